Background: an optimization exercise with open tools, aiming at small area. Do not read the settings as production practice.
Where RTL was checked, it was by simulation tests only, not by an equivalence proof against the original.
The runs stand in the order in which they began. Some may have run side by side, so a run need not build on the results above it, and the first need not be the original design.
The series may have gaps, and a smaller design here may also do less where the tests do not look.
The RTL of run 10 was laid out without a check of its function.
In runs 7 to 16 the design's own scripts or RTL, not TritonCTS, make the clock network.
The clock port is modelled as an ideal driver, which makes a skipped or thinned clock tree look cheaper than it is; a real chip needs a root buffer or a tree.

**design/flow/config.mk**
```make
export PLATFORM = sky130hd
export DESIGN_NAME = vending_machine
export DESIGN_NICKNAME = vending_machine
export VERILOG_FILES = /design/flow/design.v
export SDC_FILE = /design/flow/constraint.sdc
export NUM_CORES = 4
export LEC_CHECK = 0
export CAP_MARGIN = 20
export CORE_MARGIN = 2
export CORE_UTILIZATION = 40
export SLEW_MARGIN = 20
```
**design/flow/constraint.sdc**
```tcl
create_clock -name core_clock -period 10.0 [get_ports {CLK}]
set_input_delay 2.0000 -clock core_clock [delete_from_list [all_inputs] [get_ports {CLK}]]
set_output_delay 2.0000 -clock core_clock [all_outputs]
set_load 0.01 [all_outputs]
```
**design/flow/design.v**
```verilog
`timescale 1ns / 1ps
module vending_machine(
    input CLK,
    input RESET,
    input RELOAD,
    input CARD_IN,
    input [3:0] ITEM_CODE,
    input KEY_PRESS,
    input VALID_TRAN,
    input DOOR_OPEN,
    output reg VEND,
    output reg INVALID_SEL,
    output reg [2:0] COST,
    output reg FAILED_TRAN
    );
	 parameter IDLE = 4'b0000;
	 parameter RELOADING = 4'b0001;
	 parameter AWAIT_DIGIT = 4'b0010;
	 parameter CHECK_CODE = 4'b0100;
	 parameter INVALID_INPUT = 4'b0101;
	 parameter AWAIT_VALIDATION = 4'b0110;
	 parameter TRANSACTION_FAILED = 4'b0111;
	 parameter VEND_STATE = 4'b1000;
	 parameter OPEN_DOOR = 4'b1001;
	 parameter RST = 4'b1010;
	 parameter WAIT = 4'b1011;
	 parameter CHECK_VALID = 4'b1100;
	 parameter WAIT_TRAN = 4'b1101;
	 parameter WAIT_VEND = 4'b1110;
	 reg [3:0] current_state;
	 reg [3:0] next_state;
	 reg [3:0] selections [20:0];
	 reg [2:0] timeoutCounter;
	 reg clk_start;
	 reg awaitingTimeout;
	 reg [3:0] digit1;
	 reg [3:0] digit2;
	 reg awaitingDigit2;
	 reg [3:0] digit1_next;
	 reg [3:0] digit2_next;
	 reg awaitingDigit2_next;
	 reg VEND_q;
	 reg INVALID_SEL_q;
	 reg [2:0] COST_q;
	 reg FAILED_TRAN_q;
	 always@(posedge CLK)
	 begin
		if(RESET)
			current_state <= RST;
		else
			current_state <= next_state;
	 end
	 always@(posedge CLK)
	 begin
		if(RESET)
		begin
			digit1 <= 0;
			digit2 <= 0;
			awaitingDigit2 <= 0;
		end
		else
		begin
			digit1 <= digit1_next;
			digit2 <= digit2_next;
			awaitingDigit2 <= awaitingDigit2_next;
		end
	 end
	 always@(posedge CLK)
	 begin
		if(RESET)
		begin
			VEND_q <= 0;
			INVALID_SEL_q <= 0;
			COST_q <= 0;
			FAILED_TRAN_q <= 0;
		end
		else
		begin
			VEND_q <= VEND;
			INVALID_SEL_q <= INVALID_SEL;
			COST_q <= COST;
			FAILED_TRAN_q <= FAILED_TRAN;
		end
	 end
	 always@(posedge CLK)
	 begin
		if(RESET)
			clk_start <= 0;
		else if((current_state == AWAIT_DIGIT || current_state == AWAIT_VALIDATION || current_state == VEND_STATE) 
			&& clk_start == 0)	
			clk_start <= 1;
		else
			clk_start <= 0;
	 end
	 always @ (posedge CLK)
    begin
		if (RESET)
			timeoutCounter <= 3'b000;
		else if (clk_start)
			timeoutCounter <= 3'b000;
		else if(awaitingTimeout)
			timeoutCounter <= timeoutCounter + 1;
	 end
	 integer i;
	 always @ (posedge CLK)
	 begin
		if (current_state == RST)
		begin
			for (i = 0; i < 20; i = i + 1) begin
				selections[i] <= 0;
			end
		end
		else if (current_state == RELOADING)
		begin
			for (i = 0; i < 20; i = i + 1) begin
				selections[i] <= 10;
			end
		end
		else if(current_state == VEND_STATE)
		begin
			selections[digit1*10 + digit2] <= selections[digit1*10 + digit2] - 1;
		end
	 end
	 always @ (*) begin
		digit1_next = digit1;
		digit2_next = digit2;
		awaitingDigit2_next = awaitingDigit2;
		case(current_state)
			RST:
			begin
				next_state = IDLE;
				awaitingTimeout = 0;
			end
			IDLE:
				begin
					awaitingDigit2_next = 0;
					awaitingTimeout = 0;
					if(RELOAD)
						next_state = RELOADING;
					else if(CARD_IN)
						next_state = AWAIT_DIGIT;
					else
						next_state = IDLE;
				end
			RELOADING:
				begin
					awaitingTimeout = 0;
					next_state = IDLE;
				end
			AWAIT_DIGIT:
				begin
					if(KEY_PRESS && ~awaitingDigit2)
					begin
						digit1_next = ITEM_CODE;
						awaitingDigit2_next = 1;
						awaitingTimeout = 1;
						next_state = AWAIT_DIGIT;
					end
					else if(KEY_PRESS && awaitingDigit2)
					begin 
						digit2_next = ITEM_CODE;
						next_state = CHECK_VALID;
						awaitingTimeout = 0;
					end
					else
					begin
						next_state = WAIT;
						awaitingTimeout = 1;
					end
				end
			WAIT:
				begin 
					if(timeoutCounter == 2)
					begin
						next_state = INVALID_INPUT;
						awaitingTimeout = 0;
					end
					else if(KEY_PRESS && awaitingDigit2)
					begin
						digit2_next = ITEM_CODE;
						next_state = CHECK_VALID;
						awaitingTimeout = 0;
					end
					else if(KEY_PRESS && ~awaitingDigit2)
					begin
						digit1_next = ITEM_CODE;
						digit2_next = 0;
						next_state = AWAIT_DIGIT;
						awaitingDigit2_next = 1;
						awaitingTimeout = 0;
					end
					else
					begin
						next_state = WAIT;
						awaitingTimeout = 1;
					end
				end
			CHECK_VALID:
				begin
					awaitingTimeout = 0;
					if((digit1 == 1 || digit1 == 0) && (digit2 >= 0) && (digit2 <= 9))
					begin
						if (selections[digit1*10 + digit2] > 0)
							next_state = AWAIT_VALIDATION;
						else
							next_state = INVALID_INPUT;
					end
					else
						next_state = INVALID_INPUT;
				end
			INVALID_INPUT:
			begin
				next_state = IDLE;
				awaitingTimeout = 0;
			end
			AWAIT_VALIDATION:
				begin
					if(VALID_TRAN)
					begin
						next_state = VEND_STATE;
						awaitingTimeout = 0;
					end
					else
					begin
						next_state = WAIT_TRAN;
						awaitingTimeout = 1;
					end
				end
			WAIT_TRAN:
				begin
					if(timeoutCounter == 2)
					begin
						next_state = TRANSACTION_FAILED;
						awaitingTimeout = 0;
					end
					else if(VALID_TRAN)
					begin
						next_state = VEND_STATE;
						awaitingTimeout = 0;
					end
					else
					begin
						next_state = WAIT_TRAN;
						awaitingTimeout = 1;
					end
				end
			TRANSACTION_FAILED:
			begin
				next_state = IDLE;
				awaitingTimeout = 0;
			end
			VEND_STATE:
				begin
					if(DOOR_OPEN)
					begin
						next_state = OPEN_DOOR;
						awaitingTimeout = 0;
					end
					else
					begin
						next_state = WAIT_VEND;
						awaitingTimeout = 1; 
					end
				end
			WAIT_VEND:
				begin
					if(timeoutCounter == 2)
					begin
						next_state = IDLE;
						awaitingTimeout = 0;
					end
					else if(DOOR_OPEN)
					begin
						next_state = OPEN_DOOR;
						awaitingTimeout = 0;
					end
					else
					begin
						next_state = WAIT_VEND;
						awaitingTimeout = 1;
					end
				end
			OPEN_DOOR:
				begin
					awaitingTimeout = 0;
					if(~DOOR_OPEN)
						next_state = IDLE;
					else
						next_state = OPEN_DOOR;
				end
			default: 
			begin
				next_state = IDLE;
				awaitingTimeout = 0;
			end
		endcase	
	end
	always @(*) begin
		VEND = VEND_q;
		INVALID_SEL = INVALID_SEL_q;
		COST = COST_q;
		FAILED_TRAN = FAILED_TRAN_q;
		case(current_state)
			IDLE,
			AWAIT_DIGIT,
			CHECK_CODE,
			WAIT,
			CHECK_VALID,
			RST,
			RELOADING:
				begin
					VEND = 0;
					INVALID_SEL = 0;
					COST = 3'b000;
					FAILED_TRAN = 0;
				end
			INVALID_INPUT:
				begin
					VEND = 0;
					INVALID_SEL = 1;
					COST = 3'b000;
					FAILED_TRAN = 0;
				end
			AWAIT_VALIDATION:
				begin
					if((digit1 == 0) && (digit2 >= 0) && (digit2 <= 3))
						COST = 1;
					else if((digit1 == 0) && (digit2 >= 4) && (digit2 <= 7))
						COST = 2;
					else if(((digit1 == 0) && (digit2 >= 8) && (digit2 <= 9))
								|| ((digit1 == 1) && (digit2 >= 0) && (digit2 <= 1)))
						COST = 3;
					else if((digit1 == 1) && (digit2 >= 2) && (digit2 <= 5))
						COST = 4;
					else if((digit1 == 1) && (digit2 >= 6) && (digit2 <= 7))
						COST = 5;
					else if((digit1 == 1) && (digit2 >= 8) && (digit2 <= 9))
						COST = 6;
				end
			TRANSACTION_FAILED:
				FAILED_TRAN = 1;
			VEND_STATE:
				begin
					VEND = 1;
				end
		endcase
	end  
endmodule
```
**design/flow/run.sh**
```bash
#!/bin/bash
# synth_recipe.tcl (not shown) runs the flow's synth.tcl, then flattens the netlist and writes it again
# the make line also repeats each setting of config.mk as NAME=value (left out here)
make -C /OpenROAD-flow-scripts/flow DESIGN_CONFIG=/design/flow/config.mk WORK_HOME=/design/flow/orfs CLKGATE_MAP_FILE= SYNTH_SCRIPT=/design/flow/synth_recipe.tcl finish
```
==> summary.md, run 1 <==
| Metric | Value |
|---|---|
| Max Buffers Root-to-Sink | 2 |
| Fmax | 196.6 MHz |
| Vias | 4809 |
| Crit path required time | 10120 ps |
| Crit path cell chain | ha_2 -> buf_4 -> mux4_2 -> nand2_1 -> mux2i_1 -> or4_4 -> inv_2 -> ha_1 -> xor2_1 -> buf_4 -> inv_1 |
| DR WL met2 | 8.133 mm |
| Clk_skew | 8.011 ps |
| Detailed Route WL | 16.53 mm |
| Layout Cells excl Fill | 850 |
| Slew Viols, Final | 0 |
| Total GRT Usage | 17.98% |
| Setup bufs post-CTS | 0 |
| Critical-path top delay cell | xor2_1 |
| Final Hold Violating Endpoints | 0 |
| Unrepaired setup endpoints after global routing | false |
| Main synth FF type | edfxtp_1 |
| CP max stage delay | 820 ps |
| Post-synthesis sequential area ratio | 59.26% |
| Final Critical Period | 5086 ps |
| Max Cap Violations | 0 |
| First-pass GRT wire length | 26.84 mm |
| Commonest cells after routing, fill and taps aside | edfxtp_1 (128), nor2_1 (84), nand2_1 (65) |
| Yosys reg bits | 151 |
| Area after DPL | 7570 sq um |
| Final Wtd Congestion | 0.8598 |
| Clock Sinks | 151 |
| Antenna diodes | 0 |
| Initial cell density of the core | 40.57% |
| 1st-pass router iterations | 5 |
| NumNets Final | 627 |
| Post-cts repair resize count | 0 |
| Async set-reset flop share out of synthesis | 0% |
| CP most frequent cell | buf_4 |
| Final core utilization | 45.32% |
| Kind of critical path | flip-flop to flip-flop |
| DRC Markers | 0 |
| Syn_nets | 626 |
| Initial antenna violation count | 0 |
| Max-slew headroom | 31.12% |
| Met3 Routed Length | 758 um |
| Worst R2R Setup Slack | 4910 ps |
| Area Overhead vs Synth | 11.70% |
| CTS Root Cell | clkbuf_16 |
| EDFF count, synth | 128 |
| Total CTS buffers | 17 |
| Die Ht | 138.8 um |
| Clock latency on the worst-skew pair | 430 ps |
| PortBufs | 16 |
| Mapped cell area | 7263 sq um |
| Die Wd | 138.8 um |
| Wire length on met1 | 7.315 mm |
| Critical path's top delay family | buffers and inverters |
| Core ar. | 17900 sq um |
| Hpwl dp | 11.15 mm |
| Highest routed layer | met4 |
| Clock H-tree levels | 4 |
| Crit path max fanout | 27 |
| Post-route ant nets | 0 |
| CP bufs+invs | 4 |
| Netlist cell types | 55 |
| Ys Warns | 1 |
| Worst Hold Class | flip-flop to flip-flop |
| FP Rows | 49 |
| Vias in the first global route | 4871 |
| Initial DRC Count | 416 |
| Post-DR wirelength/cell | 19.44 um |
| Crit path DAT | 5210 ps |
| Layout cells sized above 1 | 11.27% |
| FILL cells | 1643 |
| TritonCTS clock tree | done |
| Die ar. | 19250 sq um |
| Largest net degree at the start of global routing | 37 |
| Outcome | no timing/DRC/antenna violations |
| Tcrit/Tclk final | 50.86% |
| TNS Setup | 0 ps |
| Worst Tran Pin Value | 1030 ps |
| Setup Viol. Count Final | 0 |
| Fin area | 8113 sq um |
| I/O pin count | 17 |
| Dpl cells | 818 |
| Commonest non-fill, non-tap cell in the layout | edfxtp_1 |
| Grt total ovfl | 0 |
| Setup crit end kind | flip-flop |
| Cts hold-fix bufs | 0 |
| Via density | 5.658 |
| Worst-path clk slew | 60 ps |
| Mapped Avg Cell Area | 11.97 sq um |
| Worst setup SP type | flip-flop |
| Synth Instances | 607 |
logic make-up after synthesis:
| logic type | count (synthesis) | synth area share (%) |
|---|---|---|
| AO/OA/AOI/OAI | 117 | 9.458 |
| XOR/XNOR | 10 | 1.671 |
| adder cells (fa/ha/maj) | 8 | 1.481 |
| buffers and inverters | 48 | 3.118 |
| flip-flops | 151 | 59.26 |
| multiplexers | 55 | 11.54 |
| AND/OR/NAND/NOR | 218 | 13.47 |
cells in the mapped netlist (all sizes together), types with 9 or more instances:
| cell | n | area [sq um] |
|---|---|---|
| nor2b | 13 | 81.33 |
| a21oi | 26 | 130.1 |
| nor3 | 10 | 50.05 |
| buf | 12 | 91.33 |
| nand3 | 19 | 100.1 |
| mux2i | 33 | 342.8 |
| inv | 9 | 33.79 |
| nand2 | 66 | 247.7 |
| dfxtp | 23 | 460.4 |
| nor2 | 84 | 315.3 |
| edfxtp | 128 | 3844 |
| o21ai | 56 | 280.3 |
| clkbuf | 27 | 101.4 |
| mux4 | 22 | 495.5 |
area by class of cell:
cell class	instances	area (sq um)	area share [%]
clock inverters	14	111.4	1.373
flip-flops and latches	151	4305	53.07
multi-input cells	408	2749	33.88
well taps	229	286.5	3.532
inverters	9	33.78	0.4164
clock buffers	18	429.2	5.290
repair buffers	21	197.7	2.437
registers in the layout, summed over array words and instances, names as in the netlist:
signal and count:
timeoutCounter 3, FAILED_TRAN_q 1, awaitingDigit2 1, current_state 4, digit2 4, VEND_q 1
digit1 4, COST_q 3, INVALID_SEL_q 1, clk_start 1, selections 128
stage by stage:
stage	hold slack [ps]	setup WS [ps]
floorplan	446.5	6416
global placement	473.8	5129
detailed placement	498.7	4965
CTS	505.5	4933
global route	532.5	4663
finish	499.2	4914
worst reg2reg max path: stages, from the launching register on:
cell     delay, ps
dfxtp_1        380
ha_2           790
buf_4          510
mux4_2         380
nand2_1         80
mux2i_1         70
or4_4          710
inv_2          250
ha_1           240
xor2_1         820
buf_4          360
inv_1          210
layer usage:
| layer | vias up | track usage, % |
|---|---|---|
| met5 | - | 0 |
| met4 | 0 | 6.858 |
| met3 | 28 | 3.867 |
| met2 | 131 | 29.23 |
| met1 | 2400 | 23.86 |
| li1 | 2250 | - |
final timing paths:
path                                         end  depth (start not counted)              startpoint
setup / recovery     selections[28][2]$_DFFE_PP_                         11  digit1[0]$_SDFFE_PP0P_
hold / removal    timeoutCounter[2]$_SDFFE_PP0P_                          1    clk_start$_SDFF_PP0_
setup reg to reg     selections[28][2]$_DFFE_PP_                         11  digit1[0]$_SDFFE_PP0P_
hold reg to reg   timeoutCounter[2]$_SDFFE_PP0P_                          1    clk_start$_SDFF_PP0_
Power of run 1 is not shown: the default activity estimate is doubtful for this run.
==> run 2, diff against run 1 <==
==> design/flow/design.v (replaced) <==
`timescale 1ns / 1ps
module vending_machine(
    input CLK,
    input RESET,
    input RELOAD,
    input CARD_IN,
    input [3:0] ITEM_CODE,
    input KEY_PRESS,
    input VALID_TRAN,
    input DOOR_OPEN,
    output VEND,
    output INVALID_SEL,
    output [2:0] COST,
    output FAILED_TRAN
    );
	localparam RST = 4'd0, IDLE = 4'd1, RELOADING = 4'd2, AD0 = 4'd3, AD1 = 4'd4,
	           WT0 = 4'd5, WT1 = 4'd6, CV = 4'd7, INV = 4'd8, AV = 4'd9, WTR = 4'd10,
	           TF = 4'd11, VS = 4'd12, WV = 4'd13, OD = 4'd14;
	reg [3:0] S, NS;
	reg tstart;
	reg [1:0] tc;
	reg cnt;
	reg h;
	reg [3:0] dd;
	reg ld1, ld2;
	reg [6:0] pr [0:9];
	wire valid = ~(dd[3] & (dd[2] | dd[1]));
	reg [9:0] sel;
	reg [6:0] cur;
	integer j;
	always @(*) begin
		cur = 7'd0;
		for (j = 0; j < 10; j = j + 1) begin
			sel[j] = (dd == j);
			cur = cur | (pr[j] & {7{sel[j]}});
		end
	end
	wire nz = h ? (cur >= 7'd11) : (cur % 7'd11 != 7'd0);
	wire t2 = (tc == 2'd2);
	always @(*) begin
		NS = S; cnt = 1'b0; ld1 = 1'b0; ld2 = 1'b0;
		case (S)
			RST: NS = IDLE;
			IDLE: NS = RELOAD ? RELOADING : CARD_IN ? AD0 : IDLE;
			RELOADING: NS = IDLE;
			AD0: begin
				cnt = 1'b1;
				if (KEY_PRESS) begin ld1 = 1'b1; NS = AD1; end
				else NS = WT0;
			end
			AD1: begin
				if (KEY_PRESS) begin ld2 = 1'b1; NS = CV; end
				else begin NS = WT1; cnt = 1'b1; end
			end
			WT0: begin
				if (t2) NS = INV;
				else if (KEY_PRESS) begin ld1 = 1'b1; NS = AD1; end
				else cnt = 1'b1;
			end
			WT1: begin
				if (t2) NS = INV;
				else if (KEY_PRESS) begin ld2 = 1'b1; NS = CV; end
				else cnt = 1'b1;
			end
			CV: NS = (valid && nz) ? AV : INV;
			INV: NS = IDLE;
			AV: begin
				if (VALID_TRAN) NS = VS;
				else begin NS = WTR; cnt = 1'b1; end
			end
			WTR: begin
				if (t2) NS = TF;
				else if (VALID_TRAN) NS = VS;
				else cnt = 1'b1;
			end
			TF: NS = IDLE;
			VS: begin
				if (DOOR_OPEN) NS = OD;
				else begin NS = WV; cnt = 1'b1; end
			end
			WV: begin
				if (t2) NS = IDLE;
				else if (DOOR_OPEN) NS = OD;
				else cnt = 1'b1;
			end
			OD: NS = DOOR_OPEN ? OD : IDLE;
			default: NS = IDLE;
		endcase
	end
	always @(posedge CLK) begin
		if (RESET) begin
			S <= RST; tstart <= 1'b0; tc <= 2'd0;
		end else begin
			S <= NS;
			tstart <= (S == AD0 || S == AD1 || S == AV || S == VS) && !tstart;
			if (tstart) tc <= 2'd0;
			else if (cnt) tc <= tc + 2'd1;
		end
	end
	always @(posedge CLK) begin
		if (ld1) begin
			h <= ITEM_CODE[0];
			dd <= {4{|ITEM_CODE[3:1]}};
		end else if (ld2)
			dd <= dd | ITEM_CODE;
	end
	wire st_rst = (S == RST), st_rel = (S == RELOADING), st_vs = (S == VS);
	wire [6:0] bus = st_rst ? 7'd0 : st_rel ? 7'd120 : cur - (h ? 7'd11 : 7'd1);
	integer i;
	always @(posedge CLK) begin
		for (i = 0; i < 10; i = i + 1)
			if (st_rst || st_rel || (st_vs && sel[i])) pr[i] <= bus;
	end
	wire active = (S == AV) || (S == WTR) || (S == TF) || (S == VS) || (S == WV) || (S == OD);
	assign VEND = (S == VS) || (S == WV) || (S == OD);
	assign INVALID_SEL = (S == INV);
	assign FAILED_TRAN = (S == TF);
	reg [2:0] cls;
	always @(*) begin
		case ({h, dd})
			5'h00, 5'h01, 5'h02, 5'h03: cls = 3'd1;
			5'h04, 5'h05, 5'h06, 5'h07: cls = 3'd2;
			5'h08, 5'h09, 5'h10, 5'h11: cls = 3'd3;
			5'h12, 5'h13, 5'h14, 5'h15: cls = 3'd4;
			5'h16, 5'h17: cls = 3'd5;
			default: cls = 3'd6;
		endcase
	end
	assign COST = active ? cls : 3'd0;
endmodule
==> design/flow/flow/run.sh (new file) <==
#!/bin/bash
# Layout flow: the standard ORFS flow, except that the combinational logic
# is mapped with an area-oriented ABC script (flow/area.abc, loaded by
# flow/synth.tcl, which is synth_recipe.tcl with that one change), adders are
# left to ABC, ports are buffered with buf_1 and the clock tree uses small
# buffers. Each tool's output goes to the ORFS logs under orfs/logs and to
# make.log in this folder.
set -euo pipefail
W=$(pwd)
CTS_BUFS="sky130_fd_sc_hd__clkbuf_8"
export MY_ABC_SCRIPT=$W/flow/area.abc
ARGS=(
  -C "$FLOW_HOME"
  DESIGN_CONFIG="$FLOW_CONFIG"
  WORK_HOME="$W/orfs"
  CLKGATE_MAP_FILE=
  ADDER_MAP_FILE=
  SYNTH_SCRIPT="$W/flow/synth.tcl"
  CAP_MARGIN=20 SLEW_MARGIN=20 CORE_MARGIN=2
  CORE_UTILIZATION="${U:-45}"
  BUFFER_PORTS_ARGS="-buffer_cell sky130_fd_sc_hd__buf_1"
  GPL_TIMING_DRIVEN=0
  CTS_ARGS="-sink_clustering_enable -repair_clock_nets -dont_use_dummy_load -buf_list $CTS_BUFS"
)
make "${ARGS[@]}" finish > "$W/make.log" 2>&1
R=$W/orfs/results/$FLOW_PLATFORM/vending_machine/base
: # left out here: write the final layout as DEF
==> design/flow/flow/area.abc (new file) <==
strash
&get -n
&deepsyn -T 30
&put
dch
map -a
topo
==> design/flow/flow/synth.tcl (new file) <==
proc synth {args} { yosys synth -nofsm -noshare {*}$args }
proc abc {args} {
  set i [lsearch -exact $args -script]
  if { $i >= 0 && [info exists ::env(MY_ABC_SCRIPT)] } {
    set args [lreplace $args [expr {$i + 1}] [expr {$i + 1}] $::env(MY_ABC_SCRIPT)]
  }
  yosys abc {*}$args
}
source $::env(SCRIPTS_DIR)/synth.tcl
# left out here: clear keep_hierarchy, flatten, clean up, hide names made inside functions, write 1_2_yosys.v
==> design/flow/standard.sh (new file) <==
#!/bin/bash
# synth_recipe.tcl (not shown) runs the flow's synth.tcl, then flattens the netlist and writes it again
# the make line also repeats each setting of config.mk as NAME=value (left out here)
make -C /OpenROAD-flow-scripts/flow DESIGN_CONFIG=/design/flow/config.mk WORK_HOME=/design/flow/orfs CLKGATE_MAP_FILE= SYNTH_SCRIPT=/design/flow/synth_recipe.tcl "${@:-finish}"
removed: design/flow/run.sh
==> summary.md, run 2 <==
| Metric | Value |
|---|---|
| Post-DR wirelength/cell | 18.69 um (-3.9%) |
| Syn_nets | 333 (-47%) |
| Max reg flops | 70 (-45%) |
| Critical-path top delay cell | a21oi_1 |
| Outcome | no timing/DRC/antenna violations |
| Crit path DAT | 4920 ps (-290 ps) |
| Hold Path Cell Cnt | 2 (+1) |
| Launch point of the worst path | dd[0]$_DFFE_PP_ |
| Crit path max fanout | 10 (-63%) |
| Initial DRC Count | 218 (-48%) |
| Worst Tran Pin Value | 1037 ps (+7.796 ps) |
| Worst Hold Class | flip-flop to flip-flop |
| Worst-path clk slew | 70 ps (about the same) |
| Main synth FF type | edfxtp_1 |
| Register name with the most flops | pr |
| Area of the multi-input gates | 1056 sq um (-62%) |
| CP max stage delay | 740 ps (-80 ps) |
| Unrepaired setup endpoints after global routing | false |
| TritonCTS clock tree | done |
| Max-slew headroom | 30.10% (-1.0 points) |
| FP Rows | 32 (-35%) |
| NumNets Final | 360 (-43%) |
| Post-synth top area cell | edfxtp_1 |
| Crit path cell chain | clkinv_1 -> nand3_1 -> clkinv_1 -> a22o_2 -> nor3_1 -> clkinv_1 -> nand2_1 -> o21ai_0 -> or2_2 -> maj3_1 -> nor2_1 -> clkinv_1 -> nor2_1 -> clkinv_1 -> a21oi_1 |
| Vias in the first global route | 2435 (-50%) |
| Most frequent cell after synthesis | edfxtp_1 |
| Worst setup SP type | flip-flop |
| Register area | 2392 sq um (-44%) |
| Yosys reg bits | 82 (-46%) |
| Total GRT Usage | 21.17% (+3.2 points) |
| Final Critical Period | 4922 ps (-163.8 ps) |
| Die ar. | 8676 sq um (-55%) |
| Mapped cell area | 3576 sq um (-51%) |
| Grt total ovfl | 0 (unchanged) |
| Commonest non-fill, non-tap cell in the layout | edfxtp_1 |
| FILL cells | 699 (-57%) |
| PortBufs | 16 (unchanged) |
| Initial cell density of the core | 46.28% (+5.7 points) |
| Kind of critical path | flip-flop to flip-flop |
| Synth top area share | 62.98% (+10 points) |
| 1st-pass router iterations | 5 (unchanged) |
| Die Wd | 93.15 um (-33%) |
| Slew Viols, Final | 0 (unchanged) |
| Reg2Reg Depth | 15 (+4) |
| Via density | 5.704 (+0.82%) |
| Worst R2R Setup Slack | 5080 ps (+160 ps) |
| Netlist cell types | 27 (-51%) |
| Mapped Avg Cell Area | 11.11 sq um (-7.2%) |
| Die Ht | 93.15 um (-33%) |
| First-pass GRT wire length | 13.37 mm (-50%) |
| Largest net degree at the start of global routing | 16 (-57%) |
| Layout cells sized above 1 | 6.052% (-5.2 points) |
| Initial antenna violation count | 0 (unchanged) |
| Vias | 2561 (-47%) |
| Setup Viol. Count Final | 0 (unchanged) |
| Largest regs | pr (70), S (4), dd (4) |
| Fmax | 203.2 MHz (+3.3%) |
| Cts hold-fix bufs | 0 (unchanged) |
| Post-route ant nets | 0 (unchanged) |
| Total CTS buffers | 9 (-8) |
| Commonest cells after routing, fill and taps aside | edfxtp_1 (75), nor2_1 (52), clkinv_1 (42) |
| Tcrit/Tclk final | 49.22% (-1.6 points) |
| Synth Instances | 322 (-47%) |
| Async set-reset flop share out of synthesis | 0% (unchanged) |
| DRC Markers | 0 (unchanged) |
| Setup bufs post-CTS | 0 (unchanged) |
| Clock latency on the worst-skew pair | 360 ps (-70 ps) |
| Clock Sinks | 82 (-46%) |
| Reg-to-Reg Start | dd[0]$_DFFE_PP_ |
| I/O pin count | 17 (unchanged) |
| CTS Root Cell | clkbuf_8 |
| Crit path required time | 10000 ps (-120 ps) |
| Core ar. | 7727 sq um (-57%) |
| Final Hold Violating Endpoints | 0 (unchanged) |
| Hold wc startpoint | tc[1]$_SDFFE_PP0P_ |
| Antenna diodes | 0 (unchanged) |
| Detailed Route WL | 8.391 mm (-49%) |
| Area Overhead vs Synth | 9.552% |
| CP most frequent cell | clkinv_1 |
| Setup crit end kind | flip-flop |
| TNS Setup | 0 ps (unchanged) |
| Clk_skew | 31.74 ps (+23.73 ps) |
| Max Cap Violations | 0 (unchanged) |
| Final Wtd Congestion | 0.8591 (about the same) |
| Post-synth top cells | edfxtp_1 (75), nor2_1 (52), clkinv_1 (42) |
| Ys Warns | 2 (+1) |
| Max Buffers Root-to-Sink | 2 (unchanged) |
| Post-cts repair resize count | 0 (unchanged) |
| CP Capture Point | pr[6][5]$_DFFE_PP_ |
| EDFF count, synth | 75 (-41%) |
| Hpwl dp | 6.005 mm (-46%) |
| Clock H-tree levels | 3 (-1) |
| Post-synthesis sequential area ratio | 66.90% (+7.6 points) |
| FF-to-FF End | pr[6][5]$_DFFE_PP_ |
| Area contributors post-synth | edfxtp_1 (63%), nor2_1 (5.5%), clkinv_1 (4.4%) |
[run 2: cell count changes after synthesis, sizes merged, moves of 29 or more]
| cell | delta |
|---|---|
| edfxtp | -53 |
| clkinv | +42 |
| o21ai | -41 |
| mux2i | -33 |
| nor2 | -32 |
| nand2 | -29 |
[run 2: layout make-up]
| type | count | share of cell area [%] |
|---|---|---|
| well taps | 102 | 3.258 |
| clock buffers | 9 | 3.162 |
| flip-flops and latches | 82 | 61.07 |
| inverters | 42 | 4.024 |
| repair buffers | 16 | 1.533 |
| multi-input cells | 198 | 26.96 |
[run 2: cells by family (layout without fill, tap and decap cells)]
kind of cell	count (synthesis)	count (layout)	synth area share, %
AOI/OAI and AO/OA	73	73	13.47
xor gates and xnor gates	2	2	0.4899
adders and majority gates	1	1	0.2799
buffers and inverters	42	67	4.409
DFF	82	82	66.90
and+or+nand+nor	122	122	14.45
[run 2: worst max-delay path: cells and delay by family (launching register included)]
family / cells / cell delay, ps
and+or+nand+nor: 6 / 1470
buffers and inverters: 5 / 1010
AOI/OAI and AO/OA: 3 / 1130
adders and majority gates: 1 / 350
DFF: 1 / 590
[run 2: worst min path at each step]
stage	slack, ps	end
2_1_floorplan	470	tc[1]$_SDFFE_PP0P_
3_3_place_gp	480	tc[1]$_SDFFE_PP0P_
3_5_place_dp	500	tc[1]$_SDFFE_PP0P_
4_1_cts	510	tc[1]$_SDFFE_PP0P_
5_1_grt	530	tc[1]$_SDFFE_PP0P_
6_report	500	tc[1]$_SDFFE_PP0P_
[run 2: per-stage QoR]
| stage | util [%] | hold slack [ps] | setup slack, ps | instances | instance area [sq um] |
|---|---|---|---|---|---|
| after floorplan | - | 472.3 | 6497 | 322 | 3576 |
| after global placement | 48.70 | 482.1 | 5198 | 440 | 3764 |
| after detailed placement | 48.96 | 495.0 | 5017 | 440 | 3784 |
| after CTS | 50.57 | 505.1 | 4992 | 449 | 3908 |
| after global routing | 50.70 | 534.2 | 4502 | 449 | 3918 |
| final | 50.70 | 502.2 | 5078 | 449 | 3918 |
[run 2: metal layers]
layer	vias to the layer above	GRT usage, %	part of all wire, %	routed length, um
li1	1228	-	-	-
met1	1228	31.84	47	3946
met2	91	31.28	45	3753
met3	14	3.546	6.5	543
met4	0	7.353	1.8	147
met5	-	0	0	0
Power of run 2 is not shown: the default activity estimate is doubtful for this run.
==> run 3, diff against run 2 <==
--- a/design/flow/flow/run.sh
+++ b/design/flow/flow/run.sh
@@ -20,7 +20,7 @@
   CORE_UTILIZATION="${U:-45}"
   BUFFER_PORTS_ARGS="-buffer_cell sky130_fd_sc_hd__buf_1"
   GPL_TIMING_DRIVEN=0
-  CTS_ARGS="-sink_clustering_enable -repair_clock_nets -dont_use_dummy_load -buf_list $CTS_BUFS"
+  CTS_ARGS="-sink_clustering_enable -repair_clock_nets -dont_use_dummy_load -buf_list $CTS_BUFS -sink_clustering_size 25 -sink_clustering_max_diameter 200"
 )
 make "${ARGS[@]}" finish > "$W/make.log" 2>&1
 R=$W/orfs/results/$FLOW_PLATFORM/vending_machine/base
==> summary.md, run 3 <==
| Metric | Value |
|---|---|
| Setup Viol. Count Final | 0 (unchanged) |
| Die Wd | 93.15 um (unchanged) |
| Post-cts repair resize count | 0 (unchanged) |
| Final Critical Period | 4922 ps (unchanged) |
| Syn_nets | 333 (unchanged) |
| Via density | 5.704 (unchanged) |
| Mapped Avg Cell Area | 11.11 sq um (unchanged) |
| Worst Hold Class | flip-flop to flip-flop |
| Worst-path clk slew | 70 ps (about the same) |
| Clk_skew | 31.74 ps (unchanged) |
| Outcome | no timing/DRC/antenna violations |
| Kind of critical path | flip-flop to flip-flop |
| Clock H-tree levels | 3 (unchanged) |
| EDFF count, synth | 75 (unchanged) |
| Layout cells sized above 1 | 6.052% (unchanged) |
| TNS Setup | 0 ps (unchanged) |
| Post-DR wirelength/cell | 18.69 um (unchanged) |
| Register name with the most flops | pr |
| Async set-reset flop share out of synthesis | 0% (unchanged) |
| Most frequent cell after synthesis | edfxtp_1 |
| Cts hold-fix bufs | 0 (unchanged) |
| Post-synthesis sequential area ratio | 66.90% (unchanged) |
| Total CTS buffers | 9 (unchanged) |
| Max reg flops | 70 (unchanged) |
| NumNets Final | 360 (unchanged) |
| FP Rows | 32 (unchanged) |
| Final Wtd Congestion | 0.8591 (unchanged) |
| Crit path DAT | 4920 ps (about the same) |
| Commonest cells after routing, fill and taps aside | edfxtp_1 (75), nor2_1 (52), clkinv_1 (42) |
| TritonCTS clock tree | done |
| Unrepaired setup endpoints after global routing | false |
| Commonest non-fill, non-tap cell in the layout | edfxtp_1 |
| Die Ht | 93.15 um (unchanged) |
| PortBufs | 16 (unchanged) |
| FILL cells | 699 (unchanged) |
| DRC Markers | 0 (unchanged) |
| Initial DRC Count | 218 (unchanged) |
| Vias | 2561 (unchanged) |
| First-pass GRT wire length | 13.37 mm (unchanged) |
| I/O pin count | 17 (unchanged) |
| Crit path max fanout | 10 (unchanged) |
| 1st-pass router iterations | 5 (unchanged) |
| Max-slew headroom | 30.10% (unchanged) |
| Clock Sinks | 82 (unchanged) |
| Synth Instances | 322 (unchanged) |
| Tcrit/Tclk final | 49.22% (unchanged) |
| Die ar. | 8676 sq um (unchanged) |
| Max Cap Violations | 0 (unchanged) |
| Final Hold Violating Endpoints | 0 (unchanged) |
| Slew Viols, Final | 0 (unchanged) |
| Total GRT Usage | 21.17% (unchanged) |
| Detailed Route WL | 8.391 mm (unchanged) |
| Area contributors post-synth | edfxtp_1 (63%), nor2_1 (5.5%), clkinv_1 (4.4%) |
| Fmax | 203.2 MHz (unchanged) |
| Hpwl dp | 6.005 mm (unchanged) |
| Yosys reg bits | 82 (unchanged) |
| Worst Tran Pin Value | 1037 ps (unchanged) |
| Clock latency on the worst-skew pair | 360 ps (about the same) |
| Area Overhead vs Synth | 9.552% (unchanged) |
| Netlist cell types | 27 (unchanged) |
| Setup bufs post-CTS | 0 (unchanged) |
| Post-route ant nets | 0 (unchanged) |
| Crit path required time | 10000 ps (about the same) |
| Largest regs | pr (70), S (4), dd (4) |
| Main synth FF type | edfxtp_1 |
| Antenna diodes | 0 (unchanged) |
| Largest net degree at the start of global routing | 16 (unchanged) |
| Grt total ovfl | 0 (unchanged) |
| Setup crit end kind | flip-flop |
| Initial cell density of the core | 46.28% (unchanged) |
| Core ar. | 7727 sq um (unchanged) |
| Mapped cell area | 3576 sq um (unchanged) |
| CTS Root Cell | clkbuf_8 |
| Vias in the first global route | 2435 (unchanged) |
| Worst setup SP type | flip-flop |
| Post-synth top cells | edfxtp_1 (75), nor2_1 (52), clkinv_1 (42) |
| Max Buffers Root-to-Sink | 2 (unchanged) |
| Ys Warns | 2 (unchanged) |
| Synth top area share | 62.98% (unchanged) |
| Initial antenna violation count | 0 (unchanged) |
| Post-synth top area cell | edfxtp_1 |
## run 3: cell counts in the layout (fill, tap and decap cells not counted)
Identical to the previous run, type by type.
## run 3: metrics by stage
step / hold slack, ps / area [sq um] / instances / setup WS, ps / util (%)
floorplan: 472.3 / 3576 / 322 / 6497 / -
global placement: 482.1 / 3764 / 440 / 5198 / 48.70
detailed placement: 495.0 / 3784 / 440 / 5017 / 48.96
CTS: 505.1 / 3908 / 449 / 4992 / 50.57
global route: 534.2 / 3918 / 449 / 4502 / 50.70
finish: 502.2 / 3918 / 449 / 5078 / 50.70
## run 3: worst paths after layout
kind                                         start                 end  slack [ps]  cells after the start
worst max-delay path               dd[0]$_DFFE_PP_  pr[6][5]$_DFFE_PP_        5080                     15
worst max register to register     dd[0]$_DFFE_PP_  pr[6][5]$_DFFE_PP_        5080                     15
worst min-delay path            tc[1]$_SDFFE_PP0P_  tc[1]$_SDFFE_PP0P_         500                      2
worst min register to register  tc[1]$_SDFFE_PP0P_  tc[1]$_SDFFE_PP0P_         500                      2
## run 3: worst max-delay path: stages, from the launching register on
cell and delay (ps):
edfxtp_1 590, clkinv_1 380, nand3_1 250, clkinv_1 240, a22o_2 290, nor3_1 520
clkinv_1 180, nand2_1 110, o21ai_0 100, or2_2 350, maj3_1 350, nor2_1 100
clkinv_1 110, nor2_1 140, clkinv_1 100, a21oi_1 740
## run 3: cell type report
type / instances / area (sq um) / area share (%)
multi-input cells: 198 / 1056 / 26.96
well taps: 102 / 127.6 / 3.258
repair buffers: 16 / 60.06 / 1.533
clock buffers: 9 / 123.9 / 3.162
inverters: 42 / 157.7 / 4.024
flip-flops and latches: 82 / 2392 / 61.07
## run 3: logic make-up (layout without fill, tap and decap cells)
kind of cell	count (synthesis)	after routing	synth area share, %
flip-flops	82	82	66.90
buffers and inverters	42	67	4.409
adder cells (fa/ha/maj)	1	1	0.2799
AO/OA/AOI/OAI	73	73	13.47
AND/OR/NAND/NOR	122	122	14.45
XOR/XNOR	2	2	0.4899
## run 3: per-layer routing
layer / global-route usage [%] / vias up / part of all wire (%)
met5: 0 / - / 0
met4: 7.353 / 0 / 1.8
met3: 3.546 / 14 / 6.5
met2: 31.28 / 91 / 45
met1: 31.84 / 1228 / 47
li1: - / 1228 / -
Power of run 3 is not shown: the default activity estimate is doubtful for this run.
==> run 4, diff against run 3 <==
--- a/design/flow/flow/run.sh
+++ b/design/flow/flow/run.sh
@@ -20,7 +20,7 @@
   CORE_UTILIZATION="${U:-45}"
   BUFFER_PORTS_ARGS="-buffer_cell sky130_fd_sc_hd__buf_1"
   GPL_TIMING_DRIVEN=0
-  CTS_ARGS="-sink_clustering_enable -repair_clock_nets -dont_use_dummy_load -buf_list $CTS_BUFS -sink_clustering_size 25 -sink_clustering_max_diameter 200"
+  CTS_ARGS="-sink_clustering_enable -repair_clock_nets -dont_use_dummy_load -root_buf sky130_fd_sc_hd__clkbuf_8 -buf_list sky130_fd_sc_hd__clkbuf_16 -sink_clustering_size 40 -sink_clustering_max_diameter 300"
 )
 make "${ARGS[@]}" finish > "$W/make.log" 2>&1
 R=$W/orfs/results/$FLOW_PLATFORM/vending_machine/base
==> summary.md, run 4 <==
| Metric | Value |
|---|---|
| Total GRT Usage | 21.17% (unchanged) |
| Critical-path top delay cell | a21oi_1 |
| Initial cell density of the core | 46.28% (unchanged) |
| Crit path DAT | 4920 ps (about the same) |
| Syn_nets | 333 (unchanged) |
| Register name with the most flops | pr |
| Clock latency on the worst-skew pair | 360 ps (about the same) |
| Total CTS buffers | 9 (unchanged) |
| Kind of critical path | flip-flop to flip-flop |
| FP Rows | 32 (unchanged) |
| Crit path max fanout | 10 (unchanged) |
| Ys Warns | 2 (unchanged) |
| Die Ht | 93.15 um (unchanged) |
| Final Wtd Congestion | 0.8591 (unchanged) |
| Setup bufs post-CTS | 0 (unchanged) |
| Most frequent cell after synthesis | edfxtp_1 |
| Clock Sinks | 82 (unchanged) |
| Initial DRC Count | 218 (unchanged) |
| Hpwl dp | 6.005 mm (unchanged) |
| Worst Hold Class | flip-flop to flip-flop |
| Clk_skew | 31.74 ps (unchanged) |
| TritonCTS clock tree | done |
| Max Cap Violations | 0 (unchanged) |
| Grt total ovfl | 0 (unchanged) |
| Max reg flops | 70 (unchanged) |
| Worst Tran Pin Value | 1037 ps (unchanged) |
| DRC Markers | 0 (unchanged) |
| Worst setup SP type | flip-flop |
| Area contributors post-synth | edfxtp_1 (63%), nor2_1 (5.5%), clkinv_1 (4.4%) |
| CP most frequent cell | clkinv_1 |
| CP max stage delay | 740 ps (about the same) |
| Outcome | no timing/DRC/antenna violations |
| Slew Viols, Final | 0 (unchanged) |
| Vias in the first global route | 2435 (unchanged) |
| Fmax | 203.2 MHz (unchanged) |
| Tcrit/Tclk final | 49.22% (unchanged) |
| GRT met1 Usage | 31.84% (unchanged) |
| PortBufs | 16 (unchanged) |
| EDFF count, synth | 75 (unchanged) |
| Largest regs | pr (70), S (4), dd (4) |
| Layout cells sized above 1 | 6.052% (unchanged) |
| Setup crit end kind | flip-flop |
| Post-synthesis sequential area ratio | 66.90% (unchanged) |
| Mapped cell area | 3576 sq um (unchanged) |
| Die Wd | 93.15 um (unchanged) |
| Detailed Route WL | 8.391 mm (unchanged) |
| Core ar. | 7727 sq um (unchanged) |
| Commonest cells after routing, fill and taps aside | edfxtp_1 (75), nor2_1 (52), clkinv_1 (42) |
| Via density | 5.704 (unchanged) |
| Initial antenna violation count | 0 (unchanged) |
| I/O pin count | 17 (unchanged) |
| Unrepaired setup endpoints after global routing | false |
| Largest net degree at the start of global routing | 16 (unchanged) |
| Global routing's busiest layer | met1 |
| Routing usage on met3 | 3.546% (unchanged) |
| Post-synth top cells | edfxtp_1 (75), nor2_1 (52), clkinv_1 (42) |
| Max-slew headroom | 30.10% (unchanged) |
| Final Critical Period | 4922 ps (unchanged) |
| First-pass GRT wire length | 13.37 mm (unchanged) |
| Main synth FF type | edfxtp_1 |
| Netlist cell types | 27 (unchanged) |
| Synth Instances | 322 (unchanged) |
| GR Util met2 | 31.28% (unchanged) |
| Synth top area share | 62.98% (unchanged) |
| Max Buffers Root-to-Sink | 2 (unchanged) |
| Post-DR wirelength/cell | 18.69 um (unchanged) |
| CTS Root Cell | clkbuf_8 |
| Vias | 2561 (unchanged) |
| Crit path required time | 10000 ps (about the same) |
| Mapped Avg Cell Area | 11.11 sq um (unchanged) |
| Post-cts repair resize count | 0 (unchanged) |
| Cts hold-fix bufs | 0 (unchanged) |
| Setup Viol. Count Final | 0 (unchanged) |
| Final Hold Violating Endpoints | 0 (unchanged) |
| Worst-path clk slew | 70 ps (about the same) |
| Async set-reset flop share out of synthesis | 0% (unchanged) |
| Worst R2R Setup Slack | 5080 ps (about the same) |
| Post-synth top area cell | edfxtp_1 |
| Post-route ant nets | 0 (unchanged) |
| Yosys reg bits | 82 (unchanged) |
| Area Overhead vs Synth | 9.552% (unchanged) |
| TNS Setup | 0 ps (unchanged) |
| Antenna diodes | 0 (unchanged) |
| Commonest non-fill, non-tap cell in the layout | edfxtp_1 |
| Die ar. | 8676 sq um (unchanged) |
| Clock H-tree levels | 3 (unchanged) |
| Crit path cell chain | clkinv_1 -> nand3_1 -> clkinv_1 -> a22o_2 -> nor3_1 -> clkinv_1 -> nand2_1 -> o21ai_0 -> or2_2 -> maj3_1 -> nor2_1 -> clkinv_1 -> nor2_1 -> clkinv_1 -> a21oi_1 |
| 1st-pass router iterations | 5 (unchanged) |
| NumNets Final | 360 (unchanged) |
-- run 4: cell counts after synthesis --
Identical to the previous run, type by type.
-- run 4: layout make-up --
cell class,instances,area (sq um)
Multi-Input combinational cell,198,1056
Fill cell,699,3810
Clock buffer,9,123.9
Sequential cell,82,2392
Timing Repair Buffer,16,60.06
Tap cell,102,127.6
Inverter,42,157.7
-- run 4: cells by family after synthesis --
| logic type | Yosys count | synth area share (%) |
|---|---|---|
| simple gates | 122 | 14.45 |
| flops | 82 | 66.90 |
| compound gates | 73 | 13.47 |
| buf+inv | 42 | 4.409 |
| xor+xnor | 2 | 0.4899 |
| fa+ha+maj | 1 | 0.2799 |
-- run 4: worst max-delay path: cells and delay by family (launching register included) --
| kind | cells | cell delay (ps) |
|---|---|---|
| compound gates | 3 | 1130 |
| fa+ha+maj | 1 | 350 |
| buf+inv | 5 | 1010 |
| flops | 1 | 590 |
| simple gates | 6 | 1470 |
-- run 4: path summary, 6_finish.rpt --
check | to | depth (start not counted) | startpoint
min reg2reg | tc[1]$_SDFFE_PP0P_ | 2 | tc[1]$_SDFFE_PP0P_
max | pr[6][5]$_DFFE_PP_ | 15 | dd[0]$_DFFE_PP_
max reg2reg | pr[6][5]$_DFFE_PP_ | 15 | dd[0]$_DFFE_PP_
min | tc[1]$_SDFFE_PP0P_ | 2 | tc[1]$_SDFFE_PP0P_
-- run 4: stage by stage --
stage	instances	utilization, %	area, sq um	hold WS, ps	setup WS [ps]
after floorplan	322	-	3576	472.3	6497
after global placement	440	48.70	3764	482.1	5198
after detailed placement	440	48.96	3784	495.0	5017
after CTS	449	50.57	3908	505.1	4992
after global routing	449	50.70	3918	534.2	4502
final	449	50.70	3918	502.2	5078
-- run 4: metal layers --
metal / vias to the layer above / part of all wire [%]
li1: 1228 / -
met1: 1228 / 47
met2: 91 / 45
met3: 14 / 6.5
met4: 0 / 1.8
met5: - / 0
Power of run 4 is not shown: the default activity estimate is doubtful for this run.
==> run 5, diff against run 4 <==
--- a/design/flow/flow/run.sh
+++ b/design/flow/flow/run.sh
@@ -17,10 +17,10 @@
   ADDER_MAP_FILE=
   SYNTH_SCRIPT="$W/flow/synth.tcl"
   CAP_MARGIN=20 SLEW_MARGIN=20 CORE_MARGIN=2
-  CORE_UTILIZATION="${U:-45}"
+  CORE_UTILIZATION=65 PLACE_DENSITY=0.75
   BUFFER_PORTS_ARGS="-buffer_cell sky130_fd_sc_hd__buf_1"
   GPL_TIMING_DRIVEN=0
-  CTS_ARGS="-sink_clustering_enable -repair_clock_nets -dont_use_dummy_load -root_buf sky130_fd_sc_hd__clkbuf_8 -buf_list sky130_fd_sc_hd__clkbuf_16 -sink_clustering_size 40 -sink_clustering_max_diameter 300"
+  CTS_ARGS="-sink_clustering_enable -repair_clock_nets -dont_use_dummy_load -buf_list sky130_fd_sc_hd__clkbuf_8"
 )
 make "${ARGS[@]}" finish > "$W/make.log" 2>&1
 R=$W/orfs/results/$FLOW_PLATFORM/vending_machine/base
==> summary.md, run 5 <==
| Metric | Value |
|---|---|
| Fmax | 205.3 MHz (+1.1%) |
| 1st-pass router iterations | 5 (unchanged) |
| Layout Cells excl Fill | 419 (-6.7%) |
| NumNets Final | 360 (unchanged) |
| Kind of critical path | flip-flop to flip-flop |
| Worst setup SP type | flip-flop |
| FP Rows | 27 (-16%) |
| Initial DRC Count | 248 (+14%) |
| Crit path required time | 10020 ps (+20 ps) |
| Worst-path clk slew | 60 ps (about the same) |
| Max reg flops | 70 (unchanged) |
| Slew Viols, Final | 0 (unchanged) |
| Layout cells sized above 1 | 5.764% (-0.29 points) |
| FILL cells | 400 (-43%) |
| PortBufs | 16 (unchanged) |
| Area contributors post-synth | edfxtp_1 (63%), nor2_1 (5.5%), clkinv_1 (4.4%) |
| Area after DPL | 3751 sq um (-0.86%) |
| Critical-path top delay cell | a21oi_1 |
| Initial cell density of the core | 66.16% (+20 points) |
| Post-Synth XOR/XNOR Area | 0.4899% (unchanged) |
| Vias | 2603 (+1.6%) |
| TNS Setup | 0 ps (unchanged) |
| Yosys reg bits | 82 (unchanged) |
| Clock latency on the worst-skew pair | 350 ps (about the same) |
| Post-synthesis sequential area ratio | 66.90% (unchanged) |
| Tcrit/Tclk final | 48.71% (-0.52 points) |
| Grt total ovfl | 0 (unchanged) |
| Setup Viol. Count Final | 0 (unchanged) |
| Fin area | 3875 sq um (-1.1%) |
| EDFF count, synth | 75 (unchanged) |
| Largest net degree at the start of global routing | 15 (-1) |
| Final Critical Period | 4871 ps (-51.85 ps) |
| Max Buffers Root-to-Sink | 2 (unchanged) |
| Post-synth top cells | edfxtp_1 (75), nor2_1 (52), clkinv_1 (42) |
| Post-synthesis adder-cell area fraction | 0.2799% (unchanged) |
| Synthesized-area fraction occupied by and/or/nand/nor cells | 14.45% (unchanged) |
| CP max stage delay | 640 ps (-100 ps) |
| TritonCTS clock tree | done |
| Async set-reset flop share out of synthesis | 0% (unchanged) |
| Initial antenna violation count | 0 (unchanged) |
| Post-synth top area cell | edfxtp_1 |
| Syn_nets | 333 (unchanged) |
| Crit path DAT | 4890 ps (-30 ps) |
| Area of the multi-input gates | 1051 sq um (-0.47%) |
| Ys Warns | 2 (unchanged) |
| Mapped Avg Cell Area | 11.11 sq um (unchanged) |
| Max-slew headroom | 29.29% (-0.82 points) |
| Max Cap Violations | 0 (unchanged) |
| Final Hold Violating Endpoints | 0 (unchanged) |
| Outcome | no timing/DRC/antenna violations |
| Die Ht | 78.17 um (-16%) |
| Total CTS buffers | 9 (unchanged) |
| Critical path's top delay family | simple AND/OR/NAND/NOR gates |
| First-pass GRT wire length | 12.51 mm (-6.4%) |
| Post-synthesis mux area share | 0% (unchanged) |
| CP bufs+invs | 5 (unchanged) |
| DRC Markers | 0 (unchanged) |
| Worst Tran Pin Value | 1053 ps (+15.13 ps) |
| Main synth FF type | edfxtp_1 |
| Crit path max fanout | 10 (unchanged) |
| Via density | 6.212 (+8.9%) |
| Clk_skew | 22.14 ps (-9.598 ps) |
| Synth top area share | 62.98% (unchanged) |
| Core ar. | 5405 sq um (-30%) |
| Post-DR wirelength/cell | 18.82 um (+0.70%) |
| Post-route ant nets | 0 (unchanged) |
| Antenna diodes | 0 (unchanged) |
| Detailed Route WL | 7.885 mm (-6.0%) |
| Vias in the first global route | 2504 (+2.8%) |
| Unrepaired setup endpoints after global routing | false |
| Netlist cell types | 27 (unchanged) |
| I/O pin count | 17 (unchanged) |
| Total GRT Usage | 28.32% (+7.2 points) |
| Clock Sinks | 82 (unchanged) |
| Dpl cells | 410 (-6.8%) |
| Die Wd | 78.17 um (-16%) |
| Die ar. | 6111 sq um (-30%) |
| Post-cts repair resize count | 0 (unchanged) |
| Mapped cell area | 3576 sq um (unchanged) |
| Hpwl dp | 5.613 mm (-6.5%) |
| Setup bufs post-CTS | 0 (unchanged) |
| Area Overhead vs Synth | 8.363% |
| Clock H-tree levels | 3 (unchanged) |
| CP most frequent cell | clkinv_1 |
| Largest family of logic cells by synthesized area | simple AND/OR/NAND/NOR gates |
| Setup crit end kind | flip-flop |
| CTS Root Cell | clkbuf_8 |
| Largest regs | pr (70), S (4), dd (4) |
| Commonest cells after routing, fill and taps aside | edfxtp_1 (75), nor2_1 (52), clkinv_1 (42) |
| Worst Hold Class | flip-flop to flip-flop |
| Register area | 2392 sq um (unchanged) |
| Cts hold-fix bufs | 0 (unchanged) |
| Crit path cell chain | clkinv_1 -> nand3_1 -> clkinv_1 -> a22oi_1 -> nand3_1 -> nor4_1 -> clkinv_1 -> or2_2 -> maj3_1 -> nor2_1 -> clkinv_1 -> nor2_1 -> clkinv_1 -> a21oi_1 |
| Complex-gate fraction of the synthesized area | 13.47% (unchanged) |
| Synth Instances | 322 (unchanged) |
| Register name with the most flops | pr |
| Final Wtd Congestion | 0.9046 (+5.3%) |
| Most frequent cell after synthesis | edfxtp_1 |
| Commonest non-fill, non-tap cell in the layout | edfxtp_1 |
==> run 5: cell counts after synthesis <==
No cell type changed its count.
==> run 5: layout make-up <==
class | instances | share of cell area [%]
flip-flops and latches | 82 | 61.74
multi-input cells | 198 | 27.12
inverters | 42 | 4.068
clock buffers | 9 | 3.197
well taps | 72 | 2.325
repair buffers | 16 | 1.550
==> run 5: worst register-to-register path: cells and delay by family, from the launching register on <==
family | cells | cell delay [ps]
compound gates | 2 | 890
fa+ha+maj | 1 | 360
buf+inv | 5 | 1150
flops | 1 | 560
simple gates | 6 | 1610
==> run 5: path summary, 6_finish.rpt <==
check | slack [ps] | endpoint | from | depth (start not counted)
worst max-delay path | 5130 | pr[8][5]$_DFFE_PP_ | dd[0]$_DFFE_PP_ | 14
worst min-delay path | 500 | tc[1]$_SDFFE_PP0P_ | tc[1]$_SDFFE_PP0P_ | 2
worst max register to register | 5130 | pr[8][5]$_DFFE_PP_ | dd[0]$_DFFE_PP_ | 14
worst min register to register | 500 | tc[1]$_SDFFE_PP0P_ | tc[1]$_SDFFE_PP0P_ | 2
==> run 5: per-layer routing <==
metal / vias up / wire [um] / GRT usage (%) / share of wire [%]
met5: - / 0 / 0 / 0
met4: 0 / 248 / 13.16 / 3.1
met3: 22 / 602 / 4.943 / 7.6
met2: 132 / 3651 / 43.62 / 46
met1: 1209 / 3382 / 39.95 / 43
li1: 1240 / - / - / -
==> run 5: metrics by stage <==
step	hold slack, ps	util (%)	worst slack (ps)
after floorplan	472.3	-	6497
after global placement	485.7	68.94	5210
after detailed placement	500.7	69.40	5236
after CTS	506.6	71.69	5213
after global routing	544.1	71.69	4731
final	501.2	71.69	5129
==> run 5: logic make-up after synthesis <==
| logic type | count (synthesis) |
|---|---|
| XOR/XNOR | 2 |
| adder cells (fa/ha/maj) | 1 |
| flip-flops | 82 |
| AND/OR/NAND/NOR | 122 |
| buffers and inverters | 42 |
| AO/OA/AOI/OAI | 73 |
Power of run 5 is not shown: the default activity estimate is doubtful for this run.
==> run 6, diff against run 5 <==
--- a/design/flow/flow/run.sh
+++ b/design/flow/flow/run.sh
@@ -20,7 +20,7 @@
   CORE_UTILIZATION=65 PLACE_DENSITY=0.75
   BUFFER_PORTS_ARGS="-buffer_cell sky130_fd_sc_hd__buf_1"
   GPL_TIMING_DRIVEN=0
-  CTS_ARGS="-sink_clustering_enable -repair_clock_nets -dont_use_dummy_load -buf_list sky130_fd_sc_hd__clkbuf_8"
+  CTS_ARGS="-repair_clock_nets -dont_use_dummy_load -buf_list sky130_fd_sc_hd__clkbuf_8"
 )
 make "${ARGS[@]}" finish > "$W/make.log" 2>&1
 R=$W/orfs/results/$FLOW_PLATFORM/vending_machine/base
==> summary.md, run 6 <==
| Metric | Value |
|---|---|
| Max reg flops | 70 (unchanged) |
| Slew Viols, Final | 0 (unchanged) |
| First-pass GRT wire length | 12.51 mm (unchanged) |
| Pre-CTS WS | 5236 ps (unchanged) |
| Post-synthesis sequential area ratio | 66.90% (unchanged) |
| Worst Hold Class | flip-flop to flip-flop |
| Area contributors post-synth | edfxtp_1 (63%), nor2_1 (5.5%), clkinv_1 (4.4%) |
| Worst setup SP type | flip-flop |
| Worst-path clk slew | 60 ps (about the same) |
| Post-cts repair resize count | 0 (unchanged) |
| Setup crit end kind | flip-flop |
| FP Rows | 27 (unchanged) |
| Reg-to-Reg Start | dd[0]$_DFFE_PP_ |
| Syn_nets | 333 (unchanged) |
| Worst R2R Setup Slack | 5130 ps (about the same) |
| Synth Instances | 322 (unchanged) |
| PortBufs | 16 (unchanged) |
| Ys Warns | 2 (unchanged) |
| Clock latency on the worst-skew pair | 350 ps (about the same) |
| Layout Cells excl Fill | 419 (unchanged) |
| Most frequent cell after synthesis | edfxtp_1 |
| 1st-pass router iterations | 5 (unchanged) |
| Largest net degree at the start of global routing | 15 (unchanged) |
| CP Capture Point | pr[8][5]$_DFFE_PP_ |
| Commonest cells after routing, fill and taps aside | edfxtp_1 (75), nor2_1 (52), clkinv_1 (42) |
| TritonCTS clock tree | done |
| Crit path required time | 10020 ps (about the same) |
| Final Wtd Congestion | 0.9046 (unchanged) |
| Initial cell density of the core | 66.16% (unchanged) |
| Kind of critical path | flip-flop to flip-flop |
| Core ar. | 5405 sq um (unchanged) |
| Crit path max fanout | 10 (unchanged) |
| I/O pin count | 17 (unchanged) |
| Final setup margin | 5129 ps (unchanged) |
| Max-slew headroom | 29.29% (unchanged) |
| Post-synth top area cell | edfxtp_1 |
| NumNets Final | 360 (unchanged) |
| CP most frequent cell | clkinv_1 |
| Async set-reset flop share out of synthesis | 0% (unchanged) |
| Hpwl dp | 5.613 mm (unchanged) |
| Mapped Avg Cell Area | 11.11 sq um (unchanged) |
| Register name with the most flops | pr |
| Area Overhead vs Synth | 8.363% (unchanged) |
| Crit path DAT | 4890 ps (about the same) |
| Die Wd | 78.17 um (unchanged) |
| Worst Tran Pin Value | 1053 ps (unchanged) |
| Layout cells sized above 1 | 5.764% (unchanged) |
| TNS Setup | 0 ps (unchanged) |
| Mapped cell area | 3576 sq um (unchanged) |
| Die Ht | 78.17 um (unchanged) |
| Clock H-tree levels | 3 (unchanged) |
| Commonest non-fill, non-tap cell in the layout | edfxtp_1 |
| Via density | 6.212 (unchanged) |
| CTS Root Cell | clkbuf_8 |
| Synth top area share | 62.98% (unchanged) |
| Initial DRC Count | 248 (unchanged) |
| Detailed Route WL | 7.885 mm (unchanged) |
| Total GRT Usage | 28.32% (unchanged) |
| Netlist cell types | 27 (unchanged) |
| Reg2Reg Depth | 14 (unchanged) |
| Largest regs | pr (70), S (4), dd (4) |
| Final Critical Period | 4871 ps (unchanged) |
| Total CTS buffers | 9 (unchanged) |
| Vias in the first global route | 2504 (unchanged) |
| Fmax | 205.3 MHz (unchanged) |
| CP max stage delay | 640 ps (about the same) |
| Outcome | no timing/DRC/antenna violations |
| Hold_ws | 501.2 ps (unchanged) |
| Setup bufs post-CTS | 0 (unchanged) |
| Clk_skew | 22.14 ps (unchanged) |
| Antenna diodes | 0 (unchanged) |
| Initial antenna violation count | 0 (unchanged) |
| Critical-path top delay cell | a21oi_1 |
| Die ar. | 6111 sq um (unchanged) |
| Post-synth top cells | edfxtp_1 (75), nor2_1 (52), clkinv_1 (42) |
| Dpl cells | 410 (unchanged) |
| Max Buffers Root-to-Sink | 2 (unchanged) |
| FILL cells | 400 (unchanged) |
| Max Cap Violations | 0 (unchanged) |
| Clock Sinks | 82 (unchanged) |
| Vias | 2603 (unchanged) |
| Cts hold-fix bufs | 0 (unchanged) |
| FF-to-FF End | pr[8][5]$_DFFE_PP_ |
| Tcrit/Tclk final | 48.71% (unchanged) |
| Grt total ovfl | 0 (unchanged) |
| Post-DR wirelength/cell | 18.82 um (unchanged) |
| Setup Viol. Count Final | 0 (unchanged) |
| DRC Markers | 0 (unchanged) |
| Unrepaired setup endpoints after global routing | false |
| Final Hold Violating Endpoints | 0 (unchanged) |
| Yosys reg bits | 82 (unchanged) |
| Crit path cell chain | clkinv_1 -> nand3_1 -> clkinv_1 -> a22oi_1 -> nand3_1 -> nor4_1 -> clkinv_1 -> or2_2 -> maj3_1 -> nor2_1 -> clkinv_1 -> nor2_1 -> clkinv_1 -> a21oi_1 |
| Post-route ant nets | 0 (unchanged) |
| EDFF count, synth | 75 (unchanged) |
| Launch point of the worst path | dd[0]$_DFFE_PP_ |
| Hold Path Cell Cnt | 2 (unchanged) |
| Main synth FF type | edfxtp_1 |
-- run 6: area by class of cell --
| type | count | area [sq um] | area share (%) |
|---|---|---|---|
| inverter | 42 | 157.7 | 4.068 |
| clock buffer | 9 | 123.9 | 3.197 |
| multi-input combinational | 198 | 1051 | 27.12 |
| timing repair buffer | 16 | 60.06 | 1.550 |
| sequential | 82 | 2392 | 61.74 |
| tap | 72 | 90.09 | 2.325 |
-- run 6: how the worst min path moves through the flow --
stage | start | endpoint | slack (ps)
after floorplan | tc[1]$_SDFFE_PP0P_ | tc[1]$_SDFFE_PP0P_ | 470
after global placement | tc[1]$_SDFFE_PP0P_ | tc[1]$_SDFFE_PP0P_ | 490
after detailed placement | tc[1]$_SDFFE_PP0P_ | tc[1]$_SDFFE_PP0P_ | 500
after CTS | tc[1]$_SDFFE_PP0P_ | tc[1]$_SDFFE_PP0P_ | 510
after global routing | tstart$_SDFF_PP0_ | tstart$_SDFF_PP0_ | 540
final | tc[1]$_SDFFE_PP0P_ | tc[1]$_SDFFE_PP0P_ | 500
-- run 6: routing by layer --
layer  GRT usage, %  vias to the layer above  wire [um]
met5              0                        -          0
met4          13.16                        0        248
met3          4.943                       22        602
met2          43.62                      132       3651
met1          39.95                     1209       3382
li1               -                     1240          -
-- run 6: kinds of logic after synthesis --
logic type | Yosys count | synth area share (%)
XOR/XNOR | 2 | 0.4899
buffers and inverters | 42 | 4.409
AO/OA/AOI/OAI | 73 | 13.47
adder cells (fa/ha/maj) | 1 | 0.2799
flip-flops | 82 | 66.90
AND/OR/NAND/NOR | 122 | 14.45
-- run 6: metrics by stage --
stage          util (%)  instance area (sq um)
2_1_floorplan         -                   3576
3_3_place_gp      68.94                   3726
3_5_place_dp      69.40                   3751
4_1_cts           71.69                   3875
5_1_grt           71.69                   3875
6_report          71.69                   3875
-- run 6: worst max-delay path, delay by kind of cell, from the launching register on --
family	cells	cell delay (ps)
AOI/OAI and AO/OA	2	890
adders and majority gates	1	360
DFF	1	560
buffers and inverters	5	1140
and+or+nand+nor	6	1600
Power of run 6 is not shown: the default activity estimate is doubtful for this run.
==> run 7, diff against run 6 <==
==> design/flow/flow/run.sh (replaced) <==
#!/bin/bash
# Layout flow: the standard ORFS flow, except that the combinational logic
# is mapped with an area-oriented ABC script (flow/area.abc, loaded by
# flow/synth.tcl, which is synth_recipe.tcl with that one change), adders are
# left to ABC, ports are buffered with buf_1 and the clock tree uses small
# buffers (flow/cts_hook.tcl). Each tool's output goes to the ORFS logs under orfs/logs and to
# make.log in this folder.
set -euo pipefail
W=$(pwd)
export MY_ABC_SCRIPT=$W/flow/area.abc
export CTS_NLEAF=5 CTS_LEAF_BUF=sky130_fd_sc_hd__clkbuf_8 CTS_ROOT_BUF=sky130_fd_sc_hd__clkbuf_2
ARGS=(
  -C "$FLOW_HOME"
  DESIGN_CONFIG="$FLOW_CONFIG"
  WORK_HOME="$W/orfs"
  CLKGATE_MAP_FILE=
  ADDER_MAP_FILE=
  SYNTH_SCRIPT="$W/flow/synth.tcl"
  CAP_MARGIN=20 SLEW_MARGIN=20 CORE_MARGIN=2
  CORE_UTILIZATION=65 PLACE_DENSITY=0.75
  BUFFER_PORTS_ARGS="-buffer_cell sky130_fd_sc_hd__buf_1"
  GPL_TIMING_DRIVEN=0
  PRE_CTS_TCL="$W/flow/cts_hook.tcl"
)
make "${ARGS[@]}" finish > "$W/make.log" 2>&1
R=$W/orfs/results/$FLOW_PLATFORM/vending_machine/base
: # left out here: write the final layout as DEF
==> design/flow/flow/cts_hook.tcl (new file) <==
# Clock tree (replaces TritonCTS): CTS_NLEAF leaf buffers, each driving the
# flip-flops of one cluster found by k-means on their placed positions, fed
# by one root buffer (CTS_ROOT_BUF) at their centre, which the clock port
# drives. Then the design is legalized and saved as ORFS's
# CTS step would save it, and the step ends here.
set nleaf $::env(CTS_NLEAF)
set bufname $::env(CTS_LEAF_BUF)
set db [ord::get_db]
set block [ord::get_db_block]
set master [$db findMaster $bufname]
set clkport [$block findBTerm CLK]
set clk [$clkport getNet]

set sinks {}
foreach it [$clk getITerms] {
  set bb [[$it getInst] getBBox]
  lappend sinks [list $it [expr {([$bb xMin] + [$bb xMax]) / 2.0}] [expr {([$bb yMin] + [$bb yMax]) / 2.0}]]
}
set n [llength $sinks]
puts "clock tree: $n sinks, $nleaf leaf buffers ($bufname)"

# k-means, seeded with sinks spread along the sorted x+y order
set order [lsort -real -index 0 [lmap s $sinks {list [expr {[lindex $s 1] + [lindex $s 2]}] $s}]]
set cx {}; set cy {}
for {set k 0} {$k < $nleaf} {incr k} {
  set s [lindex [lindex $order [expr {int(($k + 0.5) * $n / $nleaf)}]] 1]
  lappend cx [lindex $s 1]; lappend cy [lindex $s 2]
}
set cap [expr {int(ceil(double($n) / $nleaf))}]
for {set iter 0} {$iter < 50} {incr iter} {
  # capacity-limited assignment: nearest centre with room, sinks taken in
  # order of how much they prefer their best centre
  set prefs {}
  set idx 0
  foreach s $sinks {
    set ds {}
    for {set k 0} {$k < $nleaf} {incr k} {
      set dx [expr {[lindex $s 1] - [lindex $cx $k]}]
      set dy [expr {[lindex $s 2] - [lindex $cy $k]}]
      lappend ds [list [expr {abs($dx) + abs($dy)}] $k]
    }
    set ds [lsort -real -index 0 $ds]
    lappend prefs [list [expr {[lindex $ds 1 0] - [lindex $ds 0 0]}] $idx $ds]
    incr idx
  }
  set prefs [lsort -real -decreasing -index 0 $prefs]
  set cnt [lrepeat $nleaf 0]
  set asg [lrepeat $n 0]
  foreach p $prefs {
    foreach d [lindex $p 2] {
      set k [lindex $d 1]
      if {[lindex $cnt $k] < $cap} {
        lset cnt $k [expr {[lindex $cnt $k] + 1}]
        lset asg [lindex $p 1] $k
        break
      }
    }
  }
  set sx [lrepeat $nleaf 0.0]; set sy [lrepeat $nleaf 0.0]
  for {set i 0} {$i < $n} {incr i} {
    set k [lindex $asg $i]; set s [lindex $sinks $i]
    lset sx $k [expr {[lindex $sx $k] + [lindex $s 1]}]
    lset sy $k [expr {[lindex $sy $k] + [lindex $s 2]}]
  }
  for {set k 0} {$k < $nleaf} {incr k} {
    if {[lindex $cnt $k] > 0} {
      lset cx $k [expr {[lindex $sx $k] / [lindex $cnt $k]}]
      lset cy $k [expr {[lindex $sy $k] / [lindex $cnt $k]}]
    }
  }
}
puts "clock tree: cluster sizes $cnt"

set rootmaster [$db findMaster $::env(CTS_ROOT_BUF)]
set root [odb::dbInst_create $block $rootmaster "clkbuf_root"]
set rootnet [odb::dbNet_create $block "clknet_root"]
$rootnet setSigType CLOCK
[$root findITerm A] connect $clk
[$root findITerm X] connect $rootnet
set mx 0.0; set my 0.0
for {set k 0} {$k < $nleaf} {incr k} {
  set mx [expr {$mx + [lindex $cx $k] / $nleaf}]
  set my [expr {$my + [lindex $cy $k] / $nleaf}]
}
$root setLocation [expr {int($mx - [$rootmaster getWidth] / 2)}] [expr {int($my)}]
$root setPlacementStatus PLACED
for {set k 0} {$k < $nleaf} {incr k} {
  set inst [odb::dbInst_create $block $master "clkbuf_leaf_$k"]
  set net [odb::dbNet_create $block "clknet_leaf_$k"]
  $net setSigType CLOCK
  [$inst findITerm A] connect $rootnet
  [$inst findITerm X] connect $net
  $inst setLocation [expr {int([lindex $cx $k] - [$master getWidth] / 2)}] [expr {int([lindex $cy $k])}]
  $inst setPlacementStatus PLACED
  for {set i 0} {$i < $n} {incr i} {
    if {[lindex $asg $i] == $k} {
      set it [lindex [lindex $sinks $i] 0]
      $it disconnect
      $it connect $net
    }
  }
}
$clk setSigType CLOCK
global_connect

set_placement_padding -global \
  -left $::env(CELL_PAD_IN_SITES_DETAIL_PLACEMENT) \
  -right $::env(CELL_PAD_IN_SITES_DETAIL_PLACEMENT)
detailed_placement
check_placement -verbose

set_propagated_clock [all_clocks]
estimate_parasitics -placement
report_clock_skew
report_checks -path_delay min_max -format full_clock_expanded -group_path_count 1
orfs_write_db $::env(RESULTS_DIR)/4_1_cts.odb
orfs_write_sdc $::env(RESULTS_DIR)/4_cts.sdc
exit 0
==> summary.md, run 7 <==
| Metric | Value |
|---|---|
| Antenna diodes | 0 (unchanged) |
| Area of the multi-input gates | 1051 sq um (unchanged) |
| TNS Setup | 0 ps (unchanged) |
| Tcrit/Tclk final | 48.46% (-0.25 points) |
| Worst setup SP type | flip-flop |
| PortBufs | 16 (unchanged) |
| Reg2Reg Depth | 14 (unchanged) |
| Mapped Avg Cell Area | 11.11 sq um (unchanged) |
| FILL cells | 407 (+1.8%) |
| Layout cells sized above 1 | 4.942% (-0.82 points) |
| Crit path max fanout | 10 (unchanged) |
| Die Wd | 78.17 um (unchanged) |
| Commonest cells after routing, fill and taps aside | edfxtp_1 (75), nor2_1 (52), clkinv_1 (42) |
| Core ar. | 5405 sq um (unchanged) |
| Hold_ws | 508.2 ps (+6.968 ps) |
| Vias | 2583 (-0.77%) |
| Crit path required time | 10180 ps (+160 ps) |
| Initial DRC Count | 274 (+10%) |
| Worst Tran Pin Value | 1087 ps (+34.71 ps) |
| Vias in the first global route | 2447 (-2.3%) |
| Total GRT Usage | 26.95% (-1.4 points) |
| Ys Warns | 2 (unchanged) |
| Die Ht | 78.17 um (unchanged) |
| Async set-reset flop share out of synthesis | 0% (unchanged) |
| Register area | 2392 sq um (unchanged) |
| Worst R2R Setup Slack | 5150 ps (+20 ps) |
| Clock latency on the worst-skew pair | 490 ps (+140 ps) |
| Synth top area share | 62.98% (unchanged) |
| Post-synth top cells | edfxtp_1 (75), nor2_1 (52), clkinv_1 (42) |
| Slew Viols, Final | 0 (unchanged) |
| Area contributors post-synth | edfxtp_1 (63%), nor2_1 (5.5%), clkinv_1 (4.4%) |
| Crit path DAT | 5030 ps (+140 ps) |
| First-pass GRT wire length | 12.46 mm (-0.38%) |
| Post-synthesis sequential area ratio | 66.90% (unchanged) |
| Commonest non-fill, non-tap cell in the layout | edfxtp_1 |
| Mapped cell area | 3576 sq um (unchanged) |
| Kind of critical path | flip-flop to flip-flop |
| DRC Markers | 0 (unchanged) |
| Netlist cell types | 27 (unchanged) |
| Max-slew headroom | 26.95% (-2.3 points) |
| Via density | 6.209 (about the same) |
| Register name with the most flops | pr |
| EDFF count, synth | 75 (unchanged) |
| Initial cell density of the core | 66.16% (unchanged) |
| Setup crit end kind | flip-flop |
| Largest regs | pr (70), S (4), dd (4) |
| FF-to-FF End | pr[1][5]$_DFFE_PP_ |
| Area Overhead vs Synth | 6.963% |
| 1st-pass router iterations | 5 (unchanged) |
| Setup Viol. Count Final | 0 (unchanged) |
| Dpl cells | 410 (unchanged) |
| Initial antenna violation count | 0 (unchanged) |
| Worst Hold Class | flip-flop to flip-flop |
| Hpwl dp | 5.613 mm (unchanged) |
| Post-synth top area cell | edfxtp_1 |
| Outcome | no timing/DRC/antenna violations |
| Post-route ant nets | 0 (unchanged) |
| NumNets Final | 357 (-0.83%) |
| Final Wtd Congestion | 0.9046 (unchanged) |
| Max Cap Violations | 0 (unchanged) |
| Syn_nets | 333 (unchanged) |
| Clk_skew | 11.40 ps (-10.74 ps) |
| Max reg flops | 70 (unchanged) |
| Launch point of the worst path | dd[0]$_DFFE_PP_ |
| Final Hold Violating Endpoints | 0 (unchanged) |
| Unrepaired setup endpoints after global routing | false |
| Reg-to-Reg Start | dd[0]$_DFFE_PP_ |
| CP Capture Point | pr[1][5]$_DFFE_PP_ |
| FP Rows | 27 (unchanged) |
| Worst-path clk slew | 110 ps (+50 ps) |
| I/O pin count | 17 (unchanged) |
| Final Critical Period | 4846 ps (-24.75 ps) |
| Synth Instances | 322 (unchanged) |
| Largest net degree at the start of global routing | 18 (+3) |
| Post-DR wirelength/cell | 18.99 um (+0.89%) |
| Fmax | 206.4 MHz (+0.51%) |
| Die ar. | 6111 sq um (unchanged) |
| Layout Cells excl Fill | 416 (-0.72%) |
| Most frequent cell after synthesis | edfxtp_1 |
| Yosys reg bits | 82 (unchanged) |
| Detailed Route WL | 7.898 mm (+0.16%) |
| Grt total ovfl | 0 (unchanged) |
| Main synth FF type | edfxtp_1 |
run 7: how the worst min path moves through the flow:
stage	from	end	slack [ps]	cells after the start
2_1_floorplan	tc[1]$_SDFFE_PP0P_	tc[1]$_SDFFE_PP0P_	470	2
3_3_place_gp	tc[1]$_SDFFE_PP0P_	tc[1]$_SDFFE_PP0P_	490	2
3_5_place_dp	tc[1]$_SDFFE_PP0P_	tc[1]$_SDFFE_PP0P_	500	2
5_1_grt	tstart$_SDFF_PP0_	tstart$_SDFF_PP0_	550	2
6_report	tc[1]$_SDFFE_PP0P_	tc[1]$_SDFFE_PP0P_	510	2
run 7: logic make-up (layout without fill, tap and decap cells):
| logic type | Yosys count | after routing | share of synthesized area, % |
|---|---|---|---|
| and+or+nand+nor | 122 | 122 | 14.45 |
| DFF | 82 | 82 | 66.90 |
| AOI/OAI and AO/OA | 73 | 73 | 13.47 |
| buffers and inverters | 42 | 64 | 4.409 |
| xor gates and xnor gates | 2 | 2 | 0.4899 |
| adders and majority gates | 1 | 1 | 0.2799 |
run 7: metal layers:
metal  GRT usage [%]  wire [um]  up-vias
li1                -          -     1229
met1           39.63       3350     1211
met2           44.66       3759      131
met3           2.644        621       12
met4           5.789        166        0
met5               0          0        -
run 7: area by class of cell:
| type | count | area share [%] |
|---|---|---|
| inverter | 42 | 4.122 |
| tap | 72 | 2.355 |
| buffer | 6 | 1.930 |
| sequential | 82 | 62.54 |
| multi-input combinational | 198 | 27.48 |
| timing repair buffer | 16 | 1.570 |
run 7: critical path, stage by stage (launching register included):
cell	delay, ps
edfxtp_1	580
clkinv_1	360
nand3_1	210
clkinv_1	260
a22oi_1	250
nand3_1	120
nor4_1	600
clkinv_1	280
or2_2	390
maj3_1	360
nor2_1	110
clkinv_1	120
nor2_1	140
clkinv_1	110
a21oi_1	640
run 7: through the flow:
step	utilization, %	instance area (sq um)	worst slack (ps)
3_3_place_gp	68.94	3726	5210
2_1_floorplan	-	3576	6497
5_1_grt	70.76	3825	4724
6_report	70.76	3825	5154
3_5_place_dp	69.40	3751	5236
Power of run 7 is not shown: the default activity estimate is doubtful for this run.
==> run 8, diff against run 7 <==
--- a/design/flow/flow/run.sh
+++ b/design/flow/flow/run.sh
@@ -1,13 +1,14 @@
 #!/bin/bash
 # Layout flow: the standard ORFS flow, except that the combinational logic
-# is mapped with an area-oriented ABC script (flow/area.abc, loaded by
-# flow/synth.tcl, which is synth_recipe.tcl with that one change), adders are
+# is mapped with area-oriented ABC scripts (flow/area*.abc, run by
+# flow/synth.tcl, which keeps the smallest result and is otherwise
+# synth_recipe.tcl), adders are
 # left to ABC, ports are buffered with buf_1 and the clock tree uses small
 # buffers (flow/cts_hook.tcl). Each tool's output goes to the ORFS logs under orfs/logs and to
 # make.log in this folder.
 set -euo pipefail
 W=$(pwd)
-export MY_ABC_SCRIPT=$W/flow/area.abc
+export MY_ABC_SCRIPTS="$W/flow/area1.abc $W/flow/area2.abc $W/flow/area3.abc $W/flow/area4.abc"
 export CTS_NLEAF=5 CTS_LEAF_BUF=sky130_fd_sc_hd__clkbuf_8 CTS_ROOT_BUF=sky130_fd_sc_hd__clkbuf_2
 ARGS=(
   -C "$FLOW_HOME"
==> design/flow/flow/area1.abc (new file) <==
strash
&get -n
&deepsyn -T 60 -S 1
&dch
&nf -R 1000
&put
topo
==> design/flow/flow/area2.abc (new file) <==
strash
&get -n
&deepsyn -T 60 -S 2
&dch
&nf -R 1000
&put
topo
==> design/flow/flow/area3.abc (new file) <==
strash
&get -n
&deepsyn -T 60 -S 3
&dch
&nf -R 1000
&put
topo
==> design/flow/flow/area4.abc (new file) <==
strash
&get -n
&deepsyn -T 60 -S 4
&dch
&nf -R 1000
&put
topo
==> design/flow/flow/synth.tcl (replaced) <==
proc synth {args} { yosys synth -nofsm -noshare {*}$args }
# Map the combinational logic with each ABC script in MY_ABC_SCRIPTS and keep
# the smallest result. Everything else is synth_recipe.tcl unchanged.
proc abc {args} {
  set i [lsearch -exact $args -script]
  if { $i < 0 || ![info exists ::env(MY_ABC_SCRIPTS)] } {
    yosys abc {*}$args
    return
  }
  yosys design -save pre_abc
  set besta 1e18
  foreach scr $::env(MY_ABC_SCRIPTS) {
    yosys design -load pre_abc
    yosys abc {*}[lreplace $args [expr {$i + 1}] [expr {$i + 1}] $scr]
    set st [tee -q -s result.string stat {*}$::lib_args]
    if { ![regexp {Chip area for module[^:]*:\s*([0-9.]+)} $st -> area] } { error "no area for $scr" }
    puts "ABC script $scr: area $area"
    if { $area < $besta } {
      set besta $area
      yosys design -save best_abc
    }
  }
  puts "ABC best area $besta"
  yosys design -load best_abc
}
source $::env(SCRIPTS_DIR)/synth.tcl
# left out here: clear keep_hierarchy, flatten, clean up, hide names made inside functions, write 1_2_yosys.v
removed: design/flow/flow/area.abc
==> summary.md, run 8 <==
| Metric | Value |
|---|---|
| Post-synth top area cell | edfxtp_1 |
| Detailed Route WL | 6.876 mm (-13%) |
| Ys Warns | 2 (unchanged) |
| DR WL met2 | 3.158 mm (-16%) |
| Most frequent cell after synthesis | edfxtp_1 |
| I/O pin count | 17 (unchanged) |
| Outcome | no timing/DRC/antenna violations |
| Initial DRC Count | 236 (-14%) |
| Antenna diodes | 0 (unchanged) |
| NumNets Final | 309 (-13%) |
| Die ar. | 5942 sq um (-2.8%) |
| Final Hold Violating Endpoints | 0 (unchanged) |
| Mapped Avg Cell Area | 12.72 sq um (+15%) |
| Hold wc startpoint | tstart$_SDFF_PP0_ |
| Tcrit/Tclk final | 45.05% (-3.4 points) |
| Post-route ant nets | 0 (unchanged) |
| Critical-path top delay cell | or2_0 |
| Setup crit end kind | flip-flop |
| Fin area | 3724 sq um (-2.6%) |
| Synth Instances | 273 (-15%) |
| Pre-CTS WS | 5702 ps (+466.0 ps) |
| Core ar. | 5140 sq um (-4.9%) |
| Unrepaired setup endpoints after global routing | false |
| Wire length on met1 | 3.227 mm (-3.7%) |
| Area of the multi-input gates | 1090 sq um (+3.7%) |
| Initial antenna violation count | 0 (unchanged) |
| Largest net degree at the start of global routing | 18 (unchanged) |
| Post-DR wirelength/cell | 18.79 um (-1.0%) |
| Netlist cell types | 33 (+22%) |
| Worst-path clk slew | 100 ps (about the same) |
| Post-synthesis sequential area ratio | 68.90% (+2.0 points) |
| DRC Markers | 0 (unchanged) |
| Synth top area share | 64.86% (+1.9 points) |
| Vias in the first global route | 2214 (-9.5%) |
| Worst Tran Pin Value | 1102 ps (+14.75 ps) |
| Initial cell density of the core | 67.55% (+1.4 points) |
| Kind of critical path | flip-flop to flip-flop |
| Fmax | 222.0 MHz (+7.6%) |
| Final setup margin | 5495 ps (+340.4 ps) |
| Total GRT Usage | 23.42% (-3.5 points) |
| Area after DPL | 3640 sq um (-3.0%) |
| Via density | 6.451 (+3.9%) |
| Register name with the most flops | pr |
| Hpwl dp | 4.790 mm (-15%) |
| Async set-reset flop share out of synthesis | 0% (unchanged) |
| Setup Viol. Count Final | 0 (unchanged) |
| Final Critical Period | 4505 ps (-340.4 ps) |
| EDFF count, synth | 75 (unchanged) |
| Grt total ovfl | 0 (unchanged) |
| Register area | 2392 sq um (unchanged) |
| Slew Viols, Final | 0 (unchanged) |
| Clk_skew | 4.042 ps (-7.356 ps) |
| 1st-pass router iterations | 4 (-1) |
| FILL cells | 353 (-13%) |
| Worst setup SP type | flip-flop |
| Area Overhead vs Synth | 7.243% |
| Vias | 2361 (-8.6%) |
| Crit path max fanout | 14 (+4) |
| Commonest cells after routing, fill and taps aside | edfxtp_1 (75), nor2_1 (34), a21oi_1 (22) |
| Clock latency on the worst-skew pair | 440 ps (-50 ps) |
| CP max stage delay | 730 ps (+90 ps) |
| Worst Hold Class | flip-flop to flip-flop |
| Die Ht | 77.09 um (-1.4%) |
| Commonest non-fill, non-tap cell in the layout | edfxtp_1 |
| Post-synth top cells | edfxtp_1 (75), nor2_1 (34), a21oi_1 (22) |
| Mapped cell area | 3472 sq um (-2.9%) |
| Yosys reg bits | 82 (unchanged) |
| Max Cap Violations | 0 (unchanged) |
| Syn_nets | 284 (-15%) |
| Final Wtd Congestion | 0.8965 (-0.90%) |
| Die Wd | 77.09 um (-1.4%) |
| Launch point of the worst path | dd[3]$_DFFE_PP_ |
| TNS Setup | 0 ps (unchanged) |
| Max reg flops | 70 (unchanged) |
| Largest regs | pr (70), S (4), dd (4) |
| Layout cells sized above 1 | 4.054% (-0.89 points) |
| Crit path DAT | 4640 ps (-390 ps) |
| Max-slew headroom | 25.75% (-1.2 points) |
| FP Rows | 26 (-3.7%) |
| Reg-to-Reg Start | dd[3]$_DFFE_PP_ |
| CP bufs+invs | 0 (-5) |
| First-pass GRT wire length | 10.98 mm (-12%) |
| Highest routed layer | met4 |
| Crit path cell chain | or2_0 -> nor2_1 -> a221oi_1 -> and3_1 -> xnor2_1 -> or2_0 -> o21ai_0 -> nand2b_1 -> a21oi_1 -> and2_0 -> nand3_1 -> a21oi_1 |
| Main synth FF type | edfxtp_1 |
| PortBufs | 16 (unchanged) |
| Crit path required time | 10130 ps (-50 ps) |
| Critical path's top delay family | simple AND/OR/NAND/NOR gates |
| Met3 Routed Length | 351 um (-43%) |
| Area contributors post-synth | edfxtp_1 (65%), dfxtp_1 (4.0%), nor2_1 (3.7%) |
run 8: routing by layer:
layer  GRT usage (%)  vias up
met5               0        -
met4           5.893        0
met3           1.412       15
met2           37.54       88
met1           35.81     1132
li1                -     1126
run 8: cell families (layout without fill, tap and decap cells):
family / count (synthesis) / count (layout) / share of synthesized area (%)
buffers and inverters: 4 / 27 / 0.4323
AO/OA/AOI/OAI: 87 / 87 / 16.47
AND/OR/NAND/NOR: 96 / 96 / 13.19
XOR/XNOR: 4 / 4 / 1.009
flip-flops: 82 / 82 / 68.90
run 8: area by class of cell:
cell class                 count  area share [%]
sequential                    82           64.25
multi-input combinational    187           29.27
tap                           70           2.352
buffer                         6           1.983
timing repair buffer          17           1.747
inverter                       4          0.4032
run 8: path summary, 6_finish.rpt:
| kind | cells past startpoint | slack (ps) | end |
|---|---|---|---|
| worst max-delay path | 12 | 5490 | pr[1][6]$_DFFE_PP_ |
| worst max register to register | 12 | 5490 | pr[1][6]$_DFFE_PP_ |
| worst min-delay path | 1 | 430 | tstart$_SDFF_PP0_ |
| worst min register to register | 1 | 430 | tstart$_SDFF_PP0_ |
run 8: per-stage QoR:
| step | hold WS (ps) | utilization [%] | std cells |
|---|---|---|---|
| 5_1_grt | 448.0 | 72.44 | 366 |
| 2_1_floorplan | 398.8 | - | 273 |
| 3_5_place_dp | 419.6 | 70.81 | 360 |
| 3_3_place_gp | 414.6 | 70.42 | 359 |
| 6_report | 430.3 | 72.44 | 366 |
Power of run 8 is not shown: the default activity estimate is doubtful for this run.
==> run 9, diff against run 8 <==
--- a/design/flow/flow/run.sh
+++ b/design/flow/flow/run.sh
@@ -17,7 +17,7 @@
   CLKGATE_MAP_FILE=
   ADDER_MAP_FILE=
   SYNTH_SCRIPT="$W/flow/synth.tcl"
-  CAP_MARGIN=20 SLEW_MARGIN=20 CORE_MARGIN=2
+  CAP_MARGIN=0 SLEW_MARGIN=0 CORE_MARGIN=2
   CORE_UTILIZATION=65 PLACE_DENSITY=0.75
   BUFFER_PORTS_ARGS="-buffer_cell sky130_fd_sc_hd__buf_1"
   GPL_TIMING_DRIVEN=0
==> summary.md, run 9 <==
| Metric | Value |
|---|---|
| Outcome | no timing/DRC/antenna violations |
| Post-DR wirelength/cell | 18.52 um (-1.4%) |
| Final setup margin | 5675 ps (+179.9 ps) |
| I/O pin count | 17 (unchanged) |
| Critical-path top delay cell | or2_0 |
| Crit path max fanout | 14 (unchanged) |
| Via density | 6.522 (+1.1%) |
| Final Hold Violating Endpoints | 0 (unchanged) |
| Layout cells sized above 1 | 2.365% (-1.7 points) |
| TNS Setup | 0 ps (unchanged) |
| Setup crit end kind | flip-flop |
| Hold_ws | 434.9 ps (+4.638 ps) |
| Syn_nets | 284 (unchanged) |
| Most frequent cell after synthesis | edfxtp_1 |
| Hpwl dp | 4.765 mm (-0.51%) |
| Kind of critical path | flip-flop to flip-flop |
| Clock latency on the worst-skew pair | 450 ps (about the same) |
| Main synth FF type | edfxtp_1 |
| Pre-CTS WS | 5781 ps (+79.06 ps) |
| Complex-gate fraction of the synthesized area | 16.47% (unchanged) |
| Die Wd | 77.09 um (unchanged) |
| Fmax | 231.2 MHz (+4.2%) |
| Synth Instances | 273 (unchanged) |
| Worst-path clk slew | 100 ps (about the same) |
| Async set-reset flop share out of synthesis | 0% (unchanged) |
| Crit path cell chain | or2_0 -> nor2_1 -> a221oi_1 -> and3_1 -> xnor2_1 -> or2_0 -> o21ai_0 -> nand2b_1 -> a21oi_1 -> and2_0 -> nand3_1 -> a21oi_1 |
| Initial cell density of the core | 67.55% (unchanged) |
| Total GRT Usage | 23.47% (+0.041 points) |
| Largest net degree at the start of global routing | 18 (unchanged) |
| Register area | 2392 sq um (unchanged) |
| Yosys reg bits | 82 (unchanged) |
| Area contributors post-synth | edfxtp_1 (65%), dfxtp_1 (4.0%), nor2_1 (3.7%) |
| Vias in the first global route | 2243 (+1.3%) |
| FILL cells | 381 (+7.9%) |
| Ys Warns | 2 (unchanged) |
| Post-Synth XOR/XNOR Area | 1.009% (unchanged) |
| Post-synthesis mux area share | 0% (unchanged) |
| CP bufs+invs | 0 (unchanged) |
| Commonest non-fill, non-tap cell in the layout | edfxtp_1 |
| Mapped cell area | 3472 sq um (unchanged) |
| Die ar. | 5942 sq um (unchanged) |
| Slew Viols, Final | 0 (unchanged) |
| Initial antenna violation count | 0 (unchanged) |
| Worst Hold Class | flip-flop to flip-flop |
| Area Overhead vs Synth | 6.523% |
| Post-synth top cells | edfxtp_1 (75), nor2_1 (34), a21oi_1 (22) |
| Final Critical Period | 4325 ps (-179.9 ps) |
| Vias | 2387 (+1.1%) |
| Post-route ant nets | 0 (unchanged) |
| Post-synthesis adder-cell area fraction | 0% (unchanged) |
| Max reg flops | 70 (unchanged) |
| Crit path DAT | 4480 ps (-160 ps) |
| PortBufs | 16 (unchanged) |
| Setup Viol. Count Final | 0 (unchanged) |
| Initial DRC Count | 204 (-14%) |
| Synthesized-area fraction occupied by and/or/nand/nor cells | 13.19% (unchanged) |
| Unrepaired setup endpoints after global routing | false |
| Synth top area share | 64.86% (unchanged) |
| DRC Markers | 0 (unchanged) |
| CP max stage delay | 650 ps (-80 ps) |
| Core ar. | 5140 sq um (unchanged) |
| Final Wtd Congestion | 0.8965 (unchanged) |
| Grt total ovfl | 0 (unchanged) |
| Post-synth top area cell | edfxtp_1 |
| Mapped Avg Cell Area | 12.72 sq um (unchanged) |
| Commonest cells after routing, fill and taps aside | edfxtp_1 (75), nor2_1 (34), a21oi_1 (22) |
| Clk_skew | 7.080 ps (+3.038 ps) |
| 1st-pass router iterations | 6 (+2) |
| Post-synthesis sequential area ratio | 68.90% (unchanged) |
| Critical path's top delay family | simple AND/OR/NAND/NOR gates |
| First-pass GRT wire length | 11.12 mm (+1.3%) |
| EDFF count, synth | 75 (unchanged) |
| Tcrit/Tclk final | 43.25% (-1.8 points) |
| Max Cap Violations | 0 (unchanged) |
| Register name with the most flops | pr |
| Detailed Route WL | 6.777 mm (-1.4%) |
| Antenna diodes | 0 (unchanged) |
| Largest regs | pr (70), S (4), dd (4) |
| Die Ht | 77.09 um (unchanged) |
| Worst Tran Pin Value | 1291 ps (+188.6 ps) |
| NumNets Final | 309 (unchanged) |
| FP Rows | 26 (unchanged) |
| Netlist cell types | 33 (unchanged) |
| Max-slew headroom | 13.22% (-13 points) |
| Worst setup SP type | flip-flop |
| Largest family of logic cells by synthesized area | compound AO/OA/AOI/OAI gates |
| Area of the multi-input gates | 1065 sq um (-2.3%) |
| Crit path required time | 10150 ps (+20 ps) |
==> run 9: kinds of logic after synthesis <==
family / Yosys count
AO/OA/AOI/OAI: 87
XOR/XNOR: 4
buffers and inverters: 4
flip-flops: 82
AND/OR/NAND/NOR: 96
==> run 9: layout make-up <==
class                   count  share of cell area, %
plain buffers               6                  1.996
inverters                   4                 0.4060
multi-input cells         187                  28.79
flip-flops and latches     82                  64.68
well taps                  70                  2.368
repair buffers             17                  1.759
==> run 9: final timing paths <==
path                      from            endpoint  slack (ps)  cells past startpoint
min          tstart$_SDFF_PP0_   tstart$_SDFF_PP0_         430                      1
min reg2reg  tstart$_SDFF_PP0_   tstart$_SDFF_PP0_         430                      1
max            dd[3]$_DFFE_PP_  pr[1][6]$_DFFE_PP_        5670                     12
max reg2reg    dd[3]$_DFFE_PP_  pr[1][6]$_DFFE_PP_        5670                     12
==> run 9: routing by layer <==
metal  up-vias  GRT usage (%)  wire (um)
met3        10          1.412        357
li1       1128              -          -
met2        87          37.89       3164
met4         0          5.893        123
met1      1162          35.55       3132
met5         -              0          0
==> run 9: metrics by stage <==
stage / utilization, % / area (sq um) / std cells
6_report: 71.96 / 3699 / 366
3_3_place_gp: 70.42 / 3620 / 359
3_5_place_dp: 70.42 / 3620 / 359
2_1_floorplan: - / 3472 / 273
5_1_grt: 71.96 / 3699 / 366
Power of run 9 is not shown: the default activity estimate is doubtful for this run.
==> run 10, diff against run 9 <==
--- a/design/flow/design.v
+++ b/design/flow/design.v
@@ -13,9 +13,9 @@
     output [2:0] COST,
     output FAILED_TRAN
     );
-	localparam RST = 4'd0, IDLE = 4'd1, RELOADING = 4'd2, AD0 = 4'd3, AD1 = 4'd4,
-	           WT0 = 4'd5, WT1 = 4'd6, CV = 4'd7, INV = 4'd8, AV = 4'd9, WTR = 4'd10,
-	           TF = 4'd11, VS = 4'd12, WV = 4'd13, OD = 4'd14;
+	localparam RST = 4'd2, IDLE = 4'd5, RELOADING = 4'd1, AD0 = 4'd15, AD1 = 4'd10,
+	           WT0 = 4'd8, WT1 = 4'd9, CV = 4'd12, INV = 4'd14, AV = 4'd3, WTR = 4'd13,
+	           TF = 4'd6, VS = 4'd4, WV = 4'd11, OD = 4'd0;
 	reg [3:0] S, NS;
 	reg tstart;
 	reg [1:0] tc;
--- a/design/flow/flow/run.sh
+++ b/design/flow/flow/run.sh
@@ -17,7 +17,7 @@
   CLKGATE_MAP_FILE=
   ADDER_MAP_FILE=
   SYNTH_SCRIPT="$W/flow/synth.tcl"
-  CAP_MARGIN=0 SLEW_MARGIN=0 CORE_MARGIN=2
+  CAP_MARGIN=20 SLEW_MARGIN=20 CORE_MARGIN=2
   CORE_UTILIZATION=65 PLACE_DENSITY=0.75
   BUFFER_PORTS_ARGS="-buffer_cell sky130_fd_sc_hd__buf_1"
   GPL_TIMING_DRIVEN=0
==> summary.md, run 10 <==
| Metric | Value |
|---|---|
| Outcome | no timing/DRC/antenna violations |
| Clock latency on the worst-skew pair | 490 ps (+40 ps) |
| Worst R2R Setup Slack | 5680 ps (about the same) |
| Total GRT Usage | 27.52% (+4.1 points) |
| Critical path's top delay family | simple AND/OR/NAND/NOR gates |
| Hold EP | tc[1]$_SDFFE_PP0P_ |
| Hold wc startpoint | tstart$_SDFF_PP0_ |
| Main synth FF type | edfxtp_1 |
| Critical-path top delay cell | dfxtp_1 |
| NumNets Final | 317 (+2.6%) |
| Max reg flops | 70 (unchanged) |
| Post-DR wirelength/cell | 21.96 um (+19%) |
| Clk_skew | 10.43 ps (+3.354 ps) |
| Ys Warns | 2 (unchanged) |
| Layout Cells excl Fill | 374 (+2.2%) |
| Hpwl dp | 5.541 mm (+16%) |
| Crit path cell chain | nor2_1 -> nand2_1 -> nand2_1 -> nor4_1 -> a221oi_1 -> buf_1 |
| Grt total ovfl | 0 (unchanged) |
| Post-route ant nets | 0 (unchanged) |
| Die Wd | 77.82 um (+0.95%) |
| 1st-pass router iterations | 5 (-1) |
| Crit path required time | 8000 ps (-2150 ps) |
| Layout cells sized above 1 | 6.250% (+3.9 points) |
| Post-synthesis mux area share | 0% (unchanged) |
| Initial antenna violation count | 0 (unchanged) |
| Async set-reset flop share out of synthesis | 0% (unchanged) |
| Syn_nets | 290 (+2.1%) |
| Area Overhead vs Synth | 8.301% |
| Largest family of logic cells by synthesized area | simple AND/OR/NAND/NOR gates |
| Yosys reg bits | 82 (unchanged) |
| Die ar. | 6056 sq um (+1.9%) |
| Post-synthesis sequential area ratio | 67.54% (-1.4 points) |
| Area contributors post-synth | edfxtp_1 (64%), a222oi_1 (5.4%), dfxtp_1 (4.0%) |
| PortBufs | 16 (unchanged) |
| FP Rows | 26 (unchanged) |
| Setup crit end kind | output pin |
| Setup Viol. Count Final | 0 (unchanged) |
| Post-synth top area cell | edfxtp_1 |
| Worst Hold Class | flip-flop to flip-flop |
| Vias | 2489 (+4.3%) |
| Mapped cell area | 3542 sq um (+2.0%) |
| DRC Markers | 0 (unchanged) |
| Fin area | 3836 sq um (+3.7%) |
| Max Cap Violations | 0 (unchanged) |
| Detailed Route WL | 8.212 mm (+21%) |
| CP bufs+invs | 1 (+1) |
| Complex-gate fraction of the synthesized area | 14.62% (-1.8 points) |
| Register name with the most flops | pr |
| Worst Tran Pin Value | 922.2 ps (-368.5 ps) |
| Largest regs | pr (70), S (4), dd (4) |
| Reg2Reg Depth | 12 (unchanged) |
| Tcrit/Tclk final | 44.15% (+0.89 points) |
| Crit path max fanout | 10 (-4) |
| Mapped Avg Cell Area | 12.70 sq um (-0.18%) |
| Netlist cell types | 33 (unchanged) |
| Post-synthesis adder-cell area fraction | 0.5652% (+0.57 points) |
| Via density | 6.655 (+2.0%) |
| Vias in the first global route | 2309 (+2.9%) |
| Commonest cells after routing, fill and taps aside | edfxtp_1 (75), nor2_1 (35), nand2_1 (21) |
| Hold Path Cell Cnt | 1 (unchanged) |
| Largest net degree at the start of global routing | 18 (unchanged) |
| Die Ht | 77.82 um (+0.95%) |
| Post-Synth XOR/XNOR Area | 0.9890% (-0.020 points) |
| I/O pin count | 17 (unchanged) |
| Worst setup SP type | flip-flop |
| Core ar. | 5172 sq um (+0.63%) |
| Final Critical Period | 4415 ps (+89.40 ps) |
| FF-to-FF End | pr[2][6]$_DFFE_PP_ |
| EDFF count, synth | 75 (unchanged) |
| Area after DPL | 3762 sq um (+3.9%) |
| Fmax | 226.5 MHz (-2.0%) |
| Max-slew headroom | 38.11% (+25 points) |
| Unrepaired setup endpoints after global routing | false |
| Initial cell density of the core | 68.48% (+0.93 points) |
| Crit path DAT | 2410 ps (-2070 ps) |
| TNS Setup | 0 ps (unchanged) |
| Reg-to-Reg Start | dd[0]$_DFFE_PP_ |
| Synth top area share | 63.58% (-1.3 points) |
| Most frequent cell after synthesis | edfxtp_1 |
| Synthesized-area fraction occupied by and/or/nand/nor cells | 15.44% (+2.2 points) |
| Synth Instances | 279 (+2.2%) |
| Worst-path clk slew | 90 ps (about the same) |
| Final Hold Violating Endpoints | 0 (unchanged) |
| Commonest non-fill, non-tap cell in the layout | edfxtp_1 |
| Post-synth top cells | edfxtp_1 (75), nor2_1 (35), nand2_1 (21) |
| Dpl cells | 368 (+2.5%) |
| Final Wtd Congestion | 0.9778 (+9.1%) |
| Kind of critical path | flip-flop to output pin |
| Initial DRC Count | 360 (+76%) |
| Antenna diodes | 0 (unchanged) |
| FILL cells | 364 (-4.5%) |
| Slew Viols, Final | 0 (unchanged) |
| First-pass GRT wire length | 12.39 mm (+11%) |
| CP most frequent cell | nand2_1 |
| CP max stage delay | 530 ps (-120 ps) |
[run 10: how the worst max path moves through the flow]
stage | start | to | slack, ps | cells after the start
2_1_floorplan | S[1]$_SDFFE_PP1P_ | COST[0] | 6390 | 5
3_5_place_dp | dd[0]$_DFFE_PP_ | pr[2][6]$_DFFE_PP_ | 5800 | 12
5_1_grt | dd[0]$_DFFE_PP_ | pr[8][6]$_DFFE_PP_ | 5400 | 12
6_report | S[1]$_SDFFE_PP1P_ | COST[0] | 5590 | 6
3_3_place_gp | dd[0]$_DFFE_PP_ | pr[0][6]$_DFFE_PP_ | 5700 | 12
[run 10: worst register-to-register path: stages, from the launching register on]
cell and delay, ps:
edfxtp_1 630, clkinv_1 390, nor3_2 750, a222oi_1 190, a21boi_0 180, and3_1 250, maj3_1 390, nand2_1 160
a21oi_1 110, and2_0 200, nand2_1 130, nand2_1 60, a31oi_1 580
[run 10: kinds of logic after synthesis]
kind of cell             count (synthesis)
XOR/XNOR                                 4
adder cells (fa/ha/maj)                  2
buffers and inverters                    8
flip-flops                              82
AO/OA/AOI/OAI                           71
AND/OR/NAND/NOR                        112
[run 10: layer usage]
metal  part of all wire [%]  track usage, %  vias to the layer above
met4                    1.6           5.536                        0
met5                      0               0                        -
met3                     10           3.721                       10
li1                       -               -                     1154
met2                     48           45.69                      134
met1                     41           39.59                     1191
[run 10: layout make-up]
type / instances / area, sq um / area share (%)
Multi-Input combinational cell: 189 / 1170 / 30.50
Buffer: 6 / 73.82 / 1.924
Sequential cell: 82 / 2392 / 62.36
Timing Repair Buffer: 19 / 82.58 / 2.153
Tap cell: 70 / 87.58 / 2.283
Inverter: 8 / 30.03 / 0.7828
[run 10: through the flow]
step | util, % | setup slack, ps | hold slack (ps)
after floorplan | - | 6387 | 422.4
after global placement | 71.34 | 5695 | 447.1
after detailed placement | 72.74 | 5801 | 454.1
after global routing | 74.17 | 5400 | 504.5
final | 74.17 | 5585 | 471.2
Power of run 10 is not shown: the default activity estimate is doubtful for this run.
==> run 11, diff against run 10 <==
--- a/design/flow/design.v
+++ b/design/flow/design.v
@@ -13,9 +13,9 @@
     output [2:0] COST,
     output FAILED_TRAN
     );
-	localparam RST = 4'd2, IDLE = 4'd5, RELOADING = 4'd1, AD0 = 4'd15, AD1 = 4'd10,
-	           WT0 = 4'd8, WT1 = 4'd9, CV = 4'd12, INV = 4'd14, AV = 4'd3, WTR = 4'd13,
-	           TF = 4'd6, VS = 4'd4, WV = 4'd11, OD = 4'd0;
+	localparam RST = 4'd0, IDLE = 4'd1, RELOADING = 4'd2, AD0 = 4'd3, AD1 = 4'd4,
+	           WT0 = 4'd5, WT1 = 4'd6, CV = 4'd7, INV = 4'd8, AV = 4'd9, WTR = 4'd10,
+	           TF = 4'd11, VS = 4'd12, WV = 4'd13, OD = 4'd14;
 	reg [3:0] S, NS;
 	reg tstart;
 	reg [1:0] tc;
==> design/flow/flow/run.sh (replaced) <==
#!/bin/bash
# Layout flow: the standard ORFS flow, except that
# - the combinational logic is mapped with area-oriented ABC scripts
#   (flow/area*.abc, run by flow/synth.tcl, which keeps the smallest result
#   and is otherwise synth_recipe.tcl), and adders are left to ABC;
# - ports are buffered with buf_1 and resizing aims at the library limits;
# - the clock tree is built by flow/cts_hook.tcl: one clkbuf_2 root and five
#   clkbuf_8 leaves over k-means clusters of the flip-flops.
# Each tool's output goes to the ORFS logs under orfs/logs and to make.log
# and write_def.log in this folder.
set -euo pipefail
W=$(pwd)
export MY_ABC_SCRIPTS="$W/flow/area1.abc $W/flow/area2.abc $W/flow/area3.abc $W/flow/area4.abc"
export CTS_NLEAF=5 CTS_LEAF_BUF=sky130_fd_sc_hd__clkbuf_8 CTS_ROOT_BUF=sky130_fd_sc_hd__clkbuf_2
ARGS=(
  -C "$FLOW_HOME"
  DESIGN_CONFIG="$FLOW_CONFIG"
  WORK_HOME="$W/orfs"
  CLKGATE_MAP_FILE=
  ADDER_MAP_FILE=
  SYNTH_SCRIPT="$W/flow/synth.tcl"
  CAP_MARGIN=0 SLEW_MARGIN=0 CORE_MARGIN=2
  CORE_UTILIZATION=65 PLACE_DENSITY=0.75
  BUFFER_PORTS_ARGS="-buffer_cell sky130_fd_sc_hd__buf_1"
  GPL_TIMING_DRIVEN=0
  PRE_CTS_TCL="$W/flow/cts_hook.tcl"
)
make "${ARGS[@]}" finish > "$W/make.log" 2>&1
R=$W/orfs/results/$FLOW_PLATFORM/vending_machine/base
: # left out here: write the final layout as DEF
==> design/flow/flow/area1.abc (replaced) <==
strash
&get -n
&deepsyn -J 500 -T 240 -S 3
&dch
&nf -R 1000
&put
topo
==> design/flow/flow/area2.abc (replaced) <==
strash
&get -n
&deepsyn -J 500 -T 240 -S 6
&dch
&nf -R 1000
&put
topo
==> design/flow/flow/area3.abc (replaced) <==
strash
&get -n
&deepsyn -J 500 -T 240 -S 7
&dch
&nf -R 1000
&put
topo
==> design/flow/flow/area4.abc (replaced) <==
strash
&get -n
&deepsyn -J 500 -T 240 -S 4
&dch
&nf -R 1000
&put
topo
==> summary.md, run 11 <==
| Metric | Value |
|---|---|
| Vias | 2387 (-4.1%) |
| CP bufs+invs | 0 (-1) |
| Synth Instances | 273 (-2.2%) |
| 1st-pass router iterations | 6 (+1) |
| Critical path's top delay family | simple AND/OR/NAND/NOR gates |
| Initial antenna violation count | 0 (unchanged) |
| PortBufs | 16 (unchanged) |
| Final Critical Period | 4325 ps (-89.40 ps) |
| Post-DR wirelength/cell | 18.52 um (-16%) |
| Mapped cell area | 3472 sq um (-2.0%) |
| NumNets Final | 309 (-2.5%) |
| Async set-reset flop share out of synthesis | 0% (unchanged) |
| Clock latency on the worst-skew pair | 450 ps (-40 ps) |
| Largest regs | pr (70), S (4), dd (4) |
| Yosys reg bits | 82 (unchanged) |
| Synth top area share | 64.86% (+1.3 points) |
| Total GRT Usage | 23.47% (-4.1 points) |
| FP Rows | 26 (unchanged) |
| Unrepaired setup endpoints after global routing | false |
| Fin area | 3699 sq um (-3.6%) |
| Register area | 2392 sq um (unchanged) |
| Largest net degree at the start of global routing | 18 (unchanged) |
| Kind of critical path | flip-flop to flip-flop |
| CP max stage delay | 650 ps (+120 ps) |
| Initial DRC Count | 204 (-43%) |
| DRC Markers | 0 (unchanged) |
| Slew Viols, Final | 0 (unchanged) |
| Syn_nets | 284 (-2.1%) |
| Area of the multi-input gates | 1065 sq um (-9.0%) |
| Grt total ovfl | 0 (unchanged) |
| Final Hold Violating Endpoints | 0 (unchanged) |
| Max-slew headroom | 13.22% (-25 points) |
| Crit path max fanout | 14 (+4) |
| Hpwl dp | 4.765 mm (-14%) |
| Commonest cells after routing, fill and taps aside | edfxtp_1 (75), nor2_1 (34), a21oi_1 (22) |
| Vias in the first global route | 2243 (-2.9%) |
| TNS Setup | 0 ps (unchanged) |
| EDFF count, synth | 75 (unchanged) |
| Via density | 6.522 (-2.0%) |
| Setup crit end kind | flip-flop |
| Final setup margin | 5675 ps (+89.40 ps) |
| Die Wd | 77.09 um (-0.94%) |
| Detailed Route WL | 6.777 mm (-17%) |
| Core ar. | 5140 sq um (-0.63%) |
| Most frequent cell after synthesis | edfxtp_1 |
| Crit path required time | 10150 ps (+2150 ps) |
| Netlist cell types | 33 (unchanged) |
| Register name with the most flops | pr |
| Main synth FF type | edfxtp_1 |
| Worst Tran Pin Value | 1291 ps (+368.5 ps) |
| FILL cells | 381 (+4.7%) |
| Area Overhead vs Synth | 6.523% |
| Die ar. | 5942 sq um (-1.9%) |
| Final Wtd Congestion | 0.8965 (-8.3%) |
| Post-route ant nets | 0 (unchanged) |
| Outcome | no timing/DRC/antenna violations |
| Reg-to-Reg Start | dd[3]$_DFFE_PP_ |
| Antenna diodes | 0 (unchanged) |
| Launch point of the worst path | dd[3]$_DFFE_PP_ |
| Commonest non-fill, non-tap cell in the layout | edfxtp_1 |
| First-pass GRT wire length | 11.12 mm (-10%) |
| Area contributors post-synth | edfxtp_1 (65%), dfxtp_1 (4.0%), nor2_1 (3.7%) |
| Crit path DAT | 4480 ps (+2070 ps) |
| Fmax | 231.2 MHz (+2.1%) |
| Crit path cell chain | or2_0 -> nor2_1 -> a221oi_1 -> and3_1 -> xnor2_1 -> or2_0 -> o21ai_0 -> nand2b_1 -> a21oi_1 -> and2_0 -> nand3_1 -> a21oi_1 |
| Layout cells sized above 1 | 2.365% (-3.9 points) |
| Max Cap Violations | 0 (unchanged) |
| Tcrit/Tclk final | 43.25% (-0.89 points) |
| Hold_ws | 434.9 ps (-36.30 ps) |
| Clk_skew | 7.080 ps (-3.354 ps) |
| I/O pin count | 17 (unchanged) |
| Post-synth top area cell | edfxtp_1 |
| Worst setup SP type | flip-flop |
| Post-synthesis sequential area ratio | 68.90% (+1.4 points) |
| Setup Viol. Count Final | 0 (unchanged) |
| Area after DPL | 3620 sq um (-3.8%) |
| Pre-CTS WS | 5781 ps (-20.36 ps) |
| Hold wc startpoint | tstart$_SDFF_PP0_ |
| Worst-path clk slew | 100 ps (about the same) |
| Initial cell density of the core | 67.55% (-0.93 points) |
| Critical-path top delay cell | or2_0 |
| Ys Warns | 2 (unchanged) |
| Post-synth top cells | edfxtp_1 (75), nor2_1 (34), a21oi_1 (22) |
| Worst Hold Class | flip-flop to flip-flop |
| Die Ht | 77.09 um (-0.94%) |
| Max reg flops | 70 (unchanged) |
| Mapped Avg Cell Area | 12.72 sq um (+0.18%) |
[run 11: cells by family after synthesis]
family                 after synthesis  synth area share (%)
AND/OR/NAND/NOR                     96                 13.19
flip-flops                          82                 68.90
buffers and inverters                4                0.4323
AO/OA/AOI/OAI                       87                 16.47
XOR/XNOR                             4                 1.009
[run 11: final cells by class]
class                      count  share of cell area [%]
sequential                    82                   64.68
multi-input combinational    187                   28.79
tap                           70                   2.368
buffer                         6                   1.996
timing repair buffer          17                   1.759
inverter                       4                  0.4060
[run 11: worst reg2reg max path, stage by stage (launching register included)]
cell	delay [ps]
edfxtp_1	470
or2_0	650
nor2_1	320
a221oi_1	430
and3_1	290
xnor2_1	160
or2_0	170
o21ai_0	140
nand2b_1	210
a21oi_1	190
and2_0	240
nand3_1	130
a21oi_1	640
[run 11: per-stage QoR]
| stage | util [%] | instances |
|---|---|---|
| floorplan | - | 273 |
| global placement | 70.42 | 359 |
| detailed placement | 70.42 | 359 |
| global route | 71.96 | 366 |
| finish | 71.96 | 366 |
[run 11: final timing paths]
kind	end	slack (ps)	cells past startpoint
setup / recovery	pr[1][6]$_DFFE_PP_	5670	12
setup reg to reg	pr[1][6]$_DFFE_PP_	5670	12
hold reg to reg	tstart$_SDFF_PP0_	430	1
hold / removal	tstart$_SDFF_PP0_	430	1
[run 11: per-layer routing]
| metal | share of wire [%] | vias up | global-route usage (%) |
|---|---|---|---|
| met3 | 5.3 | 10 | 1.412 |
| met4 | 1.8 | 0 | 5.893 |
| li1 | - | 1128 | - |
| met2 | 47 | 87 | 37.89 |
| met1 | 46 | 1162 | 35.55 |
| met5 | 0 | - | 0 |
Power of run 11 is not shown: the default activity estimate is doubtful for this run.
==> run 12, diff against run 11 <==
==> design/flow/flow/area1.abc (replaced) <==
strash
&get -n
&deepsyn -J 500 -T 240 -S 3
&dch
&nf -R 1000 -C 32 -F 8 -A 4
&put
topo
==> design/flow/flow/area2.abc (replaced) <==
strash
&get -n
&deepsyn -J 500 -T 240 -S 6
&dch
&nf -R 1000 -C 32 -F 8 -A 4
&put
topo
==> design/flow/flow/area3.abc (replaced) <==
strash
&get -n
&deepsyn -J 500 -T 240 -S 4
&dch
&nf -R 1000 -C 32 -F 8 -A 4
&put
topo
==> design/flow/flow/area4.abc (replaced) <==
strash
&get -n
&deepsyn -J 500 -T 240 -S 7
&dch
&nf -R 1000 -C 32 -F 8 -A 4
&put
topo
==> summary.md, run 12 <==
| Metric | Value |
|---|---|
| Clock latency on the worst-skew pair | 460 ps (about the same) |
| Commonest cells after routing, fill and taps aside | edfxtp_1 (75), nor2_1 (26), nand2_1 (20) |
| Hold wc startpoint | tstart$_SDFF_PP0_ |
| Reg2Reg Depth | 13 (+1) |
| Crit path required time | 10160 ps (about the same) |
| Initial cell density of the core | 67.66% (+0.11 points) |
| Detailed Route WL | 7.671 mm (+13%) |
| Synth top area share | 65.17% (+0.31 points) |
| DRC Markers | 0 (unchanged) |
| Post-synth top cells | edfxtp_1 (75), nor2_1 (26), nand2_1 (20) |
| PortBufs | 16 (unchanged) |
| Die Wd | 76.92 um (-0.22%) |
| Syn_nets | 272 (-4.2%) |
| Final Hold Violating Endpoints | 0 (unchanged) |
| Worst R2R Setup Slack | 5150 ps (-520 ps) |
| Vias in the first global route | 2260 (+0.76%) |
| Vias | 2370 (-0.71%) |
| Antenna diodes | 0 (unchanged) |
| Max Cap Violations | 0 (unchanged) |
| Via density | 6.639 (+1.8%) |
| Post-route ant nets | 0 (unchanged) |
| Commonest non-fill, non-tap cell in the layout | edfxtp_1 |
| Hpwl dp | 5.201 mm (+9.1%) |
| Mapped cell area | 3456 sq um (-0.47%) |
| Outcome | no timing/DRC/antenna violations |
| Netlist cell types | 35 (+6.1%) |
| Post-synthesis mux area share | 0.2896% (+0.29 points) |
| Post-synthesis adder-cell area fraction | 0.2896% (+0.29 points) |
| Most frequent cell after synthesis | edfxtp_1 |
| Crit path cell chain | clkinv_1 -> nor3_1 -> a222oi_1 -> and4_1 -> xnor2_1 -> o22ai_1 -> or2_0 -> nand2_1 -> o21ai_0 -> or2_0 -> nor2_1 -> nor2_1 -> a21oi_1 |
| Post-synthesis sequential area ratio | 69.23% (+0.32 points) |
| Max reg flops | 70 (unchanged) |
| CP max stage delay | 1120 ps (+470 ps) |
| Layout cells sized above 1 | 4.530% (+2.2 points) |
| First-pass GRT wire length | 11.96 mm (+7.6%) |
| Async set-reset flop share out of synthesis | 0% (unchanged) |
| Post-DR wirelength/cell | 21.49 um (+16%) |
| Register area | 2392 sq um (unchanged) |
| I/O pin count | 17 (unchanged) |
| Post-Synth XOR/XNOR Area | 1.521% (+0.51 points) |
| Tcrit/Tclk final | 48.49% (+5.2 points) |
| Crit path max fanout | 10 (-4) |
| Largest family of logic cells by synthesized area | compound AO/OA/AOI/OAI gates |
| Post-synth top area cell | edfxtp_1 |
| Initial antenna violation count | 0 (unchanged) |
| Area contributors post-synth | edfxtp_1 (65%), a222oi_1 (5.5%), dfxtp_1 (4.1%) |
| CP bufs+invs | 1 (+1) |
| Synthesized-area fraction occupied by and/or/nand/nor cells | 12.56% (-0.63 points) |
| 1st-pass router iterations | 5 (-1) |
| FF-to-FF End | pr[1][5]$_DFFE_PP_ |
| TNS Setup | 0 ps (unchanged) |
| FP Rows | 26 (unchanged) |
| Worst setup SP type | flip-flop |
| Complex-gate fraction of the synthesized area | 14.81% (-1.7 points) |
| Setup Viol. Count Final | 0 (unchanged) |
| Grt total ovfl | 0 (unchanged) |
| Main synth FF type | edfxtp_1 |
| Worst Hold Class | flip-flop to flip-flop |
| Max-slew headroom | 6.413% (-6.8 points) |
| Pre-CTS WS | 5248 ps (-532.3 ps) |
| Die ar. | 5916 sq um (-0.44%) |
| Worst Tran Pin Value | 1389 ps (+98.41 ps) |
| Mapped Avg Cell Area | 13.24 sq um (+4.1%) |
| Hold Path Cell Cnt | 1 (unchanged) |
| EDFF count, synth | 75 (unchanged) |
| Critical-path top delay cell | nor3_1 |
| Initial DRC Count | 273 (+34%) |
| Final Wtd Congestion | 0.8565 (-4.5%) |
| Kind of critical path | flip-flop to flip-flop |
| Area of the multi-input gates | 1036 sq um (-2.7%) |
| Largest regs | pr (70), S (4), dd (4) |
| Yosys reg bits | 82 (unchanged) |
| Setup crit end kind | flip-flop |
| Die Ht | 76.92 um (-0.22%) |
| Core ar. | 5107 sq um (-0.63%) |
| Hold EP | tc[1]$_SDFFE_PP0P_ |
| FILL cells | 360 (-5.5%) |
| Ys Warns | 2 (unchanged) |
| Unrepaired setup endpoints after global routing | false |
| Final Critical Period | 4849 ps (+523.4 ps) |
| Critical path's top delay family | simple AND/OR/NAND/NOR gates |
| Fmax | 206.2 MHz (-11%) |
| Clk_skew | 6.630 ps (-0.4498 ps) |
| Register name with the most flops | pr |
| Synth Instances | 261 (-4.4%) |
| Largest net degree at the start of global routing | 18 (unchanged) |
| NumNets Final | 300 (-2.9%) |
| Area Overhead vs Synth | 7.784% |
| Reg-to-Reg Start | dd[0]$_DFFE_PP_ |
| Crit path DAT | 5010 ps (+530 ps) |
| Total GRT Usage | 26.25% (+2.8 points) |
| Slew Viols, Final | 0 (unchanged) |
| Worst-path clk slew | 100 ps (about the same) |
| Final setup margin | 5151 ps (-523.4 ps) |
run 12: changes by cell type in the layout (fill, tap and decap cells not counted), sizes merged, moves of 4 or more:
cell	previous run	this run
nor2b	8	1
o21ai	21	17
o22ai	8	2
a222oi	9	19
nand2b	8	1
a21oi	22	18
clkinv	4	12
o221ai	5	0
nor2	34	26
run 12: cell type report:
cell class | instances | share of cell area [%]
Buffer | 6 | 1.982
Sequential cell | 82 | 64.23
Multi-Input combinational cell | 167 | 27.81
Timing Repair Buffer | 20 | 2.419
Inverter | 12 | 1.209
Tap cell | 70 | 2.351
run 12: worst max path at each step:
| stage | depth (start not counted) | endpoint | startpoint |
|---|---|---|---|
| 2_1_floorplan | 14 | pr[0][5]$_DFFE_PP_ | dd[0]$_DFFE_PP_ |
| 3_3_place_gp | 14 | pr[4][5]$_DFFE_PP_ | dd[0]$_DFFE_PP_ |
| 3_5_place_dp | 13 | pr[0][6]$_DFFE_PP_ | dd[2]$_DFFE_PP_ |
| 5_1_grt | 13 | pr[3][6]$_DFFE_PP_ | dd[2]$_DFFE_PP_ |
| 6_report | 13 | pr[1][5]$_DFFE_PP_ | dd[0]$_DFFE_PP_ |
run 12: through the flow:
| step | instances | cell area [sq um] | hold slack, ps | util (%) |
|---|---|---|---|---|
| 2_1_floorplan | 261 | 3456 | 398.8 | - |
| 3_3_place_gp | 347 | 3603 | 411.9 | 70.55 |
| 3_5_place_dp | 351 | 3651 | 422.6 | 71.48 |
| 5_1_grt | 357 | 3725 | 450.4 | 72.93 |
| 6_report | 357 | 3725 | 430.5 | 72.93 |
run 12: cell families after synthesis:
logic type | after synthesis
muxes | 1
adders and majority gates | 1
xor gates and xnor gates | 6
and+or+nand+nor | 86
buffers and inverters | 12
AOI/OAI and AO/OA | 73
DFF | 82
run 12: routing by layer:
metal | vias up | GRT usage [%] | part of all wire, %
met1 | 1149 | 39.29 | 43
met4 | 0 | 5.455 | 1.9
met5 | - | 0 | 0
met2 | 92 | 43.33 | 48
li1 | 1112 | - | -
met3 | 17 | 1.647 | 7.1
Power of run 12 is not shown: the default activity estimate is doubtful for this run.
==> run 13, diff against run 12 <==
--- a/design/flow/flow/synth.tcl
+++ b/design/flow/flow/synth.tcl
@@ -6,6 +6,10 @@
   if { $i < 0 || ![info exists ::env(MY_ABC_SCRIPTS)] } {
     yosys abc {*}$args
     return
+  }
+  # weak x0 cells whose x1 version has the same area are left out
+  foreach c {a21boi_0 and2_0 o21ai_0 o311ai_0 or2_0} {
+    lappend args -dont_use sky130_fd_sc_hd__$c
   }
   yosys design -save pre_abc
   set besta 1e18
==> summary.md, run 13 <==
| Metric | Value |
|---|---|
| Post-synth top area cell | edfxtp_1 |
| Async set-reset flop share out of synthesis | 0% (unchanged) |
| Die Wd | 76.92 um (unchanged) |
| Crit path DAT | 5030 ps (+20 ps) |
| Via density | 6.700 (+0.93%) |
| Setup crit end kind | flip-flop |
| First-pass GRT wire length | 12.07 mm (+0.87%) |
| PortBufs | 16 (unchanged) |
| 1st-pass router iterations | 7 (+2) |
| FILL cells | 345 (-4.2%) |
| Area contributors post-synth | edfxtp_1 (65%), a222oi_1 (5.5%), dfxtp_1 (4.1%) |
| Setup Viol. Count Final | 0 (unchanged) |
| Tcrit/Tclk final | 48.64% (+0.15 points) |
| Post-synth top cells | edfxtp_1 (75), nor2_1 (26), nand2_1 (20) |
| I/O pin count | 17 (unchanged) |
| Hpwl dp | 5.151 mm (-0.97%) |
| Post-route ant nets | 0 (unchanged) |
| Clk_skew | 8.318 ps (+1.687 ps) |
| Initial DRC Count | 321 (+18%) |
| Worst-path clk slew | 100 ps (about the same) |
| Register name with the most flops | pr |
| Largest regs | pr (70), S (4), dd (4) |
| Layout cells sized above 1 | 4.530% (unchanged) |
| NumNets Final | 300 (unchanged) |
| Worst setup SP type | flip-flop |
| Die Ht | 76.92 um (unchanged) |
| EDFF count, synth | 75 (unchanged) |
| Hold wc startpoint | tstart$_SDFF_PP0_ |
| Worst R2R Setup Slack | 5140 ps (about the same) |
| Max Cap Violations | 1 (+1) |
| Hold Path Cell Cnt | 1 (unchanged) |
| Die ar. | 5916 sq um (unchanged) |
| Synth Instances | 261 (unchanged) |
| Crit path required time | 10160 ps (about the same) |
| Vias | 2392 (+0.93%) |
| Final Wtd Congestion | 0.8554 (-0.13%) |
| Final Critical Period | 4864 ps (+14.81 ps) |
| Final Hold Violating Endpoints | 0 (unchanged) |
| Synth top area share | 65.17% (unchanged) |
| SO Faults | max-capacitance violations, max-slew violations |
| FF-to-FF End | pr[6][5]$_DFFE_PP_ |
| Ys Warns | 2 (unchanged) |
| Area Overhead vs Synth | 7.712% (about the same) |
| Largest net degree at the start of global routing | 18 (unchanged) |
| Netlist cell types | 35 (unchanged) |
| Max reg flops | 70 (unchanged) |
| Commonest cells after routing, fill and taps aside | edfxtp_1 (75), nor2_1 (26), nand2_1 (20) |
| Core ar. | 5107 sq um (unchanged) |
| Main synth FF type | edfxtp_1 |
| Mapped cell area | 3456 sq um (unchanged) |
| Post-DR wirelength/cell | 21.80 um (+1.5%) |
| Antenna diodes | 0 (unchanged) |
| Fmax | 205.6 MHz (-0.30%) |
| Commonest non-fill, non-tap cell in the layout | edfxtp_1 |
| Total GRT Usage | 26.64% (+0.39 points) |
| TNS Setup | 0 ps (unchanged) |
| Worst Tran Pin Value | 1506 ps (+116.5 ps) |
| Outcome | complete, but fails checks |
| Initial antenna violation count | 0 (unchanged) |
| Kind of critical path | flip-flop to flip-flop |
| Crit path max fanout | 10 (unchanged) |
| Most frequent cell after synthesis | edfxtp_1 |
| Layout Cells excl Fill | 357 (unchanged) |
| Mapped Avg Cell Area | 13.24 sq um (unchanged) |
| Reg-to-Reg Start | dd[0]$_DFFE_PP_ |
| Unrepaired setup endpoints after global routing | false |
| Max-slew headroom | -1.145% (-7.6 points) |
| FP Rows | 26 (unchanged) |
| Detailed Route WL | 7.783 mm (+1.5%) |
| Worst Hold Class | flip-flop to flip-flop |
| Area of the multi-input gates | 1036 sq um (unchanged) |
| Reg2Reg Depth | 13 (unchanged) |
| Hold EP | tc[1]$_SDFFE_PP0P_ |
| Grt total ovfl | 0 (unchanged) |
| Dpl cells | 350 (-0.28%) |
| Register area | 2392 sq um (unchanged) |
| Vias in the first global route | 2150 (-4.9%) |
| DRC Markers | 0 (unchanged) |
| Clock latency on the worst-skew pair | 460 ps (about the same) |
| Post-synthesis sequential area ratio | 69.23% (unchanged) |
| Initial cell density of the core | 67.66% (unchanged) |
| Syn_nets | 272 (unchanged) |
| Yosys reg bits | 82 (unchanged) |
| Slew Viols, Final | 9 (+9) |
==> run 13: cell types whose count changed after synthesis <==
cell | before | now
o21ai_0 | 17 | 0
o21ai_1 | 0 | 17
and2_0 | 3 | 0
and2_1 | 0 | 3
or2_0 | 3 | 0
or2_1 | 0 | 3
==> run 13: logic make-up (layout without fill, tap and decap cells) <==
logic type      Yosys count  count (layout)  share of synthesized area (%)
buf+inv                  12              38                          1.303
mux                       1               1                         0.2897
simple gates             86              86                          12.56
fa+ha+maj                 1               1                         0.2897
xor+xnor                  6               6                          1.521
flops                    82              82                          69.23
compound gates           73              73                          14.81
==> run 13: worst max-delay path by stage <==
stage                          from                  to  cells past startpoint
finish              dd[0]$_DFFE_PP_  pr[6][5]$_DFFE_PP_                     13
global route        dd[0]$_DFFE_PP_  pr[7][5]$_DFFE_PP_                     13
detailed placement  dd[0]$_DFFE_PP_  pr[2][5]$_DFFE_PP_                     13
global placement    dd[0]$_DFFE_PP_  pr[5][5]$_DFFE_PP_                     14
floorplan           dd[0]$_DFFE_PP_  pr[0][5]$_DFFE_PP_                     14
==> run 13: area by class of cell <==
class,count,area share (%)
Tap cell,70,2.353
Multi-Input combinational cell,167,27.83
Inverter,12,1.210
Timing Repair Buffer,20,2.353
Sequential cell,82,64.27
Buffer,6,1.983
==> run 13: through the flow <==
stage / utilization, % / hold slack (ps) / cell area [sq um] / setup WS, ps
floorplan: - / 398.8 / 3456 / 6198
global placement: 70.55 / 411.9 / 3603 / 4662
detailed placement: 71.24 / 434.0 / 3638 / 5283
global route: 72.88 / 463.5 / 3722 / 4819
finish: 72.88 / 445.5 / 3722 / 5136
==> run 13: worst max-delay path, cell delays in order (launching register included) <==
cell and delay, ps:
edfxtp_1 540, clkinv_1 300, nor3_1 1240, a222oi_1 150, and4_1 380, xnor2_1 250
o22ai_1 140, or2_1 280, nand2_1 70, o21ai_1 70, or2_1 280, nor2_1 190
nor2_1 70, a21oi_1 590
==> run 13: per-layer routing <==
| layer | vias up | global-route usage (%) | share of wire (%) |
|---|---|---|---|
| met4 | 0 | 6.727 | 2.0 |
| met2 | 115 | 41.75 | 48 |
| met1 | 1156 | 41.47 | 42 |
| met3 | 15 | 1.765 | 8.6 |
| met5 | - | 0 | 0 |
| li1 | 1106 | - | - |
Power of run 13 is not shown: the default activity estimate is doubtful for this run.
==> run 14, diff against run 13 <==
--- a/design/flow/flow/run.sh
+++ b/design/flow/flow/run.sh
@@ -19,7 +19,7 @@
   CLKGATE_MAP_FILE=
   ADDER_MAP_FILE=
   SYNTH_SCRIPT="$W/flow/synth.tcl"
-  CAP_MARGIN=0 SLEW_MARGIN=0 CORE_MARGIN=2
+  CAP_MARGIN=10 SLEW_MARGIN=10 CORE_MARGIN=2
   CORE_UTILIZATION=65 PLACE_DENSITY=0.75
   BUFFER_PORTS_ARGS="-buffer_cell sky130_fd_sc_hd__buf_1"
   GPL_TIMING_DRIVEN=0
==> summary.md, run 14 <==
| Metric | Value |
|---|---|
| Via density | 6.817 (+1.7%) |
| Synth Instances | 261 (unchanged) |
| I/O pin count | 17 (unchanged) |
| Largest net degree at the start of global routing | 18 (unchanged) |
| EDFF count, synth | 75 (unchanged) |
| Mapped Avg Cell Area | 13.24 sq um (unchanged) |
| Worst-path clk slew | 100 ps (about the same) |
| First-pass GRT wire length | 11.98 mm (-0.75%) |
| Syn_nets | 272 (unchanged) |
| Core ar. | 5107 sq um (unchanged) |
| Post-synth top area cell | edfxtp_1 |
| Die ar. | 5916 sq um (unchanged) |
| Crit path DAT | 4670 ps (-360 ps) |
| Register area | 2392 sq um (unchanged) |
| Critical-path top delay cell | nor2_1 |
| Dpl cells | 349 (-0.29%) |
| Async set-reset flop share out of synthesis | 0% (unchanged) |
| Final Wtd Congestion | 0.8554 (unchanged) |
| Initial cell density of the core | 67.66% (unchanged) |
| Synth top area share | 65.17% (unchanged) |
| Post-Synth XOR/XNOR Area | 1.521% (unchanged) |
| Register name with the most flops | pr |
| CP most frequent cell | nor2_1 |
| Area contributors post-synth | edfxtp_1 (65%), a222oi_1 (5.5%), dfxtp_1 (4.1%) |
| Crit path required time | 10160 ps (about the same) |
| Ys Warns | 2 (unchanged) |
| Final Critical Period | 4506 ps (-357.3 ps) |
| Commonest non-fill, non-tap cell in the layout | edfxtp_1 |
| Max-slew headroom | 30.87% (+32 points) |
| Slew Viols, Final | 0 (-9) |
| Post-synth top cells | edfxtp_1 (75), nor2_1 (26), nand2_1 (20) |
| Crit path cell chain | clkinv_1 -> nor2_1 -> a222oi_1 -> and4_1 -> xnor2_1 -> o22ai_1 -> or2_1 -> nand2_1 -> o21ai_1 -> or2_1 -> nor2_1 -> nor2_1 -> a21oi_1 |
| Grt total ovfl | 0 (unchanged) |
| FP Rows | 26 (unchanged) |
| Worst setup SP type | flip-flop |
| CP max stage delay | 730 ps (-510 ps) |
| Clock latency on the worst-skew pair | 460 ps (about the same) |
| Crit path max fanout | 10 (unchanged) |
| Mapped cell area | 3456 sq um (unchanged) |
| Main synth FF type | edfxtp_1 |
| Clk_skew | 8.664 ps (+0.3465 ps) |
| GRT met1 Usage | 40.75% (-0.72 points) |
| Worst Hold Class | flip-flop to flip-flop |
| Total GRT Usage | 26.75% (+0.11 points) |
| Post-synthesis sequential area ratio | 69.23% (unchanged) |
| DRC Markers | 0 (unchanged) |
| PortBufs | 16 (unchanged) |
| Antenna diodes | 0 (unchanged) |
| Die Ht | 76.92 um (unchanged) |
| GR Util met2 | 42.02% (+0.26 points) |
| Setup Viol. Count Final | 0 (unchanged) |
| Die Wd | 76.92 um (unchanged) |
| FILL cells | 368 (+6.7%) |
| Final Hold Violating Endpoints | 0 (unchanged) |
| Detailed Route WL | 7.768 mm (-0.19%) |
| Post-synthesis adder-cell area fraction | 0.2896% (unchanged) |
| Layout cells sized above 1 | 5.614% (+1.1 points) |
| Initial DRC Count | 319 (-0.62%) |
| Outcome | no timing/DRC/antenna violations |
| Kind of critical path | flip-flop to flip-flop |
| Hpwl dp | 5.153 mm (about the same) |
| Fmax | 221.9 MHz (+7.9%) |
| Post-synthesis mux area share | 0.2896% (unchanged) |
| Post-route ant nets | 0 (unchanged) |
| NumNets Final | 298 (-0.67%) |
| Synthesized-area fraction occupied by and/or/nand/nor cells | 12.56% (unchanged) |
| Post-DR wirelength/cell | 21.88 um (+0.37%) |
| Largest regs | pr (70), S (4), dd (4) |
| Setup crit end kind | flip-flop |
| Largest family of logic cells by synthesized area | compound AO/OA/AOI/OAI gates |
| Netlist cell types | 35 (unchanged) |
| Vias in the first global route | 2202 (+2.4%) |
| Unrepaired setup endpoints after global routing | false |
| Vias | 2420 (+1.2%) |
| Max Cap Violations | 0 (-1) |
| Yosys reg bits | 82 (unchanged) |
| Layout Cells excl Fill | 355 (-0.56%) |
| Tcrit/Tclk final | 45.06% (-3.6 points) |
| Area Overhead vs Synth | 8.074% |
| Most frequent cell after synthesis | edfxtp_1 |
| Initial antenna violation count | 0 (unchanged) |
| Worst R2R Setup Slack | 5490 ps (+360 ps) |
| Global routing's busiest layer | met2 |
| Max reg flops | 70 (unchanged) |
| Worst Tran Pin Value | 1030 ps (-475.5 ps) |
| Area of the multi-input gates | 1061 sq um (+2.4%) |
| TNS Setup | 0 ps (unchanged) |
| Routing usage on met3 | 2.235% (+0.47 points) |
| Commonest cells after routing, fill and taps aside | edfxtp_1 (75), nor2_1 (26), nand2_1 (20) |
| Complex-gate fraction of the synthesized area | 14.81% (unchanged) |
| 1st-pass router iterations | 5 (-2) |
[run 14: cell counts after synthesis]
No cell type changed its count.
[run 14: final timing paths]
kind                                            to               from  cells after the start
worst min register to register  tc[1]$_SDFFE_PP0P_  tstart$_SDFF_PP0_                      1
worst max register to register  pr[3][5]$_DFFE_PP_    dd[0]$_DFFE_PP_                     13
worst min-delay path            tc[1]$_SDFFE_PP0P_  tstart$_SDFF_PP0_                      1
worst max-delay path            pr[3][5]$_DFFE_PP_    dd[0]$_DFFE_PP_                     13
[run 14: cell type report]
class                           count  share of cell area (%)
Sequential cell                    82                   64.05
Multi-Input combinational cell    167                   28.41
Tap cell                           70                   2.345
Timing Repair Buffer               18                   2.010
Buffer                              6                   1.977
Inverter                           12                   1.206
[run 14: cells by family (layout without fill, tap and decap cells)]
kind of cell | count (synthesis) | after routing
flip-flops | 82 | 82
multiplexers | 1 | 1
XOR/XNOR | 6 | 6
AND/OR/NAND/NOR | 86 | 86
buffers and inverters | 12 | 36
AO/OA/AOI/OAI | 73 | 73
adder cells (fa/ha/maj) | 1 | 1
[run 14: metal layers]
metal / vias to the layer above / wire length, um
li1: 1104 / -
met1: 1152 / 3191
met2: 144 / 3630
met3: 20 / 737
met4: 0 / 210
met5: - / 0
[run 14: worst max-delay path: cells and delay by family, from the launching register on]
family,cells,cell delay (ps)
compound gates,4,1040
buf+inv,1,350
simple gates,7,1970
flops,1,580
xor+xnor,1,260
[run 14: stage by stage]
| stage | instance area [sq um] | utilization (%) | setup WS, ps | hold WS (ps) |
|---|---|---|---|---|
| floorplan | 3456 | - | 6198 | 398.8 |
| global placement | 3603 | 70.55 | 4662 | 411.9 |
| detailed placement | 3651 | 71.48 | 5257 | 433.5 |
| global route | 3735 | 73.13 | 5203 | 462.6 |
| finish | 3735 | 73.13 | 5494 | 442.1 |
Power of run 14 is not shown: the default activity estimate is doubtful for this run.
==> run 15, diff against run 14 <==
--- a/design/flow/flow/run.sh
+++ b/design/flow/flow/run.sh
@@ -20,7 +20,7 @@
   ADDER_MAP_FILE=
   SYNTH_SCRIPT="$W/flow/synth.tcl"
   CAP_MARGIN=10 SLEW_MARGIN=10 CORE_MARGIN=2
-  CORE_UTILIZATION=65 PLACE_DENSITY=0.75
+  CORE_UTILIZATION=75 PLACE_DENSITY=0.85
   BUFFER_PORTS_ARGS="-buffer_cell sky130_fd_sc_hd__buf_1"
   GPL_TIMING_DRIVEN=0
   PRE_CTS_TCL="$W/flow/cts_hook.tcl"
==> summary.md, run 15 <==
| Metric | Value |
|---|---|
| Synth Instances | 261 (unchanged) |
| Reg2Reg Depth | 13 (unchanged) |
| Hold wc startpoint | tstart$_SDFF_PP0_ |
| Area Overhead vs Synth | 6.988% |
| 1st-pass router iterations | 6 (+1) |
| Async set-reset flop share out of synthesis | 0% (unchanged) |
| Reg-to-Reg Start | dd[0]$_DFFE_PP_ |
| Commonest non-fill, non-tap cell in the layout | edfxtp_1 |
| Largest net degree at the start of global routing | 18 (unchanged) |
| I/O pin count | 17 (unchanged) |
| Post-route ant nets | 0 (unchanged) |
| Hold Path Cell Cnt | 1 (unchanged) |
| Vias | 2472 (+2.1%) |
| Worst R2R Setup Slack | 5240 ps (-250 ps) |
| FP Rows | 24 (-7.7%) |
| Most frequent cell after synthesis | edfxtp_1 |
| Tcrit/Tclk final | 47.55% (+2.5 points) |
| FF-to-FF End | pr[6][6]$_DFFE_PP_ |
| Initial antenna violation count | 0 (unchanged) |
| Final Critical Period | 4755 ps (+249.1 ps) |
| Crit path max fanout | 10 (unchanged) |
| Mapped Avg Cell Area | 13.24 sq um (unchanged) |
| Die Ht | 71.88 um (-6.5%) |
| Launch point of the worst path | dd[0]$_DFFE_PP_ |
| Worst setup SP type | flip-flop |
| First-pass GRT wire length | 12.35 mm (+3.1%) |
| Worst Tran Pin Value | 1312 ps (+281.7 ps) |
| PortBufs | 16 (unchanged) |
| Max-slew headroom | 11.88% (-19 points) |
| Via density | 7.335 (+7.6%) |
| Slew Viols, Final | 0 (unchanged) |
| DRC Markers | 0 (unchanged) |
| Worst-path clk slew | 100 ps (about the same) |
| Post-synth top area cell | edfxtp_1 |
| Setup Viol. Count Final | 0 (unchanged) |
| NumNets Final | 298 (unchanged) |
| Final Hold Violating Endpoints | 0 (unchanged) |
| Netlist cell types | 35 (unchanged) |
| Antenna diodes | 0 (unchanged) |
| Initial cell density of the core | 78.82% (+11 points) |
| Clk_skew | 11.54 ps (+2.876 ps) |
| Final Wtd Congestion | 0.8938 (+4.5%) |
| Synth top area share | 65.17% (unchanged) |
| Kind of critical path | flip-flop to flip-flop |
| Setup crit end kind | flip-flop |
| Fmax | 210.3 MHz (-5.2%) |
| Area contributors post-synth | edfxtp_1 (65%), a222oi_1 (5.5%), dfxtp_1 (4.1%) |
| Clock latency on the worst-skew pair | 490 ps (+30 ps) |
| Worst Hold Class | flip-flop to flip-flop |
| Register name with the most flops | pr |
| Crit path DAT | 4950 ps (+280 ps) |
| Vias in the first global route | 2386 (+8.4%) |
| Initial DRC Count | 513 (+61%) |
| Outcome | no timing/DRC/antenna violations |
| Post-synth top cells | edfxtp_1 (75), nor2_1 (26), nand2_1 (20) |
| Ys Warns | 2 (unchanged) |
| Commonest cells after routing, fill and taps aside | edfxtp_1 (75), nor2_1 (26), nand2_1 (20) |
| EDFF count, synth | 75 (unchanged) |
| Total GRT Usage | 32.27% (+5.5 points) |
| Grt total ovfl | 0 (unchanged) |
| Die ar. | 5167 sq um (-13%) |
| Max Cap Violations | 0 (unchanged) |
| Post-synthesis sequential area ratio | 69.23% (unchanged) |
| Yosys reg bits | 82 (unchanged) |
| Layout cells sized above 1 | 4.561% (-1.1 points) |
| Core ar. | 4384 sq um (-14%) |
| Mapped cell area | 3456 sq um (unchanged) |
| Hold EP | tc[1]$_SDFFE_PP0P_ |
| Unrepaired setup endpoints after global routing | false |
| Crit path required time | 10190 ps (+30 ps) |
| Hpwl dp | 5.343 mm (+3.7%) |
| Detailed Route WL | 8.088 mm (+4.1%) |
| Main synth FF type | edfxtp_1 |
| Die Wd | 71.88 um (-6.5%) |
| Syn_nets | 272 (unchanged) |
| Largest regs | pr (70), S (4), dd (4) |
| TNS Setup | 0 ps (unchanged) |
| Max reg flops | 70 (unchanged) |
| Post-DR wirelength/cell | 24.00 um (+9.7%) |
[run 15: cell types whose count changed in the layout (fill, tap and decap cells not counted)]
cell,change
o31ai_2,-1
o31ai_1,+1
nor3_1,+2
nor3_2,-2
[run 15: how the worst max path moves through the flow]
stage                                     to  slack, ps  cells past startpoint
final                     pr[6][6]$_DFFE_PP_       5240                     13
after global routing      pr[3][5]$_DFFE_PP_       4960                     13
after detailed placement  pr[7][5]$_DFFE_PP_       5390                     13
after global placement    pr[5][5]$_DFFE_PP_       4780                     14
after floorplan           pr[0][5]$_DFFE_PP_       6200                     14
[run 15: through the flow]
step	setup WS [ps]	instance area (sq um)	util [%]	std cells	hold slack (ps)
global route	4958	3697	84.33	337	460.7
finish	5245	3697	84.33	337	441.8
floorplan	6198	3456	-	261	398.8
detailed placement	5393	3623	82.65	331	420.9
global placement	4776	3581	81.68	329	410.1
[run 15: cell families after synthesis]
kind of cell	after synthesis	share of synthesized area [%]
adders and majority gates	1	0.2897
AOI/OAI and AO/OA	73	14.81
buffers and inverters	12	1.303
muxes	1	0.2897
xor gates and xnor gates	6	1.521
and+or+nand+nor	86	12.56
DFF	82	69.23
[run 15: worst max-delay path, cell delays in order, from the launching register on]
cell and delay [ps]:
edfxtp_1 570, clkinv_1 330, nor3_1 1040, a222oi_1 160
and4_1 370, xnor2_1 240, o22ai_1 150, or2_1 290
nand2_1 70, o21ai_1 70, or2_1 270, nor2_1 180
nand2_1 110, a21oi_1 600
[run 15: final cells by class]
cell class,instances,area (sq um)
Sequential cell,82,2392
Multi-Input combinational cell,167,1046
Fill cell,224,686.9
Timing Repair Buffer,18,75.07
Buffer,6,73.82
Tap cell,52,65.06
Inverter,12,45.04
[run 15: routing by layer]
layer / routed length, um / vias up / track usage, % / share of wire, %
met4: 246 / 0 / 9.224 / 3.0
li1: - / 1101 / - / -
met5: 0 / - / 0 / 0
met1: 2860 / 1164 / 45.63 / 35
met3: 1068 / 34 / 4.923 / 13
met2: 3912 / 173 / 53.19 / 48
Power of run 15 is not shown: the default activity estimate is doubtful for this run.
==> run 16, diff against run 15 <==
==> design/flow/flow/run.sh (replaced) <==
#!/bin/bash
# Layout flow: the standard ORFS flow, except that
# - the combinational logic is mapped with area-oriented ABC scripts
#   (flow/area*.abc, run by flow/synth.tcl, which keeps the smallest result
#   and is otherwise synth_recipe.tcl), and adders are left to ABC;
# - ports are buffered with buf_1 and resizing aims at the library limits;
# - the clock tree is built by flow/cts_hook.tcl: one clkbuf_2 root and
#   clkbuf_4 leaves (seven) over k-means clusters of the flip-flops.
# Each tool's output goes to the ORFS logs under orfs/logs and to make.log
# and write_def.log in this folder.
set -euo pipefail
W=$(pwd)
export MY_ABC_SCRIPTS="$W/flow/area1.abc $W/flow/area2.abc $W/flow/area3.abc $W/flow/area4.abc"
export CTS_NLEAF=7 CTS_LEAF_BUF=sky130_fd_sc_hd__clkbuf_4 CTS_ROOT_BUF=sky130_fd_sc_hd__clkbuf_2
ARGS=(
  -C "$FLOW_HOME"
  DESIGN_CONFIG="$FLOW_CONFIG"
  WORK_HOME="$W/orfs"
  CLKGATE_MAP_FILE=
  ADDER_MAP_FILE=
  SYNTH_SCRIPT="$W/flow/synth.tcl"
  CAP_MARGIN=0 SLEW_MARGIN=0 CORE_MARGIN=2
  CORE_UTILIZATION=65 PLACE_DENSITY=0.75
  BUFFER_PORTS_ARGS="-buffer_cell sky130_fd_sc_hd__buf_1"
  GPL_TIMING_DRIVEN=0
  PRE_CTS_TCL="$W/flow/cts_hook.tcl"
)
make "${ARGS[@]}" finish > "$W/make.log" 2>&1
R=$W/orfs/results/$FLOW_PLATFORM/vending_machine/base
: # left out here: write the final layout as DEF
==> design/flow/flow/area1.abc (replaced) <==
strash
&get -n
&deepsyn -J 500 -T 240 -S 3
&dch
&nf -R 1000
&put
topo
==> design/flow/flow/area2.abc (replaced) <==
strash
&get -n
&deepsyn -J 500 -T 240 -S 6
&dch
&nf -R 1000
&put
topo
==> design/flow/flow/area3.abc (replaced) <==
strash
&get -n
&deepsyn -J 500 -T 240 -S 7
&dch
&nf -R 1000
&put
topo
==> design/flow/flow/area4.abc (replaced) <==
strash
&get -n
&deepsyn -J 500 -T 240 -S 4
&dch
&nf -R 1000
&put
topo
--- a/design/flow/flow/synth.tcl
+++ b/design/flow/flow/synth.tcl
@@ -6,10 +6,6 @@
   if { $i < 0 || ![info exists ::env(MY_ABC_SCRIPTS)] } {
     yosys abc {*}$args
     return
-  }
-  # weak x0 cells whose x1 version has the same area are left out
-  foreach c {a21boi_0 and2_0 o21ai_0 o311ai_0 or2_0} {
-    lappend args -dont_use sky130_fd_sc_hd__$c
   }
   yosys design -save pre_abc
   set besta 1e18
==> summary.md, run 16 <==
| Metric | Value |
|---|---|
| Post-DR wirelength/cell | 18.63 um (-22%) |
| Die ar. | 5942 sq um (+15%) |
| Clock latency on the worst-skew pair | 480 ps (about the same) |
| Clk_skew | 12.95 ps (+1.409 ps) |
| Initial cell density of the core | 67.55% (-11 points) |
| Largest regs | pr (70), S (4), dd (4) |
| Synth Instances | 273 (+4.6%) |
| Vias | 2394 (-3.2%) |
| Yosys reg bits | 82 (unchanged) |
| Total GRT Usage | 23.78% (-8.5 points) |
| Unrepaired setup endpoints after global routing | false |
| Max Cap Violations | 0 (unchanged) |
| Post-route ant nets | 0 (unchanged) |
| Reg-to-Reg Start | dd[3]$_DFFE_PP_ |
| Max reg flops | 70 (unchanged) |
| Synthesized-area fraction occupied by and/or/nand/nor cells | 13.19% (+0.63 points) |
| Antenna diodes | 0 (unchanged) |
| Final setup margin | 5665 ps (+420.8 ps) |
| Syn_nets | 284 (+4.4%) |
| Max-slew headroom | 13.34% (+1.5 points) |
| NumNets Final | 311 (+4.4%) |
| Pre-CTS WS | 5781 ps (+387.5 ps) |
| Area after DPL | 3620 sq um (-0.10%) |
| Netlist cell types | 33 (-5.7%) |
| Tcrit/Tclk final | 43.35% (-4.2 points) |
| Async set-reset flop share out of synthesis | 0% (unchanged) |
| Die Ht | 77.09 um (+7.2%) |
| Outcome | no timing/DRC/antenna violations |
| Complex-gate fraction of the synthesized area | 16.47% (+1.7 points) |
| Launch point of the worst path | dd[3]$_DFFE_PP_ |
| DRC Markers | 0 (unchanged) |
| Vias in the first global route | 2266 (-5.0%) |
| I/O pin count | 17 (unchanged) |
| Worst Tran Pin Value | 1289 ps (-22.92 ps) |
| Final Hold Violating Endpoints | 0 (unchanged) |
| Most frequent cell after synthesis | edfxtp_1 |
| Detailed Route WL | 6.855 mm (-15%) |
| Ys Warns | 2 (unchanged) |
| Worst Hold Class | flip-flop to flip-flop |
| Setup crit end kind | flip-flop |
| Post-synthesis sequential area ratio | 68.90% (-0.32 points) |
| FILL cells | 392 (+75%) |
| Post-synth top cells | edfxtp_1 (75), nor2_1 (34), a21oi_1 (22) |
| Commonest non-fill, non-tap cell in the layout | edfxtp_1 |
| First-pass GRT wire length | 11.22 mm (-9.2%) |
| Post-Synth XOR/XNOR Area | 1.009% (-0.51 points) |
| Hold wc startpoint | tstart$_SDFF_PP0_ |
| Largest family of logic cells by synthesized area | compound AO/OA/AOI/OAI gates |
| Crit path required time | 10170 ps (-20 ps) |
| Layout cells sized above 1 | 3.020% (-1.5 points) |
| Worst-path clk slew | 120 ps (+20 ps) |
| Final Wtd Congestion | 0.8965 (+0.30%) |
| EDFF count, synth | 75 (unchanged) |
| Crit path max fanout | 14 (+4) |
| Largest net degree at the start of global routing | 18 (unchanged) |
| Mapped cell area | 3472 sq um (+0.47%) |
| Commonest cells after routing, fill and taps aside | edfxtp_1 (75), nor2_1 (34), a21oi_1 (22) |
| Fmax | 230.7 MHz (+9.7%) |
| Setup Viol. Count Final | 0 (unchanged) |
| PortBufs | 16 (unchanged) |
| Slew Viols, Final | 0 (unchanged) |
| Post-synthesis adder-cell area fraction | 0% (-0.29 points) |
| Via density | 6.505 (-11%) |
| Hpwl dp | 4.765 mm (-11%) |
| FP Rows | 26 (+8.3%) |
| Die Wd | 77.09 um (+7.2%) |
| Main synth FF type | edfxtp_1 |
| Final Critical Period | 4335 ps (-420.8 ps) |
| Initial antenna violation count | 0 (unchanged) |
| Synth top area share | 64.86% (-0.31 points) |
| Initial DRC Count | 182 (-65%) |
| Register name with the most flops | pr |
| Post-synthesis mux area share | 0% (-0.29 points) |
| Crit path DAT | 4510 ps (-440 ps) |
| Post-synth top area cell | edfxtp_1 |
| Area Overhead vs Synth | 6.054% |
| Worst setup SP type | flip-flop |
| Kind of critical path | flip-flop to flip-flop |
| Mapped Avg Cell Area | 12.72 sq um (-3.9%) |
| Grt total ovfl | 0 (unchanged) |
| Fin area | 3682 sq um (-0.41%) |
| 1st-pass router iterations | 4 (-2) |
| Core ar. | 5140 sq um (+17%) |
| TNS Setup | 0 ps (unchanged) |
| Area contributors post-synth | edfxtp_1 (65%), dfxtp_1 (4.0%), nor2_1 (3.7%) |
[run 16: changes by cell type in the layout (fill, tap and decap cells not counted), moves of 5 or more]
cell	change
o21ai_0	+21
clkinv_1	-8
o221ai_1	+5
nor2_1	+8
o22ai_1	+6
a222oi_1	-10
o21ai_1	-17
nand2b_1	+7
clkbuf_4	+7
and2_0	+5
clkbuf_8	-5
nor2b_1	+7
[run 16: per-layer routing]
layer / wire length, um / global-route usage, %
met1: 3145 / 36.29
met2: 3201 / 37.54
met3: 364 / 1.647
met4: 144 / 6.786
met5: 0 / 0
[run 16: cell type report]
| cell class | count | area [sq um] | area share (%) |
|---|---|---|---|
| Timing Repair Buffer | 17 | 65.06 | 1.767 |
| Tap cell | 70 | 87.58 | 2.379 |
| Multi-Input combinational cell | 187 | 1065 | 28.92 |
| Sequential cell | 82 | 2392 | 64.97 |
| Buffer | 8 | 57.56 | 1.563 |
| Inverter | 4 | 15.01 | 0.4077 |
[run 16: final timing paths]
kind | to | slack, ps | depth (start not counted)
worst max-delay path | pr[3][6]$_DFFE_PP_ | 5670 | 12
worst min-delay path | tstart$_SDFF_PP0_ | 440 | 1
worst max register to register | pr[3][6]$_DFFE_PP_ | 5670 | 12
worst min register to register | tstart$_SDFF_PP0_ | 440 | 1
[run 16: through the flow]
stage | hold WS [ps] | utilization [%] | cells
after floorplan | 398.8 | - | 273
after global placement | 414.6 | 70.42 | 359
after detailed placement | 423.8 | 70.42 | 359
after global routing | 456.5 | 71.64 | 368
final | 438.3 | 71.64 | 368
[run 16: cell families after synthesis]
kind of cell	count (synthesis)
buffers and inverters	4
XOR/XNOR	4
AO/OA/AOI/OAI	87
flip-flops	82
AND/OR/NAND/NOR	96
[run 16: critical path: stages (launching register included)]
cell and delay [ps]:
edfxtp_1 480, or2_0 640, nor2_1 320, a221oi_1 420, and3_1 290, xnor2_1 160
or2_0 170, o21ai_0 140, nand2b_1 210, a21oi_1 190, and2_0 240, nand3_1 130
a21oi_1 630
Power of run 16 is not shown: the default activity estimate is doubtful for this run.

afterwards: timing with drivers on the ports:
Ports are ideal in the flow. The routed layouts listed here were re-timed in OpenROAD. Step 1, drivers: a clkbuf_16 drives CLK and a buf_2 each remaining input, both assumed. Step 2 times the ports against the registers' clock, not the clock port: input delays grow and output delays shrink by t, the midpoint of the rising clock arrivals with the driver on. a / b / c = ideal / step 1 / step 2; a / b = the first two.
run | t (ns) | setup WS [ns] | worst setup path after step 2 | clock arrival spread, ns | pins driven straight from the clock port
run 1 | 0.471 | 4.914 / 4.914 / 4.914 | register to register | 0.008 / 0.008 | 1
run 2 | 0.373 | 5.078 / 5.078 / 5.078 | register to register | 0.032 / 0.032 | 1
run 3 | 0.373 | 5.078 / 5.078 / 5.078 | register to register | 0.032 / 0.032 | 1
run 4 | 0.373 | 5.078 / 5.078 / 5.078 | register to register | 0.032 / 0.032 | 1
run 5 | 0.371 | 5.129 / 5.129 / 5.129 | register to register | 0.023 / 0.022 | 1
run 6 | 0.371 | 5.129 / 5.129 / 5.129 | register to register | 0.023 / 0.022 | 1
run 7 | 0.516 | 5.154 / 5.154 / 5.154 | register to register | 0.012 / 0.011 | 1
run 8 | 0.459 | 5.495 / 5.495 / 5.495 | register to register | 0.004 / 0.004 | 1
run 9 | 0.474 | 5.675 / 5.675 / 5.675 | register to register | 0.007 / 0.007 | 1
run 10 | 0.510 | 5.585 / 5.556 / 5.675 | register to register | 0.011 / 0.010 | 1
run 11 | 0.474 | 5.675 / 5.675 / 5.675 | register to register | 0.007 / 0.007 | 1
run 12 | 0.478 | 5.151 / 5.151 / 5.151 | register to register | 0.007 / 0.007 | 1
run 13 | 0.481 | 5.136 / 5.136 / 5.136 | register to register | 0.008 / 0.009 | 1
run 14 | 0.481 | 5.494 / 5.494 / 5.494 | register to register | 0.009 / 0.009 | 1
run 15 | 0.512 | 5.245 / 5.245 / 5.245 | register to register | 0.011 / 0.012 | 1
run 16 | 0.498 | 5.665 / 5.665 / 5.665 | register to register | 0.013 / 0.013 | 1
